This is an optimization exercise on Yosys and OpenROAD, whose aim is small area, not a production implementation.
Where RTL was checked, it was by simulation tests only, not by an equivalence proof against the original.
Runs are listed by start time; runs that overlapped did not see each other's results, and the first one shown may already differ from the original design.
Some runs may be left out. An edit can pass the tests and still lose a function that they never use.
The RTL of runs 3 to 6 was laid out without a check of its function.
The flow treats the clock pin as an ideal source, which a real chip does not have.
No activity file was given, so power comes from the tool's default toggle rates.

$ cat flow/design.v
module CH3_WT_SEP(
	NUMBER,
	SEP_A, SEP_B
);
input [6:0]NUMBER;
output [3:0]SEP_A, SEP_B;
reg [3:0]SEP_A, SEP_B;
always @(NUMBER)
begin
	if(NUMBER<=9)
		begin
			SEP_A=3'b000;
			SEP_B=NUMBER[3:0];
		end
	else if(NUMBER<=19)
		begin
			SEP_A=1;
			SEP_B=NUMBER-10;
		end
	else if(NUMBER<=29)
		begin
			SEP_A=2;
			SEP_B=NUMBER-20;
		end
	else if(NUMBER<=39)
		begin
			SEP_A=3;
			SEP_B=NUMBER-30;
		end
	else if(NUMBER<=49)
		begin
			SEP_A=4;
			SEP_B=NUMBER-40;
		end
	else if(NUMBER<=59)
		begin
			SEP_A=5;
			SEP_B=NUMBER-50;
		end
	else if(NUMBER<=69)
		begin
			SEP_A=6;
			SEP_B=NUMBER-60;
		end
	else if(NUMBER<=79)
		begin
			SEP_A=7;
			SEP_B=NUMBER-70;
		end
	else if(NUMBER<=89)
		begin
			SEP_A=8;
			SEP_B=NUMBER-80;
		end
	else if(NUMBER<=99)
		begin
			SEP_A=9;
			SEP_B=NUMBER-90;
		end
	else
		begin
			SEP_A=0;
			SEP_B=0;
		end
end
endmodule
module CH3_VFD(
	RESETN, CLK,
	KEY,
	LCD_E, LCD_RS, LCD_RW,
	LCD_DATA,
	PIEZO
);
input RESETN, CLK;
input [7:0]KEY;
output LCD_E, LCD_RS, LCD_RW;
output [7:0] LCD_DATA;
output PIEZO;
wire LCD_E;
reg LCD_RS, LCD_RW;
reg [7:0] LCD_DATA;
reg [7:0] STATE;
parameter DELAY = 3'b000,
		FUNCTION_SET = 3'b001,
		ENTRY_MODE = 3'b010,
		DISP_ONOFF = 3'b011,
		LINE1 = 3'b100,
		LINE2 = 3'b101,
		DELAY_T = 3'b110,
		CLEAR_DISP = 3'b111;
integer CNT;
reg [6:0]HOUR, MIN, SEC;
wire [3:0]H10, H1, M10, M1, S10, S1;
reg [3:0]NUM;
integer CNT_T;
integer C_SIGNAL;
reg signal;
reg [2:0] flag;
reg alarm_set;
reg melody_set;
wire [3:0]H10_SET, H1_SET, M10_SET, M1_SET, S10_SET, S1_SET;
reg [6:0]HOUR_BUF, MIN_BUF, SEC_BUF;
integer TIME_SET_CURSOR;
integer KEY_TIMER;
reg [6:0]ALRM_HOUR, ALRM_MIN, ALRM_SEC; 
reg [7:0] ALRM_SET1, ALRM_SET2, ALRM_SET3, ALRM_SET4, ALRM_BUF;
integer ALRM_SET_CNT;
reg P_CLK;
wire PIEZO;
integer LIMIT;
integer CNT_SOUND;
integer P_CNT;
integer OFF_CNT;
reg [7:0] P_SCAN;
integer LIMIT_n, P_CNT_n;
reg [7:0] P_SCAN_n, ALRM_BUF_n;
reg [2:0] flag_n;
reg alarm_set_n, melody_set_n;
reg [6:0] HOUR_BUF_n, MIN_BUF_n, SEC_BUF_n;
integer TIME_SET_CURSOR_n, KEY_TIMER_n, OFF_CNT_n, ALRM_SET_CNT_n;
reg [6:0] ALRM_HOUR_n, ALRM_MIN_n, ALRM_SEC_n;
reg [7:0] ALRM_SET1_n, ALRM_SET2_n, ALRM_SET3_n, ALRM_SET4_n;
wire sig_rise = (C_SIGNAL >= 40) && (signal == 1'b0);
always @(posedge CLK)
begin
	if(~RESETN)
		begin
			P_CLK <=  1'b0;
			CNT_SOUND <=  0;
		end
	else
		begin
			if(CNT_SOUND >= LIMIT)
				begin
					CNT_SOUND <=  0;
					P_CLK <=  ~P_CLK;
				end
			else
				CNT_SOUND <=  CNT_SOUND + 1;
		end
end
assign PIEZO = P_CLK;
always @(posedge CLK)
begin
	LIMIT_n = LIMIT;
	P_CNT_n = P_CNT;
	P_SCAN_n = P_SCAN;
	ALRM_BUF_n = ALRM_BUF;
	if(~RESETN)
		begin
			LIMIT_n = 0;
			P_CNT_n = 0;
			P_SCAN_n = 8'h00;
			ALRM_BUF_n = 8'h00;
		end
	else
		begin
			if(alarm_set == 1'b1 && flag == 3'b111)
				begin
					if(CNT_T >= 99999)
						P_CNT_n = P_CNT_n + 1;
					if(P_CNT_n < 2)
						begin
							if(melody_set == 1'b0)
								ALRM_BUF_n = 8'b00001000;
							else
								ALRM_BUF_n = ALRM_SET1;
						end
					else if(P_CNT_n < 4)
						begin
							if(melody_set == 1'b0)
								ALRM_BUF_n = 8'b00000100;
							else
								ALRM_BUF_n = ALRM_SET2;
						end
					else if(P_CNT_n < 6)
						begin
							if(melody_set == 1'b0)
								ALRM_BUF_n = 8'b00000010;
							else
								ALRM_BUF_n = ALRM_SET3;
						end
					else if(P_CNT_n < 8)
						begin
							if(melody_set == 1'b0)
								ALRM_BUF_n = 8'b00000001;
							else
								ALRM_BUF_n = ALRM_SET4;
						end
					else
						P_CNT_n = 0;
					case(ALRM_BUF_n)
						8'b00001000: LIMIT_n = 190;
						8'b00000100: LIMIT_n = 169;
						8'b00000010: LIMIT_n = 151;
						8'b00000001: LIMIT_n = 142;
					endcase
					P_SCAN_n = ALRM_BUF_n;
				end
			else
				begin
					P_CNT_n = 0;
					LIMIT_n = 0;
				end
		end
	LIMIT <= LIMIT_n;
	P_CNT <= P_CNT_n;
	P_SCAN <= P_SCAN_n;
	ALRM_BUF <= ALRM_BUF_n;
end
always @(posedge CLK)
begin
	flag_n = flag;
	TIME_SET_CURSOR_n = TIME_SET_CURSOR;
	SEC_BUF_n = SEC_BUF;
	MIN_BUF_n = MIN_BUF;
	HOUR_BUF_n = HOUR_BUF;
	KEY_TIMER_n = KEY_TIMER;
	ALRM_HOUR_n = ALRM_HOUR;
	ALRM_MIN_n = ALRM_MIN;
	ALRM_SEC_n = ALRM_SEC;
	alarm_set_n = alarm_set;
	OFF_CNT_n = OFF_CNT;
	ALRM_SET_CNT_n = ALRM_SET_CNT;
	ALRM_SET1_n = ALRM_SET1;
	ALRM_SET2_n = ALRM_SET2;
	ALRM_SET3_n = ALRM_SET3;
	ALRM_SET4_n = ALRM_SET4;
	melody_set_n = melody_set;
	if(~RESETN)
		begin
			flag_n = 3'b000;
			TIME_SET_CURSOR_n = 0;
			SEC_BUF_n = 0;
			MIN_BUF_n = 0;
			HOUR_BUF_n = 0;
			KEY_TIMER_n = 0;
			ALRM_HOUR_n = 0;
			ALRM_MIN_n = 0;
			ALRM_SEC_n = 0;
			alarm_set_n = 1'b0;
			OFF_CNT_n = 0;
			ALRM_SET_CNT_n = 0;
			ALRM_SET1_n = 8'h00;
			ALRM_SET2_n = 8'h00;
			ALRM_SET3_n = 8'h00;
			ALRM_SET4_n = 8'h00;
			melody_set_n = 1'b0;
		end
	else
		begin
			if(alarm_set_n == 1'b1 && HOUR == ALRM_HOUR_n && MIN == ALRM_MIN_n && SEC == ALRM_SEC_n)
				flag_n = 3'b111;
			if(KEY_TIMER_n <= 99999)
				KEY_TIMER_n = KEY_TIMER_n + 1;
			else
				begin
					KEY_TIMER_n = 0;
					if(flag_n == 3'b000)
						begin
							if(KEY == 8'b10000000)	 
								begin
									flag_n = 3'b001;
									HOUR_BUF_n = HOUR;
									MIN_BUF_n = MIN;
									SEC_BUF_n = SEC;
								end
							else if(KEY == 8'b01000000)
								begin
									flag_n = 3'b010;
									HOUR_BUF_n = HOUR;
									MIN_BUF_n = MIN;
									SEC_BUF_n = SEC;
								end
							else if(KEY == 8'b00100000)
								begin
									flag_n = 3'b011;
									HOUR_BUF_n = HOUR;
									MIN_BUF_n = MIN;
									SEC_BUF_n = SEC;
								end
							else if(KEY == 8'b00010000)
								begin
									flag_n = 3'b100;
									melody_set_n = 1'b1;
									ALRM_SET_CNT_n = 0;
								end
							else
								flag_n = flag_n;
						end
					if(flag_n == 3'b001 || flag_n == 3'b010)
						begin
							if(KEY == 8'b00000010)
								begin
									if(flag_n == 3'b010)
										begin
											ALRM_HOUR_n = HOUR_BUF_n;
											ALRM_MIN_n = MIN_BUF_n;
											ALRM_SEC_n = SEC_BUF_n;
											alarm_set_n = 1'b1;
										end
									flag_n = 3'b000;
									TIME_SET_CURSOR_n = 0;
								end
							else if(KEY == 8'b00000100)	 
								begin
									TIME_SET_CURSOR_n = TIME_SET_CURSOR_n + 1;
									if(TIME_SET_CURSOR_n >= 6)
										TIME_SET_CURSOR_n = 0;
								end
							else if(KEY == 8'b00001000)
								begin
									begin
										case(TIME_SET_CURSOR_n)
											0:
												begin
													HOUR_BUF_n = HOUR_BUF_n + 10;
												end
											1:
												begin
													HOUR_BUF_n = HOUR_BUF_n + 1;
												end
											2:
												begin
													MIN_BUF_n = MIN_BUF_n + 10;
												end
											3:
												begin
													MIN_BUF_n = MIN_BUF_n + 1;
												end
											4:
												begin
													SEC_BUF_n = SEC_BUF_n + 10;
												end
											5:
												begin
													SEC_BUF_n = SEC_BUF_n + 1;
												end
										endcase
									end
								end
							else
								begin
								end
						end
					if(flag_n == 3'b011)
						begin
							if(KEY == 8'b00000010)
								flag_n = 3'b000;
							if(alarm_set_n == 1'b1)
								begin
									SEC_BUF_n = ALRM_SEC_n;
									MIN_BUF_n = ALRM_MIN_n;
									HOUR_BUF_n = ALRM_HOUR_n;
								end
							else
								flag_n = 3'b010;
						end
					if(flag_n == 3'b100)
						begin
							if(KEY == 8'b00001000 || KEY == 8'b00000100 || KEY == 8'b00000010 || KEY == 8'b00000001)
								begin
									case(ALRM_SET_CNT_n)
										0:
											ALRM_SET1_n = KEY;
										1:
											ALRM_SET2_n = KEY;
										2:
											ALRM_SET3_n = KEY;
										3:
											ALRM_SET4_n = KEY;
										default:
											ALRM_SET_CNT_n = ALRM_SET_CNT_n;
									endcase
									if(ALRM_SET_CNT_n >= 3)
										begin
											flag_n = 3'b000;
											ALRM_SET_CNT_n = 0;
										end
									else
										ALRM_SET_CNT_n = ALRM_SET_CNT_n + 1;
								end
						end
					if(flag_n == 3'b111)
						begin
							if(OFF_CNT_n >= 4)
								begin
									OFF_CNT_n = 0;
									flag_n = 3'b000;
								end
							if(KEY == P_SCAN)
								OFF_CNT_n = OFF_CNT_n + 1;
						end
					if(SEC_BUF_n > 59)
						SEC_BUF_n = 0;
					if(MIN_BUF_n > 59)
						MIN_BUF_n = 0;
					if(HOUR_BUF_n > 23)
						HOUR_BUF_n = 0;
				end
		end
	flag <= flag_n;
	TIME_SET_CURSOR <= TIME_SET_CURSOR_n;
	SEC_BUF <= SEC_BUF_n;
	MIN_BUF <= MIN_BUF_n;
	HOUR_BUF <= HOUR_BUF_n;
	KEY_TIMER <= KEY_TIMER_n;
	ALRM_HOUR <= ALRM_HOUR_n;
	ALRM_MIN <= ALRM_MIN_n;
	ALRM_SEC <= ALRM_SEC_n;
	alarm_set <= alarm_set_n;
	OFF_CNT <= OFF_CNT_n;
	ALRM_SET_CNT <= ALRM_SET_CNT_n;
	ALRM_SET1 <= ALRM_SET1_n;
	ALRM_SET2 <= ALRM_SET2_n;
	ALRM_SET3 <= ALRM_SET3_n;
	ALRM_SET4 <= ALRM_SET4_n;
	melody_set <= melody_set_n;
end
always @(posedge CLK)
begin
	if(~RESETN)
		begin
			C_SIGNAL <=  0;
			signal <=  1'b0;
		end
	else
		begin
			if(C_SIGNAL >= 40)
				begin
					signal <=  ~signal;
					C_SIGNAL <=  0;
				end
			else
				C_SIGNAL <=  C_SIGNAL + 1;
		end
end
always @(posedge CLK)
begin
	if(~RESETN)
		CNT_T <= 0;
	else
		begin
			if(CNT_T>=99999)
				CNT_T <= 0;
			else
				CNT_T <=  CNT_T+1;
		end
end
always @(posedge CLK)
begin
	if(~RESETN)
		begin
			SEC <= 0;
			MIN <= 0;
			HOUR <= 0;
		end
	else
		begin
			if(flag == 3'b001)
				begin
					HOUR <=  HOUR_BUF;
					MIN <=  MIN_BUF;
					SEC <=  SEC_BUF;
				end
			else
				begin
					if((CNT_T==99999)&&(SEC==59)&&(MIN==59))
						begin
							if(HOUR>=23)
								HOUR <= 0;
							else
								HOUR <= HOUR+1;
						end
					if((CNT_T == 99999)&&(SEC == 59))
						begin
							if(MIN>=59)
								MIN <=  0;
							else
								MIN <=  MIN+1;
						end
					if(CNT_T==99999)
						begin
							if(SEC>=59)
								SEC <= 0;
							else
								SEC <= SEC+1;
						end	
				end
		end
end
always @(posedge CLK)
begin
	if(RESETN == 1'b0)
		STATE <=  DELAY;
	else if(sig_rise)
		begin
			case(STATE)
				DELAY:
					if(CNT == 70) STATE <=  FUNCTION_SET;
				FUNCTION_SET:
					if(CNT == 30) STATE <=  DISP_ONOFF;
				DISP_ONOFF:
					if(CNT == 30) STATE <=  ENTRY_MODE;
				ENTRY_MODE:
					if(CNT == 30) STATE <=  LINE1;
				LINE1:
					if(CNT == 20) STATE <=  LINE2;
				LINE2:
					if(CNT == 20) STATE <=  LINE1;
				DELAY_T:
					if(CNT == 0) STATE <=  CLEAR_DISP;
				CLEAR_DISP:
					if(CNT == 0) STATE <=  LINE1;
				default:STATE <=  DELAY;
			endcase
		end
end
always @(posedge CLK)
begin
	if(RESETN == 1'b0)
		CNT <=  0;
	else if(sig_rise)
		begin
			case(STATE)
				DELAY:
					if(CNT >= 70) CNT <=  0;
					else CNT <=  CNT + 1;
				FUNCTION_SET:
					if(CNT >= 30) CNT <=  0;
					else CNT <=  CNT + 1;
				DISP_ONOFF:
					if(CNT >= 30) CNT <=  0;
					else CNT <=  CNT + 1;
				ENTRY_MODE:
					if(CNT >= 30) CNT <=  0;
					else CNT <=  CNT + 1;
				LINE1:
					if(CNT >= 20) CNT <=  0;
					else CNT <=  CNT + 1;
				LINE2:
					if(CNT >= 20) CNT <=  0;
					else CNT <=  CNT + 1;
				DELAY_T:
					if(CNT >= 0)CNT <=  0;
					else CNT <=  CNT;
				CLEAR_DISP:
					if(CNT >= 0)CNT <=  0;
					else CNT <=  CNT;
				default: CNT <=  0;
			endcase
	end
end
always @(posedge CLK)
begin 
	if(RESETN == 1'b0)
		begin
			LCD_RS <=  1'b1;
			LCD_RW <=  1'b1;
			LCD_DATA <=  8'b00000000;
			NUM = 0;
		end
	else if(sig_rise)
		begin
				case (STATE)
					FUNCTION_SET:
						begin
							LCD_RS <=  1'b0;
							LCD_RW <=  1'b0;
							LCD_DATA <=  8'b00111100;
						end
					DISP_ONOFF:
						begin
							LCD_RS <=  1'b0;
							LCD_RW <=  1'b0;
							LCD_DATA <=  8'b00001100;
						end
					ENTRY_MODE:
						begin
							LCD_RS <=  1'b0;
							LCD_RW <=  1'b0;
							LCD_DATA <=  8'b00000110;
						end
					LINE1:
						begin
							if(flag == 3'b001 || flag == 3'b010 || flag == 3'b011)
								begin
									LCD_RW <=  1'b0;
									case (CNT)
										0:
											begin
												LCD_RS <=  1'b0;
												LCD_DATA <=  8'b10000000;
											end
										1:
											begin
												LCD_RS <=  1'b1;
												LCD_DATA <=  8'b00100000;
											end
										2:
											begin
												LCD_RS <=  1'b1;
												NUM = H10_SET;
												case(NUM)
													4'b0000:LCD_DATA <= 8'h30;	 
													4'b0001:LCD_DATA <= 8'h31;	 
													4'b0010:LCD_DATA <= 8'h32;	 
													4'b0011:LCD_DATA <= 8'h33;	 
													4'b0100:LCD_DATA <= 8'h34;	 
													4'b0101:LCD_DATA <= 8'h35;	 
													4'b0110:LCD_DATA <= 8'h36;	 
													4'b0111:LCD_DATA <= 8'h37;	 
													4'b1000:LCD_DATA <= 8'h38;	 
													4'b1001:LCD_DATA <= 8'h39;	 
													default:LCD_DATA <= 8'h00;	 
												endcase
											end
										3:
											begin
												LCD_RS <=  1'b1;
												NUM = H1_SET;
												case(NUM)
													4'b0000:LCD_DATA <= 8'h30;	 
													4'b0001:LCD_DATA <= 8'h31;	 
													4'b0010:LCD_DATA <= 8'h32;	 
													4'b0011:LCD_DATA <= 8'h33;	 
													4'b0100:LCD_DATA <= 8'h34;	 
													4'b0101:LCD_DATA <= 8'h35;	 
													4'b0110:LCD_DATA <= 8'h36;	 
													4'b0111:LCD_DATA <= 8'h37;	 
													4'b1000:LCD_DATA <= 8'h38;	 
													4'b1001:LCD_DATA <= 8'h39;	 
													default:LCD_DATA <= 8'h00;	 
												endcase
											end
										4:
											begin
												LCD_RS <=  1'b1;
												if(CNT_T < 50000)
													LCD_DATA <=  8'h3A; 
												else
													LCD_DATA <=  8'h20;
											end
										5:
											begin
												LCD_RS <=  1'b1;
												NUM = M10_SET;
												case(NUM)
													4'b0000:LCD_DATA <= 8'h30;	 
													4'b0001:LCD_DATA <= 8'h31;	 
													4'b0010:LCD_DATA <= 8'h32;	 
													4'b0011:LCD_DATA <= 8'h33;	 
													4'b0100:LCD_DATA <= 8'h34;	 
													4'b0101:LCD_DATA <= 8'h35;	 
													4'b0110:LCD_DATA <= 8'h36;	 
													4'b0111:LCD_DATA <= 8'h37;	 
													4'b1000:LCD_DATA <= 8'h38;	 
													4'b1001:LCD_DATA <= 8'h39;	 
													default:LCD_DATA <= 8'h00;	 
												endcase
											end
										6:	
											begin
												LCD_RS <=  1'b1;
												NUM = M1_SET;
												case(NUM)
													4'b0000:LCD_DATA <= 8'h30;	 
													4'b0001:LCD_DATA <= 8'h31;	 
													4'b0010:LCD_DATA <= 8'h32;	 
													4'b0011:LCD_DATA <= 8'h33;	 
													4'b0100:LCD_DATA <= 8'h34;	 
													4'b0101:LCD_DATA <= 8'h35;	 
													4'b0110:LCD_DATA <= 8'h36;	 
													4'b0111:LCD_DATA <= 8'h37;	 
													4'b1000:LCD_DATA <= 8'h38;	 
													4'b1001:LCD_DATA <= 8'h39;	 
													default:LCD_DATA <= 8'h00;	 
												endcase
											end
										7:
											begin
												LCD_RS <=  1'b1;
												if(CNT_T < 50000)
													LCD_DATA <=  8'h3A; 
												else
													LCD_DATA <=  8'h20;
											end
										8:
											begin
												LCD_RS <=  1'b1;
												NUM = S10_SET;
												case(NUM)
													4'b0000:LCD_DATA <= 8'h30;	 
													4'b0001:LCD_DATA <= 8'h31;	 
													4'b0010:LCD_DATA <= 8'h32;	 
													4'b0011:LCD_DATA <= 8'h33;	 
													4'b0100:LCD_DATA <= 8'h34;	 
													4'b0101:LCD_DATA <= 8'h35;	 
													4'b0110:LCD_DATA <= 8'h36;	 
													4'b0111:LCD_DATA <= 8'h37;	 
													4'b1000:LCD_DATA <= 8'h38;	 
													4'b1001:LCD_DATA <= 8'h39;	 
													default:LCD_DATA <= 8'h00;	 
												endcase
											end
										9:
											begin
												LCD_RS <=  1'b1;
												NUM = S1_SET;
												case(NUM)
													4'b0000:LCD_DATA <= 8'h30;	 
													4'b0001:LCD_DATA <= 8'h31;	 
													4'b0010:LCD_DATA <= 8'h32;	 
													4'b0011:LCD_DATA <= 8'h33;	 
													4'b0100:LCD_DATA <= 8'h34;	 
													4'b0101:LCD_DATA <= 8'h35;	 
													4'b0110:LCD_DATA <= 8'h36;	 
													4'b0111:LCD_DATA <= 8'h37;	 
													4'b1000:LCD_DATA <= 8'h38;	 
													4'b1001:LCD_DATA <= 8'h39;	 
													default:LCD_DATA <= 8'h00;	 
												endcase
											end
										11:
											begin
												LCD_RS <=  1'b1;
												if(flag == 3'b010 || flag == 3'b011)
													LCD_DATA <=  8'h41;	 
												else if(flag == 3'b001)
													LCD_DATA <=  8'h54;	 
												else
													LCD_DATA <=  8'h4D;	 
											end
										12:
											begin
												LCD_RS <=  1'b1;
												if(flag == 3'b010 || flag == 3'b011)
													LCD_DATA <=  8'h4C;	 
												else if(flag == 3'b001)
													LCD_DATA <=  8'h49;	 
												else
													LCD_DATA <=  8'h65;	 
											end
										13:
											begin
												LCD_RS <=  1'b1;
												if(flag == 3'b010 || flag == 3'b011)
													LCD_DATA <=  8'h41;	 
												else if(flag == 3'b001)
													LCD_DATA <=  8'h4D;	 
												else
													LCD_DATA <=  8'h6C;	 
											end
										14:
											begin
												LCD_RS <=  1'b1;
												if(flag == 3'b010 || flag == 3'b011)
													LCD_DATA <=  8'h52;	 
												else if(flag == 3'b001)
													LCD_DATA <=  8'h45;	 
												else
													LCD_DATA <=  8'h6F;	 
											end
										15:
											begin
												LCD_RS <=  1'b1;
												if(flag == 3'b010 || flag == 3'b011)
													LCD_DATA <=  8'h4D;	 
												else if(flag == 3'b001)
													LCD_DATA <=  8'h20;
												else
													LCD_DATA <=  8'h64;	 
											end
										16:
											begin
												LCD_RS <=  1'b1;
												if(flag == 3'b100)
													LCD_DATA <=  8'h64;	 
												else
													LCD_DATA <=  8'h20;
											end
										default:
											begin
												LCD_RS <=  1'b1;
												LCD_DATA <=  8'b00100000;
											end
										endcase
									end
							else	 
								begin
									LCD_RW <=  1'b0;
									case (CNT)
										0:
											begin
												LCD_RS <=  1'b0;
												LCD_DATA <=  8'b10000000;
											end
										2:
											begin
												LCD_RS <=  1'b1;
												NUM = H10;
												case(NUM)
													4'b0000:LCD_DATA <= 8'h30;	 
													4'b0001:LCD_DATA <= 8'h31;	 
													4'b0010:LCD_DATA <= 8'h32;	 
													4'b0011:LCD_DATA <= 8'h33;	 
													4'b0100:LCD_DATA <= 8'h34;	 
													4'b0101:LCD_DATA <= 8'h35;	 
													4'b0110:LCD_DATA <= 8'h36;	 
													4'b0111:LCD_DATA <= 8'h37;	 
													4'b1000:LCD_DATA <= 8'h38;	 
													4'b1001:LCD_DATA <= 8'h39;	 
													default:LCD_DATA <= 8'h00;	 
												endcase
											end
										3:
											begin
												LCD_RS <=  1'b1;
												NUM = H1;
												case(NUM)
													4'b0000:LCD_DATA <= 8'h30;	 
													4'b0001:LCD_DATA <= 8'h31;	 
													4'b0010:LCD_DATA <= 8'h32;	 
													4'b0011:LCD_DATA <= 8'h33;	 
													4'b0100:LCD_DATA <= 8'h34;	 
													4'b0101:LCD_DATA <= 8'h35;	 
													4'b0110:LCD_DATA <= 8'h36;	 
													4'b0111:LCD_DATA <= 8'h37;	 
													4'b1000:LCD_DATA <= 8'h38;	 
													4'b1001:LCD_DATA <= 8'h39;	 
													default:LCD_DATA <= 8'h00;	 
												endcase
											end
										4:
											begin
												LCD_RS <=  1'b1;
												if(CNT_T < 50000)
													LCD_DATA <=  8'h3A; 
												else
													LCD_DATA <=  8'h20;
											end
										5:
											begin
												LCD_RS <=  1'b1;
												NUM = M10;
												case(NUM)
													4'b0000:LCD_DATA <= 8'h30;	 
													4'b0001:LCD_DATA <= 8'h31;	 
													4'b0010:LCD_DATA <= 8'h32;	 
													4'b0011:LCD_DATA <= 8'h33;	 
													4'b0100:LCD_DATA <= 8'h34;	 
													4'b0101:LCD_DATA <= 8'h35;	 
													4'b0110:LCD_DATA <= 8'h36;	 
													4'b0111:LCD_DATA <= 8'h37;	 
													4'b1000:LCD_DATA <= 8'h38;	 
													4'b1001:LCD_DATA <= 8'h39;	 
													default:LCD_DATA <= 8'h00;	 
												endcase
											end
										6:	
											begin
												LCD_RS <=  1'b1;
												NUM = M1;
												case(NUM)
													4'b0000:LCD_DATA <= 8'h30;	 
													4'b0001:LCD_DATA <= 8'h31;	 
													4'b0010:LCD_DATA <= 8'h32;	 
													4'b0011:LCD_DATA <= 8'h33;	 
													4'b0100:LCD_DATA <= 8'h34;	 
													4'b0101:LCD_DATA <= 8'h35;	 
													4'b0110:LCD_DATA <= 8'h36;	 
													4'b0111:LCD_DATA <= 8'h37;	 
													4'b1000:LCD_DATA <= 8'h38;	 
													4'b1001:LCD_DATA <= 8'h39;	 
													default:LCD_DATA <= 8'h00;	 
												endcase
											end
										7:
											begin
												LCD_RS <=  1'b1;
												if(CNT_T < 50000)
													LCD_DATA <=  8'h3A; 
												else
													LCD_DATA <=  8'h20;
											end
										8:
											begin
												LCD_RS <=  1'b1;
												NUM = S10;
												case(NUM)
													4'b0000:LCD_DATA <= 8'h30;	 
													4'b0001:LCD_DATA <= 8'h31;	 
													4'b0010:LCD_DATA <= 8'h32;	 
													4'b0011:LCD_DATA <= 8'h33;	 
													4'b0100:LCD_DATA <= 8'h34;	 
													4'b0101:LCD_DATA <= 8'h35;	 
													4'b0110:LCD_DATA <= 8'h36;	 
													4'b0111:LCD_DATA <= 8'h37;	 
													4'b1000:LCD_DATA <= 8'h38;	 
													4'b1001:LCD_DATA <= 8'h39;	 
													default:LCD_DATA <= 8'h00;	 
												endcase
											end
										9:
											begin
												LCD_RS <=  1'b1;
												NUM = S1;
												case(NUM)
													4'b0000:LCD_DATA <= 8'h30;	 
													4'b0001:LCD_DATA <= 8'h31;	 
													4'b0010:LCD_DATA <= 8'h32;	 
													4'b0011:LCD_DATA <= 8'h33;	 
													4'b0100:LCD_DATA <= 8'h34;	 
													4'b0101:LCD_DATA <= 8'h35;	 
													4'b0110:LCD_DATA <= 8'h36;	 
													4'b0111:LCD_DATA <= 8'h37;	 
													4'b1000:LCD_DATA <= 8'h38;	 
													4'b1001:LCD_DATA <= 8'h39;	 
													default:LCD_DATA <= 8'h00;	 
												endcase
											end
										11:
											begin
												LCD_RS <=  1'b1;
												LCD_DATA <=  8'h43;	 
											end
										12:
											begin
												LCD_RS <=  1'b1;
												LCD_DATA <=  8'h4C;	 
											end
										13:
											begin
												LCD_RS <=  1'b1;
												LCD_DATA <=  8'h4F;	 
											end
										14:
											begin
												LCD_RS <=  1'b1;
												LCD_DATA <=  8'h43;	 
											end
										15:
											begin
												LCD_RS <=  1'b1;
												LCD_DATA <=  8'h4B;	 
											end
										default :
											begin
												LCD_RS <=  1'b1;
												LCD_DATA <=  8'h20;
											end
										endcase
									end
								end
					LINE2:
						begin
							LCD_RW <=  1'b0;
							if(flag == 3'b001 || flag == 3'b010)
								begin
									case (CNT)
										0:
											begin
												LCD_RS <=  1'b0;
												LCD_DATA <=  8'b11000000;
											end
										2:
											begin
												LCD_RS <=  1'b1;
												if(TIME_SET_CURSOR == 0)
													LCD_DATA <=  8'h18;
												else
													LCD_DATA <=  8'b00100000;
											end
										3:
											begin
												LCD_RS <=  1'b1;
												if(TIME_SET_CURSOR == 1)
													LCD_DATA <=  8'h18;	 
												else
													LCD_DATA <=  8'h20; 
											end
										5:
											begin
												LCD_RS <=  1'b1;
												if(TIME_SET_CURSOR == 2)
													LCD_DATA <=  8'h18;
												else
													LCD_DATA <=  8'h20; 
											end
										6:
											begin
												LCD_RS <=  1'b1;
												if(TIME_SET_CURSOR == 3)
													LCD_DATA <=  8'h18;
												else
													LCD_DATA <=  8'h20;
											end
										8:
											begin
												LCD_RS <=  1'b1;
												if(TIME_SET_CURSOR == 4)
													LCD_DATA <=  8'h18;
												else
													LCD_DATA <=  8'h20;
											end
										9:
											begin
												LCD_RS <=  1'b1;
												if(TIME_SET_CURSOR == 5)
													LCD_DATA <=  8'h18;
												else
													LCD_DATA <=  8'h20;
											end
										12:
											begin
												LCD_RS <=  1'b1;
												LCD_DATA <=  8'h53;
											end
										13:
											begin
												LCD_RS <=  1'b1;
												LCD_DATA <=  8'h45;
											end
										14:
											begin
												LCD_RS <=  1'b1;
												LCD_DATA <=  8'h54;
											end
										default :
											begin
												LCD_RS <=  1'b1;
												LCD_DATA <=  8'h20;
											end
										endcase
									end
							else if(flag == 3'b011)
								begin
									case(CNT)
										0:
											begin
												LCD_RS <=  1'b0;
												LCD_DATA <=  8'b11000000;
											end
										10:
											begin
												LCD_RS <=  1'b1;
												LCD_DATA <=  8'h53;	 
											end
										11:
											begin
												LCD_RS <=  1'b1;
												LCD_DATA <=  8'h65;	 
											end
										12:
											begin
												LCD_RS <=  1'b1;
												LCD_DATA <=  8'h74;	 
											end
										13:
											begin
												LCD_RS <=  1'b1;
												LCD_DATA <=  8'h74;	 
											end
										14:
											begin
												LCD_RS <=  1'b1;
												LCD_DATA <=  8'h65;	 
											end
										15:
											begin
												LCD_RS <=  1'b1;
												LCD_DATA <=  8'h64;	 
											end
										default :
											begin
												LCD_RS <=  1'b1;
												LCD_DATA <=  8'h20;
											end
										endcase
									end
							else if(flag == 3'b100)
								begin
									case(CNT)
										0:
											begin
												LCD_RS <=  1'b0;
												LCD_DATA <=  8'b11000000;
											end
										2:
											begin
												LCD_RS <=  1'b1;
												case(ALRM_SET_CNT)
													0: LCD_DATA <=  8'h30;
													1:	LCD_DATA <=  8'h31;
													2: LCD_DATA <=  8'h32;
													3: LCD_DATA <=  8'h33;
												endcase
											end
										3:
											begin
												LCD_RS <=  1'b1;
												LCD_DATA <=  8'h2F;	 
											end
										4:
											begin
												LCD_RS <=  1'b1;
												LCD_DATA <=  8'h34;	 
											end
										6:
											begin
												LCD_RS <=  1'b1;
												LCD_DATA <=  8'h53;	 
											end
										7:
											begin
												LCD_RS <=  1'b1;
												LCD_DATA <=  8'h65;	 
											end
										8:
											begin
												LCD_RS <=  1'b1;
												LCD_DATA <=  8'h74;	 
											end
										default :
											begin
												LCD_RS <=  1'b1;
												LCD_DATA <=  8'h20;
											end
										endcase
								end
							else if(flag == 3'b111)
								begin
									case(CNT)
										0:
											begin
												LCD_RS <=  1'b0;
												LCD_DATA <=  8'b11000000;
											end
										2:
											begin
												LCD_RS <=  1'b1;
												case(OFF_CNT)
													0: LCD_DATA <=  8'h30;
													1:	LCD_DATA <=  8'h31;
													2: LCD_DATA <=  8'h32;
													3: LCD_DATA <=  8'h33;
													4: LCD_DATA <=  8'h34;
												endcase
											end
										3:
											begin
												LCD_RS <=  1'b1;
												LCD_DATA <=  8'h2F;	 
											end
										4:
											begin
												LCD_RS <=  1'b1;
												LCD_DATA <=  8'h34;	 
											end
										6:
											begin
												LCD_RS <=  1'b1;
												LCD_DATA <=  8'h53;	 
											end
										7:
											begin
												LCD_RS <=  1'b1;
												LCD_DATA <=  8'h65;	 
											end
										8:
											begin
												LCD_RS <=  1'b1;
												LCD_DATA <=  8'h74;	 
											end
										default :
											begin
												LCD_RS <=  1'b1;
												LCD_DATA <=  8'h20;
											end
									endcase
								end
							else
								begin
									case (CNT)
										0:
											begin
												LCD_RS <=  1'b0;
												LCD_DATA <=  8'b11000000;
											end
										2:
											begin
												LCD_RS <=  1'b1;
												LCD_DATA <=  8'h31;	 
											end
										3:
											begin
												LCD_RS <=  1'b1;
												LCD_DATA <=  8'h2C;	 
											end
										4:
											begin
												LCD_RS <=  1'b1;
												LCD_DATA <=  8'h32;	 
											end
										5:
											begin
												LCD_RS <=  1'b1;
												LCD_DATA <=  8'h2C;	 
											end
										6:
											begin
												LCD_RS <=  1'b1;
												LCD_DATA <=  8'h33;	 
											end
										7:
											begin
												LCD_RS <=  1'b1;
												LCD_DATA <=  8'h2C;	 
											end
										8:
											begin
												LCD_RS <=  1'b1;
												LCD_DATA <=  8'h34;	 
											end
										9:
											begin
												LCD_RS <=  1'b1;
												LCD_DATA <=  8'h3A;	 
											end
										11:
											begin
												LCD_RS <=  1'b1;
												LCD_DATA <=  8'h4D;	 
											end
										12:
											begin
												LCD_RS <=  1'b1;
												LCD_DATA <=  8'h45;	 
											end
										13:
											begin
												LCD_RS <=  1'b1;
												LCD_DATA <=  8'h4E;	 
											end
										14:
											begin
												LCD_RS <=  1'b1;
												LCD_DATA <=  8'h55;	 
											end
										default :
											begin
												LCD_RS <=  1'b1;
												LCD_DATA <=  8'h20;
											end
										endcase
									end
							end
					DELAY_T:
						begin
							LCD_RS <=  1'b0;
							LCD_RW <=  1'b0;
							LCD_DATA <=  8'b00000010;
						end
					CLEAR_DISP:
						begin
							LCD_RS <=  1'b0;
							LCD_RW <=  1'b0;
							LCD_DATA <=  8'b00000001;
						end
					default :
						begin
							LCD_RS <=  1'b1;
							LCD_RW <=  1'b1;
							LCD_DATA <=  8'b00000000;
						end
				endcase
			end
end
CH3_WT_SEP S_SEP(SEC, S10, S1);
CH3_WT_SEP M_SEP(MIN, M10, M1);
CH3_WT_SEP H_SEP(HOUR, H10, H1);
CH3_WT_SEP S_BUF_SEP(SEC_BUF, S10_SET, S1_SET);
CH3_WT_SEP M_BUF_SEP(MIN_BUF, M10_SET, M1_SET);
CH3_WT_SEP H_BUF_SEP(HOUR_BUF, H10_SET, H1_SET);
assign LCD_E = ~signal;
endmodule
$ cat flow/run.sh
#!/bin/bash
# synth_recipe.tcl (not shown) runs the flow's synth.tcl, then flattens the netlist and writes it again
# the make line also repeats each setting of config.mk as NAME=value (left out here)
make -C /OpenROAD-flow-scripts/flow DESIGN_CONFIG=/design/flow/config.mk WORK_HOME=/design/flow/orfs CLKGATE_MAP_FILE= SYNTH_SCRIPT=/design/flow/synth_recipe.tcl finish
$ cat flow/config.mk
export PLATFORM = sky130hd
export DESIGN_NAME = CH3_VFD
export DESIGN_NICKNAME = CH3_VFD
export VERILOG_FILES = /design/flow/design.v
export SDC_FILE = /design/flow/constraint.sdc
export NUM_CORES = 4
export LEC_CHECK = 0
export CAP_MARGIN = 20
export CORE_MARGIN = 2
export CORE_UTILIZATION = 40
export SLEW_MARGIN = 20
$ cat flow/constraint.sdc
create_clock -name core_clock -period 10.0 [get_ports {CLK}]
set_input_delay 2.0000 -clock core_clock [delete_from_list [all_inputs] [get_ports {CLK}]]
set_output_delay 2.0000 -clock core_clock [all_outputs]
set_load 0.01 [all_outputs]
==> results of run 1 <==
## final cells by class
type	instances	area, sq um	share of cell area, %
Multi-Input combinational cell	3132	19300	60.8
Timing Repair Buffer	64	546	1.72
Clock buffer	63	1360	4.29
Tap cell	950	1190	3.75
Inverter	123	462	1.46
Antenna cell	2	5.00	0.0158
Clock inverter	22	307	0.968
Sequential cell	426	8530	26.9
## per-layer routing
layer	global-route usage, %	up-vias
li1	-	13904
met1	30.5	13125
met2	34.2	760
met3	2.79	161
met4	7.49	0
met5	0	-
## final timing paths
check	startpoint	end	slack (ps)	cells past startpoint
setup / recovery	KEY[2]	SEC_BUF[1]$_SDFFE_PN0N_	3420	14
hold / removal	KEY_TIMER[0]$_SDFF_PN0_	KEY_TIMER[0]$_SDFF_PN0_	460	1
setup reg to reg	CNT_T[14]$_SDFF_PP0_	LIMIT[0]$_SDFFE_PN0P_	3780	19
hold reg to reg	KEY_TIMER[0]$_SDFF_PN0_	KEY_TIMER[0]$_SDFF_PN0_	460	1
## critical path: stages
cell,delay (ps)
clkdlybuf4s50_1,690
or3_1,510
nor4_1,390
nand4_1,230
a31oi_4,190
buf_4,410
mux2i_1,660
o21a_1,220
nor2_1,30
or3_1,380
a31o_2,280
and2_0,170
a311oi_1,680
a32o_1,260
## layout by cell type (no fill, tap or decap), drive strengths merged, types with 53 or more instances in the layout
cell,n
and2,67
o21a,53
clkbuf,63
dfxtp,426
nor2,418
ha,94
xnor2,127
and3,115
o21ai,200
nand4,76
nor3,122
nand3,189
nand2,435
a21oi,228
inv,123
nor2b,85
nor4,91
xor2,124
## kinds of logic after synthesis
group | share of synthesized area, %
muxes | 1.92
adders and majority gates | 4.04
buffers and inverters | 4.74
AOI/OAI and AO/OA | 22.3
and+or+nand+nor | 30.1
xor gates and xnor gates | 7.56
DFF | 29.3
## metrics by stage
stage          hold WS (ps)  cells
5_1_grt                 480   4782
4_1_cts                 462   4778
2_1_floorplan           426   3915
3_3_place_gp            441   4693
3_5_place_dp            453   4693
6_report                460   4782
==> flow_metrics.py, run 1 <==
metrics = {
    "finish": {
        "nNetsFinal": 3899,
        "n_fill_cell": 7304,
        "design_area_sq_um": 31700,
        "drive_gt1_share_pct": 4.73,
        "syn2layout_area_growth_pct": 8.81,
        "utilization_pct": 44.1,
    },
    "routing": {
        "drt-total-wl_um": 83700,
        "drt_iter0_drc": 2303,
        "ant_nets": 0,
        "wl_met3_um": 4280,
        "routedWlPerCell_um": 17.5,
        "met1_length_um": 40400,
        "dr.pass1.iters": 7,
        "top_layer_used": "met4",
        "via_count": 27950,
        "via_per_inst": 5.84,
        "dr_wl_met2_um": 36500,
        "drc_errors": 0,
    },
    "run_status": {
        "status": "timing/DRC/antenna clean",
    },
    "floorplan": {
        "io_pins": 22,
        "die_h_um": 274,
        "rows": 98,
        "initial_core_util_pct": 40.6,
        "coreArea_sq_um": 71700,
        "die-area_sq_um": 74900,
        "die_w_um": 274,
    },
    "logic_synthesis": {
        "synth_fp_nets": 4019,
        "synth-seq-cells": 426,
        "ys.flop_type": "dfxtp_1",
        "yosysTopAreaCell": "dfxtp_1",
        "synthTopCellsByArea": "dfxtp_1, nand2_1, nor2_1",
        "seq_area_frac_synth_pct": 29.3,
        "yosysMostFrequentCell": "nand2_1",
        "synth_warnings": 2,
        "synth_top_area_share_pct": 29.3,
        "synth_edf_count": 0,
        "syn_inst": 3915,
        "synthTopCellsByCount": "nand2_1, dfxtp_1, nor2_1, a21oi_1, clkbuf_1",
        "async_reset_ff_share_pct": 0,
        "ys_types": 93,
        "syn_area_sq_um": 29100,
        "syn_area_per_cell_sq_um": 7.43,
    },
    "clock_tree": {
        "ctsHoldBuffers": 0,
        "cts_tree": "done",
        "htree_levels": 2,
        "clock_sinks": 426,
        "cts_buffers": 48,
        "cts.reportedPaths.clkPinSlew_ps": 60,
        "post-cts-setup-buffer-count": 0,
        "clockBufferDepth": 3,
        "clk_latency_ps": 590,
        "cts_resized": 0,
        "cts-root-buf": "clkbuf_16",
    },
    "global_route": {
        "antenna_found_initial": 2,
        "grt_overflow_total": 0,
        "grt_pass1_wl_um": 137000,
        "grt_pass1_vias": 25754,
        "grt_usage_pct": 21.7,
        "grt_max_degree": 79,
    },
    "sta": {
        "drv_slew": 0,
        "final.period_utilization_pct": 65.8,
        "final-hold-violation-count": 0,
        "setup_slack_ps": 3420,
        "tightest_slew_ps": 1150,
        "max_freq_mhz": 152,
        "period_minus_slack_ps": 6580,
        "tns_ps": 0,
        "setup_viol": 0,
        "skew_ps": 12.7,
        "max-slew-margin-rel_pct": 22.4,
        "grt_setup_unrepaired": "false",
    },
    "worst_setup_path": {
        "critPathKind": "in2reg",
        "worst_setup_path_start_kind": "primary input",
        "end_kind": "register",
        "worstPathArrival_ps": 7120,
        "worstPathMaxFanout": 32,
        "cp_data_required_time_ps": 10540,
    },
    "placed_design": {
        "hpwl_um": 58900,
        "placed_cell_area_sq_um": 30000,
        "finalWeightedCongestion": 0.931,
        "portBuffers": 21,
        "place_ws_ps": 2860,
    },
    "flow_run": {
        "maxCapViolCount": 0,
    },
    "min_path": {
        "worstHoldPathType": "reg2reg",
    },
}
Power of run 1 is not shown: the default activity estimate is doubtful for this run.
==> inputs of run 2 (changes only) <==
==> flow/design.v (replaced) <==
module CH3_WT_SEP(
	NUMBER,
	SEP_A, SEP_B
);
input [5:0]NUMBER;
output [3:0]SEP_A, SEP_B;
wire [3:0] SEP_A = (NUMBER >= 6'd50) ? 4'd5 :
                   (NUMBER >= 6'd40) ? 4'd4 :
                   (NUMBER >= 6'd30) ? 4'd3 :
                   (NUMBER >= 6'd20) ? 4'd2 :
                   (NUMBER >= 6'd10) ? 4'd1 : 4'd0;
wire [5:0] REM = NUMBER - {SEP_A[2:0], 3'b000} - {SEP_A[2:0], 1'b0};
wire [3:0] SEP_B = REM[3:0];
endmodule
module CH3_VFD(
	RESETN, CLK,
	KEY,
	LCD_E, LCD_RS, LCD_RW,
	LCD_DATA,
	PIEZO
);
input RESETN, CLK;
input [7:0]KEY;
output LCD_E, LCD_RS, LCD_RW;
output [7:0] LCD_DATA;
output PIEZO;
reg LCD_RS;
reg [7:0] LCD_DATA;
reg P_CLK;
reg        half;
reg [15:0] ct;
wire ct_end = ct[15] & ct[14] & ct[9] & ct[8] & ct[6] & ct[3] & ct[2] & ct[1] & ct[0];  
wire tick = half & ct_end;                  
wire colon = ~half;                         
always @(posedge CLK)
begin
	if(~RESETN)
		begin
			ct <= 16'd0;
			half <= 1'b0;
		end
	else if(ct_end)
		begin
			ct <= 16'd0;
			half <= ~half;
		end
	else
		ct <= ct + 16'd1;
end
reg [16:0] kt;
wire sample = kt[16] & kt[15] & kt[10] & kt[9] & kt[7] & kt[5];    
always @(posedge CLK)
begin
	if(~RESETN | sample)
		kt <= 17'd0;
	else
		kt <= kt + 17'd1;
end
reg [5:0] cs;
reg signal;
wire cs_end = cs[5] & cs[3];               
wire sig_rise = cs_end & ~signal;
always @(posedge CLK)
begin
	if(~RESETN)
		begin
			cs <= 6'd0;
			signal <= 1'b0;
		end
	else if(cs_end)
		begin
			cs <= 6'd0;
			signal <= ~signal;
		end
	else
		cs <= cs + 6'd1;
end
assign LCD_E = ~signal;
reg [4:0] hr;
reg [5:0] mn, sc;
reg [4:0] hb;            
reg [5:0] mb, sb;
reg [4:0] ah;            
reg [5:0] am, as;
reg [2:0] flag;
reg alarm_set, melody_set;
reg [2:0] cursor;
reg [1:0] asc;           
reg [2:0] off_cnt;
reg [2:0] aset0, aset1, aset2, aset3;    
reg [2:0] p_cnt;
reg [2:0] p_scan;        
reg [2:0] limit;         
reg [7:0] cnt_sound;
wire sc59 = sc[5] & sc[4] & sc[3] & sc[1] & sc[0];
wire mn59 = mn[5] & mn[4] & mn[3] & mn[1] & mn[0];
wire hr23 = hr[4] & hr[2] & hr[1] & hr[0];
always @(posedge CLK)
begin
	if(~RESETN)
		begin
			hr <= 5'd0;
			mn <= 6'd0;
			sc <= 6'd0;
		end
	else if(flag == 3'b001)
		begin
			hr <= hb;
			mn <= mb;
			sc <= sb;
		end
	else if(tick)
		begin
			sc <= sc59 ? 6'd0 : sc + 6'd1;
			if(sc59)
				mn <= mn59 ? 6'd0 : mn + 6'd1;
			if(sc59 & mn59)
				hr <= hr23 ? 5'd0 : hr + 5'd1;
		end
end
wire alarm_hit = alarm_set & (hr == ah) & (mn == am) & (sc == as);
wire k80 = (KEY == 8'h80);
wire k40 = (KEY == 8'h40);
wire k20 = (KEY == 8'h20);
wire k10 = (KEY == 8'h10);
wire k08 = (KEY == 8'h08);
wire k04 = (KEY == 8'h04);
wire k02 = (KEY == 8'h02);
wire knote = (KEY[7:4] == 4'h0) & ((KEY[3:0] == 4'h8) | (KEY[3:0] == 4'h4) | (KEY[3:0] == 4'h2) | (KEY[3:0] == 4'h1));
wire [1:0] kidx = {KEY[1] | KEY[0], KEY[2] | KEY[0]};
wire [7:0] p_key = p_scan[2] ? (8'h08 >> p_scan[1:0]) : 8'h00;
wire [5:0] e_val = (cursor[2:1] == 2'd0) ? {1'b0, hb} : (cursor[2:1] == 2'd1) ? mb : sb;
wire [6:0] e_sum = {1'b0, e_val} + (cursor[0] ? 7'd1 : 7'd10);
wire e_over = (cursor[2:1] == 2'd0) ? (e_sum > 7'd23) : (e_sum > 7'd59);
wire [5:0] e_res = e_over ? 6'd0 : e_sum[5:0];
reg [2:0] flag_n;
reg [4:0] hb_n, ah_n;
reg [5:0] mb_n, sb_n, am_n, as_n;
reg alarm_set_n, melody_set_n;
reg [2:0] cursor_n, off_cnt_n;
reg [1:0] asc_n;
reg [2:0] aset0_n, aset1_n, aset2_n, aset3_n;
always @(*)
begin
	flag_n = flag;
	hb_n = hb; mb_n = mb; sb_n = sb;
	ah_n = ah; am_n = am; as_n = as;
	alarm_set_n = alarm_set;
	melody_set_n = melody_set;
	cursor_n = cursor;
	off_cnt_n = off_cnt;
	asc_n = asc;
	aset0_n = aset0; aset1_n = aset1; aset2_n = aset2; aset3_n = aset3;
	if(alarm_hit)
		flag_n = 3'b111;
	if(sample)
		begin
			if(flag_n == 3'b000)
				begin
					if(k80 | k40 | k20)
						begin
							flag_n = k80 ? 3'b001 : k40 ? 3'b010 : 3'b011;
							hb_n = hr; mb_n = mn; sb_n = sc;
						end
					else if(k10)
						begin
							flag_n = 3'b100;
							melody_set_n = 1'b1;
							asc_n = 2'd0;
						end
				end
			if(flag_n == 3'b001 || flag_n == 3'b010)
				begin
					if(k02)
						begin
							if(flag_n == 3'b010)
								begin
									ah_n = hb_n; am_n = mb_n; as_n = sb_n;
									alarm_set_n = 1'b1;
								end
							flag_n = 3'b000;
							cursor_n = 3'd0;
						end
					else if(k04)
						cursor_n = (cursor_n == 3'd5) ? 3'd0 : cursor_n + 3'd1;
					else if(k08)
						case(cursor_n[2:1])
							2'd0: hb_n = e_res[4:0];
							2'd1: mb_n = e_res;
							default: sb_n = e_res;
						endcase
				end
			if(flag_n == 3'b011)
				begin
					if(k02)
						flag_n = 3'b000;
					if(alarm_set_n)
						begin
							hb_n = ah_n; mb_n = am_n; sb_n = as_n;
						end
					else
						flag_n = 3'b010;
				end
			if(flag_n == 3'b100)
				begin
					if(knote)
						begin
							case(asc_n)
								2'd0: aset0_n = {1'b1, kidx};
								2'd1: aset1_n = {1'b1, kidx};
								2'd2: aset2_n = {1'b1, kidx};
								2'd3: aset3_n = {1'b1, kidx};
							endcase
							if(asc_n == 2'd3)
								flag_n = 3'b000;
							asc_n = asc_n + 2'd1;
						end
				end
			if(flag_n == 3'b111)
				begin
					if(off_cnt_n[2])
						begin
							off_cnt_n = 3'd0;
							flag_n = 3'b000;
						end
					if(KEY == p_key)
						off_cnt_n = off_cnt_n + 3'd1;
				end
		end
end
always @(posedge CLK)
begin
	hb <= hb_n; mb <= mb_n; sb <= sb_n;
	ah <= ah_n; am <= am_n; as <= as_n;
	if(~RESETN)
		begin
			flag <= 3'b000;
			alarm_set <= 1'b0;
			melody_set <= 1'b0;
			cursor <= 3'd0;
			off_cnt <= 3'd0;
			asc <= 2'd0;
			aset0 <= 3'd0; aset1 <= 3'd0; aset2 <= 3'd0; aset3 <= 3'd0;
		end
	else
		begin
			flag <= flag_n;
			alarm_set <= alarm_set_n;
			melody_set <= melody_set_n;
			cursor <= cursor_n;
			off_cnt <= off_cnt_n;
			asc <= asc_n;
			aset0 <= aset0_n; aset1 <= aset1_n; aset2 <= aset2_n; aset3 <= aset3_n;
		end
end
wire ringing = alarm_set & (flag == 3'b111);
wire [3:0] p_next = {1'b0, p_cnt} + {3'b000, tick};
wire [2:0] p_note = melody_set ?
	((p_next[2:1] == 2'd0) ? aset0 : (p_next[2:1] == 2'd1) ? aset1 : (p_next[2:1] == 2'd2) ? aset2 : aset3) :
	{1'b1, p_next[2:1]};
always @(posedge CLK)
begin
	if(~RESETN)
		begin
			p_cnt <= 3'd0;
			p_scan <= 3'd0;
			limit <= 3'd0;
		end
	else if(ringing)
		begin
			p_cnt <= p_next[2:0];
			if(~p_next[3])
				begin
					p_scan <= p_note;
					if(p_note[2])
						limit <= p_note;
				end
		end
	else
		begin
			p_cnt <= 3'd0;
			limit <= 3'd0;
		end
end
wire snd_ge = ~limit[2] |
	((limit[1:0] == 2'd0) ? (cnt_sound >= 8'd190) :
	 (limit[1:0] == 2'd1) ? (cnt_sound >= 8'd169) :
	 (limit[1:0] == 2'd2) ? (cnt_sound >= 8'd151) : (cnt_sound >= 8'd142));
always @(posedge CLK)
begin
	if(~RESETN)
		begin
			P_CLK <= 1'b0;
			cnt_sound <= 8'd0;
		end
	else if(snd_ge)
		begin
			cnt_sound <= 8'd0;
			P_CLK <= ~P_CLK;
		end
	else
		cnt_sound <= cnt_sound + 8'd1;
end
assign PIEZO = P_CLK;
reg [7:0] lc;
wire init = lc[7] | lc[6];
wire [4:0] cnt = lc[4:0];
wire line2 = lc[5];
wire ph_delay = init & (lc < 8'd163);
wire ph_fs = init & (lc >= 8'd163) & (lc < 8'd194);
wire ph_do = init & (lc >= 8'd194) & (lc < 8'd225);
wire line_end = ~init & cnt[4] & cnt[2];     
always @(posedge CLK)
begin
	if(~RESETN)
		lc <= 8'd92;
	else if(sig_rise)
		begin
			if(line_end)
				lc <= {2'b00, ~line2, 5'd0};
			else
				lc <= lc + 8'd1;
		end
end
assign LCD_RW = init & (lc < 8'd164);
wire setmode = (flag == 3'b001) | (flag == 3'b010) | (flag == 3'b011);
wire [5:0] d_hr = setmode ? {1'b0, hb} : {1'b0, hr};
wire [5:0] d_mn = setmode ? mb : mn;
wire [5:0] d_sc = setmode ? sb : sc;
wire [5:0] d_val = (cnt == 5'd2 || cnt == 5'd3) ? d_hr : (cnt == 5'd5 || cnt == 5'd6) ? d_mn : d_sc;
wire d_tens = (cnt == 5'd2) | (cnt == 5'd5) | (cnt == 5'd8);
wire [3:0] d_t, d_o;
CH3_WT_SEP SEP(d_val, d_t, d_o);
wire [3:0] digit = d_tens ? d_t : d_o;
reg [7:0] l1, l2;
always @(*)
begin
	case(cnt)
		5'd0: l1 = 8'h80;
		5'd2, 5'd3, 5'd5, 5'd6, 5'd8, 5'd9: l1 = {4'h3, digit};
		5'd4, 5'd7: l1 = colon ? 8'h3A : 8'h20;
		5'd11: l1 = ~setmode ? 8'h43 : (flag == 3'b001) ? 8'h54 : 8'h41;
		5'd12: l1 = ~setmode ? 8'h4C : (flag == 3'b001) ? 8'h49 : 8'h4C;
		5'd13: l1 = ~setmode ? 8'h4F : (flag == 3'b001) ? 8'h4D : 8'h41;
		5'd14: l1 = ~setmode ? 8'h43 : (flag == 3'b001) ? 8'h45 : 8'h52;
		5'd15: l1 = ~setmode ? 8'h4B : (flag == 3'b001) ? 8'h20 : 8'h4D;
		default: l1 = 8'h20;
	endcase
	l2 = 8'h20;
	if(cnt == 5'd0)
		l2 = 8'hC0;
	else if(flag == 3'b001 || flag == 3'b010)
		case(cnt)
			5'd2: l2 = (cursor == 3'd0) ? 8'h18 : 8'h20;
			5'd3: l2 = (cursor == 3'd1) ? 8'h18 : 8'h20;
			5'd5: l2 = (cursor == 3'd2) ? 8'h18 : 8'h20;
			5'd6: l2 = (cursor == 3'd3) ? 8'h18 : 8'h20;
			5'd8: l2 = (cursor == 3'd4) ? 8'h18 : 8'h20;
			5'd9: l2 = (cursor == 3'd5) ? 8'h18 : 8'h20;
			5'd12: l2 = 8'h53;
			5'd13: l2 = 8'h45;
			5'd14: l2 = 8'h54;
			default: l2 = 8'h20;
		endcase
	else if(flag == 3'b011)
		case(cnt)
			5'd10: l2 = 8'h53;
			5'd11: l2 = 8'h65;
			5'd12: l2 = 8'h74;
			5'd13: l2 = 8'h74;
			5'd14: l2 = 8'h65;
			5'd15: l2 = 8'h64;
			default: l2 = 8'h20;
		endcase
	else if(flag == 3'b100 || flag == 3'b111)
		case(cnt)
			5'd2: l2 = (flag == 3'b100) ? {6'b001100, asc} : {5'b00110, off_cnt};
			5'd3: l2 = 8'h2F;
			5'd4: l2 = 8'h34;
			5'd6: l2 = 8'h53;
			5'd7: l2 = 8'h65;
			5'd8: l2 = 8'h74;
			default: l2 = 8'h20;
		endcase
	else
		case(cnt)
			5'd2: l2 = 8'h31;
			5'd3: l2 = 8'h2C;
			5'd4: l2 = 8'h32;
			5'd5: l2 = 8'h2C;
			5'd6: l2 = 8'h33;
			5'd7: l2 = 8'h2C;
			5'd8: l2 = 8'h34;
			5'd9: l2 = 8'h3A;
			5'd11: l2 = 8'h4D;
			5'd12: l2 = 8'h45;
			5'd13: l2 = 8'h4E;
			5'd14: l2 = 8'h55;
			default: l2 = 8'h20;
		endcase
end
always @(posedge CLK)
begin
	if(~RESETN)
		begin
			LCD_RS <= 1'b1;
			LCD_DATA <= 8'h00;
		end
	else if(sig_rise)
		begin
			if(init)
				begin
					LCD_RS <= ph_delay;
					LCD_DATA <= ph_delay ? 8'h00 : ph_fs ? 8'h3C : ph_do ? 8'h0C : 8'h06;
				end
			else
				begin
					LCD_RS <= (cnt != 5'd0);
					LCD_DATA <= line2 ? l2 : l1;
				end
		end
end
endmodule
==> flow_metrics.py, run 2 <==
metrics = {
    "run_status": {
        "status": "timing/DRC/antenna clean",
    },
    "sta": {
        "max-slew-margin-rel_pct": 33.9,
        "grt_setup_unrepaired": "false",
        "tns_ps": 0,
        "skew_ps": 12.2,
        "tightest_slew_ps": 988,
        "max_freq_mhz": 201,
        "drv_slew": 0,
        "final.period_utilization_pct": 49.6,
        "period_minus_slack_ps": 4960,
        "final-hold-violation-count": 0,
        "setup_viol": 0,
    },
    "worst_setup_path": {
        "r2r_end": "LCD_DATA[2]$_SDFFE_PN0P_",
        "r2r_slack_ps": 5850,
        "r2r-start": "lc[0]$_SDFFE_PN0P_",
        "end_kind": "register",
        "worstPathArrival_ps": 5150,
        "cp_data_required_time_ps": 10190,
        "critPathKind": "in2reg",
        "reg2reg_depth": 17,
        "worst_setup_path_start_kind": "primary input",
        "worstPathMaxFanout": 21,
        "worstSetupStartpoint": "KEY[2]",
    },
    "clock_tree": {
        "cts-root-buf": "clkbuf_16",
        "post-cts-setup-buffer-count": 0,
        "cts_buffers": 17,
        "clockBufferDepth": 2,
        "htree_levels": 4,
        "cts_tree": "done",
        "cts.reportedPaths.clkPinSlew_ps": 70,
        "clock_sinks": 159,
        "clk_latency_ps": 440,
        "cts_resized": 0,
        "ctsHoldBuffers": 0,
    },
    "logic_synthesis": {
        "ys_types": 91,
        "synth_warnings": 1,
        "synth_fp_nets": 1274,
        "yosysTopAreaCell": "dfxtp_1",
        "yosysMostFrequentCell": "nand2_1",
        "syn_area_per_cell_sq_um": 8.24,
        "syn_area_sq_um": 10100,
        "async_reset_ff_share_pct": 0,
        "synthTopCellsByCount": "nand2_1, nor2_1, dfxtp_1, a21oi_1, nand3_1",
        "synthTopCellsByArea": "dfxtp_1, edfxtp_1, nand2_1",
        "synth-seq-cells": 159,
        "synth_edf_count": 34,
        "syn_inst": 1227,
        "synth_top_area_share_pct": 24.7,
        "ys.flop_type": "dfxtp_1",
        "seq_area_frac_synth_pct": 34.8,
    },
    "power": {
        "pwr-share-comb_pct": 2.3,
        "power.leakage_nw": 3.92,
        "ir_drop_uv": 96.4,
        "p_switching_mw": 0.312,
        "power.internal_mw": 1.02,
        "seqPwrFrac_pct": 49.3,
        "clkPwrFrac_pct": 48.4,
        "netSwitchingFraction_pct": 23.4,
        "power.density_nw_per_um2": 120,
    },
    "finish": {
        "most-common-layout-cells": "nand2_1, nor2_1, dfxtp_1, a21oi_1, nand3_1",
        "nNetsFinal": 1258,
        "n_fill_cell": 2486,
        "top_register": "kt",
        "largest_reg_flops": 17,
        "layout_commonest_cell": "nand2_1",
        "utilization_pct": 44.4,
        "top_regs": "kt: 17 flops, ct: 16 flops",
        "instances_no_fill": 1554,
        "num_antenna_cells": 0,
        "syn2layout_area_growth_pct": 9.74,
        "drive_gt1_share_pct": 7.19,
    },
    "global_route": {
        "grt_pass1_wl_um": 42700,
        "grt_pass1_vias": 8175,
        "grt_overflow_total": 0,
        "grt_most_used_layer": "met2",
        "grt_usage_pct": 20.1,
        "met3_usage_pct": 3.28,
        "use_met1_pct": 28.1,
        "grt_max_degree": 67,
        "globalRouteMet2Util_pct": 31.9,
        "antenna_found_initial": 0,
    },
    "routing": {
        "drt_iter0_drc": 893,
        "via_count": 8815,
        "dr.pass1.iters": 5,
        "drc_errors": 0,
        "ant_nets": 0,
        "via_per_inst": 5.67,
        "drt-total-wl_um": 26300,
        "routedWlPerCell_um": 16.9,
    },
    "min_path": {
        "holdPathEnd": "limit[2]$_SDFFE_PN0P_",
        "hold_path_depth": 2,
        "worstHoldPathType": "reg2reg",
        "min-delay-start": "limit[2]$_SDFFE_PN0P_",
    },
    "flow_run": {
        "maxCapViolCount": 0,
    },
    "placed_design": {
        "place_inst": 1522,
        "finalWeightedCongestion": 0.882,
        "hpwl_um": 18600,
        "portBuffers": 21,
    },
    "floorplan": {
        "rows": 58,
        "initial_core_util_pct": 40.5,
        "die-area_sq_um": 26600,
        "die_h_um": 163,
        "die_w_um": 163,
        "io_pins": 22,
        "coreArea_sq_um": 25000,
    },
}
## run 2: area by class of cell
cell class,instances,area (sq um),area share [%]
Sequential cell,159,3520,31.8
Multi-Input combinational cell,963,6170,55.6
Timing Repair Buffer,28,258,2.32
Clock inverter,13,126,1.14
Inverter,42,158,1.42
Tap cell,330,413,3.72
Clock buffer,19,443,3.99
## run 2: power groups by stage
| stage | Clock [mW] | Sequential (mW) | Combinational (mW) |
|---|---|---|---|
| 2_1_floorplan | 0 | 0.672 | 0.0194 |
| 3_3_place_gp | 0 | 0.672 | 0.0305 |
| 3_5_place_dp | 0 | 0.673 | 0.0311 |
| 4_1_cts | 0.661 | 0.658 | 0.0313 |
| 5_1_grt | 0.686 | 0.658 | 0.0344 |
| 6_report | 0.645 | 0.658 | 0.0308 |
## run 2: how the worst max path moves through the flow
stage	cells past startpoint	endpoint	slack (ps)
floorplan	10	cursor[2]$_SDFFE_PN0P_	5560
global placement	10	mb[5]$_DFFE_PP_	4670
detailed placement	9	hb[2]$_DFFE_PP_	4590
CTS	10	mb[5]$_DFFE_PP_	5040
global route	10	mb[5]$_DFFE_PP_	4870
finish	10	mb[5]$_DFFE_PP_	5040
## run 2: cell families after synthesis
logic type               synth area share, %
AO/OA/AOI/OAI                           18.6
XOR/XNOR                                6.84
adder cells (fa/ha/maj)                 4.65
buffers and inverters                   4.20
flip-flops                              34.8
multiplexers                            5.59
AND/OR/NAND/NOR                         25.3
## run 2: worst max-delay path, stage by stage
cell and delay (ps):
clkdlybuf4s50_1 530, nor2_2 230, nand4b_1 190, or2_1 290, o32ai_2 380, nand2_2 230, nand4_1 680, and2_1 360
a22oi_1 130, o21a_1 120
## run 2: stage by stage
stage	total power [mW]	setup WS, ps	hold slack [ps]	instance area, sq um
after floorplan	0.692	5560	417	10100
after global placement	0.703	4670	432	10500
after detailed placement	0.704	4590	439	10500
after CTS	1.35	5040	463	11100
after global routing	1.38	4870	488	11100
final	1.33	5040	457	11100
## run 2: routing by layer
layer,vias to the layer above,routed length [um]
li1,4344,-
met4,0,539
met1,4168,12500
met3,47,1330
met5,-,0
met2,256,11900
==> inputs of run 3 (changes only) <==
--- a/flow/design.v
+++ b/flow/design.v
@@ -29,51 +29,45 @@
 reg P_CLK;
 reg        half;
 reg [15:0] ct;
-wire ct_end = ct[15] & ct[14] & ct[9] & ct[8] & ct[6] & ct[3] & ct[2] & ct[1] & ct[0];  
+wire ct_end = ~ct[14] & ~ct[13] & ct[11] & ~ct[10] & ct[9] & ~ct[7] & ct[6] & ~ct[5] &
+              ct[4] & ct[3] & ct[2] & ct[1] & ct[0];
 wire tick = half & ct_end;                  
 wire colon = ~half;                         
 always @(posedge CLK)
 begin
+	if(~RESETN | ct_end)
+		ct <= 16'd20350;
+	else
+		ct <= {ct[14:0], ct[15] ^ ct[14] ^ ct[12] ^ ct[3]};
 	if(~RESETN)
-		begin
-			ct <= 16'd0;
-			half <= 1'b0;
-		end
+		half <= 1'b0;
 	else if(ct_end)
-		begin
-			ct <= 16'd0;
-			half <= ~half;
-		end
-	else
-		ct <= ct + 16'd1;
+		half <= ~half;
 end
 reg [16:0] kt;
-wire sample = kt[16] & kt[15] & kt[10] & kt[9] & kt[7] & kt[5];    
+wire sample = kt[15] & ~kt[14] & kt[13] & kt[12] & kt[11] & kt[10] & ~kt[9] & kt[8] &
+              ~kt[7] & kt[5] & ~kt[4] & ~kt[3] & ~kt[2] & kt[1] & ~kt[0];
 always @(posedge CLK)
 begin
 	if(~RESETN | sample)
-		kt <= 17'd0;
+		kt <= 17'd13708;
 	else
-		kt <= kt + 17'd1;
+		kt <= {kt[15:0], kt[16] ^ kt[13]};
 end
 reg [5:0] cs;
 reg signal;
-wire cs_end = cs[5] & cs[3];               
+wire cs_end = cs[5] & cs[2] & cs[1] & ~cs[0];      
 wire sig_rise = cs_end & ~signal;
 always @(posedge CLK)
 begin
+	if(~RESETN | cs_end)
+		cs <= 6'd1;
+	else
+		cs <= {cs[4:0], cs[5] ^ cs[4]};
 	if(~RESETN)
-		begin
-			cs <= 6'd0;
-			signal <= 1'b0;
-		end
+		signal <= 1'b0;
 	else if(cs_end)
-		begin
-			cs <= 6'd0;
-			signal <= ~signal;
-		end
-	else
-		cs <= cs + 6'd1;
+		signal <= ~signal;
 end
 assign LCD_E = ~signal;
 reg [4:0] hr;
==> flow/flow/run.sh (new file) <==
#!/bin/bash
# Own layout flow: the standard flow, except that synthesis maps the
# logic with an area-oriented ABC script (flow/abc_area.script). Registers,
# their names and cells are the standard synthesis's; only the combinational
# mapping differs. Each tool's output goes to a log file in this folder.
set -euo pipefail
W=$PWD
rm -rf "$W/scripts_area"
mkdir -p "$W/scripts_area"
cp -r "$FLOW_HOME/scripts/." "$W/scripts_area/"
cp "$W/flow/abc_area.script" "$W/scripts_area/abc_area.script"
bash standard.sh synth ABC_AREA=1 SCRIPTS_DIR="$W/scripts_area" > "$W/synth.log" 2>&1
bash standard.sh finish > "$W/layout.log" 2>&1
test -s "$W/out/final.def"
==> flow/flow/abc_area.script (new file) <==
strash
&get -n
&deepsyn -I 4 -T 60
&put
dch -f
amap
topo
==> flow/standard.sh (new file) <==
#!/bin/bash
# synth_recipe.tcl (not shown) runs the flow's synth.tcl, then flattens the netlist and writes it again
# the make line also repeats each setting of config.mk as NAME=value (left out here)
make -C /OpenROAD-flow-scripts/flow DESIGN_CONFIG=/design/flow/config.mk WORK_HOME=/design/flow/orfs CLKGATE_MAP_FILE= SYNTH_SCRIPT=/design/flow/synth_recipe.tcl "${@:-finish}"
--- a/flow/config.mk
+++ b/flow/config.mk
@@ -5,6 +5,7 @@
 export SDC_FILE = /design/flow/constraint.sdc
 export NUM_CORES = 4
 export LEC_CHECK = 0
+export ABC_AREA = 1
 export CAP_MARGIN = 20
 export CORE_MARGIN = 2
 export CORE_UTILIZATION = 40
removed: flow/run.sh
==> flow_metrics.py, run 3 <==
metrics = {
    "logic_synthesis": {
        "seq_area_frac_synth_pct": 41.7,
        "yosysTopAreaCell": "dfxtp_1",
        "synthXorXnorAreaFrac_pct": 0,
        "syn_inst": 1086,
        "synth_fp_nets": 1129,
        "synth_compound_area_share_pct": 23.1,
        "synthTopCellsByCount": "nor2_1, clkinv_1, dfxtp_1, nand2_1, o21ai_0",
        "synth-seq-cells": 159,
        "synth_top_area_share_pct": 29.6,
        "synthSimpleGateAreaFrac_pct": 22.7,
        "ys_types": 52,
        "synth_fa_ha_area_share_pct": 4.97,
        "muxShareOfSynthArea_pct": 0,
        "synth_warnings": 1,
        "synth_edf_count": 34,
        "synth_top_family_by_area": "compound AO/OA/AOI/OAI gates",
        "async_reset_ff_share_pct": 0,
        "yosysMostFrequentCell": "nor2_1",
        "syn_area_sq_um": 8460,
        "synthTopCellsByArea": "dfxtp_1, edfxtp_1, nor2_1",
        "ys.flop_type": "dfxtp_1",
        "syn_area_per_cell_sq_um": 7.79,
    },
    "clock_tree": {
        "htree_levels": 4,
        "cts.reportedPaths.clkPinSlew_ps": 70,
        "cts_buffers": 17,
        "clockBufferDepth": 2,
        "cts-root-buf": "clkbuf_16",
        "cts_resized": 0,
        "post-cts-setup-buffer-count": 0,
        "clk_latency_ps": 430,
        "clock_sinks": 159,
        "cts_tree": "done",
        "ctsHoldBuffers": 0,
    },
    "worst_setup_path": {
        "slowest_stage": "nor4_2",
        "worst_setup_path_start_kind": "primary input",
        "worstPathMaxFanout": 28,
        "cp_common_cell": "nor2_1",
        "end_kind": "register",
        "worst-path-buf-inv": 3,
        "path_cells": "clkdlybuf4s50_1, nor2_1, nand2_1, nor2_1, nand3_1, nor4_2, clkinv_1, o21ai_0, nor2_1, nand2_1, clkinv_1, o22a_1, nor2_1, a41oi_1",
        "worstPathArrival_ps": 6890,
        "critPathKind": "in2reg",
        "cp_data_required_time_ps": 10130,
        "reg2reg_depth": 17,
        "r2r_slack_ps": 4280,
        "critical-path-top-delay-family": "simple AND/OR/NAND/NOR gates",
        "cpPeakStageDelay_ps": 750,
        "crit_cells": 14,
    },
    "finish": {
        "top_register": "kt",
        "layout_commonest_cell": "nor2_1",
        "drive_gt1_share_pct": 3.67,
        "n_fill_cell": 2098,
        "utilization_pct": 46.3,
        "nNetsFinal": 1174,
        "most-common-layout-cells": "nor2_1, clkinv_1, dfxtp_1, nand2_1, o21ai_0",
        "top_regs": "kt: 17 flops, ct: 16 flops",
        "largest_reg_flops": 17,
        "num_antenna_cells": 0,
        "syn2layout_area_growth_pct": 14.3,
    },
    "placed_design": {
        "finalWeightedCongestion": 0.931,
        "hpwl_um": 18000,
        "portBuffers": 21,
        "place_ws_ps": 2840,
    },
    "sta": {
        "drv_slew": 0,
        "period_minus_slack_ps": 6750,
        "max_freq_mhz": 148,
        "tightest_slew_ps": 1010,
        "tns_ps": 0,
        "setup_viol": 0,
        "skew_ps": 19.2,
        "grt_setup_unrepaired": "false",
        "setup_slack_ps": 3250,
        "final-hold-violation-count": 0,
        "hold-worst-slack_ps": 408,
        "final.period_utilization_pct": 67.5,
        "max-slew-margin-rel_pct": 32.5,
    },
    "routing": {
        "via_per_inst": 5.65,
        "drc_errors": 0,
        "routedWlPerCell_um": 16.8,
        "via_count": 8016,
        "drt-total-wl_um": 23900,
        "drt_iter0_drc": 679,
        "dr.pass1.iters": 7,
        "ant_nets": 0,
    },
    "floorplan": {
        "initial_core_util_pct": 40.5,
        "rows": 53,
        "io_pins": 22,
        "coreArea_sq_um": 20900,
        "die-area_sq_um": 22300,
        "die_h_um": 149,
        "die_w_um": 149,
    },
    "global_route": {
        "grt_usage_pct": 21.9,
        "grt_max_degree": 42,
        "grt_pass1_wl_um": 38600,
        "grt_pass1_vias": 7520,
        "antenna_found_initial": 0,
        "grt_overflow_total": 0,
    },
    "min_path": {
        "hold_path_depth": 1,
        "worstHoldPathType": "reg2reg",
    },
    "flow_run": {
        "maxCapViolCount": 0,
    },
    "power": {
        "power.leakage_nw": 3.21,
        "power.density_nw_per_um2": 141,
        "ir_drop_uv": 106,
    },
    "run_status": {
        "status": "timing/DRC/antenna clean",
    },
}
==> run 3: path summary, 6_finish.rpt <==
kind	start	endpoint
worst max-delay path	KEY[2]	mb[1]$_DFFE_PP_
worst min-delay path	ct[8]$_SDFF_PP1_	ct[9]$_SDFF_PP1_
worst max register to register	mn[3]$_SDFFE_PN0P_	mb[1]$_DFFE_PP_
worst min register to register	ct[8]$_SDFF_PP1_	ct[9]$_SDFF_PP1_
==> run 3: final cells by class <==
| class | count | area (sq um) | area share (%) |
|---|---|---|---|
| multi-input combinational | 756 | 4310 | 44.6 |
| sequential | 159 | 3520 | 36.4 |
| inverter | 169 | 634 | 6.56 |
| tap | 275 | 344 | 3.56 |
| clock inverter | 15 | 169 | 1.75 |
| timing repair buffer | 28 | 263 | 2.72 |
| clock buffer | 17 | 425 | 4.40 |
==> run 3: logic make-up after synthesis <==
kind of cell / count (synthesis)
buffers and inverters: 171
AOI/OAI and AO/OA: 292
DFF: 159
and+or+nand+nor: 431
adders and majority gates: 33
==> run 3: worst register-to-register path: stages, from the launching register on <==
cell and delay [ps]:
dfxtp_1 450, clkinv_1 200, o221a_1 300, o211ai_1 100
a2111oi_0 90, o2111ai_1 90, nor3_1 130, nor2_1 230
nand3_1 170, nor4_2 750, clkinv_1 620, o21ai_0 520
nor2_1 120, nand2_1 300, clkinv_1 740, o22a_1 480
nor2_1 90, a41oi_1 50
==> run 3: routing by layer <==
layer  vias up  GRT usage, %  share of wire (%)
li1       4002             -                  -
met1      3665          29.7                 46
met2       293          33.9                 45
met3        56          3.63                5.8
met4         0          10.7                3.5
met5         -             0                  0
==> run 3: where the power goes <==
| part | internal, mW | leakage (nW) | switching, mW | total (mW) |
|---|---|---|---|---|
| sequential | 0.661 | 1.26 | 0.00396 | 0.665 |
| clock | 0.357 | 0.289 | 0.304 | 0.661 |
| combinational | 0.0123 | 1.66 | 0.0206 | 0.0328 |
| total | 1.03 | 3.21 | 0.328 | 1.36 |
==> run 3: stage by stage <==
stage	area, sq um	total power, mW	cells
floorplan	8460	0.697	1086
global placement	9070	0.712	1387
detailed placement	9070	0.712	1387
CTS	9660	1.37	1419
global route	9670	1.41	1419
finish	9670	1.36	1419
==> inputs of run 4 (changes only) <==
--- a/flow/design.v
+++ b/flow/design.v
@@ -2,15 +2,43 @@
 	NUMBER,
 	SEP_A, SEP_B
 );
-input [5:0]NUMBER;
-output [3:0]SEP_A, SEP_B;
-wire [3:0] SEP_A = (NUMBER >= 6'd50) ? 4'd5 :
-                   (NUMBER >= 6'd40) ? 4'd4 :
-                   (NUMBER >= 6'd30) ? 4'd3 :
-                   (NUMBER >= 6'd20) ? 4'd2 :
-                   (NUMBER >= 6'd10) ? 4'd1 : 4'd0;
-wire [5:0] REM = NUMBER - {SEP_A[2:0], 3'b000} - {SEP_A[2:0], 1'b0};
-wire [3:0] SEP_B = REM[3:0];
+input [4:0]NUMBER;	 
+output reg [2:0]SEP_A, SEP_B;	 
+always @(*)
+	case(NUMBER)
+		5'd0: begin SEP_A = 3'd0; SEP_B = 3'd0; end
+		5'd1: begin SEP_A = 3'd0; SEP_B = 3'd1; end
+		5'd2: begin SEP_A = 3'd0; SEP_B = 3'd2; end
+		5'd3: begin SEP_A = 3'd0; SEP_B = 3'd3; end
+		5'd4: begin SEP_A = 3'd0; SEP_B = 3'd4; end
+		5'd5: begin SEP_A = 3'd1; SEP_B = 3'd0; end
+		5'd6: begin SEP_A = 3'd1; SEP_B = 3'd1; end
+		5'd7: begin SEP_A = 3'd1; SEP_B = 3'd2; end
+		5'd8: begin SEP_A = 3'd1; SEP_B = 3'd3; end
+		5'd9: begin SEP_A = 3'd1; SEP_B = 3'd4; end
+		5'd10: begin SEP_A = 3'd2; SEP_B = 3'd0; end
+		5'd11: begin SEP_A = 3'd2; SEP_B = 3'd1; end
+		5'd12: begin SEP_A = 3'd2; SEP_B = 3'd2; end
+		5'd13: begin SEP_A = 3'd2; SEP_B = 3'd3; end
+		5'd14: begin SEP_A = 3'd2; SEP_B = 3'd4; end
+		5'd15: begin SEP_A = 3'd3; SEP_B = 3'd0; end
+		5'd16: begin SEP_A = 3'd3; SEP_B = 3'd1; end
+		5'd17: begin SEP_A = 3'd3; SEP_B = 3'd2; end
+		5'd18: begin SEP_A = 3'd3; SEP_B = 3'd3; end
+		5'd19: begin SEP_A = 3'd3; SEP_B = 3'd4; end
+		5'd20: begin SEP_A = 3'd4; SEP_B = 3'd0; end
+		5'd21: begin SEP_A = 3'd4; SEP_B = 3'd1; end
+		5'd22: begin SEP_A = 3'd4; SEP_B = 3'd2; end
+		5'd23: begin SEP_A = 3'd4; SEP_B = 3'd3; end
+		5'd24: begin SEP_A = 3'd4; SEP_B = 3'd4; end
+		5'd25: begin SEP_A = 3'd5; SEP_B = 3'd0; end
+		5'd26: begin SEP_A = 3'd5; SEP_B = 3'd1; end
+		5'd27: begin SEP_A = 3'd5; SEP_B = 3'd2; end
+		5'd28: begin SEP_A = 3'd5; SEP_B = 3'd3; end
+		5'd29: begin SEP_A = 3'd5; SEP_B = 3'd4; end
+		5'd30: begin SEP_A = 3'd6; SEP_B = 3'd0; end
+		5'd31: begin SEP_A = 3'd6; SEP_B = 3'd1; end
+	endcase
 endmodule
 module CH3_VFD(
 	RESETN, CLK,
@@ -317,81 +345,55 @@
 		end
 end
 assign LCD_RW = init & (lc < 8'd164);
-wire setmode = (flag == 3'b001) | (flag == 3'b010) | (flag == 3'b011);
+wire f_clock = (flag == 3'b000);
+wire f_time = (flag == 3'b001);
+wire f_edit = (flag == 3'b001) | (flag == 3'b010);
+wire f_show = (flag == 3'b011);
+wire setmode = f_edit | f_show;
+wire f_ring = flag[2];                   
+wire [1:0] fsel = cnt[3] ? 2'd2 : (cnt[2] & (cnt[1] | cnt[0])) ? 2'd1 : 2'd0;
+wire osel = (cnt == 5'd3) | (cnt == 5'd6) | (cnt == 5'd9);
 wire [5:0] d_hr = setmode ? {1'b0, hb} : {1'b0, hr};
 wire [5:0] d_mn = setmode ? mb : mn;
 wire [5:0] d_sc = setmode ? sb : sc;
-wire [5:0] d_val = (cnt == 5'd2 || cnt == 5'd3) ? d_hr : (cnt == 5'd5 || cnt == 5'd6) ? d_mn : d_sc;
-wire d_tens = (cnt == 5'd2) | (cnt == 5'd5) | (cnt == 5'd8);
-wire [3:0] d_t, d_o;
-CH3_WT_SEP SEP(d_val, d_t, d_o);
-wire [3:0] digit = d_tens ? d_t : d_o;
+wire [5:0] d_val = (fsel == 2'd0) ? d_hr : (fsel == 2'd1) ? d_mn : d_sc;
+wire [2:0] d_q, d_r;
+CH3_WT_SEP SEP(d_val[5:1], d_q, d_r);
+wire [3:0] digit = osel ? {d_r, d_val[0]} : {1'b0, d_q};
+wire arrow = f_edit & (cursor == {fsel, osel});
+wire [7:0] sp = 8'h20;
 reg [7:0] l1, l2;
 always @(*)
 begin
 	case(cnt)
 		5'd0: l1 = 8'h80;
 		5'd2, 5'd3, 5'd5, 5'd6, 5'd8, 5'd9: l1 = {4'h3, digit};
-		5'd4, 5'd7: l1 = colon ? 8'h3A : 8'h20;
-		5'd11: l1 = ~setmode ? 8'h43 : (flag == 3'b001) ? 8'h54 : 8'h41;
-		5'd12: l1 = ~setmode ? 8'h4C : (flag == 3'b001) ? 8'h49 : 8'h4C;
-		5'd13: l1 = ~setmode ? 8'h4F : (flag == 3'b001) ? 8'h4D : 8'h41;
-		5'd14: l1 = ~setmode ? 8'h43 : (flag == 3'b001) ? 8'h45 : 8'h52;
-		5'd15: l1 = ~setmode ? 8'h4B : (flag == 3'b001) ? 8'h20 : 8'h4D;
-		default: l1 = 8'h20;
+		5'd4, 5'd7: l1 = colon ? 8'h3A : sp;
+		5'd11: l1 = ~setmode ? 8'h43 : f_time ? 8'h54 : 8'h41;
+		5'd12: l1 = ~setmode ? 8'h4C : f_time ? 8'h49 : 8'h4C;
+		5'd13: l1 = ~setmode ? 8'h4F : f_time ? 8'h4D : 8'h41;
+		5'd14: l1 = ~setmode ? 8'h43 : f_time ? 8'h45 : 8'h52;
+		5'd15: l1 = ~setmode ? 8'h4B : f_time ? sp : 8'h4D;
+		default: l1 = sp;
+	endcase
+	case(cnt)
+		5'd0: l2 = 8'hC0;
+		5'd2: l2 = arrow ? 8'h18 : f_ring ? {5'b00110, (flag[0] ? off_cnt : {1'b0, asc})} : f_clock ? 8'h31 : sp;
+		5'd3: l2 = arrow ? 8'h18 : f_ring ? 8'h2F : f_clock ? 8'h2C : sp;
+		5'd4: l2 = f_ring ? 8'h34 : f_clock ? 8'h32 : sp;
+		5'd5: l2 = arrow ? 8'h18 : f_clock ? 8'h2C : sp;
+		5'd6: l2 = arrow ? 8'h18 : f_ring ? 8'h53 : f_clock ? 8'h33 : sp;
+		5'd7: l2 = f_ring ? 8'h65 : f_clock ? 8'h2C : sp;
+		5'd8: l2 = arrow ? 8'h18 : f_ring ? 8'h74 : f_clock ? 8'h34 : sp;
+		5'd9: l2 = arrow ? 8'h18 : f_clock ? 8'h3A : sp;
+		5'd10: l2 = f_show ? 8'h53 : sp;
+		5'd11: l2 = f_show ? 8'h65 : f_clock ? 8'h4D : sp;
+		5'd12: l2 = f_edit ? 8'h53 : f_show ? 8'h74 : f_clock ? 8'h45 : sp;
+		5'd13: l2 = f_edit ? 8'h45 : f_show ? 8'h74 : f_clock ? 8'h4E : sp;
+		5'd14: l2 = f_edit ? 8'h54 : f_show ? 8'h65 : f_clock ? 8'h55 : sp;
+		5'd15: l2 = f_show ? 8'h64 : sp;
+		default: l2 = sp;
 	endcase
-	l2 = 8'h20;
-	if(cnt == 5'd0)
-		l2 = 8'hC0;
-	else if(flag == 3'b001 || flag == 3'b010)
-		case(cnt)
-			5'd2: l2 = (cursor == 3'd0) ? 8'h18 : 8'h20;
-			5'd3: l2 = (cursor == 3'd1) ? 8'h18 : 8'h20;
-			5'd5: l2 = (cursor == 3'd2) ? 8'h18 : 8'h20;
-			5'd6: l2 = (cursor == 3'd3) ? 8'h18 : 8'h20;
-			5'd8: l2 = (cursor == 3'd4) ? 8'h18 : 8'h20;
-			5'd9: l2 = (cursor == 3'd5) ? 8'h18 : 8'h20;
-			5'd12: l2 = 8'h53;
-			5'd13: l2 = 8'h45;
-			5'd14: l2 = 8'h54;
-			default: l2 = 8'h20;
-		endcase
-	else if(flag == 3'b011)
-		case(cnt)
-			5'd10: l2 = 8'h53;
-			5'd11: l2 = 8'h65;
-			5'd12: l2 = 8'h74;
-			5'd13: l2 = 8'h74;
-			5'd14: l2 = 8'h65;
-			5'd15: l2 = 8'h64;
-			default: l2 = 8'h20;
-		endcase
-	else if(flag == 3'b100 || flag == 3'b111)
-		case(cnt)
-			5'd2: l2 = (flag == 3'b100) ? {6'b001100, asc} : {5'b00110, off_cnt};
-			5'd3: l2 = 8'h2F;
-			5'd4: l2 = 8'h34;
-			5'd6: l2 = 8'h53;
-			5'd7: l2 = 8'h65;
-			5'd8: l2 = 8'h74;
-			default: l2 = 8'h20;
-		endcase
-	else
-		case(cnt)
-			5'd2: l2 = 8'h31;
-			5'd3: l2 = 8'h2C;
-			5'd4: l2 = 8'h32;
-			5'd5: l2 = 8'h2C;
-			5'd6: l2 = 8'h33;
-			5'd7: l2 = 8'h2C;
-			5'd8: l2 = 8'h34;
-			5'd9: l2 = 8'h3A;
-			5'd11: l2 = 8'h4D;
-			5'd12: l2 = 8'h45;
-			5'd13: l2 = 8'h4E;
-			5'd14: l2 = 8'h55;
-			default: l2 = 8'h20;
-		endcase
 end
 always @(posedge CLK)
 begin
==> flow/flow/run.sh (replaced) <==
#!/bin/bash
# Own layout flow: the standard flow with two changes.
# 1. Synthesis maps the logic with an area-oriented ABC script
#    (flow/abc_area.script). Registers, their names and cells are the
#    standard synthesis's; only the combinational mapping differs.
# 2. Clock tree synthesis uses the options in flow/cts_args.txt (smaller
#    clock buffers, no dummy loads).
# Each tool's output goes to a log file in this folder.
set -euo pipefail
W=$PWD
rm -rf "$W/scripts_area"
mkdir -p "$W/scripts_area"
cp -r "$FLOW_HOME/scripts/." "$W/scripts_area/"
cp "$W/flow/abc_area.script" "$W/scripts_area/abc_area.script"
bash standard.sh synth ABC_AREA=1 SCRIPTS_DIR="$W/scripts_area" > "$W/synth.log" 2>&1
CTS_ARGS="$(tr '\n' ' ' < "$W/flow/cts_args.txt")"
bash standard.sh finish "CTS_ARGS=$CTS_ARGS" > "$W/layout.log" 2>&1
test -s "$W/out/final.def"
==> flow/flow/cts_args.txt (new file) <==
-sink_clustering_enable -repair_clock_nets -dont_use_dummy_load
==> flow_metrics.py, run 4 <==
metrics = {
    "run_status": {
        "status": "timing/DRC/antenna clean",
    },
    "finish": {
        "utilization_pct": 45.6,
        "num_antenna_cells": 0,
        "syn2layout_area_growth_pct": 12.9,
        "most-common-layout-cells": "nor2_1, clkinv_1, dfxtp_1, o21ai_0, nand2_1",
        "layout_commonest_cell": "nor2_1",
        "top_register": "kt",
        "top_regs": "kt: 17 flops, ct: 16 flops",
        "drive_gt1_share_pct": 2.49,
        "largest_reg_flops": 17,
        "nNetsFinal": 1127,
    },
    "sta": {
        "max_freq_mhz": 182,
        "period_minus_slack_ps": 5500,
        "drv_slew": 0,
        "tns_ps": 0,
        "tightest_slew_ps": 981,
        "final-hold-violation-count": 0,
        "final.period_utilization_pct": 55.0,
        "skew_ps": 18.5,
        "setup_viol": 0,
        "max-slew-margin-rel_pct": 34.0,
        "grt_setup_unrepaired": "false",
    },
    "logic_synthesis": {
        "synth_fp_nets": 1080,
        "synth_top_family_by_area": "compound AO/OA/AOI/OAI gates",
        "synthTopCellsByArea": "dfxtp_1, edfxtp_1, nor2_1",
        "async_reset_ff_share_pct": 0,
        "seq_area_frac_synth_pct": 41.8,
        "ys_types": 46,
        "synthSimpleGateAreaFrac_pct": 21.3,
        "syn_inst": 1041,
        "synth_fa_ha_area_share_pct": 4.58,
        "synthXorXnorAreaFrac_pct": 0,
        "syn_area_sq_um": 8090,
        "yosysMostFrequentCell": "nor2_1",
        "synth_compound_area_share_pct": 24.3,
        "muxShareOfSynthArea_pct": 0,
        "syn_area_per_cell_sq_um": 7.77,
        "synth_top_area_share_pct": 29.2,
        "synth_warnings": 2,
        "synth_edf_count": 34,
        "synthTopCellsByCount": "nor2_1, clkinv_1, dfxtp_1, o21ai_0, nand2_1",
        "synth-seq-cells": 152,
        "yosysTopAreaCell": "dfxtp_1",
        "ys.flop_type": "dfxtp_1",
    },
    "clock_tree": {
        "htree_levels": 4,
        "clockBufferDepth": 2,
        "cts_buffers": 17,
        "post-cts-setup-buffer-count": 0,
        "cts-root-buf": "clkbuf_16",
        "cts_tree": "done",
        "cts.reportedPaths.clkPinSlew_ps": 60,
        "clk_latency_ps": 420,
        "ctsHoldBuffers": 0,
        "clock_sinks": 152,
        "cts_resized": 0,
    },
    "worst_setup_path": {
        "worstPathArrival_ps": 5660,
        "worstPathMaxFanout": 9,
        "slowest_stage": "clkdlybuf4s50_1",
        "cp_data_required_time_ps": 10160,
        "end_kind": "register",
        "worst_setup_path_start_kind": "primary input",
        "critPathKind": "in2reg",
        "path_cells": "clkdlybuf4s50_1, or2_0, nor3_1, nand2_1, nor2_1, o21ai_0, buf_4, nor2_1, nor2_1, clkinv_1, nor2_1, or4_1, or2_0, nor2_1, clkinv_1, nand2_1, nor2_1, o32a_1",
        "cp_common_cell": "nor2_1",
        "cpPeakStageDelay_ps": 500,
    },
    "routing": {
        "drc_errors": 0,
        "ant_nets": 0,
        "via_per_inst": 5.68,
        "routedWlPerCell_um": 17.0,
        "drt-total-wl_um": 23100,
        "dr.pass1.iters": 5,
        "drt_iter0_drc": 724,
        "via_count": 7698,
    },
    "global_route": {
        "grt_usage_pct": 21.8,
        "grt_pass1_wl_um": 37600,
        "grt_max_degree": 43,
        "grt_overflow_total": 0,
        "antenna_found_initial": 0,
        "grt_pass1_vias": 7316,
    },
    "placed_design": {
        "portBuffers": 21,
        "hpwl_um": 17400,
        "finalWeightedCongestion": 0.934,
    },
    "floorplan": {
        "io_pins": 22,
        "die_h_um": 146,
        "die-area_sq_um": 21400,
        "coreArea_sq_um": 20000,
        "initial_core_util_pct": 40.4,
        "rows": 52,
        "die_w_um": 146,
    },
    "power": {
        "power.leakage_nw": 2.96,
        "fin_total_pwr_mw": 1.19,
        "power.density_nw_per_um2": 131,
        "ir_drop_uv": 104,
    },
    "min_path": {
        "worstHoldPathType": "reg2reg",
    },
    "flow_run": {
        "maxCapViolCount": 0,
    },
}
run 4: cell count changes in the layout (fill, tap and decap cells not counted), moves of 7 or more:
cell      before  now
a21oi_1       56   40
a221oi_1       6   15
dfxtp_1      125  118
nand2_1       87   65
nor2_1       199  186
nor3_1        36   26
o21ai_0       63   90
o22ai_1       40   49
run 4: area by class of cell:
type	count	area (sq um)
Clock buffer	17	425
Fill cell	2047	10900
Inverter	173	649
Multi-Input combinational cell	716	4070
Sequential cell	152	3380
Tap cell	270	338
Timing Repair Buffer	28	263
run 4: cell families after synthesis:
kind of cell / after synthesis
simple gates: 386
compound gates: 301
buf+inv: 173
flops: 152
fa+ha+maj: 29
run 4: per-layer routing:
metal	GRT usage, %	vias to the layer above	routed length [um]
li1	-	3838	-
met1	30.5	3535	10700
met2	33.3	285	10000
met3	4.56	40	1690
met4	8.11	0	588
met5	0	-	0
run 4: stage by stage:
step,area [sq um],instances,hold slack [ps],worst slack (ps)
after floorplan,8090,1041,384,3930
after global placement,8710,1339,389,4270
after detailed placement,8710,1339,394,4150
after CTS,9130,1356,414,4560
after global routing,9130,1356,445,4200
final,9130,1356,414,4500
run 4: power by group:
part	internal (mW)	switching, mW
clock network	0.295	0.225
registers	0.634	0.00509
logic	0.0127	0.0208
run 4: worst paths after layout:
kind                            from          endpoint  slack, ps  cells past startpoint
hold reg to reg     kt[6]$_SDFF_PP0_  kt[7]$_SDFF_PP1_        410                      1
setup / recovery              KEY[0]   mb[5]$_DFFE_PP_       4500                     18
hold / removal      kt[6]$_SDFF_PP0_  kt[7]$_SDFF_PP1_        410                      1
setup reg to reg  mn[2]$_SDFFE_PN0P_   mb[5]$_DFFE_PP_       4890                     19
run 4: worst max-delay path: cells and delay by family:
family          cells  cell delay, ps
simple gates       12            2300
buf+inv             4             970
compound gates      2             380
==> inputs of run 5 (changes only) <==
==> flow/flow/cts_args.txt (replaced) <==
-sink_clustering_enable -repair_clock_nets -dont_use_dummy_load -buf_list {sky130_fd_sc_hd__clkbuf_4 sky130_fd_sc_hd__clkbuf_8}
==> flow_metrics.py, run 5 <==
metrics = {
    "run_status": {
        "status": "timing/DRC/antenna clean",
    },
    "global_route": {
        "grt_most_used_layer": "met2",
        "grt_usage_pct": 21.7,
        "grt_pass1_vias": 7264,
        "met3_usage_pct": 4.25,
        "globalRouteMet2Util_pct": 33.3,
        "grt_max_degree": 43,
        "grt_overflow_total": 0,
        "grt_pass1_wl_um": 37500,
        "use_met1_pct": 30.7,
        "antenna_found_initial": 0,
    },
    "routing": {
        "drc_errors": 0,
        "drt-total-wl_um": 23100,
        "via_per_inst": 5.69,
        "routedWlPerCell_um": 17.0,
        "via_count": 7714,
        "ant_nets": 0,
        "drt_iter0_drc": 699,
        "dr.pass1.iters": 5,
    },
    "clock_tree": {
        "clock_sinks": 152,
        "cts_buffers": 17,
        "cts.reportedPaths.clkPinSlew_ps": 80,
        "cts-root-buf": "clkbuf_8",
        "ctsHoldBuffers": 0,
        "htree_levels": 4,
        "cts_tree": "done",
        "post-cts-setup-buffer-count": 0,
        "cts_resized": 0,
        "clockBufferDepth": 2,
        "clk_latency_ps": 450,
    },
    "finish": {
        "top_regs": "kt: 17 flops, ct: 16 flops",
        "nNetsFinal": 1127,
        "syn2layout_area_growth_pct": 10.5,
        "largest_reg_flops": 17,
        "n_fill_cell": 2061,
        "most-common-layout-cells": "nor2_1, clkinv_1, dfxtp_1, o21ai_0, nand2_1",
        "instances_no_fill": 1356,
        "num_antenna_cells": 0,
        "drive_gt1_share_pct": 2.49,
        "layout_commonest_cell": "nor2_1",
        "top_register": "kt",
    },
    "placed_design": {
        "portBuffers": 21,
        "hpwl_um": 17400,
        "place_inst": 1339,
        "finalWeightedCongestion": 0.934,
    },
    "sta": {
        "drv_slew": 0,
        "period_minus_slack_ps": 5480,
        "max_freq_mhz": 182,
        "hold-worst-slack_ps": 417,
        "tns_ps": 0,
        "final.period_utilization_pct": 54.8,
        "setup_viol": 0,
        "grt_setup_unrepaired": "false",
        "final-hold-violation-count": 0,
        "tightest_slew_ps": 995,
        "max-slew-margin-rel_pct": 33.1,
        "skew_ps": 26.6,
    },
    "logic_synthesis": {
        "synth_edf_count": 34,
        "syn_inst": 1041,
        "syn_area_sq_um": 8090,
        "ys_types": 46,
        "synth_top_area_share_pct": 29.2,
        "yosysMostFrequentCell": "nor2_1",
        "synth_top_family_by_area": "compound AO/OA/AOI/OAI gates",
        "syn_area_per_cell_sq_um": 7.77,
        "synthSimpleGateAreaFrac_pct": 21.3,
        "synth_fp_nets": 1080,
        "synth-seq-cells": 152,
        "yosysTopAreaCell": "dfxtp_1",
        "synth_warnings": 2,
        "synthTopCellsByCount": "nor2_1, clkinv_1, dfxtp_1, o21ai_0, nand2_1",
        "async_reset_ff_share_pct": 0,
        "synthTopCellsByArea": "dfxtp_1, edfxtp_1, nor2_1",
        "seq_area_frac_synth_pct": 41.8,
        "synthXorXnorAreaFrac_pct": 0,
        "ys.flop_type": "dfxtp_1",
        "muxShareOfSynthArea_pct": 0,
        "synth_compound_area_share_pct": 24.3,
        "synth_fa_ha_area_share_pct": 4.58,
    },
    "worst_setup_path": {
        "r2r_end": "mb[5]$_DFFE_PP_",
        "worst_setup_path_start_kind": "primary input",
        "r2r_slack_ps": 4870,
        "critPathKind": "in2reg",
        "path_cells": "clkdlybuf4s50_1, or2_0, nor3_1, nand2_1, nor2_1, o21ai_0, buf_4, nor2_1, nor2_1, clkinv_1, nor2_1, or4_1, or2_0, nor2_1, clkinv_1, nand2_1, nor2_1, o32a_1",
        "r2r-start": "mn[0]$_SDFFE_PN0P_",
        "end_kind": "register",
        "reg2reg_depth": 21,
        "worstPathArrival_ps": 5680,
        "worst-path-buf-inv": 4,
        "cp_common_cell": "nor2_1",
        "cp_data_required_time_ps": 10200,
        "critical-path-top-delay-family": "simple AND/OR/NAND/NOR gates",
        "slowest_stage": "clkdlybuf4s50_1",
        "cpPeakStageDelay_ps": 500,
        "worstPathMaxFanout": 9,
    },
    "min_path": {
        "min-delay-start": "kt[6]$_SDFF_PP0_",
        "holdPathEnd": "kt[7]$_SDFF_PP1_",
        "worstHoldPathType": "reg2reg",
        "hold_path_depth": 1,
    },
    "floorplan": {
        "coreArea_sq_um": 20000,
        "die_w_um": 146,
        "die-area_sq_um": 21400,
        "initial_core_util_pct": 40.4,
        "die_h_um": 146,
        "io_pins": 22,
        "rows": 52,
    },
    "power": {
        "ir_drop_uv": 74.5,
        "power.density_nw_per_um2": 115,
        "fin_total_pwr_mw": 1.03,
        "power.leakage_nw": 2.87,
    },
    "flow_run": {
        "maxCapViolCount": 0,
    },
}
==> run 5: worst max-delay path by stage <==
| stage | end | slack, ps | startpoint | cells past startpoint |
|---|---|---|---|---|
| finish | mb[5]$_DFFE_PP_ | 4520 | KEY[0] | 18 |
| global route | mb[5]$_DFFE_PP_ | 4240 | KEY[0] | 18 |
| CTS | mb[5]$_DFFE_PP_ | 4600 | KEY[0] | 18 |
| detailed placement | mb[5]$_DFFE_PP_ | 4150 | KEY[0] | 18 |
| global placement | mb[5]$_DFFE_PP_ | 4270 | KEY[0] | 18 |
| floorplan | aset3[0]$_SDFFE_PN0P_ | 3930 | kt[3]$_SDFF_PP1_ | 12 |
==> run 5: layer usage <==
layer | vias up | routed length (um)
li1 | 3828 | -
met1 | 3549 | 11000
met2 | 295 | 10000
met3 | 42 | 1570
met4 | 0 | 548
met5 | - | 0
==> run 5: logic make-up after synthesis <==
group,after synthesis
buf+inv,173
fa+ha+maj,29
simple gates,386
compound gates,301
flops,152
==> run 5: area by class of cell <==
| cell class | count | area (sq um) | area share [%] |
|---|---|---|---|
| Clock buffer | 17 | 234 | 2.62 |
| Multi-Input combinational cell | 716 | 4070 | 45.6 |
| Inverter | 173 | 649 | 7.26 |
| Sequential cell | 152 | 3380 | 37.8 |
| Timing Repair Buffer | 28 | 263 | 2.94 |
| Tap cell | 270 | 338 | 3.78 |
==> run 5: stage by stage <==
| step | utilization, % | setup WS [ps] | cell area (sq um) |
|---|---|---|---|
| final | 44.6 | 4520 | 8940 |
| after global routing | 44.6 | 4240 | 8940 |
| after CTS | 44.6 | 4600 | 8940 |
| after detailed placement | 43.4 | 4150 | 8710 |
| after global placement | 43.4 | 4270 | 8710 |
| after floorplan | - | 3930 | 8090 |
==> run 5: where the power goes <==
part	switching, mW	total (mW)	internal, mW
Clock	0.204	0.354	0.150
Combinational	0.0208	0.0336	0.0127
Sequential	0.00509	0.638	0.633
==> inputs of run 6 (changes only) <==
--- a/flow/flow/run.sh
+++ b/flow/flow/run.sh
@@ -5,6 +5,8 @@
 #    standard synthesis's; only the combinational mapping differs.
 # 2. Clock tree synthesis uses the options in flow/cts_args.txt (smaller
 #    clock buffers, no dummy loads).
+# 3. Every input and output port still gets its own buffer, of the cell
+#    named in flow/port_buffer.txt.
 # Each tool's output goes to a log file in this folder.
 set -euo pipefail
 W=$PWD
@@ -14,5 +16,6 @@
 cp "$W/flow/abc_area.script" "$W/scripts_area/abc_area.script"
 bash standard.sh synth ABC_AREA=1 SCRIPTS_DIR="$W/scripts_area" > "$W/synth.log" 2>&1
 CTS_ARGS="$(tr '\n' ' ' < "$W/flow/cts_args.txt")"
-bash standard.sh finish "CTS_ARGS=$CTS_ARGS" > "$W/layout.log" 2>&1
+PORT_BUF="$(tr -d ' \n' < "$W/flow/port_buffer.txt")"
+bash standard.sh finish "CTS_ARGS=$CTS_ARGS" "BUFFER_PORTS_ARGS=-buffer_cell $PORT_BUF" > "$W/layout.log" 2>&1
 test -s "$W/out/final.def"
==> flow/flow/cts_args.txt (replaced) <==
-sink_clustering_enable -repair_clock_nets -dont_use_dummy_load -buf_list {sky130_fd_sc_hd__clkbuf_4 sky130_fd_sc_hd__clkbuf_8} -sink_clustering_size 25 -sink_clustering_max_diameter 80
==> flow/flow/port_buffer.txt (new file) <==
sky130_fd_sc_hd__buf_1
==> flow_metrics.py, run 6 <==
metrics = {
    "sta": {
        "setup_viol": 0,
        "final-hold-violation-count": 0,
        "period_minus_slack_ps": 5120,
        "grt_setup_unrepaired": "false",
        "setup_slack_ps": 4880,
        "tightest_slew_ps": 916,
        "max-slew-margin-rel_pct": 38.4,
        "hold-worst-slack_ps": 403,
        "drv_slew": 0,
        "final.period_utilization_pct": 51.2,
        "skew_ps": 36.2,
        "max_freq_mhz": 195,
        "tns_ps": 0,
    },
    "clock_tree": {
        "clockBufferDepth": 2,
        "cts.reportedPaths.clkPinSlew_ps": 60,
        "clock_sinks": 152,
        "cts-root-buf": "clkbuf_8",
        "cts_resized": 0,
        "htree_levels": 4,
        "cts_tree": "done",
        "post-cts-setup-buffer-count": 0,
        "cts_buffers": 17,
        "clk_latency_ps": 460,
        "ctsHoldBuffers": 0,
    },
    "run_status": {
        "status": "timing/DRC/antenna clean",
    },
    "worst_setup_path": {
        "worstPathMaxFanout": 9,
        "r2r-start": "mn[2]$_SDFFE_PN0P_",
        "reg2reg_depth": 19,
        "worst_setup_path_start_kind": "primary input",
        "cp_data_required_time_ps": 10190,
        "end_kind": "register",
        "r2r_end": "mb[5]$_DFFE_PP_",
        "r2r_slack_ps": 4930,
        "worstPathArrival_ps": 5310,
        "critPathKind": "in2reg",
    },
    "placed_design": {
        "hpwl_um": 17200,
        "portBuffers": 21,
        "placed_cell_area_sq_um": 8580,
        "place_ws_ps": 4510,
        "finalWeightedCongestion": 0.968,
    },
    "logic_synthesis": {
        "yosysMostFrequentCell": "nor2_1",
        "ys_types": 46,
        "ys.flop_type": "dfxtp_1",
        "synthTopCellsByCount": "nor2_1, clkinv_1, dfxtp_1, o21ai_0, nand2_1",
        "yosysTopAreaCell": "dfxtp_1",
        "syn_area_sq_um": 8090,
        "async_reset_ff_share_pct": 0,
        "seq_area_frac_synth_pct": 41.8,
        "synth_warnings": 2,
        "synth_fp_nets": 1080,
        "synth_top_area_share_pct": 29.2,
        "syn_inst": 1041,
        "syn_area_per_cell_sq_um": 7.77,
        "synth-seq-cells": 152,
        "synthTopCellsByArea": "dfxtp_1, edfxtp_1, nor2_1",
        "synth_edf_count": 34,
    },
    "floorplan": {
        "die-area_sq_um": 21400,
        "initial_core_util_pct": 40.4,
        "die_w_um": 146,
        "die_h_um": 146,
        "coreArea_sq_um": 20000,
        "rows": 52,
        "io_pins": 22,
    },
    "global_route": {
        "grt_usage_pct": 21.7,
        "grt_pass1_wl_um": 37500,
        "grt_max_degree": 46,
        "grt_overflow_total": 0,
        "grt_pass1_vias": 7132,
        "antenna_found_initial": 0,
    },
    "finish": {
        "layout_commonest_cell": "nor2_1",
        "num_antenna_cells": 0,
        "design_area_sq_um": 8820,
        "top_regs": "kt: 17 flops, ct: 16 flops",
        "largest_reg_flops": 17,
        "drive_gt1_share_pct": 2.58,
        "utilization_pct": 44.0,
        "top_register": "kt",
        "syn2layout_area_growth_pct": 8.99,
        "most-common-layout-cells": "nor2_1, clkinv_1, dfxtp_1, o21ai_0, nand2_1",
        "n_fill_cell": 2150,
        "nNetsFinal": 1128,
    },
    "routing": {
        "dr.pass1.iters": 6,
        "routedWlPerCell_um": 16.8,
        "via_count": 7685,
        "drc_errors": 0,
        "drt_iter0_drc": 743,
        "drt-total-wl_um": 22800,
        "via_per_inst": 5.66,
        "ant_nets": 0,
    },
    "flow_run": {
        "maxCapViolCount": 0,
    },
    "power": {
        "ir_drop_uv": 78.5,
        "power.leakage_nw": 2.83,
        "power.density_nw_per_um2": 116,
    },
    "min_path": {
        "worstHoldPathType": "reg2reg",
        "min-delay-start": "kt[6]$_SDFF_PP0_",
        "holdPathEnd": "kt[7]$_SDFF_PP1_",
        "hold_path_depth": 1,
    },
}
## run 6: cell counts after synthesis
No cell type changed its count.
## run 6: critical path, stage by stage
cell      delay (ps)
buf_1            140
or2_0            260
nor3_1           360
nand2_1          120
nor2_1           160
o21ai_0          100
buf_4            200
nor2_1            90
nor2_1            70
clkinv_1          80
nor2_1            60
or4_1            430
or2_0            320
nor2_1           250
clkinv_1         170
nand2_1          170
nor2_1            60
o32a_1           280
## run 6: how the worst max path moves through the flow
stage	from	end	slack [ps]	cells after the start
finish	KEY[0]	mb[5]$_DFFE_PP_	4880	18
global route	KEY[0]	mb[5]$_DFFE_PP_	4500	18
CTS	KEY[0]	mb[5]$_DFFE_PP_	4960	18
detailed placement	KEY[0]	mb[5]$_DFFE_PP_	4510	18
global placement	KEY[0]	mb[5]$_DFFE_PP_	4640	18
floorplan	kt[3]$_SDFF_PP1_	aset3[0]$_SDFFE_PN0P_	3930	12
## run 6: cell type report
type | count | area, sq um | share of cell area [%]
Clock buffer | 17 | 234 | 2.65
Inverter | 173 | 649 | 7.37
Multi-Input combinational cell | 716 | 4070 | 46.2
Sequential cell | 152 | 3380 | 38.4
Tap cell | 270 | 338 | 3.83
Timing Repair Buffer | 29 | 139 | 1.58
## run 6: metal layers
metal  wire length [um]  share of wire (%)  GRT usage, %  up-vias
met1              11000                 48          30.9     3568
met4                498                2.2          7.18        0
met2               9950                 44          33.3      256
li1                   -                  -             -     3820
met5                  0                  0             0        -
met3               1350                5.9          4.13       41
## run 6: cells by family after synthesis
kind of cell	Yosys count	synth area share (%)
AOI/OAI and AO/OA	301	24.3
adders and majority gates	29	4.58
buffers and inverters	173	8.03
DFF	152	41.8
and+or+nand+nor	386	21.3
## run 6: power by group
group / total [mW] / switching (mW) / leakage (nW) / internal, mW
Clock: 0.350 / 0.200 / 0.122 / 0.150
Sequential: 0.638 / 0.00488 / 1.21 / 0.633
Combinational: 0.0309 / 0.0209 / 1.50 / 0.0101
## run 6: per-stage QoR
stage / std cells / total power [mW]
finish: 1357 / 1.02
global route: 1357 / 1.06
CTS: 1357 / 1.03
detailed placement: 1340 / 0.683
global placement: 1340 / 0.683
floorplan: 1041 / 0.670
==> inputs of run 7 (changes only) <==
--- a/flow/design.v
+++ b/flow/design.v
@@ -117,29 +117,38 @@
 wire sc59 = sc[5] & sc[4] & sc[3] & sc[1] & sc[0];
 wire mn59 = mn[5] & mn[4] & mn[3] & mn[1] & mn[0];
 wire hr23 = hr[4] & hr[2] & hr[1] & hr[0];
-always @(posedge CLK)
+reg [4:0] hr_d;
+reg [5:0] mn_d, sc_d;
+always @(*)
 begin
+	hr_d = hr; mn_d = mn; sc_d = sc;
 	if(~RESETN)
 		begin
-			hr <= 5'd0;
-			mn <= 6'd0;
-			sc <= 6'd0;
+			hr_d = 5'd0;
+			mn_d = 6'd0;
+			sc_d = 6'd0;
 		end
 	else if(flag == 3'b001)
 		begin
-			hr <= hb;
-			mn <= mb;
-			sc <= sb;
+			hr_d = hb;
+			mn_d = mb;
+			sc_d = sb;
 		end
 	else if(tick)
 		begin
-			sc <= sc59 ? 6'd0 : sc + 6'd1;
+			sc_d = sc59 ? 6'd0 : sc + 6'd1;
 			if(sc59)
-				mn <= mn59 ? 6'd0 : mn + 6'd1;
+				mn_d = mn59 ? 6'd0 : mn + 6'd1;
 			if(sc59 & mn59)
-				hr <= hr23 ? 5'd0 : hr + 5'd1;
+				hr_d = hr23 ? 5'd0 : hr + 5'd1;
 		end
 end
+always @(posedge CLK)
+begin
+	hr <= hr_d;
+	mn <= mn_d;
+	sc <= sc_d;
+end
 wire alarm_hit = alarm_set & (hr == ah) & (mn == am) & (sc == as);
 wire k80 = (KEY == 8'h80);
 wire k40 = (KEY == 8'h40);
@@ -180,10 +189,7 @@
 			if(flag_n == 3'b000)
 				begin
 					if(k80 | k40 | k20)
-						begin
-							flag_n = k80 ? 3'b001 : k40 ? 3'b010 : 3'b011;
-							hb_n = hr; mb_n = mn; sb_n = sc;
-						end
+						flag_n = k80 ? 3'b001 : k40 ? 3'b010 : 3'b011;
 					else if(k10)
 						begin
 							flag_n = 3'b100;
@@ -250,10 +256,19 @@
 				end
 		end
 end
+wire follow = ~RESETN | ~((flag_n == 3'b001) | (flag_n == 3'b010) | (flag_n == 3'b011));
 always @(posedge CLK)
 begin
-	hb <= hb_n; mb <= mb_n; sb <= sb_n;
+	if(follow)
+		begin
+			hb <= hr_d; mb <= mn_d; sb <= sc_d;
+		end
+	else
+		begin
+			hb <= hb_n; mb <= mb_n; sb <= sb_n;
+		end
 	ah <= ah_n; am <= am_n; as <= as_n;
+	asc <= asc_n;
 	if(~RESETN)
 		begin
 			flag <= 3'b000;
@@ -261,7 +276,6 @@
 			melody_set <= 1'b0;
 			cursor <= 3'd0;
 			off_cnt <= 3'd0;
-			asc <= 2'd0;
 			aset0 <= 3'd0; aset1 <= 3'd0; aset2 <= 3'd0; aset3 <= 3'd0;
 		end
 	else
@@ -271,7 +285,6 @@
 			melody_set <= melody_set_n;
 			cursor <= cursor_n;
 			off_cnt <= off_cnt_n;
-			asc <= asc_n;
 			aset0 <= aset0_n; aset1 <= aset1_n; aset2 <= aset2_n; aset3 <= aset3_n;
 		end
 end
@@ -353,10 +366,7 @@
 wire f_ring = flag[2];                   
 wire [1:0] fsel = cnt[3] ? 2'd2 : (cnt[2] & (cnt[1] | cnt[0])) ? 2'd1 : 2'd0;
 wire osel = (cnt == 5'd3) | (cnt == 5'd6) | (cnt == 5'd9);
-wire [5:0] d_hr = setmode ? {1'b0, hb} : {1'b0, hr};
-wire [5:0] d_mn = setmode ? mb : mn;
-wire [5:0] d_sc = setmode ? sb : sc;
-wire [5:0] d_val = (fsel == 2'd0) ? d_hr : (fsel == 2'd1) ? d_mn : d_sc;
+wire [5:0] d_val = (fsel == 2'd0) ? {1'b0, hb} : (fsel == 2'd1) ? mb : sb;
 wire [2:0] d_q, d_r;
 CH3_WT_SEP SEP(d_val[5:1], d_q, d_r);
 wire [3:0] digit = osel ? {d_r, d_val[0]} : {1'b0, d_q};
==> flow/flow/cts_args.txt (replaced) <==
-sink_clustering_enable -repair_clock_nets -dont_use_dummy_load -buf_list {sky130_fd_sc_hd__clkbuf_8} -sink_clustering_size 30 -sink_clustering_max_diameter 250
==> flow_metrics.py, run 7 <==
metrics = {
    "worst_setup_path": {
        "worst_setup_path_start_kind": "primary input",
        "critPathKind": "in2reg",
        "r2r_end": "hb[4]$_DFFE_PP_",
        "worst-path-buf-inv": 5,
        "cp_data_required_time_ps": 10170,
        "reg2reg_depth": 21,
        "path_cells": "buf_1, nor2_1, nand2_1, or3_1, nor3_1, clkinv_1, o21ai_0, clkinv_1, nor2_1, nand3_1, o21ai_0, nor2_1, o21ai_0, buf_4, clkinv_1, nand3_1, nor2_1, a21oi_1, o221ai_1",
        "end_kind": "register",
        "r2r_slack_ps": 3950,
        "r2r-start": "as[2]$_DFFE_PP_",
        "cp_common_cell": "nor2_1",
        "worstPathArrival_ps": 6760,
        "worstSetupStartpoint": "KEY[0]",
        "worstPathMaxFanout": 20,
        "slowest_stage": "nand3_1",
        "critical-path-top-delay-family": "simple AND/OR/NAND/NOR gates",
        "cpPeakStageDelay_ps": 710,
    },
    "flow_run": {
        "maxCapViolCount": 0,
    },
    "logic_synthesis": {
        "syn_inst": 1009,
        "synth-seq-cells": 152,
        "yosysMostFrequentCell": "nor2_1",
        "yosysTopAreaCell": "dfxtp_1",
        "synthTopCellsByArea": "dfxtp_1, edfxtp_1, nor2_1",
        "ys.flop_type": "dfxtp_1",
        "syn_area_per_cell_sq_um": 7.85,
        "synth_fp_nets": 1048,
        "synth_warnings": 2,
        "synth_edf_count": 36,
        "synthTopCellsByCount": "nor2_1, clkinv_1, dfxtp_1, nand2_1, o21ai_0",
        "seq_area_frac_synth_pct": 43.0,
        "async_reset_ff_share_pct": 0,
        "syn_area_sq_um": 7920,
        "ys_types": 48,
        "synth_top_area_share_pct": 29.3,
    },
    "min_path": {
        "worstHoldPathType": "reg2reg",
        "hold_path_depth": 1,
        "min-delay-start": "ct[8]$_SDFF_PP1_",
        "holdPathEnd": "ct[9]$_SDFF_PP1_",
    },
    "global_route": {
        "met3_usage_pct": 4.24,
        "use_met1_pct": 30.3,
        "grt_max_degree": 34,
        "grt_pass1_vias": 6930,
        "grt_usage_pct": 21.9,
        "grt_most_used_layer": "met2",
        "globalRouteMet2Util_pct": 35.1,
        "grt_pass1_wl_um": 35800,
        "antenna_found_initial": 0,
        "grt_overflow_total": 0,
    },
    "routing": {
        "ant_nets": 0,
        "drt_iter0_drc": 600,
        "routedWlPerCell_um": 16.6,
        "via_per_inst": 5.67,
        "drc_errors": 0,
        "drt-total-wl_um": 21800,
        "dr.pass1.iters": 5,
        "via_count": 7470,
    },
    "power": {
        "p_switching_mw": 0.224,
        "clkPwrFrac_pct": 34.6,
        "seqPwrFrac_pct": 62.8,
        "pwr-share-comb_pct": 2.6,
        "netSwitchingFraction_pct": 22.1,
        "power.internal_mw": 0.792,
        "power.density_nw_per_um2": 118,
        "fin_total_pwr_mw": 1.02,
        "ir_drop_uv": 82.4,
        "power.leakage_nw": 2.92,
    },
    "floorplan": {
        "io_pins": 22,
        "initial_core_util_pct": 40.7,
        "die_w_um": 145,
        "rows": 51,
        "die-area_sq_um": 20900,
        "coreArea_sq_um": 19500,
        "die_h_um": 145,
    },
    "clock_tree": {
        "htree_levels": 4,
        "post-cts-setup-buffer-count": 0,
        "clock_sinks": 152,
        "cts.reportedPaths.clkPinSlew_ps": 90,
        "ctsHoldBuffers": 0,
        "clk_latency_ps": 470,
        "cts_tree": "done",
        "cts-root-buf": "clkbuf_8",
        "cts_resized": 0,
        "clockBufferDepth": 2,
        "cts_buffers": 17,
    },
    "finish": {
        "ff_latch_area_sq_um": 3400,
        "syn2layout_area_growth_pct": 8.77,
        "top_register": "kt",
        "nNetsFinal": 1094,
        "top_regs": "kt: 17 flops, ct: 16 flops",
        "largest_reg_flops": 17,
        "design_area_sq_um": 8610,
        "num_antenna_cells": 0,
        "most-common-layout-cells": "nor2_1, clkinv_1, dfxtp_1, nand2_1, o21ai_0",
        "n_fill_cell": 1984,
        "drive_gt1_share_pct": 2.28,
        "multiInputGateArea_sq_um": 3970,
        "layout_commonest_cell": "nor2_1",
    },
    "sta": {
        "max_freq_mhz": 152,
        "final-hold-violation-count": 0,
        "final.period_utilization_pct": 66.0,
        "setup_viol": 0,
        "skew_ps": 30.8,
        "drv_slew": 0,
        "tightest_slew_ps": 1090,
        "period_minus_slack_ps": 6600,
        "setup_slack_ps": 3400,
        "tns_ps": 0,
        "max-slew-margin-rel_pct": 27.0,
        "grt_setup_unrepaired": "false",
    },
    "placed_design": {
        "finalWeightedCongestion": 0.941,
        "placed_cell_area_sq_um": 8380,
        "hpwl_um": 16800,
        "portBuffers": 21,
        "place_ws_ps": 3030,
    },
    "run_status": {
        "status": "timing/DRC/antenna clean",
    },
}
[run 7: layout make-up]
cell class                 instances  area share [%]
timing repair buffer              27            1.44
inverter                         148            6.45
multi-input combinational        709            46.0
clock buffer                      17            2.72
sequential                       152            39.5
tap                              265            3.85
[run 7: metal layers]
metal  part of all wire (%)  vias up
met2                     46      287
met3                    6.5       45
met1                     46     3423
li1                       -     3715
met5                      0        -
met4                    2.0        0
[run 7: kinds of logic after synthesis]
| family | Yosys count | share of synthesized area (%) |
|---|---|---|
| flip-flops | 152 | 43.0 |
| AND/OR/NAND/NOR | 424 | 24.1 |
| adder cells (fa/ha/maj) | 29 | 4.68 |
| buffers and inverters | 148 | 7.02 |
| AO/OA/AOI/OAI | 256 | 21.2 |
[run 7: how the worst max path moves through the flow]
stage | depth (start not counted) | end | slack, ps
2_1_floorplan | 17 | hb[4]$_DFFE_PP_ | 3730
3_3_place_gp | 19 | hb[4]$_DFFE_PP_ | 3240
3_5_place_dp | 19 | hb[4]$_DFFE_PP_ | 3030
4_1_cts | 19 | hb[4]$_DFFE_PP_ | 3480
5_1_grt | 18 | hb[2]$_DFFE_PP_ | 2720
6_report | 19 | hb[4]$_DFFE_PP_ | 3400
[run 7: per-stage QoR]
stage	utilization (%)	std cells	hold slack, ps
2_1_floorplan	-	1009	384
3_3_place_gp	43.1	1301	388
3_5_place_dp	43.1	1301	398
4_1_cts	44.3	1318	405
5_1_grt	44.3	1318	423
6_report	44.3	1318	400
[run 7: power by group through the flow]
stage	Combinational, mW	Sequential [mW]	Clock [mW]
CTS	0.0269	0.638	0.360
floorplan	0.0161	0.651	0
finish	0.0265	0.638	0.352
global placement	0.0266	0.652	0
detailed placement	0.0268	0.652	0
global route	0.0307	0.639	0.383
==> inputs of run 8 (changes only) <==
==> flow/flow/abc_area.script (replaced) <==
strash
&get -n
&deepsyn -T 90
&put
dch -f
amap -m -F 4 -A 10
topo
==> flow/flow/cts_args.txt (replaced) <==
-sink_clustering_enable -repair_clock_nets -dont_use_dummy_load -buf_list {sky130_fd_sc_hd__clkbuf_8}
--- a/flow/config.mk
+++ b/flow/config.mk
@@ -8,5 +8,6 @@
 export ABC_AREA = 1
 export CAP_MARGIN = 20
 export CORE_MARGIN = 2
-export CORE_UTILIZATION = 40
+export CORE_UTILIZATION = 65
+export PLACE_DENSITY = 0.8
 export SLEW_MARGIN = 20
==> flow_metrics.py, run 8 <==
metrics = {
    "clock_tree": {
        "ctsHoldBuffers": 0,
        "cts_resized": 0,
        "cts-root-buf": "clkbuf_8",
        "cts_tree": "done",
        "post-cts-setup-buffer-count": 0,
        "cts_buffers": 17,
        "htree_levels": 4,
        "clk_latency_ps": 460,
        "clock_sinks": 152,
        "cts.reportedPaths.clkPinSlew_ps": 90,
        "clockBufferDepth": 2,
    },
    "routing": {
        "dr.pass1.iters": 6,
        "dr_wl_met2_um": 10200,
        "drt-total-wl_um": 21400,
        "top_layer_used": "met4",
        "drt_iter0_drc": 943,
        "wl_met3_um": 1930,
        "routedWlPerCell_um": 18.5,
        "via_count": 7558,
        "drc_errors": 0,
        "ant_nets": 0,
        "met1_length_um": 8710,
        "via_per_inst": 6.50,
    },
    "finish": {
        "syn2layout_area_growth_pct": 7.31,
        "num_antenna_cells": 0,
        "top_regs": "kt: 17 flops, ct: 16 flops",
        "top_register": "kt",
        "most-common-layout-cells": "clkinv_1, nor2_1, dfxtp_1, o21ai_0, o22ai_1",
        "drive_gt1_share_pct": 2.76,
        "largest_reg_flops": 17,
        "layout_commonest_cell": "clkinv_1",
        "multiInputGateArea_sq_um": 3840,
        "n_fill_cell": 976,
        "ff_latch_area_sq_um": 3400,
        "nNetsFinal": 1056,
    },
    "global_route": {
        "grt_overflow_total": 0,
        "grt_pass1_vias": 7085,
        "antenna_found_initial": 0,
        "grt_max_degree": 46,
        "grt_usage_pct": 33.7,
        "grt_pass1_wl_um": 34500,
    },
    "logic_synthesis": {
        "synthTopCellsByArea": "dfxtp_1, edfxtp_1, clkinv_1",
        "ys_types": 47,
        "synthTopCellsByCount": "clkinv_1, nor2_1, dfxtp_1, o21ai_0, o22ai_1",
        "syn_area_sq_um": 7860,
        "yosysMostFrequentCell": "clkinv_1",
        "synth_edf_count": 36,
        "synth-seq-cells": 152,
        "synth_top_area_share_pct": 29.5,
        "syn_inst": 968,
        "synth_fp_nets": 1007,
        "synth_warnings": 2,
        "ys.flop_type": "dfxtp_1",
        "async_reset_ff_share_pct": 0,
        "seq_area_frac_synth_pct": 43.3,
        "yosysTopAreaCell": "dfxtp_1",
        "syn_area_per_cell_sq_um": 8.12,
    },
    "power": {
        "fin_total_pwr_mw": 1.01,
        "pwr-share-comb_pct": 2.6,
        "netSwitchingFraction_pct": 21.6,
        "power.leakage_nw": 2.85,
        "p_switching_mw": 0.219,
        "power.density_nw_per_um2": 120,
        "ir_drop_uv": 91.9,
        "power.internal_mw": 0.792,
        "clkPwrFrac_pct": 34.3,
        "seqPwrFrac_pct": 63.1,
    },
    "worst_setup_path": {
        "reg2reg_depth": 20,
        "r2r_end": "mb[4]$_DFFE_PP_",
        "end_kind": "register",
        "worstPathMaxFanout": 14,
        "cp_data_required_time_ps": 10200,
        "cpPeakStageDelay_ps": 470,
        "critPathKind": "in2reg",
        "slowest_stage": "nor4_1",
        "path_cells": "buf_1, nor2_1, nand2_1, o21ai_0, clkinv_1, nor4_1, a21oi_1, clkinv_1, nor2_1, o21ai_0, buf_4, clkinv_1, nand3_1, nor2_1, or3_1, o21a_1",
        "worst_setup_path_start_kind": "primary input",
        "r2r_slack_ps": 4770,
        "r2r-start": "mn[2]$_DFF_P_",
        "worstPathArrival_ps": 5940,
    },
    "placed_design": {
        "hpwl_um": 16300,
        "place_ws_ps": 4030,
        "finalWeightedCongestion": 1.03,
        "portBuffers": 21,
    },
    "min_path": {
        "min-delay-start": "kt[6]$_SDFF_PP0_",
        "hold_path_depth": 1,
        "worstHoldPathType": "reg2reg",
        "holdPathEnd": "kt[7]$_SDFF_PP1_",
    },
    "sta": {
        "tns_ps": 0,
        "drv_slew": 0,
        "skew_ps": 36.5,
        "max-slew-margin-rel_pct": 46.9,
        "setup_slack_ps": 4260,
        "tightest_slew_ps": 777,
        "period_minus_slack_ps": 5740,
        "final-hold-violation-count": 0,
        "final.period_utilization_pct": 57.4,
        "max_freq_mhz": 174,
        "grt_setup_unrepaired": "false",
        "setup_viol": 0,
    },
    "floorplan": {
        "die_h_um": 114,
        "initial_core_util_pct": 66.0,
        "die_w_um": 114,
        "io_pins": 22,
        "die-area_sq_um": 13000,
        "rows": 40,
        "coreArea_sq_um": 11900,
    },
    "run_status": {
        "status": "timing/DRC/antenna clean",
    },
    "flow_run": {
        "maxCapViolCount": 0,
    },
}
-- run 8: changes by cell type after synthesis, moves of 8 or more --
cell,before,now
nor2_1,209,160
clkinv_1,148,168
a21oi_1,54,36
o22ai_1,39,55
nand2_1,66,52
nor4_1,23,11
o21ai_0,61,72
nor2b_1,16,6
o21a_1,3,12
a221oi_1,7,15
-- run 8: cell families after synthesis --
group	count (synthesis)	share of synthesized area (%)
flops	152	43.3
simple gates	326	18.6
compound gates	293	25.4
fa+ha+maj	29	4.71
buf+inv	168	8.02
-- run 8: layout make-up --
cell class	instances	share of cell area (%)
Clock buffer	17	2.77
Inverter	168	7.48
Multi-Input combinational cell	648	45.5
Sequential cell	152	40.3
Tap cell	147	2.18
Timing Repair Buffer	30	1.74
-- run 8: worst max-delay path by stage --
| stage | start | to | slack [ps] |
|---|---|---|---|
| finish | KEY[1] | mb[4]$_DFFE_PP_ | 4260 |
| global route | KEY[5] | mb[4]$_DFFE_PP_ | 4050 |
| CTS | KEY[1] | mb[4]$_DFFE_PP_ | 4490 |
| detailed placement | KEY[1] | mb[4]$_DFFE_PP_ | 4030 |
| global placement | KEY[5] | mb[2]$_DFFE_PP_ | 4290 |
| floorplan | kt[3]$_SDFF_PP1_ | mb[1]$_DFFE_PP_ | 3470 |
-- run 8: power by group through the flow --
stage	clock network, mW	logic, mW	registers [mW]
global route	0.373	0.0296	0.639
finish	0.346	0.0262	0.638
detailed placement	0	0.0257	0.652
global placement	0	0.0250	0.652
floorplan	0	0.0156	0.651
CTS	0.347	0.0259	0.638
-- run 8: metal layers --
metal	GRT usage (%)	up-vias
li1	-	3636
met1	42.2	3442
met2	56.2	421
met3	8.34	59
met4	13.3	0
met5	0	-
-- run 8: critical path, delay by kind of cell --
| kind | cells | cell delay [ps] |
|---|---|---|
| buffers and inverters | 5 | 1050 |
| AOI/OAI and AO/OA | 4 | 990 |
| and+or+nand+nor | 7 | 1890 |
-- run 8: stage by stage --
step / hold slack, ps / instances / area (sq um) / util (%)
after floorplan: 384 / 968 / 7860 / -
after global placement: 386 / 1145 / 8200 / 68.9
after detailed placement: 400 / 1145 / 8200 / 68.9
after CTS: 396 / 1162 / 8440 / 70.8
after global routing: 410 / 1162 / 8440 / 70.8
final: 394 / 1162 / 8440 / 70.8
==> inputs of run 9 (changes only) <==
==> flow/flow/run.sh (replaced) <==
#!/bin/bash
# Own layout flow: the standard flow (standard.sh) with these changes.
# 1. Synthesis maps the logic with an area-oriented ABC script
#    (flow/abc_area.script). Registers, their names and cells are the
#    standard synthesis's; only the combinational mapping differs.
# 2. Clock tree synthesis uses the options in flow/cts_args.txt: small
#    clock buffers and no dummy loads. After it, flow/post_cts.tcl upsizes
#    each clock buffer whose flip-flop clock pins see a slow slew.
# 3. Every input and output port still gets its own buffer, of the cell
#    named in flow/port_buffer.txt.
# Each tool's output goes to a log file in this folder (synth.log,
# layout.log, and ORFS's own logs under orfs/logs).
set -euo pipefail
W=$PWD
rm -rf "$W/scripts_area"
mkdir -p "$W/scripts_area"
cp -r "$FLOW_HOME/scripts/." "$W/scripts_area/"
cp "$W/flow/abc_area.script" "$W/scripts_area/abc_area.script"
bash standard.sh synth ABC_AREA=1 SCRIPTS_DIR="$W/scripts_area" > "$W/synth.log" 2>&1
CTS_ARGS="$(tr '\n' ' ' < "$W/flow/cts_args.txt")"
PORT_BUF="$(tr -d ' \n' < "$W/flow/port_buffer.txt")"
bash standard.sh finish "CTS_ARGS=$CTS_ARGS" "BUFFER_PORTS_ARGS=-buffer_cell $PORT_BUF" \
  "POST_CTS_TCL=$W/flow/post_cts.tcl" > "$W/layout.log" 2>&1
test -s "$W/out/final.def"
==> flow/flow/cts_args.txt (replaced) <==
-sink_clustering_enable -repair_clock_nets -dont_use_dummy_load -buf_list {sky130_fd_sc_hd__clkbuf_4} -root_buf sky130_fd_sc_hd__clkbuf_8
==> flow/flow/post_cts.tcl (new file) <==
estimate_parasitics -placement
set fixed 0
foreach pass {1 2 3} {
  set up {}
  foreach pin [get_pins -hierarchical */CLK] {
    set s [get_property $pin slew_max]
    if {$s eq "" || $s < 0.110} { continue }
    set net [get_nets -of_objects $pin]
    foreach drv [get_pins -of_objects $net -filter "direction==output"] {
      set inst [get_cells -of_objects $drv]
      set m [get_property $inst ref_name]
      if {[string match "sky130_fd_sc_hd__clkbuf_*" $m] && [lsearch $up [get_full_name $inst]] < 0} {
        lappend up [get_full_name $inst]
      }
    }
  }
  if {[llength $up] == 0} { break }
  foreach name $up {
    set inst [get_cells $name]
    set m [get_property $inst ref_name]
    set nm [string map {clkbuf_1 clkbuf_2 clkbuf_2 clkbuf_4 clkbuf_4 clkbuf_8 clkbuf_8 clkbuf_16} $m]
    if {$nm ne $m} { replace_cell $inst [get_lib_cells */$nm]; incr fixed }
  }
  estimate_parasitics -placement
}
puts "post_cts: upsized $fixed clock buffers"
detailed_placement
estimate_parasitics -placement
==> flow_metrics.py, run 9 <==
metrics = {
    "logic_synthesis": {
        "ys.flop_type": "dfxtp_1",
        "syn_area_per_cell_sq_um": 8.12,
        "yosysMostFrequentCell": "clkinv_1",
        "async_reset_ff_share_pct": 0,
        "synth_fp_nets": 1007,
        "synthTopCellsByArea": "dfxtp_1, edfxtp_1, clkinv_1",
        "syn_area_sq_um": 7860,
        "synth-seq-cells": 152,
        "synth_edf_count": 36,
        "ys_types": 47,
        "synth_top_area_share_pct": 29.5,
        "synthTopCellsByCount": "clkinv_1, nor2_1, dfxtp_1, o21ai_0, o22ai_1",
        "synth_warnings": 2,
        "seq_area_frac_synth_pct": 43.3,
        "syn_inst": 968,
        "yosysTopAreaCell": "dfxtp_1",
    },
    "finish": {
        "most-common-layout-cells": "clkinv_1, nor2_1, dfxtp_1, o21ai_0, o22ai_1",
        "syn2layout_area_growth_pct": 6.43,
        "top_register": "kt",
        "design_area_sq_um": 8370,
        "top_regs": "kt: 17 flops, ct: 16 flops",
        "nNetsFinal": 1056,
        "layout_commonest_cell": "clkinv_1",
        "instances_no_fill": 1162,
        "drive_gt1_share_pct": 2.76,
        "largest_reg_flops": 17,
        "num_antenna_cells": 0,
    },
    "routing": {
        "dr_wl_met2_um": 10100,
        "drt_iter0_drc": 953,
        "drt-total-wl_um": 21300,
        "via_per_inst": 6.50,
        "ant_nets": 0,
        "top_layer_used": "met4",
        "wl_met3_um": 1940,
        "dr.pass1.iters": 7,
        "met1_length_um": 8690,
        "via_count": 7551,
        "routedWlPerCell_um": 18.4,
        "drc_errors": 0,
    },
    "global_route": {
        "grt_overflow_total": 0,
        "antenna_found_initial": 0,
        "grt_usage_pct": 33.5,
        "grt_pass1_wl_um": 34400,
        "grt_pass1_vias": 7085,
        "grt_max_degree": 46,
    },
    "sta": {
        "skew_ps": 32.4,
        "final.period_utilization_pct": 57.2,
        "grt_setup_unrepaired": "false",
        "setup_viol": 0,
        "drv_slew": 0,
        "period_minus_slack_ps": 5720,
        "tns_ps": 0,
        "tightest_slew_ps": 744,
        "final-hold-violation-count": 0,
        "max_freq_mhz": 175,
        "max-slew-margin-rel_pct": 49.1,
    },
    "flow_run": {
        "maxCapViolCount": 0,
    },
    "floorplan": {
        "initial_core_util_pct": 66.0,
        "die_h_um": 114,
        "die_w_um": 114,
        "die-area_sq_um": 13000,
        "coreArea_sq_um": 11900,
        "io_pins": 22,
        "rows": 40,
    },
    "worst_setup_path": {
        "cp_data_required_time_ps": 10210,
        "worst_setup_path_start_kind": "primary input",
        "worstPathArrival_ps": 5930,
        "critPathKind": "in2reg",
        "worstPathMaxFanout": 14,
        "end_kind": "register",
    },
    "placed_design": {
        "place_inst": 1145,
        "finalWeightedCongestion": 1.03,
        "placed_cell_area_sq_um": 8200,
        "hpwl_um": 16300,
        "portBuffers": 21,
    },
    "power": {
        "power.leakage_nw": 2.82,
        "power.density_nw_per_um2": 114,
        "ir_drop_uv": 77.2,
        "fin_total_pwr_mw": 0.957,
    },
    "run_status": {
        "status": "timing/DRC/antenna clean",
    },
    "clock_tree": {
        "cts_tree": "done",
        "cts.reportedPaths.clkPinSlew_ps": 110,
        "clock_sinks": 152,
        "clk_latency_ps": 440,
    },
    "min_path": {
        "worstHoldPathType": "reg2reg",
    },
}
-- run 9: worst max-delay path, stage by stage --
cell and delay (ps):
buf_1 180, nor2_1 320, nand2_1 190, o21ai_0 420
clkinv_1 190, nor4_1 440, a21oi_1 200, clkinv_1 120
nor2_1 60, o21ai_0 170, buf_4 210, clkinv_1 340
nand3_1 280, nor2_1 150, or3_1 430, o21a_1 220
-- run 9: worst paths after layout --
kind / cells past startpoint / startpoint / to / slack (ps)
setup / recovery: 16 / KEY[1] / mb[4]$_DFFE_PP_ / 4280
hold / removal: 1 / kt[6]$_SDFF_PP0_ / kt[7]$_SDFF_PP1_ / 390
setup reg to reg: 19 / am[2]$_DFFE_PP_ / mb[4]$_DFFE_PP_ / 4810
hold reg to reg: 1 / kt[6]$_SDFF_PP0_ / kt[7]$_SDFF_PP1_ / 390
-- run 9: logic make-up after synthesis --
kind of cell	share of synthesized area, %
DFF	43.3
AOI/OAI and AO/OA	25.4
adders and majority gates	4.71
buffers and inverters	8.02
and+or+nand+nor	18.6
-- run 9: layout make-up --
type                       count  area (sq um)
inverter                     168           631
clock buffer                  17           165
tap                          147           184
fill                         984          3540
sequential                   152          3400
timing repair buffer          30           146
multi-input combinational    648          3840
-- run 9: metal layers --
metal	GRT usage [%]	vias to the layer above
met4	14.6	0
met2	55.1	414
met3	7.07	56
met1	42.9	3454
met5	0	-
li1	-	3627
-- run 9: power breakdown --
group	switching [mW]	total [mW]	internal [mW]	leakage, nW
clock network	0.189	0.293	0.104	0.0937
logic	0.0177	0.0262	0.00857	1.46
registers	0.00413	0.638	0.633	1.27
total	0.210	0.957	0.747	2.82
-- run 9: stage by stage --
stage | setup slack (ps) | utilization [%] | hold WS [ps]
floorplan | 3470 | - | 384
global placement | 4290 | 68.9 | 386
detailed placement | 4030 | 68.9 | 400
global route | 4050 | 70.2 | 410
finish | 4280 | 70.2 | 394
==> inputs of run 10 (changes only) <==
--- a/flow/flow/run.sh
+++ b/flow/flow/run.sh
@@ -1,8 +1,10 @@
 #!/bin/bash
 # Own layout flow: the standard flow (standard.sh) with these changes.
 # 1. Synthesis maps the logic with an area-oriented ABC script
-#    (flow/abc_area.script). Registers, their names and cells are the
-#    standard synthesis's; only the combinational mapping differs.
+#    (flow/abc_area.script), and leaves adders to ABC instead of mapping
+#    them to half/full adder cells first (ADDER_MAP_FILE empty). Registers,
+#    their names and cells are the standard synthesis's; only the
+#    combinational mapping differs.
 # 2. Clock tree synthesis uses the options in flow/cts_args.txt: small
 #    clock buffers and no dummy loads. After it, flow/post_cts.tcl upsizes
 #    each clock buffer whose flip-flop clock pins see a slow slew.
@@ -16,7 +18,7 @@
 mkdir -p "$W/scripts_area"
 cp -r "$FLOW_HOME/scripts/." "$W/scripts_area/"
 cp "$W/flow/abc_area.script" "$W/scripts_area/abc_area.script"
-bash standard.sh synth ABC_AREA=1 SCRIPTS_DIR="$W/scripts_area" > "$W/synth.log" 2>&1
+bash standard.sh synth ABC_AREA=1 SCRIPTS_DIR="$W/scripts_area" ADDER_MAP_FILE= > "$W/synth.log" 2>&1
 CTS_ARGS="$(tr '\n' ' ' < "$W/flow/cts_args.txt")"
 PORT_BUF="$(tr -d ' \n' < "$W/flow/port_buffer.txt")"
 bash standard.sh finish "CTS_ARGS=$CTS_ARGS" "BUFFER_PORTS_ARGS=-buffer_cell $PORT_BUF" \
==> flow_metrics.py, run 10 <==
metrics = {
    "floorplan": {
        "die_h_um": 110,
        "rows": 38,
        "initial_core_util_pct": 67.4,
        "io_pins": 22,
        "coreArea_sq_um": 10900,
        "die_w_um": 110,
        "die-area_sq_um": 12200,
    },
    "finish": {
        "design_area_sq_um": 7850,
        "drive_gt1_share_pct": 2.66,
        "most-common-layout-cells": "nor2_1, clkinv_1, dfxtp_1, o21ai_0, o22ai_1",
        "nNetsFinal": 991,
        "top_regs": "kt: 17 flops, ct: 16 flops",
        "syn2layout_area_growth_pct": 6.54,
        "instances_no_fill": 1119,
        "utilization_pct": 71.8,
        "layout_commonest_cell": "nor2_1",
        "num_antenna_cells": 0,
        "largest_reg_flops": 17,
        "top_register": "kt",
    },
    "placed_design": {
        "place_inst": 1102,
        "finalWeightedCongestion": 1.08,
        "place_ws_ps": 3180,
        "hpwl_um": 17200,
        "portBuffers": 21,
        "placed_cell_area_sq_um": 7680,
    },
    "worst_setup_path": {
        "path_cells": "buf_1, or4_1, o311ai_0, nand2_1, nor2_1, clkinv_1, nor2_1, clkinv_1, a21oi_1, nor3_1, o21ai_0, buf_4, clkinv_1, nand2_1",
        "worstPathMaxFanout": 27,
        "cp_data_required_time_ps": 10060,
        "critical-path-top-delay-family": "simple AND/OR/NAND/NOR gates",
        "slowest_stage": "nand2_1",
        "cp_common_cell": "clkinv_1",
        "worstPathArrival_ps": 6600,
        "end_kind": "register",
        "worst_setup_path_start_kind": "primary input",
        "reg2reg_depth": 18,
        "crit_cells": 14,
        "cpPeakStageDelay_ps": 830,
        "worst-path-buf-inv": 5,
        "critPathKind": "in2reg",
    },
    "logic_synthesis": {
        "synthTopCellsByCount": "nor2_1, clkinv_1, dfxtp_1, o21ai_0, o22ai_1",
        "synth-seq-cells": 152,
        "seq_area_frac_synth_pct": 46.2,
        "yosysMostFrequentCell": "nor2_1",
        "yosysTopAreaCell": "dfxtp_1",
        "async_reset_ff_share_pct": 0,
        "synth_fp_nets": 944,
        "synth_edf_count": 36,
        "syn_inst": 934,
        "syn_area_sq_um": 7370,
        "synthTopCellsByArea": "dfxtp_1, edfxtp_1, nor2_1",
        "synth_warnings": 2,
        "syn_area_per_cell_sq_um": 7.89,
        "ys_types": 43,
        "ys.flop_type": "dfxtp_1",
        "synth_top_area_share_pct": 31.5,
    },
    "routing": {
        "ant_nets": 0,
        "dr.pass1.iters": 6,
        "routedWlPerCell_um": 20.2,
        "via_count": 7526,
        "via_per_inst": 6.73,
        "drc_errors": 0,
        "drt-total-wl_um": 22600,
        "drt_iter0_drc": 962,
    },
    "global_route": {
        "grt_overflow_total": 0,
        "grt_pass1_vias": 7237,
        "antenna_found_initial": 0,
        "grt_max_degree": 39,
        "grt_pass1_wl_um": 36100,
        "grt_usage_pct": 37.1,
    },
    "sta": {
        "max_freq_mhz": 153,
        "final-hold-violation-count": 0,
        "final.period_utilization_pct": 65.4,
        "skew_ps": 38.8,
        "max-slew-margin-rel_pct": 35.9,
        "drv_slew": 0,
        "hold-worst-slack_ps": 396,
        "tns_ps": 0,
        "period_minus_slack_ps": 6540,
        "grt_setup_unrepaired": "false",
        "setup_viol": 0,
        "tightest_slew_ps": 953,
        "setup_slack_ps": 3460,
    },
    "power": {
        "seqPwrFrac_pct": 66.6,
        "power.density_nw_per_um2": 122,
        "pwr-share-comb_pct": 2.9,
        "power.leakage_nw": 2.44,
        "netSwitchingFraction_pct": 22.1,
        "p_switching_mw": 0.212,
        "fin_total_pwr_mw": 0.959,
        "clkPwrFrac_pct": 30.6,
        "power.internal_mw": 0.747,
        "ir_drop_uv": 108,
    },
    "clock_tree": {
        "clk_latency_ps": 450,
        "cts_tree": "done",
        "cts.reportedPaths.clkPinSlew_ps": 90,
        "clock_sinks": 152,
    },
    "flow_run": {
        "maxCapViolCount": 0,
    },
    "min_path": {
        "hold_path_depth": 2,
        "worstHoldPathType": "reg2reg",
    },
    "run_status": {
        "status": "timing/DRC/antenna clean",
    },
}
-- run 10: layout make-up --
cell class / instances / area (sq um)
well taps: 140 / 175
clock buffers: 17 / 165
fillers: 851 / 3090
multi-input cells: 629 / 3400
inverters: 153 / 574
repair buffers: 28 / 131
flip-flops and latches: 152 / 3400
-- run 10: logic make-up (layout without fill, tap and decap cells) --
family          Yosys count  count (layout)  share of synthesized area (%)
compound gates          298             298                           25.9
buf+inv                 153             198                           7.80
flops                   152             152                           46.2
simple gates            331             331                           20.1
-- run 10: worst paths after layout --
path                                from               end  slack [ps]
setup / recovery                  KEY[4]   mb[0]$_DFFE_PP_        3460
hold / removal          kt[0]$_SDFF_PP0_  kt[1]$_SDFF_PP0_         400
setup reg to reg  alarm_set$_SDFFE_PN0P_   mb[0]$_DFFE_PP_        4040
hold reg to reg         kt[0]$_SDFF_PP0_  kt[1]$_SDFF_PP0_         400
-- run 10: worst register-to-register path, cell delays in order, from the launching register on --
cell,delay (ps)
dfxtp_1,330
clkinv_1,190
a2111oi_0,520
o2111ai_1,170
a2111oi_0,440
buf_4,240
clkinv_1,80
o311ai_0,150
nand2_1,180
nor2_1,210
clkinv_1,280
nor2_1,260
clkinv_1,380
a21oi_1,250
nor3_1,70
o21ai_0,190
buf_4,220
clkinv_1,580
nand2_1,830
-- run 10: per-layer routing --
metal	wire, um	track usage [%]	part of all wire, %
met1	8420	43.9	37
met2	10500	60.7	46
met3	2140	9.00	9.5
met4	1590	23.5	7.0
met5	0	0	0
-- run 10: power groups by stage --
stage / Sequential (mW) / Combinational, mW / Clock, mW
2_1_floorplan: 0.651 / 0.0164 / 0
3_3_place_gp: 0.651 / 0.0247 / 0
3_5_place_dp: 0.652 / 0.0269 / 0
5_1_grt: 0.639 / 0.0306 / 0.315
6_report: 0.638 / 0.0276 / 0.293
==> inputs of run 11 (changes only) <==
--- a/flow/design.v
+++ b/flow/design.v
@@ -52,7 +52,6 @@
 output LCD_E, LCD_RS, LCD_RW;
 output [7:0] LCD_DATA;
 output PIEZO;
-reg LCD_RS;
 reg [7:0] LCD_DATA;
 reg P_CLK;
 reg        half;
@@ -83,9 +82,9 @@
 		kt <= {kt[15:0], kt[16] ^ kt[13]};
 end
 reg [5:0] cs;
-reg signal;
+reg e_reg;
 wire cs_end = cs[5] & cs[2] & cs[1] & ~cs[0];      
-wire sig_rise = cs_end & ~signal;
+wire sig_rise = cs_end & e_reg;
 always @(posedge CLK)
 begin
 	if(~RESETN | cs_end)
@@ -93,11 +92,11 @@
 	else
 		cs <= {cs[4:0], cs[5] ^ cs[4]};
 	if(~RESETN)
-		signal <= 1'b0;
+		e_reg <= 1'b1;
 	else if(cs_end)
-		signal <= ~signal;
+		e_reg <= ~e_reg;
 end
-assign LCD_E = ~signal;
+assign LCD_E = e_reg;
 reg [4:0] hr;
 reg [5:0] mn, sc;
 reg [4:0] hb;            
@@ -358,6 +357,7 @@
 		end
 end
 assign LCD_RW = init & (lc < 8'd164);
+assign LCD_RS = ~((lc >= 8'd164) | (lc == 8'd1) | (lc == 8'd33) | ((lc == 8'd0) & LCD_DATA[2]));
 wire f_clock = (flag == 3'b000);
 wire f_time = (flag == 3'b001);
 wire f_edit = (flag == 3'b001) | (flag == 3'b010);
@@ -409,19 +409,16 @@
 begin
 	if(~RESETN)
 		begin
-			LCD_RS <= 1'b1;
 			LCD_DATA <= 8'h00;
 		end
 	else if(sig_rise)
 		begin
 			if(init)
 				begin
-					LCD_RS <= ph_delay;
 					LCD_DATA <= ph_delay ? 8'h00 : ph_fs ? 8'h3C : ph_do ? 8'h0C : 8'h06;
 				end
 			else
 				begin
-					LCD_RS <= (cnt != 5'd0);
 					LCD_DATA <= line2 ? l2 : l1;
 				end
 		end
==> flow_metrics.py, run 11 <==
metrics = {
    "global_route": {
        "antenna_found_initial": 0,
        "grt_overflow_total": 0,
        "grt_pass1_wl_um": 33900,
        "grt_usage_pct": 37.1,
        "grt_pass1_vias": 6783,
        "grt_max_degree": 42,
    },
    "logic_synthesis": {
        "synthTopCellsByArea": "dfxtp_1, edfxtp_1, nor2_1",
        "syn_area_sq_um": 7260,
        "synthTopCellsByCount": "nor2_1, clkinv_1, dfxtp_1, nand2_1, o21ai_0",
        "muxShareOfSynthArea_pct": 0,
        "async_reset_ff_share_pct": 0,
        "syn_inst": 915,
        "synth_top_family_by_area": "compound AO/OA/AOI/OAI gates",
        "synth_warnings": 2,
        "synth_fp_nets": 925,
        "ys_types": 51,
        "synthXorXnorAreaFrac_pct": 0,
        "yosysMostFrequentCell": "nor2_1",
        "synth_edf_count": 36,
        "synth_compound_area_share_pct": 25.0,
        "seq_area_frac_synth_pct": 46.6,
        "ys.flop_type": "dfxtp_1",
        "syn_area_per_cell_sq_um": 7.93,
        "synth-seq-cells": 151,
        "synth_top_area_share_pct": 31.7,
        "synthSimpleGateAreaFrac_pct": 21.2,
        "yosysTopAreaCell": "dfxtp_1",
        "synth_fa_ha_area_share_pct": 0,
    },
    "placed_design": {
        "hpwl_um": 16000,
        "finalWeightedCongestion": 0.990,
        "portBuffers": 21,
    },
    "worst_setup_path": {
        "cp_data_required_time_ps": 10050,
        "path_cells": "clkinv_1, nand2_1, o21ai_0, a221oi_1, o2111ai_1, or4_1, or4_1, nor4_1, or2_0, nor2_1, nand2_1, nand2_1, nor4_2, buf_4, clkinv_1, a21oi_1, nor3_1, o21ai_0, clkinv_1, nand2_1",
        "worstPathMaxFanout": 26,
        "worst_setup_path_start_kind": "register",
        "worst-path-buf-inv": 4,
        "end_kind": "register",
        "slowest_stage": "nand2_1",
        "critical-path-top-delay-family": "simple AND/OR/NAND/NOR gates",
        "critPathKind": "reg2reg",
        "r2r-start": "hr[1]$_DFF_P_",
        "cp_common_cell": "nand2_1",
        "worstSetupStartpoint": "hr[1]$_DFF_P_",
        "worstPathArrival_ps": 6610,
        "cpPeakStageDelay_ps": 770,
    },
    "floorplan": {
        "die-area_sq_um": 12000,
        "initial_core_util_pct": 66.7,
        "coreArea_sq_um": 10900,
        "io_pins": 22,
        "die_h_um": 110,
        "rows": 38,
        "die_w_um": 110,
    },
    "power": {
        "power.density_nw_per_um2": 123,
        "ir_drop_uv": 109,
        "pwr-share-comb_pct": 2.8,
        "power.leakage_nw": 2.48,
        "power.internal_mw": 0.743,
        "netSwitchingFraction_pct": 21.8,
        "seqPwrFrac_pct": 66.8,
        "clkPwrFrac_pct": 30.4,
        "p_switching_mw": 0.207,
    },
    "sta": {
        "final-hold-violation-count": 0,
        "hold-worst-slack_ps": 423,
        "drv_slew": 0,
        "tns_ps": 0,
        "max_freq_mhz": 152,
        "tightest_slew_ps": 969,
        "skew_ps": 35.5,
        "grt_setup_unrepaired": "false",
        "period_minus_slack_ps": 6560,
        "final.period_utilization_pct": 65.6,
        "setup_viol": 0,
        "max-slew-margin-rel_pct": 33.7,
    },
    "routing": {
        "drc_errors": 0,
        "drt_iter0_drc": 911,
        "ant_nets": 0,
        "drt-total-wl_um": 21100,
        "dr.pass1.iters": 6,
        "via_per_inst": 6.62,
        "via_count": 7266,
        "routedWlPerCell_um": 19.2,
    },
    "min_path": {
        "worstHoldPathType": "reg2reg",
        "min-delay-start": "ct[7]$_SDFF_PP0_",
    },
    "finish": {
        "num_antenna_cells": 0,
        "n_fill_cell": 876,
        "top_register": "kt",
        "layout_commonest_cell": "nor2_1",
        "largest_reg_flops": 17,
        "most-common-layout-cells": "nor2_1, clkinv_1, dfxtp_1, nand2_1, o21ai_0",
        "top_regs": "kt: 17 flops, ct: 16 flops",
        "syn2layout_area_growth_pct": 6.45,
        "utilization_pct": 71.0,
        "nNetsFinal": 970,
        "drive_gt1_share_pct": 2.51,
    },
    "flow_run": {
        "maxCapViolCount": 0,
    },
    "clock_tree": {
        "clock_sinks": 151,
        "cts_tree": "done",
        "clk_latency_ps": 440,
        "cts.reportedPaths.clkPinSlew_ps": 110,
    },
    "run_status": {
        "status": "timing/DRC/antenna clean",
    },
}
## run 11: through the flow
step	power, mW	instance area, sq um	std cells	setup WS, ps
6_report	0.949	7730	1098	3440
5_1_grt	0.980	7730	1098	3060
3_5_place_dp	0.674	7560	1081	3260
3_3_place_gp	0.672	7560	1081	3590
2_1_floorplan	0.663	7260	915	2350
## run 11: area by class of cell
cell class	count	area, sq um	share of cell area (%)
well taps	140	175	2.27
clock buffers	17	165	2.14
multi-input cells	625	3360	43.5
inverters	139	522	6.75
flip-flops and latches	151	3380	43.8
repair buffers	26	116	1.51
## run 11: path summary, 6_finish.rpt
kind                            slack (ps)  cells past startpoint          endpoint
worst min register to register         420                      1  ct[8]$_SDFF_PP1_
worst max-delay path                  3440                     20   hb[1]$_DFFE_PP_
worst max register to register        3440                     20   hb[1]$_DFFE_PP_
worst min-delay path                   420                      1  ct[8]$_SDFF_PP1_
## run 11: cells by family after synthesis
kind of cell    after synthesis
simple gates                349
compound gates              276
flops                       151
buf+inv                     139
## run 11: metal layers
| metal | vias to the layer above | wire length (um) | GRT usage [%] |
|---|---|---|---|
| li1 | 3407 | - | - |
| met1 | 3292 | 7970 | 44.4 |
| met2 | 466 | 9970 | 60.2 |
| met3 | 101 | 2170 | 11.4 |
| met4 | 0 | 1010 | 19.3 |
| met5 | - | 0 | 0 |
## run 11: power groups by stage
stage / registers (mW) / logic, mW / clock network [mW]
after floorplan: 0.647 / 0.0159 / 0
after global placement: 0.647 / 0.0243 / 0
after detailed placement: 0.648 / 0.0259 / 0
after global routing: 0.635 / 0.0293 / 0.315
final: 0.634 / 0.0264 / 0.289
==> inputs of run 12 (changes only) <==
--- a/flow/design.v
+++ b/flow/design.v
@@ -293,16 +293,16 @@
 	((p_next[2:1] == 2'd0) ? aset0 : (p_next[2:1] == 2'd1) ? aset1 : (p_next[2:1] == 2'd2) ? aset2 : aset3) :
 	{1'b1, p_next[2:1]};
 always @(posedge CLK)
+	p_cnt <= ringing ? p_next[2:0] : 3'd0;
+always @(posedge CLK)
 begin
 	if(~RESETN)
 		begin
-			p_cnt <= 3'd0;
 			p_scan <= 3'd0;
 			limit <= 3'd0;
 		end
 	else if(ringing)
 		begin
-			p_cnt <= p_next[2:0];
 			if(~p_next[3])
 				begin
 					p_scan <= p_note;
@@ -311,29 +311,20 @@
 				end
 		end
 	else
-		begin
-			p_cnt <= 3'd0;
-			limit <= 3'd0;
-		end
+		limit <= 3'd0;
 end
 wire snd_ge = ~limit[2] |
 	((limit[1:0] == 2'd0) ? (cnt_sound >= 8'd190) :
 	 (limit[1:0] == 2'd1) ? (cnt_sound >= 8'd169) :
 	 (limit[1:0] == 2'd2) ? (cnt_sound >= 8'd151) : (cnt_sound >= 8'd142));
 always @(posedge CLK)
+	cnt_sound <= snd_ge ? 8'd0 : cnt_sound + 8'd1;
+always @(posedge CLK)
 begin
 	if(~RESETN)
-		begin
-			P_CLK <= 1'b0;
-			cnt_sound <= 8'd0;
-		end
+		P_CLK <= 1'b0;
 	else if(snd_ge)
-		begin
-			cnt_sound <= 8'd0;
-			P_CLK <= ~P_CLK;
-		end
-	else
-		cnt_sound <= cnt_sound + 8'd1;
+		P_CLK <= ~P_CLK;
 end
 assign PIEZO = P_CLK;
 reg [7:0] lc;
==> flow/flow/abc_area.script (replaced) <==
strash
&get -n
&deepsyn -T 200
&put
dch -f
amap -m -F 4 -A 10
topo
--- a/flow/config.mk
+++ b/flow/config.mk
@@ -8,6 +8,6 @@
 export ABC_AREA = 1
 export CAP_MARGIN = 20
 export CORE_MARGIN = 2
-export CORE_UTILIZATION = 65
-export PLACE_DENSITY = 0.8
+export CORE_UTILIZATION = 75
+export PLACE_DENSITY = 0.88
 export SLEW_MARGIN = 20
==> flow_metrics.py, run 12 <==
metrics = {
    "floorplan": {
        "die_w_um": 103,
        "die-area_sq_um": 10600,
        "initial_core_util_pct": 76.3,
        "rows": 36,
        "die_h_um": 103,
        "io_pins": 22,
        "coreArea_sq_um": 9640,
    },
    "routing": {
        "drc_errors": 0,
        "dr.pass1.iters": 9,
        "drt_iter0_drc": 1000,
        "drt-total-wl_um": 21300,
        "ant_nets": 0,
        "routedWlPerCell_um": 19.3,
        "via_count": 7665,
        "via_per_inst": 6.92,
    },
    "sta": {
        "max_freq_mhz": 154,
        "setup_slack_ps": 3520,
        "final.period_utilization_pct": 64.8,
        "tightest_slew_ps": 1210,
        "max-slew-margin-rel_pct": 18.9,
        "hold-worst-slack_ps": 414,
        "grt_setup_unrepaired": "false",
        "drv_slew": 0,
        "period_minus_slack_ps": 6480,
        "skew_ps": 39.7,
        "final-hold-violation-count": 0,
        "setup_viol": 0,
        "tns_ps": 0,
    },
    "run_status": {
        "status": "timing/DRC/antenna clean",
    },
    "worst_setup_path": {
        "end_kind": "register",
        "worstPathMaxFanout": 19,
        "cp_data_required_time_ps": 10250,
        "critPathKind": "reg2reg",
        "worst_setup_path_start_kind": "register",
        "worstPathArrival_ps": 6730,
        "r2r-start": "sc[1]$_DFF_P_",
        "r2r_slack_ps": 3520,
        "r2r_end": "hb[3]$_DFFE_PP_",
        "reg2reg_depth": 18,
    },
    "logic_synthesis": {
        "ys_types": 43,
        "syn_area_sq_um": 7350,
        "synth-seq-cells": 151,
        "synthTopCellsByArea": "dfxtp_1, edfxtp_1, clkinv_1",
        "synth_warnings": 2,
        "ys.flop_type": "dfxtp_1",
        "synthTopCellsByCount": "clkinv_1, nor2_1, dfxtp_1, o21ai_0, nand2_1",
        "yosysTopAreaCell": "dfxtp_1",
        "synth_fp_nets": 941,
        "synth_edf_count": 36,
        "yosysMostFrequentCell": "clkinv_1",
        "syn_inst": 931,
        "syn_area_per_cell_sq_um": 7.90,
        "async_reset_ff_share_pct": 0,
        "seq_area_frac_synth_pct": 46.0,
        "synth_top_area_share_pct": 31.3,
    },
    "finish": {
        "syn2layout_area_growth_pct": 6.31,
        "drive_gt1_share_pct": 2.46,
        "most-common-layout-cells": "clkinv_1, nor2_1, dfxtp_1, o21ai_0, nand2_1",
        "num_antenna_cells": 0,
        "top_regs": "kt: 17 flops, ct: 16 flops",
        "instances_no_fill": 1107,
        "utilization_pct": 81.1,
        "top_register": "kt",
        "design_area_sq_um": 7820,
        "layout_commonest_cell": "clkinv_1",
        "nNetsFinal": 986,
        "largest_reg_flops": 17,
    },
    "flow_run": {
        "maxCapViolCount": 0,
    },
    "placed_design": {
        "placed_cell_area_sq_um": 7640,
        "hpwl_um": 15700,
        "portBuffers": 21,
        "place_inst": 1090,
        "finalWeightedCongestion": 1.13,
        "place_ws_ps": 3540,
    },
    "global_route": {
        "grt_pass1_vias": 7171,
        "globalRouteMet2Util_pct": 67.3,
        "use_met1_pct": 50.8,
        "antenna_found_initial": 0,
        "grt_max_degree": 37,
        "grt_usage_pct": 41.5,
        "met3_usage_pct": 11.2,
        "grt_pass1_wl_um": 34000,
        "grt_most_used_layer": "met2",
        "grt_overflow_total": 0,
    },
    "min_path": {
        "min-delay-start": "kt[16]$_SDFF_PP0_",
        "holdPathEnd": "kt[0]$_SDFF_PP0_",
        "worstHoldPathType": "reg2reg",
        "hold_path_depth": 1,
    },
    "clock_tree": {
        "clock_sinks": 151,
        "clk_latency_ps": 460,
        "cts.reportedPaths.clkPinSlew_ps": 100,
        "cts_tree": "done",
    },
    "power": {
        "power.density_nw_per_um2": 124,
        "power.leakage_nw": 2.58,
        "fin_total_pwr_mw": 0.970,
        "ir_drop_uv": 123,
    },
}
## run 12: worst max-delay path by stage
stage                        startpoint               to  cells past startpoint
after floorplan                  KEY[6]  hb[1]$_DFFE_PP_                     14
after global placement           KEY[1]  hb[2]$_DFFE_PP_                     14
after detailed placement         KEY[0]  hb[2]$_DFFE_PP_                     16
after global routing      sc[1]$_DFF_P_  hb[1]$_DFFE_PP_                     18
final                     sc[1]$_DFF_P_  hb[3]$_DFFE_PP_                     18
## run 12: final cells by class
type | count | area (sq um)
clock buffers | 17 | 171
fillers | 684 | 1820
inverters | 175 | 657
well taps | 133 | 166
flip-flops and latches | 151 | 3380
repair buffers | 26 | 116
multi-input cells | 605 | 3320
## run 12: kinds of logic after synthesis
kind of cell / count (synthesis) / synth area share [%]
AO/OA/AOI/OAI: 282 / 25.3
buffers and inverters: 175 / 8.94
AND/OR/NAND/NOR: 323 / 19.7
flip-flops: 151 / 46.0
## run 12: power breakdown
group	internal (mW)	switching, mW
clock network	0.109	0.195
logic	0.0102	0.0221
registers	0.630	0.00494
total	0.749	0.222
## run 12: routing by layer
metal | up-vias | wire length (um) | share of wire, %
met1 | 3460 | 7850 | 37
met2 | 611 | 9820 | 46
met5 | - | 0 | 0
met4 | 0 | 1070 | 5.0
met3 | 136 | 2590 | 12
li1 | 3458 | - | -
## run 12: worst max-delay path, stage by stage, from the launching register on
cell	delay, ps
dfxtp_1	360
clkinv_1	120
a222oi_1	350
clkinv_1	120
a2111oi_0	360
o2111ai_1	270
nor4_1	960
nor2_1	220
o41ai_1	210
o21ai_0	290
nor4_1	460
nor2_1	150
nand3_1	120
a21oi_1	50
o21ai_0	430
clkinv_1	560
nand2_1	520
clkinv_1	350
a221oi_1	360
==> inputs of run 13 (changes only) <==
==> flow/flow/run.sh (replaced) <==
#!/bin/bash
# Own layout flow: the standard flow (standard.sh) with these changes.
# 1. Synthesis maps the logic with an area-oriented ABC script
#    (flow/abc_area.script), and leaves adders to ABC instead of mapping
#    them to half/full adder cells first (ADDER_MAP_FILE empty). It runs
#    four times in parallel with different ABC random seeds, and the flow
#    goes on with the netlist of smallest cell area. Registers, their names
#    and cells are the standard synthesis's in every run; only the
#    combinational mapping differs.
# 2. Clock tree synthesis uses the options in flow/cts_args.txt: small
#    clock buffers and no dummy loads. After it, flow/post_cts.tcl upsizes
#    each clock buffer whose flip-flop clock pins see a slow slew.
# 3. Every input and output port still gets its own buffer, of the cell
#    named in flow/port_buffer.txt.
# Each tool's output goes to a log file in this folder (synth_N.log,
# layout.log, and ORFS's own logs under orfs/logs).
set -euo pipefail
W=$PWD
SEEDS="1 2 3 4"
for s in $SEEDS; do
  rm -rf "$W/scripts_s$s" "$W/orfs_s$s"
  mkdir -p "$W/scripts_s$s"
  cp -r "$FLOW_HOME/scripts/." "$W/scripts_s$s/"
  sed "s/@SEED@/$s/" "$W/flow/abc_area.script" > "$W/scripts_s$s/abc_area.script"
  sed "s#WORK_HOME=\([^ ]*\)/orfs #WORK_HOME=\1/orfs_s$s #" standard.sh > "$W/standard_s$s.sh"
  grep -q "orfs_s$s " "$W/standard_s$s.sh"
  bash "$W/standard_s$s.sh" synth ABC_AREA=1 SCRIPTS_DIR="$W/scripts_s$s" ADDER_MAP_FILE= \
    > "$W/synth_$s.log" 2>&1 &
done
wait
best=""; best_area=""
for s in $SEEDS; do
  stat="$W/orfs_s$s/reports/$FLOW_PLATFORM/CH3_VFD/base/synth_stat.txt"
  [[ -s "$stat" && -s "$W/orfs_s$s/results/$FLOW_PLATFORM/CH3_VFD/base/1_synth.odb" ]] || continue
  a=$(grep -m1 "Chip area" "$stat" | awk '{print $NF}')
  echo "seed $s: $a" >> "$W/synth_choice.log"
  if [[ -z "$best" ]] || awk -v a="$a" -v b="$best_area" 'BEGIN{exit !(a < b)}'; then
    best=$s; best_area=$a
  fi
done
test -n "$best"
echo "chosen seed $best: $best_area" >> "$W/synth_choice.log"
rm -rf "$W/orfs"
mv "$W/orfs_s$best" "$W/orfs"
CTS_ARGS="$(tr '\n' ' ' < "$W/flow/cts_args.txt")"
PORT_BUF="$(tr -d ' \n' < "$W/flow/port_buffer.txt")"
bash standard.sh finish "CTS_ARGS=$CTS_ARGS" "BUFFER_PORTS_ARGS=-buffer_cell $PORT_BUF" \
  "POST_CTS_TCL=$W/flow/post_cts.tcl" > "$W/layout.log" 2>&1
test -s "$W/out/final.def"
==> flow/flow/abc_area.script (replaced) <==
strash
&get -n
&deepsyn -T 120 -S @SEED@
&put
dch -f
amap -m -F 4 -A 10
topo
--- a/flow/config.mk
+++ b/flow/config.mk
@@ -8,6 +8,6 @@
 export ABC_AREA = 1
 export CAP_MARGIN = 20
 export CORE_MARGIN = 2
-export CORE_UTILIZATION = 75
-export PLACE_DENSITY = 0.88
+export CORE_UTILIZATION = 65
+export PLACE_DENSITY = 0.8
 export SLEW_MARGIN = 20
==> flow_metrics.py, run 13 <==
metrics = {
    "run_status": {
        "status": "timing/DRC/antenna clean",
    },
    "logic_synthesis": {
        "ys.flop_type": "dfxtp_1",
        "async_reset_ff_share_pct": 0,
        "ys_types": 48,
        "syn_area_sq_um": 7250,
        "yosysMostFrequentCell": "clkinv_1",
        "yosysTopAreaCell": "dfxtp_1",
        "synth-seq-cells": 151,
        "seq_area_frac_synth_pct": 46.7,
        "synth_top_area_share_pct": 31.8,
        "synth_warnings": 2,
        "synth_fp_nets": 922,
        "syn_area_per_cell_sq_um": 7.95,
        "synthTopCellsByCount": "clkinv_1, nor2_1, dfxtp_1, o21ai_0, nand2_1",
        "syn_inst": 912,
        "synth_edf_count": 36,
        "synthTopCellsByArea": "dfxtp_1, edfxtp_1, clkinv_1",
    },
    "routing": {
        "via_count": 7216,
        "drt-total-wl_um": 20900,
        "drt_iter0_drc": 1027,
        "ant_nets": 0,
        "via_per_inst": 6.59,
        "dr.pass1.iters": 6,
        "drc_errors": 0,
        "routedWlPerCell_um": 19.1,
    },
    "finish": {
        "nNetsFinal": 967,
        "largest_reg_flops": 17,
        "drive_gt1_share_pct": 2.41,
        "num_antenna_cells": 0,
        "top_register": "kt",
        "most-common-layout-cells": "clkinv_1, nor2_1, dfxtp_1, o21ai_0, nand2_1",
        "syn2layout_area_growth_pct": 6.37,
        "layout_commonest_cell": "clkinv_1",
        "top_regs": "kt: 17 flops, ct: 16 flops",
        "design_area_sq_um": 7710,
    },
    "flow_run": {
        "maxCapViolCount": 0,
    },
    "global_route": {
        "grt_pass1_vias": 6782,
        "grt_overflow_total": 0,
        "grt_max_degree": 39,
        "grt_usage_pct": 37.1,
        "antenna_found_initial": 0,
        "grt_pass1_wl_um": 34000,
    },
    "clock_tree": {
        "clock_sinks": 151,
        "clk_latency_ps": 450,
        "cts_tree": "done",
        "cts.reportedPaths.clkPinSlew_ps": 80,
    },
    "floorplan": {
        "die_w_um": 110,
        "io_pins": 22,
        "die_h_um": 110,
        "coreArea_sq_um": 10800,
        "initial_core_util_pct": 66.9,
        "rows": 38,
        "die-area_sq_um": 12000,
    },
    "power": {
        "power.density_nw_per_um2": 123,
        "ir_drop_uv": 139,
        "power.leakage_nw": 2.59,
        "fin_total_pwr_mw": 0.950,
    },
    "worst_setup_path": {
        "slowest_stage": "nand2_1",
        "path_cells": "buf_1, nor2_1, nand2_1, clkinv_1, nand2_1, nor3_1, o211ai_1, o21ai_0, clkinv_1, nor2_1, nand3_1, clkinv_1, nand2_1, nand2_1, o22ai_1, o21ai_1, buf_4, clkinv_1, nand2_1",
        "worstPathMaxFanout": 20,
        "critPathKind": "in2reg",
        "cp_common_cell": "nand2_1",
        "worstPathArrival_ps": 6640,
        "end_kind": "register",
        "cp_data_required_time_ps": 10060,
        "worst_setup_path_start_kind": "primary input",
        "cpPeakStageDelay_ps": 750,
        "reg2reg_depth": 18,
    },
    "sta": {
        "final-hold-violation-count": 0,
        "drv_slew": 0,
        "tightest_slew_ps": 1040,
        "period_minus_slack_ps": 6580,
        "setup_viol": 0,
        "skew_ps": 37.6,
        "final.period_utilization_pct": 65.8,
        "max_freq_mhz": 152,
        "grt_setup_unrepaired": "false",
        "max-slew-margin-rel_pct": 30.0,
        "tns_ps": 0,
    },
    "min_path": {
        "worstHoldPathType": "reg2reg",
        "hold_path_depth": 1,
    },
    "placed_design": {
        "hpwl_um": 15700,
        "finalWeightedCongestion": 1.03,
        "placed_cell_area_sq_um": 7550,
        "portBuffers": 21,
    },
}
run 13: cell families (layout without fill, tap and decap cells):
kind of cell	count (synthesis)	in the layout	synth area share (%)
flip-flops	151	151	46.7
AND/OR/NAND/NOR	306	306	18.7
buffers and inverters	161	204	8.34
AO/OA/AOI/OAI	294	294	26.3
run 13: power by group:
group          switching [mW]  leakage (nW)  internal, mW  total, mW
sequential            0.00439          1.32         0.629      0.634
clock                   0.186        0.0937         0.104      0.290
combinational          0.0174          1.18       0.00826     0.0257
total                   0.207          2.59         0.742      0.950
run 13: worst paths after layout:
path / startpoint / to / slack, ps
worst max-delay path: KEY[0] / hb[4]$_DFFE_PP_ / 3420
worst min-delay path: kt[6]$_SDFF_PP0_ / kt[7]$_SDFF_PP1_ / 410
worst max register to register: hr[0]$_DFF_P_ / hb[4]$_DFFE_PP_ / 3890
worst min register to register: kt[6]$_SDFF_PP0_ / kt[7]$_SDFF_PP1_ / 410
run 13: cell type report:
class,instances,area [sq um]
repair buffers,26,116
fillers,871,3130
multi-input cells,600,3270
clock buffers,17,165
well taps,140,175
inverters,161,604
flip-flops and latches,151,3380
run 13: per-layer routing:
metal	share of wire, %	track usage (%)	vias up
met3	11	10.3	69
met5	0	0	-
met4	3.9	16.1	0
met1	40	49.6	3297
met2	44	56.6	465
li1	-	-	3385
run 13: stage by stage:
stage	instances	hold WS [ps]	setup WS [ps]	util (%)
2_1_floorplan	912	384	3170	-
3_3_place_gp	1078	386	3370	69.6
3_5_place_dp	1078	394	3160	69.6
5_1_grt	1095	441	2900	71.1
6_report	1095	412	3420	71.1
run 13: worst max-delay path, delay by kind of cell:
| kind | cells | cell delay (ps) |
|---|---|---|
| and+or+nand+nor | 9 | 2410 |
| buffers and inverters | 6 | 1480 |
| AOI/OAI and AO/OA | 4 | 720 |
==> inputs of run 14 (changes only) <==
--- a/flow/design.v
+++ b/flow/design.v
@@ -293,16 +293,16 @@
 	((p_next[2:1] == 2'd0) ? aset0 : (p_next[2:1] == 2'd1) ? aset1 : (p_next[2:1] == 2'd2) ? aset2 : aset3) :
 	{1'b1, p_next[2:1]};
 always @(posedge CLK)
-	p_cnt <= ringing ? p_next[2:0] : 3'd0;
-always @(posedge CLK)
 begin
 	if(~RESETN)
 		begin
+			p_cnt <= 3'd0;
 			p_scan <= 3'd0;
 			limit <= 3'd0;
 		end
 	else if(ringing)
 		begin
+			p_cnt <= p_next[2:0];
 			if(~p_next[3])
 				begin
 					p_scan <= p_note;
@@ -311,20 +311,29 @@
 				end
 		end
 	else
-		limit <= 3'd0;
+		begin
+			p_cnt <= 3'd0;
+			limit <= 3'd0;
+		end
 end
 wire snd_ge = ~limit[2] |
 	((limit[1:0] == 2'd0) ? (cnt_sound >= 8'd190) :
 	 (limit[1:0] == 2'd1) ? (cnt_sound >= 8'd169) :
 	 (limit[1:0] == 2'd2) ? (cnt_sound >= 8'd151) : (cnt_sound >= 8'd142));
 always @(posedge CLK)
-	cnt_sound <= snd_ge ? 8'd0 : cnt_sound + 8'd1;
-always @(posedge CLK)
 begin
 	if(~RESETN)
-		P_CLK <= 1'b0;
+		begin
+			P_CLK <= 1'b0;
+			cnt_sound <= 8'd0;
+		end
 	else if(snd_ge)
-		P_CLK <= ~P_CLK;
+		begin
+			cnt_sound <= 8'd0;
+			P_CLK <= ~P_CLK;
+		end
+	else
+		cnt_sound <= cnt_sound + 8'd1;
 end
 assign PIEZO = P_CLK;
 reg [7:0] lc;
==> flow_metrics.py, run 14 <==
metrics = {
    "global_route": {
        "grt_max_degree": 41,
        "antenna_found_initial": 0,
        "grt_pass1_wl_um": 33200,
        "grt_overflow_total": 0,
        "grt_pass1_vias": 6777,
        "grt_usage_pct": 36.7,
    },
    "finish": {
        "nNetsFinal": 939,
        "num_antenna_cells": 0,
        "drive_gt1_share_pct": 2.80,
        "n_fill_cell": 877,
        "top_register": "kt",
        "layout_commonest_cell": "nor2_1",
        "syn2layout_area_growth_pct": 6.67,
        "utilization_pct": 71.0,
        "largest_reg_flops": 17,
        "most-common-layout-cells": "nor2_1, clkinv_1, dfxtp_1, o21ai_0, nand2_1",
        "top_regs": "kt: 17 flops, ct: 16 flops",
    },
    "routing": {
        "via_per_inst": 6.72,
        "drc_errors": 0,
        "drt-total-wl_um": 20900,
        "dr.pass1.iters": 8,
        "routedWlPerCell_um": 19.6,
        "ant_nets": 0,
        "dr_wl_met2_um": 9550,
        "via_count": 7167,
        "drt_iter0_drc": 946,
        "wl_met3_um": 2040,
        "met1_length_um": 7860,
        "top_layer_used": "met4",
    },
    "floorplan": {
        "rows": 38,
        "die_w_um": 109,
        "initial_core_util_pct": 66.5,
        "io_pins": 22,
        "die-area_sq_um": 11900,
        "coreArea_sq_um": 10800,
        "die_h_um": 109,
    },
    "clock_tree": {
        "cts.reportedPaths.clkPinSlew_ps": 110,
        "clk_latency_ps": 450,
        "clock_sinks": 151,
        "cts_tree": "done",
    },
    "sta": {
        "drv_slew": 0,
        "tightest_slew_ps": 1010,
        "skew_ps": 32.1,
        "setup_viol": 0,
        "final.period_utilization_pct": 61.8,
        "setup_slack_ps": 3820,
        "final-hold-violation-count": 0,
        "tns_ps": 0,
        "max-slew-margin-rel_pct": 32.1,
        "grt_setup_unrepaired": "false",
        "period_minus_slack_ps": 6180,
        "max_freq_mhz": 162,
        "hold-worst-slack_ps": 415,
    },
    "worst_setup_path": {
        "end_kind": "register",
        "cp_data_required_time_ps": 10200,
        "path_cells": "clkinv_1, a22o_1, a221o_1, or4_1, or4_1, nor4_1, or2_0, nor2_1, or2_0, nor4b_1, or2_0, nor3_1, o21ai_2, clkinv_1, nand3_1, clkinv_1, a222oi_1, o21ai_0",
        "critPathKind": "reg2reg",
        "r2r_slack_ps": 3820,
        "worstPathArrival_ps": 6380,
        "slowest_stage": "o21ai_2",
        "worstPathMaxFanout": 17,
        "cpPeakStageDelay_ps": 610,
        "worst_setup_path_start_kind": "register",
    },
    "power": {
        "pwr-share-comb_pct": 2.8,
        "power.internal_mw": 0.743,
        "fin_total_pwr_mw": 0.952,
        "p_switching_mw": 0.210,
        "netSwitchingFraction_pct": 22.0,
        "seqPwrFrac_pct": 66.5,
        "ir_drop_uv": 140,
        "clkPwrFrac_pct": 30.7,
        "power.density_nw_per_um2": 124,
        "power.leakage_nw": 2.49,
    },
    "logic_synthesis": {
        "synth-seq-cells": 151,
        "synthTopCellsByCount": "nor2_1, clkinv_1, dfxtp_1, o21ai_0, nand2_1",
        "synth_fp_nets": 893,
        "async_reset_ff_share_pct": 0,
        "synth_warnings": 2,
        "synth_edf_count": 36,
        "yosysMostFrequentCell": "nor2_1",
        "seq_area_frac_synth_pct": 47.1,
        "yosysTopAreaCell": "dfxtp_1",
        "ys.flop_type": "dfxtp_1",
        "synth_top_area_share_pct": 32.1,
        "syn_inst": 883,
        "ys_types": 46,
        "syn_area_sq_um": 7180,
        "syn_area_per_cell_sq_um": 8.13,
        "synthTopCellsByArea": "dfxtp_1, edfxtp_1, nor2_1",
    },
    "min_path": {
        "worstHoldPathType": "reg2reg",
    },
    "placed_design": {
        "portBuffers": 21,
        "place_ws_ps": 3590,
        "hpwl_um": 15600,
        "finalWeightedCongestion": 1.04,
    },
    "run_status": {
        "status": "timing/DRC/antenna clean",
    },
    "flow_run": {
        "maxCapViolCount": 0,
    },
}
==> run 14: changes by cell type after synthesis, sizes merged, moves of 6 or more <==
cell,delta
nor2,+19
o22ai,-28
a211oi,+6
a21oi,+6
a221o,+6
o32ai,+6
clkinv,-20
o211ai,-7
a222oi,+7
nand2,-11
o21ai,-30
or2,+7
==> run 14: power by group through the flow <==
stage / clock (mW) / sequential (mW) / combinational, mW
floorplan: 0 / 0.647 / 0.0163
global placement: 0 / 0.647 / 0.0245
detailed placement: 0 / 0.648 / 0.0262
global route: 0.311 / 0.635 / 0.0296
finish: 0.292 / 0.634 / 0.0268
==> run 14: cells by family (layout without fill, tap and decap cells) <==
| family | Yosys count | after routing | synth area share, % |
|---|---|---|---|
| and+or+nand+nor | 327 | 327 | 20.4 |
| AOI/OAI and AO/OA | 264 | 264 | 25.2 |
| DFF | 151 | 151 | 47.1 |
| buffers and inverters | 141 | 185 | 7.37 |
==> run 14: per-layer routing <==
| layer | GRT usage (%) | up-vias |
|---|---|---|
| met4 | 26.1 | 0 |
| met5 | 0 | - |
| met1 | 42.6 | 3293 |
| met3 | 9.26 | 126 |
| met2 | 58.9 | 441 |
| li1 | - | 3307 |
==> run 14: worst paths after layout <==
| kind | from | endpoint | cells after the start |
|---|---|---|---|
| max reg2reg | hr[4]$_DFF_P_ | hb[3]$_DFFE_PP_ | 18 |
| max | hr[4]$_DFF_P_ | hb[3]$_DFFE_PP_ | 18 |
| min | ct[8]$_SDFF_PP1_ | ct[9]$_SDFF_PP1_ | 1 |
| min reg2reg | ct[8]$_SDFF_PP1_ | ct[9]$_SDFF_PP1_ | 1 |
==> run 14: per-stage QoR <==
step | cell area (sq um) | std cells
final | 7660 | 1067
after global routing | 7660 | 1067
after detailed placement | 7490 | 1050
after global placement | 7490 | 1050
after floorplan | 7180 | 883
==> run 14: final cells by class <==
type	instances	area (sq um)	share of cell area, %
multi-input combinational	591	3280	42.9
timing repair buffer	27	124	1.62
tap	140	175	2.29
inverter	141	529	6.91
clock buffer	17	165	2.16
sequential	151	3380	44.2
==> run 14: worst max-delay path: cells and delay by family, from the launching register on <==
kind | cells | cell delay (ps)
compound gates | 5 | 1650
simple gates | 10 | 3240
buf+inv | 3 | 670
flops | 1 | 380
==> inputs of run 15 (changes only) <==
--- a/flow/flow/run.sh
+++ b/flow/flow/run.sh
@@ -3,8 +3,8 @@
 # 1. Synthesis maps the logic with an area-oriented ABC script
 #    (flow/abc_area.script), and leaves adders to ABC instead of mapping
 #    them to half/full adder cells first (ADDER_MAP_FILE empty). It runs
-#    four times in parallel with different ABC random seeds, and the flow
-#    goes on with the netlist of smallest cell area. Registers, their names
+#    eight times (two rounds of four in parallel) with different ABC random
+#    seeds, and the flow goes on with the netlist of smallest cell area. Registers, their names
 #    and cells are the standard synthesis's in every run; only the
 #    combinational mapping differs.
 # 2. Clock tree synthesis uses the options in flow/cts_args.txt: small
@@ -16,8 +16,9 @@
 # layout.log, and ORFS's own logs under orfs/logs).
 set -euo pipefail
 W=$PWD
-SEEDS="1 2 3 4"
-for s in $SEEDS; do
+SEEDS="1 2 3 4 5 6 7 8"
+synth_seed() {
+  local s=$1
   rm -rf "$W/scripts_s$s" "$W/orfs_s$s"
   mkdir -p "$W/scripts_s$s"
   cp -r "$FLOW_HOME/scripts/." "$W/scripts_s$s/"
@@ -25,9 +26,12 @@
   sed "s#WORK_HOME=\([^ ]*\)/orfs #WORK_HOME=\1/orfs_s$s #" standard.sh > "$W/standard_s$s.sh"
   grep -q "orfs_s$s " "$W/standard_s$s.sh"
   bash "$W/standard_s$s.sh" synth ABC_AREA=1 SCRIPTS_DIR="$W/scripts_s$s" ADDER_MAP_FILE= \
-    > "$W/synth_$s.log" 2>&1 &
+    > "$W/synth_$s.log" 2>&1
+}
+for round in "1 2 3 4" "5 6 7 8"; do
+  for s in $round; do synth_seed $s & done
+  wait
 done
-wait
 best=""; best_area=""
 for s in $SEEDS; do
   stat="$W/orfs_s$s/reports/$FLOW_PLATFORM/CH3_VFD/base/synth_stat.txt"
==> flow_metrics.py, run 15 <==
metrics = {
    "run_status": {
        "status": "timing/DRC/antenna clean",
    },
    "worst_setup_path": {
        "end_kind": "register",
        "cpPeakStageDelay_ps": 610,
        "worstPathArrival_ps": 6380,
        "critPathKind": "reg2reg",
        "worst-path-buf-inv": 3,
        "critical-path-top-delay-family": "simple AND/OR/NAND/NOR gates",
        "r2r-start": "hr[4]$_DFF_P_",
        "worst_setup_path_start_kind": "register",
        "cp_data_required_time_ps": 10200,
        "path_cells": "clkinv_1, a22o_1, a221o_1, or4_1, or4_1, nor4_1, or2_0, nor2_1, or2_0, nor4b_1, or2_0, nor3_1, o21ai_2, clkinv_1, nand3_1, clkinv_1, a222oi_1, o21ai_0",
        "worstPathMaxFanout": 17,
        "slowest_stage": "o21ai_2",
        "worstSetupStartpoint": "hr[4]$_DFF_P_",
    },
    "sta": {
        "tns_ps": 0,
        "skew_ps": 32.1,
        "setup_viol": 0,
        "setup_slack_ps": 3820,
        "max-slew-margin-rel_pct": 32.1,
        "final-hold-violation-count": 0,
        "tightest_slew_ps": 1010,
        "grt_setup_unrepaired": "false",
        "max_freq_mhz": 162,
        "period_minus_slack_ps": 6180,
        "final.period_utilization_pct": 61.8,
        "drv_slew": 0,
    },
    "floorplan": {
        "die_h_um": 109,
        "die_w_um": 109,
        "rows": 38,
        "coreArea_sq_um": 10800,
        "die-area_sq_um": 11900,
        "io_pins": 22,
        "initial_core_util_pct": 66.5,
    },
    "routing": {
        "routedWlPerCell_um": 19.6,
        "via_count": 7167,
        "drt-total-wl_um": 20900,
        "via_per_inst": 6.72,
        "drt_iter0_drc": 946,
        "drc_errors": 0,
        "dr.pass1.iters": 8,
        "ant_nets": 0,
    },
    "finish": {
        "design_area_sq_um": 7660,
        "nNetsFinal": 939,
        "utilization_pct": 71.0,
        "most-common-layout-cells": "nor2_1, clkinv_1, dfxtp_1, o21ai_0, nand2_1",
        "syn2layout_area_growth_pct": 6.67,
        "multiInputGateArea_sq_um": 3280,
        "n_fill_cell": 877,
        "largest_reg_flops": 17,
        "drive_gt1_share_pct": 2.80,
        "ff_latch_area_sq_um": 3380,
        "top_register": "kt",
        "top_regs": "kt: 17 flops, ct: 16 flops",
        "layout_commonest_cell": "nor2_1",
        "num_antenna_cells": 0,
    },
    "global_route": {
        "grt_pass1_vias": 6777,
        "grt_pass1_wl_um": 33200,
        "antenna_found_initial": 0,
        "grt_usage_pct": 36.7,
        "grt_overflow_total": 0,
        "grt_max_degree": 41,
    },
    "logic_synthesis": {
        "seq_area_frac_synth_pct": 47.1,
        "yosysTopAreaCell": "dfxtp_1",
        "syn_inst": 883,
        "synth_edf_count": 36,
        "synth_warnings": 2,
        "synth-seq-cells": 151,
        "syn_area_sq_um": 7180,
        "ys_types": 46,
        "yosysMostFrequentCell": "nor2_1",
        "synth_fp_nets": 893,
        "ys.flop_type": "dfxtp_1",
        "synthTopCellsByCount": "nor2_1, clkinv_1, dfxtp_1, o21ai_0, nand2_1",
        "async_reset_ff_share_pct": 0,
        "synthTopCellsByArea": "dfxtp_1, edfxtp_1, nor2_1",
        "syn_area_per_cell_sq_um": 8.13,
        "synth_top_area_share_pct": 32.1,
    },
    "placed_design": {
        "finalWeightedCongestion": 1.04,
        "placed_cell_area_sq_um": 7490,
        "place_ws_ps": 3590,
        "hpwl_um": 15600,
        "portBuffers": 21,
    },
    "power": {
        "power.internal_mw": 0.743,
        "p_switching_mw": 0.210,
        "power.leakage_nw": 2.49,
        "seqPwrFrac_pct": 66.5,
        "power.density_nw_per_um2": 124,
        "fin_total_pwr_mw": 0.952,
        "clkPwrFrac_pct": 30.7,
        "ir_drop_uv": 140,
        "pwr-share-comb_pct": 2.8,
        "netSwitchingFraction_pct": 22.0,
    },
    "min_path": {
        "min-delay-start": "ct[8]$_SDFF_PP1_",
        "worstHoldPathType": "reg2reg",
    },
    "clock_tree": {
        "clk_latency_ps": 450,
        "cts_tree": "done",
        "clock_sinks": 151,
        "cts.reportedPaths.clkPinSlew_ps": 110,
    },
    "flow_run": {
        "maxCapViolCount": 0,
    },
}
## run 15: logic make-up after synthesis
group / after synthesis / share of synthesized area [%]
AOI/OAI and AO/OA: 264 / 25.2
buffers and inverters: 141 / 7.37
DFF: 151 / 47.1
and+or+nand+nor: 327 / 20.4
## run 15: final timing paths
path,to,slack [ps],depth (start not counted)
max,hb[3]$_DFFE_PP_,3820,18
min,ct[9]$_SDFF_PP1_,410,1
max reg2reg,hb[3]$_DFFE_PP_,3820,18
min reg2reg,ct[9]$_SDFF_PP1_,410,1
## run 15: stage by stage
step	hold slack, ps	instances
after floorplan	384	883
after global placement	391	1050
after detailed placement	394	1050
after global routing	428	1067
final	415	1067
## run 15: layout make-up
cell class              instances  area share, %
flip-flops and latches        151           44.2
multi-input cells             591           42.9
inverters                     141           6.91
well taps                     140           2.29
clock buffers                  17           2.16
repair buffers                 27           1.62
## run 15: power groups by stage
stage          Clock [mW]  Combinational (mW)  Sequential (mW)
5_1_grt             0.311              0.0296            0.635
6_report            0.292              0.0268            0.634
3_5_place_dp            0              0.0262            0.648
3_3_place_gp            0              0.0245            0.647
2_1_floorplan           0              0.0163            0.647
## run 15: per-layer routing
metal / global-route usage [%] / wire, um / up-vias
met2: 58.9 / 9550 / 441
met4: 26.1 / 1420 / 0
met1: 42.6 / 7860 / 3293
li1: - / - / 3307
met3: 9.26 / 2040 / 126
met5: 0 / 0 / -

==> re-timing with driven ports <==
How much do the figures lean on ideal ports? The routed layouts below were timed once more, with nothing changed but the port constraints. Step 1: set_driving_cell puts a clkbuf_16 on CLK and a buf_2 on each other input, an assumption about the parent block. Step 2, shift: input delay + t, output delay - t, t = (earliest + latest rising clock arrival at the registers) / 2. This alone moves slack from input paths to output paths. a / b / c = ideal ports / drivers / drivers and shift; a / b = the first two.
run	shift t [ns]	setup WS [ns]	hold WS [ns]	worst setup path after step 2	clock arrival spread, ns
run 1	0.649	3.418 / 3.450 / 2.801	0.460 / 0.460 / 0.460	input to register	0.014 / 0.014
run 2	0.479	5.037 / 5.063 / 4.584	0.457 / 0.457 / 0.457	input to register	0.012 / 0.013
run 3	0.471	3.245 / 3.271 / 2.800	0.408 / 0.408 / 0.408	input to register	0.020 / 0.020
run 4	0.455	4.503 / 4.524 / 4.069	0.414 / 0.414 / 0.414	input to register	0.020 / 0.020
run 5	0.475	4.517 / 4.532 / 4.057	0.417 / 0.417 / 0.417	input to register	0.027 / 0.028
run 6	0.484	4.876 / 4.896 / 4.413	0.403 / 0.403 / 0.403	input to register	0.039 / 0.039
run 7	0.488	3.404 / 3.424 / 2.935	0.400 / 0.400 / 0.400	input to register	0.035 / 0.035
run 8	0.478	4.260 / 4.261 / 3.784	0.394 / 0.394 / 0.394	input to register	0.037 / 0.037
run 9	0.458	4.280 / 4.279 / 3.821	0.394 / 0.394 / 0.394	input to register	0.033 / 0.032
run 10	0.468	3.458 / 3.461 / 2.993	0.396 / 0.396 / 0.396	input to register	0.039 / 0.039
run 11	0.458	3.441 / 3.441 / 3.102	0.423 / 0.423 / 0.423	input to register	0.036 / 0.036
run 12	0.475	3.519 / 3.519 / 3.324	0.414 / 0.414 / 0.414	input to register	0.040 / 0.040
run 13	0.474	3.417 / 3.432 / 2.958	0.412 / 0.412 / 0.412	input to register	0.037 / 0.037
run 14	0.473	3.819 / 3.819 / 3.819	0.415 / 0.415 / 0.415	register to register	0.035 / 0.035
run 15	0.473	3.819 / 3.819 / 3.819	0.415 / 0.415 / 0.415	register to register	0.035 / 0.035
After both steps setup and hold are still met in every run listed. The setup slack of run 1, which loses most, moves by +0.032 ns with the drivers and by -0.617 ns with both steps.
